Context: an optimization exercise on an open-source flow, tuned for small area. The choices shown serve that exercise and are no tape-out recipe.
RTL that was checked went through simulation tests only; none was proved equivalent to the original.
Order is by start time. A run may have started before the one above it ended, and the first run may already hold edits.
Not every run is shown, and edits may drop behaviour that the tests do not exercise.
Only the layout flow was run in run 3; the RTL was not checked for function there.
No activity file was given, so power comes from the tool's default toggle rates.

===== run.sh =====
#!/bin/bash
# synth_recipe.tcl (not shown) runs the flow's synth.tcl, then flattens the netlist and writes it again
# the make line also repeats each setting of config.mk as NAME=value (left out here)
make -C /OpenROAD-flow-scripts/flow DESIGN_CONFIG=/design/flow/config.mk WORK_HOME=/design/flow/orfs CLKGATE_MAP_FILE= SYNTH_SCRIPT=/design/flow/synth_recipe.tcl finish

===== config.mk =====
export PLATFORM = sky130hd
export DESIGN_NAME = fp_convert_unit
export DESIGN_NICKNAME = fp_convert_unit
export VERILOG_FILES = /design/flow/design.v
export SDC_FILE = /design/flow/constraint.sdc
export NUM_CORES = 4
export LEC_CHECK = 0
export CAP_MARGIN = 20
export CORE_MARGIN = 2
export CORE_UTILIZATION = 40
export PLACE_DENSITY = 0.6
export SLEW_MARGIN = 20

===== constraint.sdc =====
create_clock -name core_clock -period 10.0 [get_ports {clk}]
set_input_delay 2.0000 -clock core_clock [delete_from_list [all_inputs] [get_ports {clk}]]
set_output_delay 2.0000 -clock core_clock [all_outputs]
set_load 0.01 [all_outputs]

===== design.v =====
`timescale 1ns / 1ps
module LZC
(
	input [31:0] i,
    output [5:0] o
);
wire [3:0] cnt1, cnt2, cnt3, cnt4;
cntlz8 u1 (i[ 7: 0],cnt1);
cntlz8 u2 (i[15: 8],cnt2);
cntlz8 u3 (i[23:16],cnt3);
cntlz8 u4 (i[31:24],cnt4);
assign o =
    !cnt4[3] ? cnt4 :
    !cnt3[3] ? cnt3 + 6'd8 :
    !cnt2[3] ? cnt2 + 6'd16 :
     cnt1 + 6'd24;
endmodule
module cntlz8(
input [7:0] i,
output reg [3:0] o
);
always @(i)
    case (i)
    8'b00000000:    o = 8;
    8'b00000001:    o = 7;
    8'b00000010:    o = 6;
    8'b00000011:    o = 6;
    8'b00000100:    o = 5;
    8'b00000101:    o = 5;
    8'b00000110:    o = 5;
    8'b00000111:    o = 5;
    8'b00001000:    o = 4;
    8'b00001001:    o = 4;
    8'b00001010:    o = 4;
    8'b00001011:    o = 4;
    8'b00001100:    o = 4;
    8'b00001101:    o = 4;
    8'b00001110:    o = 4;
    8'b00001111:    o = 4;
    8'b00010000:    o = 3;
    8'b00010001:    o = 3;
    8'b00010010:    o = 3;
    8'b00010011:    o = 3;
    8'b00010100:    o = 3;
    8'b00010101:    o = 3;
    8'b00010110:    o = 3;
    8'b00010111:    o = 3;
    8'b00011000:    o = 3;
    8'b00011001:    o = 3;
    8'b00011010:    o = 3;
    8'b00011011:    o = 3;
    8'b00011100:    o = 3;
    8'b00011101:    o = 3;
    8'b00011110:    o = 3;
    8'b00011111:    o = 3;
    8'b00100000:    o = 2;
    8'b00100001:    o = 2;
    8'b00100010:    o = 2;
    8'b00100011:    o = 2;
    8'b00100100:    o = 2;
    8'b00100101:    o = 2;
    8'b00100110:    o = 2;
    8'b00100111:    o = 2;
    8'b00101000:    o = 2;
    8'b00101001:    o = 2;
    8'b00101010:    o = 2;
    8'b00101011:    o = 2;
    8'b00101100:    o = 2;
    8'b00101101:    o = 2;
    8'b00101110:    o = 2;
    8'b00101111:    o = 2;
    8'b00110000:    o = 2;
    8'b00110001:    o = 2;
    8'b00110010:    o = 2;
    8'b00110011:    o = 2;
    8'b00110100:    o = 2;
    8'b00110101:    o = 2;
    8'b00110110:    o = 2;
    8'b00110111:    o = 2;
    8'b00111000:    o = 2;
    8'b00111001:    o = 2;
    8'b00111010:    o = 2;
    8'b00111011:    o = 2;
    8'b00111100:    o = 2;
    8'b00111101:    o = 2;
    8'b00111110:    o = 2;
    8'b00111111:    o = 2;
    8'b01000000:    o = 1;
    8'b01000001:    o = 1;
    8'b01000010:    o = 1;
    8'b01000011:    o = 1;
    8'b01000100:    o = 1;
    8'b01000101:    o = 1;
    8'b01000110:    o = 1;
    8'b01000111:    o = 1;
    8'b01001000:    o = 1;
    8'b01001001:    o = 1;
    8'b01001010:    o = 1;
    8'b01001011:    o = 1;
    8'b01001100:    o = 1;
    8'b01001101:    o = 1;
    8'b01001110:    o = 1;
    8'b01001111:    o = 1;
    8'b01010000:    o = 1;
    8'b01010001:    o = 1;
    8'b01010010:    o = 1;
    8'b01010011:    o = 1;
    8'b01010100:    o = 1;
    8'b01010101:    o = 1;
    8'b01010110:    o = 1;
    8'b01010111:    o = 1;
    8'b01011000:    o = 1;
    8'b01011001:    o = 1;
    8'b01011010:    o = 1;
    8'b01011011:    o = 1;
    8'b01011100:    o = 1;
    8'b01011101:    o = 1;
    8'b01011110:    o = 1;
    8'b01011111:    o = 1;
    8'b01100000:    o = 1;
    8'b01100001:    o = 1;
    8'b01100010:    o = 1;
    8'b01100011:    o = 1;
    8'b01100100:    o = 1;
    8'b01100101:    o = 1;
    8'b01100110:    o = 1;
    8'b01100111:    o = 1;
    8'b01101000:    o = 1;
    8'b01101001:    o = 1;
    8'b01101010:    o = 1;
    8'b01101011:    o = 1;
    8'b01101100:    o = 1;
    8'b01101101:    o = 1;
    8'b01101110:    o = 1;
    8'b01101111:    o = 1;
    8'b01110000:    o = 1;
    8'b01110001:    o = 1;
    8'b01110010:    o = 1;
    8'b01110011:    o = 1;
    8'b01110100:    o = 1;
    8'b01110101:    o = 1;
    8'b01110110:    o = 1;
    8'b01110111:    o = 1;
    8'b01111000:    o = 1;
    8'b01111001:    o = 1;
    8'b01111010:    o = 1;
    8'b01111011:    o = 1;
    8'b01111100:    o = 1;
    8'b01111101:    o = 1;
    8'b01111110:    o = 1;
    8'b01111111:    o = 1;
    8'b10000000:    o = 0;
    8'b10000001:    o = 0;
    8'b10000010:    o = 0;
    8'b10000011:    o = 0;
    8'b10000100:    o = 0;
    8'b10000101:    o = 0;
    8'b10000110:    o = 0;
    8'b10000111:    o = 0;
    8'b10001000:    o = 0;
    8'b10001001:    o = 0;
    8'b10001010:    o = 0;
    8'b10001011:    o = 0;
    8'b10001100:    o = 0;
    8'b10001101:    o = 0;
    8'b10001110:    o = 0;
    8'b10001111:    o = 0;
    8'b10010000:    o = 0;
    8'b10010001:    o = 0;
    8'b10010010:    o = 0;
    8'b10010011:    o = 0;
    8'b10010100:    o = 0;
    8'b10010101:    o = 0;
    8'b10010110:    o = 0;
    8'b10010111:    o = 0;
    8'b10011000:    o = 0;
    8'b10011001:    o = 0;
    8'b10011010:    o = 0;
    8'b10011011:    o = 0;
    8'b10011100:    o = 0;
    8'b10011101:    o = 0;
    8'b10011110:    o = 0;
    8'b10011111:    o = 0;
    8'b10100000:    o = 0;
    8'b10100001:    o = 0;
    8'b10100010:    o = 0;
    8'b10100011:    o = 0;
    8'b10100100:    o = 0;
    8'b10100101:    o = 0;
    8'b10100110:    o = 0;
    8'b10100111:    o = 0;
    8'b10101000:    o = 0;
    8'b10101001:    o = 0;
    8'b10101010:    o = 0;
    8'b10101011:    o = 0;
    8'b10101100:    o = 0;
    8'b10101101:    o = 0;
    8'b10101110:    o = 0;
    8'b10101111:    o = 0;
    8'b10110000:    o = 0;
    8'b10110001:    o = 0;
    8'b10110010:    o = 0;
    8'b10110011:    o = 0;
    8'b10110100:    o = 0;
    8'b10110101:    o = 0;
    8'b10110110:    o = 0;
    8'b10110111:    o = 0;
    8'b10111000:    o = 0;
    8'b10111001:    o = 0;
    8'b10111010:    o = 0;
    8'b10111011:    o = 0;
    8'b10111100:    o = 0;
    8'b10111101:    o = 0;
    8'b10111110:    o = 0;
    8'b10111111:    o = 0;
    8'b11000000:    o = 0;
    8'b11000001:    o = 0;
    8'b11000010:    o = 0;
    8'b11000011:    o = 0;
    8'b11000100:    o = 0;
    8'b11000101:    o = 0;
    8'b11000110:    o = 0;
    8'b11000111:    o = 0;
    8'b11001000:    o = 0;
    8'b11001001:    o = 0;
    8'b11001010:    o = 0;
    8'b11001011:    o = 0;
    8'b11001100:    o = 0;
    8'b11001101:    o = 0;
    8'b11001110:    o = 0;
    8'b11001111:    o = 0;
    8'b11010000:    o = 0;
    8'b11010001:    o = 0;
    8'b11010010:    o = 0;
    8'b11010011:    o = 0;
    8'b11010100:    o = 0;
    8'b11010101:    o = 0;
    8'b11010110:    o = 0;
    8'b11010111:    o = 0;
    8'b11011000:    o = 0;
    8'b11011001:    o = 0;
    8'b11011010:    o = 0;
    8'b11011011:    o = 0;
    8'b11011100:    o = 0;
    8'b11011101:    o = 0;
    8'b11011110:    o = 0;
    8'b11011111:    o = 0;
    8'b11100000:    o = 0;
    8'b11100001:    o = 0;
    8'b11100010:    o = 0;
    8'b11100011:    o = 0;
    8'b11100100:    o = 0;
    8'b11100101:    o = 0;
    8'b11100110:    o = 0;
    8'b11100111:    o = 0;
    8'b11101000:    o = 0;
    8'b11101001:    o = 0;
    8'b11101010:    o = 0;
    8'b11101011:    o = 0;
    8'b11101100:    o = 0;
    8'b11101101:    o = 0;
    8'b11101110:    o = 0;
    8'b11101111:    o = 0;
    8'b11110000:    o = 0;
    8'b11110001:    o = 0;
    8'b11110010:    o = 0;
    8'b11110011:    o = 0;
    8'b11110100:    o = 0;
    8'b11110101:    o = 0;
    8'b11110110:    o = 0;
    8'b11110111:    o = 0;
    8'b11111000:    o = 0;
    8'b11111001:    o = 0;
    8'b11111010:    o = 0;
    8'b11111011:    o = 0;
    8'b11111100:    o = 0;
    8'b11111101:    o = 0;
    8'b11111110:    o = 0;
    8'b11111111:    o = 0;
    endcase
endmodule
module FP_to_int
(
    input [63:0] INPUT,
    input SP_DP,
    input Signed_Unsigned,
    input [2:0] Rounding_Mode,
    output reg [31:0] OUTPUT,
    output reg INVALID,
    output reg OVERFLOW,                        
    output reg UNDERFLOW
);
wire [7:0] Zero_Exp_SP = {7{1'b1}};
wire [10:0] Zero_Exp_DP = {10{1'b1}};
wire sign;	
assign sign = SP_DP ? INPUT[63] : INPUT[31];
wire [7:0] exp_SP = INPUT[30:23];	
wire [10:0] exp_DP = INPUT[62:52];	
wire [23:0] man_SP = {exp_SP!=0,INPUT[22:0]};
wire [52:0] man_DP = {exp_DP!=0,INPUT[51:0]};	
wire INPUT_NaN = SP_DP ? ((&exp_DP) & (|INPUT[51:0])) : ((&exp_SP) & (|INPUT[22:0]));
wire [31:0] Max_Int_Signed  = (sign & ~INPUT_NaN) ? 32'b10000000000000000000000000000000 : 32'b01111111111111111111111111111111;
wire [31:0] Max_Int_Unsigned  = (sign & ~INPUT_NaN) ? 32'b00000000000000000000000000000000 : 32'b11111111111111111111111111111111;
wire INPUT_zero_SP = INPUT[30:0]==0;
wire INPUT_zero_DP = INPUT[62:0]==0;	
always @(*) begin
    if (INPUT_NaN == 1'b0) begin
        if(SP_DP==1) begin
            if(Signed_Unsigned==1) begin
                OVERFLOW  <= sign ?  1'b1 : exp_DP > (Zero_Exp_DP + 31);	
            end	
            else begin
                OVERFLOW  <= exp_DP > (Zero_Exp_DP + 30);
            end
            UNDERFLOW <= exp_DP < Zero_Exp_DP - 1;	
        end
        else begin
            if(Signed_Unsigned==1) begin
                OVERFLOW  <= sign ? 1'b1 : exp_SP > (Zero_Exp_SP + 31);	    
            end    
            else begin
                OVERFLOW  <= exp_SP > (Zero_Exp_SP + 30);	
            end	
            UNDERFLOW <= exp_SP < Zero_Exp_SP - 1;   
        end
    end
    else begin
        OVERFLOW  <= 1'b0;
        UNDERFLOW <= 1'b0;
    end
end				
always @(*) begin
    if ((INPUT_NaN == 1'b1) || (OVERFLOW == 1'b1) || (UNDERFLOW == 1'b1)) begin
        INVALID <= 1'b1;
    end
    else begin
        INVALID <= 1'b0;
    end
end
reg Add_Rounding_Bit;
wire [5:0] shift_SP = (31 - (exp_SP - Zero_Exp_SP));
wire [6:0] shift_DP = (63 - (exp_DP - Zero_Exp_DP));
wire [34:0] o1_SP = {man_SP,{8{1'b0}},3'b0} >> shift_SP;	
wire [31:0] o2_SP = o1_SP[34:3] + Add_Rounding_Bit;	
wire [34:0] o1_DP = {man_DP,{11{1'b0}},3'b0} >> shift_DP;	
wire [31:0] o2_DP = o1_DP[34:3] + Add_Rounding_Bit;	
wire LSB = o1_DP[3];
wire Guard = o1_DP[2];          
wire Round = o1_DP[1];
wire Sticky = o1_DP[0];
always @(*) begin
    case(Rounding_Mode)
        3'b000 : begin
                Add_Rounding_Bit <= Guard & (LSB | Round | Sticky);
                end
        3'b001  : begin
                Add_Rounding_Bit <= 1'b0;
                end
        3'b010 : begin
                Add_Rounding_Bit <= Signed_Unsigned ? 1'b0 : (sign & (Guard | Round | Sticky));
                end
        3'b011 : begin
                Add_Rounding_Bit <= Signed_Unsigned ? 1'b0 : ((~sign) & (Guard | Round | Sticky));
                end
        3'b100 : begin
                Add_Rounding_Bit <= Guard;
                end
        default: begin
                Add_Rounding_Bit <= 1'b0;
                end        
    endcase;
end
always @(*) begin
    if (SP_DP == 1) begin
        if (UNDERFLOW | INPUT_zero_DP)
            OUTPUT <= 0;
        else if (OVERFLOW | INPUT_NaN)
            if(Signed_Unsigned == 1)
                OUTPUT <= Max_Int_Unsigned;
            else
                OUTPUT <= Max_Int_Signed;
        else if (exp_DP==Zero_Exp_DP-1)
            OUTPUT <= 0;
        else
            if(Signed_Unsigned==1) begin
                OUTPUT <= o2_DP; 
            end    
            else begin
                OUTPUT <= sign ? -o2_DP : o2_DP;
            end
    end
    else begin
        if (UNDERFLOW | INPUT_zero_SP)
            OUTPUT <= 0;
        else if (OVERFLOW | INPUT_NaN)
            if(Signed_Unsigned == 1)
                OUTPUT <= Max_Int_Unsigned;
            else
                OUTPUT <= Max_Int_Signed;
        else if (exp_SP==Zero_Exp_SP-1)
            OUTPUT <= 0;
        else
            if(Signed_Unsigned==1) begin
                OUTPUT <= o2_SP; 
            end    
            else begin
                OUTPUT <= sign ? -o2_SP : o2_SP;
            end
    end
end
endmodule
`timescale 1ns / 1ps
module int_to_FP
(
    input [31:0] INPUT,
    input [2:0] Rounding_Mode,
    input SP_DP,
    input Signed_Unsigned,
    output reg [63:0] OUTPUT,
    output reg INEXACT
);
wire [7:0] Zero_Exp_SP = {7{1'b1}};
wire [10:0] Zero_Exp_DP = {10{1'b1}};
wire INPUT_zero = INPUT==0;
wire [31:0] INPUT_mag = Signed_Unsigned ? INPUT : INPUT[31] ? -INPUT : INPUT;
wire sign = Signed_Unsigned ? 1'b0 : INPUT[31];
wire [5:0] Leading_Zero_Count;
LZC  LZC (.i(INPUT_mag), .o(Leading_Zero_Count) );
wire [7:0] EXP_SP = INPUT_zero ? 0 : (Zero_Exp_SP + 31 - Leading_Zero_Count);
wire [10:0] EXP_DP = INPUT_zero ? 0 : (Zero_Exp_DP + 31 - Leading_Zero_Count);
wire [31:0] Sig_mag = INPUT_mag << Leading_Zero_Count;
wire LSB = Sig_mag[8];
wire Guard = Sig_mag[7];          
wire Round = Sig_mag[6];
wire Sticky = |Sig_mag[5:0];
reg Add_Rounding_Bit;
always @(*) begin
    case(Rounding_Mode)
        3'b000 : begin
                Add_Rounding_Bit <= Guard & (LSB | Round | Sticky);
                end
        3'b001  : begin
                Add_Rounding_Bit <= 1'b0;
                end
        3'b010 : begin
                Add_Rounding_Bit <= Signed_Unsigned ? 1'b0 : (sign & (Guard | Round | Sticky));
                end
        3'b011 : begin
                Add_Rounding_Bit <= Signed_Unsigned ? 1'b0 : ((~sign) & (Guard | Round | Sticky));
                end
        3'b100 : begin
                Add_Rounding_Bit <= Guard;
                end
        default: begin
                Add_Rounding_Bit <= 1'b0;
                end        
    endcase;
end
wire [22:0] Mantissa_SP = Sig_mag[30:8];
wire [51:0] Mantissa_DP = {Sig_mag[30:0] ,{21{1'b0}}};
always @(*) begin
    if(SP_DP==1) begin
        OUTPUT <= {sign,EXP_DP,Mantissa_DP};
        INEXACT <= 1'b0;
    end
    else begin
        OUTPUT <= {{32{1'b0}},sign,EXP_SP,Mantissa_SP} + Add_Rounding_Bit;
        INEXACT <= Add_Rounding_Bit;
    end   
end
endmodule
`timescale 1ns / 1ps
module FP_to_FP
(
    input [63:0] INPUT,
    input [2:0] Rounding_Mode,
    input SP_DP,
    output reg [63:0] OUTPUT,
    output reg OVERFLOW,                        
    output reg UNDERFLOW,
    output reg INEXACT
);
wire [10:0] Zero_Exp_DP = {10{1'b1}};
wire sign = SP_DP ? INPUT[63] : INPUT[31];
wire [7:0] exp_INPUT_SP = INPUT[30:23];	
wire [10:0] exp_INPUT_DP = INPUT[62:52];
wire [22:0] man_INPUT_SP = INPUT[22:0];
wire [51:0] man_INPUT_DP = INPUT[51:0];
wire INPUT_NaN = SP_DP ? ((&exp_INPUT_DP) & (|man_INPUT_DP)) : ((&exp_INPUT_SP) & (|man_INPUT_SP));
always @(*) begin
    if(INPUT_NaN == 1'b1) begin
       OVERFLOW  <= 1'b0;
       UNDERFLOW <= 1'b0;
    end
    else if(SP_DP==1) begin
       OVERFLOW  <= exp_INPUT_DP > (Zero_Exp_DP + 127);
       UNDERFLOW <= exp_INPUT_DP < (Zero_Exp_DP - 128);	
    end
    else begin
       OVERFLOW  <= (exp_INPUT_SP == 8'hFF);
       UNDERFLOW <= (exp_INPUT_SP == 8'h00);
    end
end	
wire [7:0] exp_SP = OVERFLOW ? {8{1'b1}} : UNDERFLOW ? {8{1'b0}} : (exp_INPUT_DP - 896);
wire [22:0] man_SP = OVERFLOW ? {23{1'b0}} : UNDERFLOW ? {23{1'b0}} : man_INPUT_DP[51:29];
wire [10:0] exp_DP = OVERFLOW ? {11{1'b1}} : UNDERFLOW ? {11{1'b0}} : ({3'b000,exp_INPUT_SP} + 896);
wire [51:0] man_DP = OVERFLOW ? {23{1'b0}} : UNDERFLOW ? {23{1'b0}} : {man_INPUT_SP,{29{1'b0}}};
wire LSB = man_INPUT_DP[29];
wire Guard = man_INPUT_DP[28];          
wire Round = man_INPUT_DP[27];
wire Sticky = |man_INPUT_DP[26:0];
reg Add_Rounding_Bit;
always @(*) begin
    case(Rounding_Mode)
        3'b000 : begin
                Add_Rounding_Bit <= Guard & (LSB | Round | Sticky);
                end
        3'b001  : begin
                Add_Rounding_Bit <= 1'b0;
                end
        3'b010 : begin
                Add_Rounding_Bit <= (sign & (Guard | Round | Sticky));
                end
        3'b011 : begin
                Add_Rounding_Bit <= ((~sign) & (Guard | Round | Sticky));
                end
        3'b100 : begin
                Add_Rounding_Bit <= Guard;
                end
        default: begin
                Add_Rounding_Bit <= 1'b0;
                end        
    endcase;
end
always @(*) begin
    if(SP_DP == 1) begin
        if(INPUT_NaN == 1'b1) begin
            OUTPUT <= {{32{1'b0}},32'h7FC00000};
            INEXACT <= 1'b0;
        end
        else begin
            OUTPUT <= {{32{1'b0}},sign,exp_SP,man_SP} + Add_Rounding_Bit;
            INEXACT <= Add_Rounding_Bit;
        end
    end
    else begin
        if(INPUT_NaN == 1'b1) begin
            OUTPUT <= 64'h7FF8000000000000;
            INEXACT <= 1'b0;
        end
        else begin
            OUTPUT <= {sign,exp_DP,man_DP};   
            INEXACT <= 1'b0;
        end
    end
end
endmodule
`timescale 1ns / 1ps
module SIGN_INJECTION
(
    input [63:0] INPUT_1,
    input [63:0] INPUT_2,
    input SP_DP,
    input [2:0] OPERATION,
    output reg [63:0] OUTPUT
);
wire sign_INPUT_1 = SP_DP ? INPUT_1[63] : INPUT_1[31];
wire sign_INPUT_2 = SP_DP ? INPUT_2[63] : INPUT_2[31];
wire sign = OPERATION[0] ? sign_INPUT_2 : OPERATION[1] ? ~sign_INPUT_2 : OPERATION[2] ? sign_INPUT_1 ^ sign_INPUT_2 : 1'b0;
always @(*) begin
    if(SP_DP == 1) begin
        OUTPUT <= {sign,INPUT_1[62:0]};
    end
    else begin
        OUTPUT <= {{32{1'b0}},sign,INPUT_1[30:0]};
    end
end
endmodule
`timescale 1ns / 1ps
module CONVERT
(
    input [63:0] INPUT_1,
    input [63:0] INPUT_2,
    input [2:0] Rounding_Mode,
    input SP_DP,
    input [2:0] OPERATION,
    output reg [63:0] OUTPUT,
    output reg INVALID,
    output reg OVERFLOW,                        
    output reg UNDERFLOW,
    output reg INEXACT
);
wire Signed_Unsigned = (OPERATION == 3'b001) || (OPERATION == 3'b011);
wire [63:0] INPUT_FP_to_int = ((OPERATION == 3'b000) || (OPERATION == 3'b001)) ? INPUT_1 : {64{1'b0}};
wire [31:0] INPUT_int_to_FP = ((OPERATION == 3'b010) || (OPERATION == 3'b011)) ? INPUT_1[31:0] : {32{1'b0}};
wire [63:0] INPUT_1_SIGN_INJECTION = ((OPERATION == 3'b100) || (OPERATION == 3'b101) || (OPERATION == 3'b110)) ? INPUT_1 : {64{1'b0}};  
wire [63:0] INPUT_2_SIGN_INJECTION = ((OPERATION == 3'b100) || (OPERATION == 3'b101) || (OPERATION == 3'b110)) ? INPUT_2 : {64{1'b0}};                     
wire [63:0] INPUT_FP_to_FP = (OPERATION == 3'b111) ? INPUT_1 : {64{1'b0}};
wire [2:0] OPERATION_SIGN_INJECTION = (OPERATION == 3'b100) ? 3'b001 : (OPERATION == 3'b101) ? 3'b010 : (OPERATION == 3'b110) ? 3'b100 : 3'b000;
wire [31:0] OUTPUT_FP_to_int;
wire [63:0] OUTPUT_int_to_FP;
wire [63:0] OUTPUT_SIGN_INJECTION;
wire [63:0] OUTPUT_FP_to_FP;
wire INVALID_FP_to_int;
wire OVERFLOW_FP_to_int;
wire OVERFLOW_FP_to_FP;
wire UNDERFLOW_FP_to_int;
wire UNDERFLOW_FP_to_FP;
wire INEXACT_int_to_FP;
wire INEXACT_FP_to_FP;
FP_to_int FP_TO_INT( .INPUT(INPUT_FP_to_int), .SP_DP(SP_DP), .Signed_Unsigned(Signed_Unsigned), .Rounding_Mode(Rounding_Mode), .OUTPUT(OUTPUT_FP_to_int), .INVALID(INVALID_FP_to_int), .OVERFLOW(OVERFLOW_FP_to_int), .UNDERFLOW(UNDERFLOW_FP_to_int));
int_to_FP INT_TO_FP( .INPUT(INPUT_int_to_FP), .Rounding_Mode(Rounding_Mode), .SP_DP(SP_DP), .Signed_Unsigned(Signed_Unsigned), .OUTPUT(OUTPUT_int_to_FP), .INEXACT(INEXACT_int_to_FP));
SIGN_INJECTION SGNJ( .INPUT_1(INPUT_1_SIGN_INJECTION), .INPUT_2(INPUT_2_SIGN_INJECTION), .SP_DP(SP_DP), .OPERATION(OPERATION_SIGN_INJECTION), .OUTPUT(OUTPUT_SIGN_INJECTION));
FP_to_FP FP_TO_FP( .INPUT(INPUT_FP_to_FP), .Rounding_Mode(Rounding_Mode), .SP_DP(~SP_DP), .OUTPUT(OUTPUT_FP_to_FP), .OVERFLOW(OVERFLOW_FP_to_FP), .UNDERFLOW(UNDERFLOW_FP_to_FP), .INEXACT(INEXACT_FP_to_FP));
always @(*) begin
    if((OPERATION == 3'b000) || (OPERATION == 3'b001)) begin
        OUTPUT <= {{32{1'b0}}, OUTPUT_FP_to_int};
        INVALID <= INVALID_FP_to_int;
        OVERFLOW <= OVERFLOW_FP_to_int;
        UNDERFLOW <= UNDERFLOW_FP_to_int;
        INEXACT <= 1'b0;
    end
    else if((OPERATION == 3'b010) || (OPERATION == 3'b011)) begin
        OUTPUT <= OUTPUT_int_to_FP;
        INVALID <= 1'b0;
        OVERFLOW <= 1'b0;
        UNDERFLOW <= 1'b0;
        INEXACT <= INEXACT_int_to_FP;
    end
    else if((OPERATION == 3'b100) || (OPERATION == 3'b101) || (OPERATION == 3'b110)) begin
        OUTPUT <= OUTPUT_SIGN_INJECTION;
        INVALID <= 1'b0;
        OVERFLOW <= 1'b0;
        UNDERFLOW <= 1'b0;
        INEXACT <= 1'b0;
    end
    else if(OPERATION == 3'b111) begin
        OUTPUT <= OUTPUT_FP_to_FP;
        INVALID <= 1'b0;
        OVERFLOW <= OVERFLOW_FP_to_FP;
        UNDERFLOW <= UNDERFLOW_FP_to_FP;
        INEXACT <= INEXACT_FP_to_FP;
    end
    else begin
        OUTPUT <= {64{1'b0}};
        INVALID <= 1'b0;
        OVERFLOW <= 1'b0;
        UNDERFLOW <= 1'b0;
        INEXACT <= 1'b0;
    end 
end
endmodule
`timescale 1ns / 1ps
module fp_convert_unit
(
    input             clk,
    input      [63:0] in1,
    input      [63:0] in2,
    input      [2:0]  rounding_mode,
    input             sp_dp,
    input      [2:0]  operation,
    output reg [63:0] result,
    output reg        invalid,
    output reg        overflow,
    output reg        underflow,
    output reg        inexact
);
reg [63:0] r_in1, r_in2;
reg [2:0]  r_rm, r_op;
reg        r_sp_dp;
wire [63:0] c_out;
wire        c_invalid, c_overflow, c_underflow, c_inexact;
CONVERT u_convert
(
    .INPUT_1       (r_in1),
    .INPUT_2       (r_in2),
    .Rounding_Mode (r_rm),
    .SP_DP         (r_sp_dp),
    .OPERATION     (r_op),
    .OUTPUT        (c_out),
    .INVALID       (c_invalid),
    .OVERFLOW      (c_overflow),
    .UNDERFLOW     (c_underflow),
    .INEXACT       (c_inexact)
);
always @(posedge clk) begin
    r_in1     <= in1;
    r_in2     <= in2;
    r_rm      <= rounding_mode;
    r_op      <= operation;
    r_sp_dp   <= sp_dp;
    result    <= c_out;
    invalid   <= c_invalid;
    overflow  <= c_overflow;
    underflow <= c_underflow;
    inexact   <= c_inexact;
end
endmodule

==> impl_metrics.yaml, run 1 <==
finish:
  fill_cells: 5088
  utilization_pct: 45.75
  final_layout_size_suffix_gt1_share_pct: 12.22
  area_growth_pct: 12.43
  final_common_cell: "nand2_1"
  design_area_um2: 23050
  layout_common_cells: "nand2_1 (267), nor2_1 (251), o21ai_0 (170)"
  final_nets: 2928
  fin_cells: 3458
  seq_area_um2: 2828
  multi_input_area_um2: 16430
setup_path:
  slowest_stage: "a211oi_1"
  r2r_setup_slack_ns: 0.95
  reg2regPathDepth: 26
  worstPathMaxFanout: 24
  crit_path_end_kind: "register"
  slowest_delay_ns: 0.58
  path_class: "reg -> reg"
  r2r-start: "r_op[2]"
  startpoint_type: "register"
  rr_endpoint: "result[25]"
  worstPathArrival_ns: 9.35
  cp.required_ns: 10.30
routing:
  vias: 24540
  routedWlPerCell_um: 29.97
  drt-initial-drc-count: 4230
  drc: 0
  drt.antenna.violating_nets: 0
  dr.pass1.iters: 9
  wl_um: 103600
  routed_via_density: 7.096
job:
  max_cap_viol_count: 0
logic_synthesis:
  synth.distinct_cells: 120
  netlist_area_um2: 20500
  synth_edf_count: 0
  synthFlopType: "dfxtp_1"
  yosys_register_bits: 141
  yosysWarnings: 7
  async_flop_share_pct: 0
  seq_area_frac_synth_pct: 13.77
  avgSynthCellArea_um2: 7.449
  syn_inst: 2752
global_routing:
  grt_pass1_wl_um: 150700
  antenna_found_initial: 10
  grt_start_max_net_pins: 63
  grt.overflow.total: 0
  grt_pass1_vias: 22550
  grt.total_usage_pct: 37.80
outcome:
  outcome: "timing/DRC/antenna clean"
timing:
  tns_ns: 0
  setup_slack_ns: 0.9489
  slew_headroom_pct: 19.03
  min_period_ns: 9.051
  finalMaxSlewViolations: 0
  fmax_mhz: 110.5
  rsz0062_at_grt: "false"
  finalSetupViolCount: 0
  fin_crit_sh_pct: 90.51
  skew_ns: 0.04357
  worst_pin_slew_ns: 1.211
  timing.hold.ws_ns: 0.5965
  hold_violations: 0
power:
  swShare_pct: 47.36
  ir_drop_mv: 0.1460
  power_mw: 2.685
  p_switching_mw: 1.272
  power_density_nw_per_um2: 116.5
  leakage_nw: 8.074
  p_int_mw: 1.414
  pwr-share-clk_pct: 24.5
  p_seq_share_pct: 24.7
  p_comb_share_pct: 50.8
place:
  dp_cells: 3421
  io_buffers: 141
  place_area_um2: 22440
  dpl.hpwl_um: 78180
  globalplace.congestion: 1.087
  post-place-ws_ns: 1.179
hold_path:
  holdCritStartpoint: "r_in1[61]"
  min_path_type: "reg -> reg"
  holdPathStages: 2
  holdPathEnd: "result[61]"
clock_tree:
  post_cts_buffers: 0
  cts_hold_buf: 0
  clockRootBuffer: "clkbuf_16"
  cts_buffer_depth: 2
  h-tree-depth: 4
  tritoncts: "built"
  cts.sinks: 141
  clk_pin_slew_ns: 0.09
  insertion_delay_ns: 0.52
  cts_buffers: 17
  cts_resized: 0
floorplan:
  dieHeight_um: 230.4
  fp-row-count: 82
  die_area_um2: 53070
  floorplan.initialDensity_pct: 40.69
  pin_count: 204
  fp.coreArea_um2: 50380
  die_x_um: 230.4
==> synth_stat cells, drive strengths merged, types with 13 or more instances <==
cell type | count | area share (%)
ha | 22 | 1.3
a211o | 14 | 0.60
a211oi | 60 | 2.2
nand3 | 102 | 2.6
mux2i | 129 | 6.3
o211ai | 42 | 1.6
nor2b | 13 | 0.40
nor3 | 102 | 2.7
or2 | 22 | 0.67
dfxtp | 141 | 14
nor2 | 256 | 4.7
o31ai | 28 | 1.0
a2111oi | 21 | 1.1
inv | 36 | 0.66
xnor2 | 103 | 4.4
a31oi | 39 | 1.2
mux2 | 48 | 2.7
and3 | 37 | 1.1
a21o | 19 | 0.70
and2 | 48 | 1.5
a221oi | 25 | 1.1
or4 | 16 | 0.59
o221ai | 34 | 1.5
or3 | 23 | 0.70
o22ai | 29 | 0.95
o2111ai | 14 | 0.63
buf | 107 | 3.1
nor4 | 47 | 1.9
xor2 | 80 | 3.5
nand4 | 38 | 1.3
o21a | 28 | 1.0
clkbuf | 140 | 2.6
o21ai | 180 | 4.4
nand2 | 267 | 4.9
mux4 | 55 | 6.0
nand2b | 22 | 0.67
a22oi | 27 | 0.99
a21oi | 139 | 3.4
a222oi | 23 | 1.1
==> worst max-delay path, delay by kind of cell, from the launching register on <==
kind | cells | cell delay, ns
xor+xnor | 2 | 0.67
fa+ha+maj | 3 | 1.18
simple gates | 11 | 3.34
flops | 1 | 0.34
mux | 1 | 0.35
buf+inv | 1 | 0.46
compound gates | 8 | 2.51
==> kinds of logic after synthesis <==
group	after synthesis	share of synthesized area, %
AND/OR/NAND/NOR	1035	25.84
XOR/XNOR	183	7.929
AO/OA/AOI/OAI	856	29.79
multiplexers	232	15.03
buffers and inverters	283	6.299
flip-flops	141	13.77
adder cells (fa/ha/maj)	22	1.343
==> cell type report <==
| type | instances | share of cell area, % |
|---|---|---|
| Multi-Input combinational cell | 2328 | 71.30 |
| Sequential cell | 141 | 12.27 |
| Timing Repair Buffer | 246 | 9.652 |
| Tap cell | 672 | 3.648 |
| Clock buffer | 18 | 1.905 |
| Clock inverter | 14 | 0.6080 |
| Inverter | 36 | 0.5863 |
| Antenna cell | 3 | 0.03257 |
==> power groups by stage <==
| stage | clock, mW | sequential [mW] | combinational [mW] |
|---|---|---|---|
| after floorplan | 0 | 0.654 | 0.812 |
| after global placement | 0 | 0.671 | 1.29 |
| after detailed placement | 0 | 0.673 | 1.29 |
| after CTS | 0.672 | 0.660 | 1.30 |
| after global routing | 0.685 | 0.665 | 1.42 |
| final | 0.657 | 0.664 | 1.36 |
==> registers in the layout, summed over array words and instances (netlist names) <==
signal / count
r_op: 3
r_in2: 2
overflow: 1
r_rm: 3
underflow: 1
result: 64
r_in1: 64
r_sp_dp: 1
inexact: 1
invalid: 1
==> worst max path at each step <==
stage / from / to / slack, ns
6_report: r_op[2] / result[25] / 0.95
5_1_grt: r_op[2] / result[25] / 0.59
4_1_cts: r_op[2] / result[25] / 1.19
3_5_place_dp: r_op[2] / result[25] / 1.18
3_3_place_gp: r_op[2] / result[25] / 1.22
2_1_floorplan: r_op[2] / result[27] / 1.43
==> metal layers <==
layer	up-vias	share of wire, %	global-route usage (%)
li1	10590	-	-
met1	11760	39	49.14
met2	1817	42	56.80
met3	372	12	8.671
met4	0	6.9	22.86
met5	-	0	0
==> inputs of run 2 (changes only) <==
==> design.v (replaced) <==
`timescale 1ns / 1ps
module fp_convert_unit
(
    input             clk,
    input      [63:0] in1,
    input      [63:0] in2,
    input      [2:0]  rounding_mode,
    input             sp_dp,
    input      [2:0]  operation,
    output reg [63:0] result,
    output reg        invalid,
    output reg        overflow,
    output reg        underflow,
    output reg        inexact
);
wire [63:0] s0_d;
wire [1:0]  s0_rc;
reg  [63:0] r_d;
reg  [2:0]  r_op;
reg         r_dp;
reg  [1:0]  r_rc;
wire [63:0] s1_res;
wire        s1_inv, s1_ovf, s1_unf, s1_inx;
cvt_pre u_pre
(
    .in1 (in1),
    .in2 (in2),
    .rm  (rounding_mode),
    .dp  (sp_dp),
    .op  (operation),
    .d   (s0_d),
    .rc  (s0_rc)
);
cvt_core u_core
(
    .d   (r_d),
    .op  (r_op),
    .dp  (r_dp),
    .rc  (r_rc),
    .res (s1_res),
    .inv (s1_inv),
    .ovf (s1_ovf),
    .unf (s1_unf),
    .inx (s1_inx)
);
always @(posedge clk) begin
    r_d       <= s0_d;
    r_op      <= operation;
    r_dp      <= sp_dp;
    r_rc      <= s0_rc;
    result    <= s1_res;
    invalid   <= s1_inv;
    overflow  <= s1_ovf;
    underflow <= s1_unf;
    inexact   <= s1_inx;
end
endmodule
module cvt_arb
(
    input  [1:0] rc,
    input        l, g, r, s,
    output       inc
);
assign inc = rc[1] ? (g | (~rc[0] & (r | s))) : (rc[0] & g & (l | r | s));
endmodule
module cvt_pre
(
    input  [63:0] in1,
    input  [63:0] in2,
    input  [2:0]  rm,
    input         dp,
    input  [2:0]  op,
    output [63:0] d,
    output [1:0]  rc
);
wire is_f2i  = ~op[2] & ~op[1];
wire is_i2f  = ~op[2] &  op[1];
wire is_f2f  = &op;
wire is_sgnj = op[2] & ~(op[1] & op[0]);
wire su      = ~op[2] & op[0];
wire sgn = is_i2f ? (~su & in1[31]) : ((dp ^ is_f2f) ? in1[63] : in1[31]);
assign rc = (rm == 3'd0) ? 2'b01 :
            (rm == 3'd2) ? {~su &  sgn, 1'b0} :
            (rm == 3'd3) ? {~su & ~sgn, 1'b0} :
            (rm == 3'd4) ? 2'b11 : 2'b00;
wire [6:0]  ws  = 7'd62 - in1[58:52];
wire [66:0] wx  = {(|in1[62:52]), in1[51:0], 14'b0};
wire [66:0] w6  = ws[6] ? {64'b0, wx[66:64]} : wx;
wire [34:0] w5  = ws[5] ? w6[66:32] : w6[34:0];
wire [18:0] w4  = ws[4] ? w5[34:16] : w5[18:0];
wire [10:0] w3  = ws[3] ? w4[18:8]  : w4[10:0];
wire [6:0]  w2  = ws[2] ? w3[10:4]  : w3[6:0];
wire [4:0]  w1  = ws[1] ? w2[6:2]   : w2[4:0];
wire [3:0]  w0  = ws[0] ? w1[4:1]   : w1[3:0];
wire arb_sp;
cvt_arb u_arb (.rc(rc), .l(w0[3]), .g(w0[2]), .r(w0[1]), .s(w0[0]), .inc(arb_sp));
wire ineg = is_i2f & ~su & in1[31];
wire [31:0] mag = (in1[31:0] ^ {32{ineg}}) + {31'b0, ineg};
wire s1 = dp ? in1[63] : in1[31];
wire s2 = dp ? in2[63] : in2[31];
wire nsign = s2 ^ op[0] ^ (op[1] & s1);
assign d[63] = (is_sgnj & dp)  ? nsign :
               (is_f2i & ~dp)  ? arb_sp :
               is_i2f          ? ineg : in1[63];
assign d[62:32] = in1[62:32];
assign d[31] = (is_sgnj & ~dp) ? nsign : mag[31];
assign d[30:0] = mag[30:0];
endmodule
module cvt_core
(
    input  [63:0] d,
    input  [2:0]  op,
    input         dp,
    input  [1:0]  rc,
    output [63:0] res,
    output        inv,
    output        ovf,
    output        unf,
    output        inx
);
wire is_f2i  = ~op[2] & ~op[1];
wire is_i2f  = ~op[2] &  op[1];
wire is_f2f  = &op;
wire is_sgnj = op[2] & ~(op[1] & op[0]);
wire su      = ~op[2] & op[0];
wire f2f_up  = is_f2f &  dp;    
wire f2f_dn  = is_f2f & ~dp;    
wire [10:0] ed = d[62:52];
wire [7:0]  es = d[30:23];
wire fsign = dp ? d[63] : d[31];
wire fnan  = dp ? ((&ed) & (|d[51:0])) : ((&es) & (|d[22:0]));
wire fbig  = su ? (fsign | (dp ? (ed > 11'd1054) : (es > 8'd158)))
                : (dp ? (ed > 11'd1053) : (es > 8'd157));
wire f_ovf = ~fnan & fbig;
wire f_unf = ~fnan & (dp ? (ed < 11'd1022) : (es < 8'd126));
wire f_half = dp ? (ed == 11'd1022) : (es == 8'd126);
wire f_max   = ~f_unf & (f_ovf | fnan);
wire f_shift = ~f_unf & ~f_ovf & ~fnan & ~f_half;
wire msel = fsign & ~fnan;
wire [31:0] fmaxv = su ? {32{~msel}} : {msel, {31{~msel}}};
wire fneg = ~su & fsign;
wire [34:0] fy = dp ? {1'b1, d[51:18]} : {1'b1, d[22:0], 11'b0};
wire [4:0] famt = 5'd30 - (dp ? d[56:52] : d[27:23]);
wire up_e1   = &es;
wire up_e0   = ~|es;
wire up_nan  = up_e1 & (|d[22:0]);
wire up_spec = up_e1 | up_e0;
wire [31:0] drev;
genvar gi;
generate
    for (gi = 0; gi < 32; gi = gi + 1) begin : g_rev
        assign drev[gi] = d[31-gi];
    end
endgenerate
wire [34:0] v0 = is_f2i ? fy : {3'b0, drev};
wire a4 = is_f2i ? famt[4] : is_i2f ? ~|v0[15:0] : up_spec;
wire [34:0] v1 = a4 ? {16'b0, v0[34:16]} : v0;
wire a3 = is_f2i ? famt[3] : is_i2f ? ~|v1[7:0] : 1'b1;
wire [34:0] v2 = a3 ? {8'b0, v1[34:8]} : v1;
wire a2 = is_f2i ? famt[2] : is_i2f ? ~|v2[3:0] : up_spec;
wire [34:0] v3 = a2 ? {4'b0, v2[34:4]} : v2;
wire a1 = is_f2i ? famt[1] : is_i2f ? ~|v3[1:0] : up_spec;
wire [34:0] v4 = a1 ? {2'b0, v3[34:2]} : v3;
wire a0 = is_f2i ? famt[0] : is_i2f ? ~v4[0] : up_spec;
wire [34:0] v5 = a0 ? {1'b0, v4[34:1]} : v4;
wire [4:0] lzc = {a4, a3, a2, a1, a0};
wire [31:0] sig;
generate
    for (gi = 0; gi < 32; gi = gi + 1) begin : g_sig
        assign sig[gi] = v5[31-gi];
    end
endgenerate
wire izero = ~|d[31:0];
wire [7:0]  iexp_sp = izero ? 8'd0  : (8'd158 - {3'b0, lzc});
wire [10:0] iexp_dp = izero ? 11'd0 : (11'd1054 - {6'b0, lzc});
wire dn_nan = (&ed) & (|d[51:0]);
wire dn_ovf = ~dn_nan & (ed > 11'd1150);
wire dn_unf = ~dn_nan & (ed < 11'd895);
wire [7:0]  dn_exp = dn_ovf ? 8'hFF : dn_unf ? 8'h00 : {~ed[7], ed[6:0]};
wire [22:0] dn_man = (dn_ovf | dn_unf) ? 23'd0 : d[51:29];
wire rl = is_f2i ? v5[3] : is_i2f ? sig[8] : d[29];
wire rg = is_f2i ? v5[2] : is_i2f ? sig[7] : d[28];
wire rr = is_f2i ? v5[1] : is_i2f ? sig[6] : d[27];
wire rs = is_f2i ? v5[0] : is_i2f ? (|sig[5:0]) : (|d[26:0]);
wire arb_c;
cvt_arb u_arb (.rc(rc), .l(rl), .g(rg), .r(rr), .s(rs), .inc(arb_c));
wire arb = (is_f2i & ~dp) ? d[63] : arb_c;
wire [31:0] inc_a = is_f2i ? (f_shift ? (v5[34:3] ^ {32{fneg}}) : f_max ? fmaxv : 32'd0) :
                    is_i2f ? {d[63], iexp_sp, sig[30:8]} :
                    dn_nan ? 32'h7FC00000 : {d[63], dn_exp, dn_man};
wire inc_b = is_f2i ? (f_shift & (arb ^ fneg)) : is_i2f ? arb : (~dn_nan & arb);
wire [32:0] inc = {1'b0, inc_a} + {32'b0, inc_b};
wire [10:0] up_exp = up_e1 ? 11'h7FF : up_e0 ? 11'h000 : {es[7], {3{~es[7]}}, es[6:0]};
wire        w_sign = is_i2f ? d[63] : (d[31] & ~up_nan);
wire [10:0] w_exp  = is_i2f ? iexp_dp : up_exp;
wire [63:0] wide   = {w_sign, w_exp, sig[30] | (f2f_up & up_nan), sig[29:0], 21'b0};
wire wide_sel = (is_i2f & dp) | f2f_up;
assign res[63:33] = (is_sgnj & dp) ? d[63:33] : wide_sel ? wide[63:33] : 31'd0;
assign res[32]    = (is_sgnj & dp) ? d[32] : wide_sel ? wide[32] : (f2f_dn & inc[32]);
assign res[31:0]  = is_sgnj ? d[31:0] : wide_sel ? wide[31:0] : inc[31:0];
assign inv = is_f2i & (fnan | f_ovf | f_unf);
assign ovf = is_f2i ? f_ovf : f2f_dn ? dn_ovf : f2f_up ? (up_e1 & ~up_nan) : 1'b0;
assign unf = is_f2i ? f_unf : f2f_dn ? dn_unf : f2f_up ? up_e0 : 1'b0;
assign inx = (is_i2f & ~dp & arb) | (f2f_dn & ~dn_nan & arb);
endmodule
--- a/config.mk
+++ b/config.mk
@@ -5,6 +5,7 @@
 export SDC_FILE = /design/flow/constraint.sdc
 export NUM_CORES = 4
 export LEC_CHECK = 0
+export ABC_AREA = 1
 export CAP_MARGIN = 20
 export CORE_MARGIN = 2
 export CORE_UTILIZATION = 40
==> run 2 against run 1 <==
- still clean on timing, DRC and antenna
- clock-buffer cell count increased by 1
- clock skew fell by 0.026 ns
- critical path depth rose by 24
- highest routed layer is now met5
==> impl_metrics.yaml, run 2 <==
outcome:
  outcome: "timing/DRC/antenna clean"
timing:
  timing.hold.ws_ns: 0.5513
  worst_pin_slew_ns: 1.100
  hold_violations: 0
  skew_ns: 0.01761
  finalSetupViolCount: 0
  rsz0062_at_grt: "false"
  min_period_ns: 8.458
  tns_ns: 0
  fin_crit_sh_pct: 84.58
  slew_headroom_pct: 26.56
  finalMaxSlewViolations: 0
  fmax_mhz: 118.2
finish:
  final_nets: 2312
  final_layout_size_suffix_gt1_share_pct: 6.055
  fill_cells: 3276
  area_growth_pct: 18.31
  final_common_cell: "nand2_1"
  fin_cells: 2570
  num_antenna_cells: 0
  layout_common_cells: "nand2_1 (563), inv_1 (279), nand3_1 (205)"
  reg_top3: "r_d: 64 flops, result: 64 flops, r_op: 3 flops"
clock_tree:
  clockRootBuffer: "clkbuf_16"
  insertion_delay_ns: 0.45
  cts_buffer_depth: 2
  post_cts_buffers: 0
  cts_resized: 0
  h-tree-depth: 4
  clk_pin_slew_ns: 0.07
  cts_buffers: 17
  cts_hold_buf: 0
  tritoncts: "built"
  cts.sinks: 138
power:
  p_seq_share_pct: 30.0
  power_density_nw_per_um2: 151.8
  leakage_nw: 6.446
  pwr-share-clk_pct: 31.8
  ir_drop_mv: 0.1206
  p_int_mw: 1.281
  p_switching_mw: 0.8729
  p_comb_share_pct: 38.2
  swShare_pct: 40.52
logic_synthesis:
  synth.distinct_cells: 53
  synth_edf_count: 0
  yosys_register_bits: 138
  syn_inst: 2078
  synthTopCellsByArea: "dfxtp_1 (23%), nand2_1 (18%), inv_1 (8.7%)"
  synthMostInstantiatedCell: "nand2_1"
  synthFlopType: "dfxtp_1"
  yosys.area.top_type: "dfxtp_1"
  async_flop_share_pct: 0
  netlist.area_leader.share_pct: 23.03
  avgSynthCellArea_um2: 5.773
  synthTopCellsByCount: "nand2_1 (563), inv_1 (279), nand3_1 (205)"
  yosysWarnings: 1
  seq_area_frac_synth_pct: 23.03
  netlist_area_um2: 12000
routing:
  drt.antenna.violating_nets: 0
  routed_via_density: 5.623
  drc: 0
  vias: 14450
  drt-initial-drc-count: 1854
  wl_um: 56210
  routedWlPerCell_um: 21.87
  dr.pass1.iters: 9
global_routing:
  grt_pass1_wl_um: 82610
  grt_pass1_vias: 13480
  grt.total_usage_pct: 35.73
  met1_usage_pct: 45.72
  met2_usage_pct: 56.92
  use_met3_pct: 4.725
  busiest_layer: "met2"
  grt_start_max_net_pins: 66
  grt.overflow.total: 0
  antenna_found_initial: 1
setup_path:
  path_class: "reg -> reg"
  reg2regPathDepth: 50
  cp.required_ns: 10.33
  worstPathMaxFanout: 65
  rr_endpoint: "result[26]"
  worstPathArrival_ns: 8.79
  r2r-start: "r_op[2]"
  startpoint_type: "register"
  cp_common_cell: "nand2_1"
  r2r_setup_slack_ns: 1.54
  slowest_delay_ns: 0.71
  slowest_stage: "a2111oi_0"
  crit_path_end_kind: "register"
floorplan:
  die_x_um: 177.2
  fp.coreArea_um2: 29560
  die_area_um2: 31390
  fp-row-count: 63
  floorplan.initialDensity_pct: 40.58
  dieHeight_um: 177.2
  pin_count: 204
place:
  dp_cells: 2538
  dpl.hpwl_um: 45270
  globalplace.congestion: 1.041
  io_buffers: 141
hold_path:
  holdPathEnd: "result[11]"
  min_path_type: "reg -> reg"
  holdCritStartpoint: "r_d[11]"
  holdPathStages: 2
job:
  max_cap_viol_count: 0
==> run 2: cell count changes after synthesis, sizes merged, moves of 55 or more <==
cell    before  now
nor3       102   22
a211oi      60    1
nand3      102  207
buf        107   37
clkbuf     140   53
xnor2      103   23
inv         36  295
a21oi      139   67
nand2      267  579
mux4        55    0
mux2i      129    0
==> run 2: through the flow <==
step                util [%]  area [µm²]  setup WS, ns  total power [mW]
floorplan                  -       12000         3.470             1.142
global placement       45.89       13570         1.741             1.457
detailed placement     45.89       13570         1.710             1.458
CTS                    47.99       14190         1.705             2.140
global route           48.02       14190        0.7126             2.258
finish                 48.02       14190         1.542             2.154
==> run 2: logic make-up (layout without fill, tap and decap cells) <==
group | count (synthesis) | after routing | share of synthesized area (%)
fa+ha+maj | 9 | 9 | 0.9387
flops | 138 | 138 | 23.03
simple gates | 1096 | 1096 | 39.85
buf+inv | 389 | 491 | 13.44
compound gates | 382 | 382 | 18.06
xor+xnor | 64 | 64 | 4.672
==> run 2: area by class of cell <==
| cell class | count | area, µm² | area share [%] |
|---|---|---|---|
| flip-flops and latches | 138 | 2763 | 19.46 |
| clock inverters | 13 | 177.7 | 1.252 |
| repair buffers | 160 | 1554 | 10.95 |
| multi-input cells | 1551 | 7641 | 53.83 |
| well taps | 390 | 488.0 | 3.438 |
| clock buffers | 19 | 442.9 | 3.121 |
| inverters | 299 | 1127 | 7.943 |
==> run 2: how the worst max path moves through the flow <==
stage                  to          from  slack, ns
2_1_floorplan     r_d[31]  operation[1]       3.47
3_3_place_gp   result[26]       r_op[2]       1.74
3_5_place_dp   result[26]       r_op[2]       1.71
4_1_cts        result[26]       r_op[2]       1.71
5_1_grt        result[12]       r_op[2]       0.71
6_report       result[26]       r_op[2]       1.54
==> run 2: metal layers <==
metal	routed length, µm	share of wire [%]
met5	9	0.016
met4	3705	6.6
met3	4333	7.7
met2	24950	44
met1	23210	41
==> run 2: power groups by stage <==
stage / Sequential (mW) / Clock [mW] / Combinational, mW
after floorplan: 0.656 / 0 / 0.486
after global placement: 0.658 / 0 / 0.799
after detailed placement: 0.658 / 0 / 0.800
after CTS: 0.646 / 0.691 / 0.804
after global routing: 0.650 / 0.713 / 0.895
final: 0.647 / 0.684 / 0.823
==> run 2: worst max-delay path: cells and delay by family, from the launching register on <==
kind / cells / cell delay (ns)
AND/OR/NAND/NOR: 42 / 5.29
buffers and inverters: 4 / 1.33
AO/OA/AOI/OAI: 2 / 0.92
adder cells (fa/ha/maj): 2 / 0.42
flip-flops: 1 / 0.29
==> inputs of run 3 (changes only) <==
==> design.v (replaced) <==
`timescale 1ns / 1ps
module fp_convert_unit
(
    input             clk,
    input      [63:0] in1,
    input      [63:0] in2,
    input      [2:0]  rounding_mode,
    input             sp_dp,
    input      [2:0]  operation,
    output     [63:0] result,
    output reg        invalid,
    output reg        overflow,
    output reg        underflow,
    output reg        inexact
);
wire [63:0] s0_d;
wire [1:0]  s0_rc;
reg  [63:0] r_d;
reg  [2:0]  r_op;
reg         r_dp;
reg  [1:0]  r_rc;
wire [63:0] s1_res;
wire        s1_inc, s1_cen;
wire        s1_inv, s1_ovf, s1_unf, s1_inx;
reg  [63:0] r_res;
reg         r_inc, r_cen;
cvt_pre u_pre
(
    .in1 (in1),
    .in2 (in2),
    .rm  (rounding_mode),
    .dp  (sp_dp),
    .op  (operation),
    .d   (s0_d),
    .rc  (s0_rc)
);
cvt_core u_core
(
    .d   (r_d),
    .op  (r_op),
    .dp  (r_dp),
    .rc  (r_rc),
    .res (s1_res),
    .inc (s1_inc),
    .cen (s1_cen),
    .inv (s1_inv),
    .ovf (s1_ovf),
    .unf (s1_unf),
    .inx (s1_inx)
);
always @(posedge clk) begin
    r_d       <= s0_d;
    r_op      <= operation;
    r_dp      <= sp_dp;
    r_rc      <= s0_rc;
    r_res     <= s1_res;
    r_inc     <= s1_inc;
    r_cen     <= s1_cen;
    invalid   <= s1_inv;
    overflow  <= s1_ovf;
    underflow <= s1_unf;
    inexact   <= s1_inx;
end
cvt_post u_post (.r(r_res), .inc(r_inc), .cen(r_cen), .res(result));
endmodule
module cvt_post
(
    input  [63:0] r,
    input         inc,
    input         cen,
    output [63:0] res
);
wire [32:0] sum;
cvt_inc #(32) u_inc (.a(r[31:0]), .b(inc), .y(sum));
assign res = {r[63:33], r[32] | (cen & sum[32]), sum[31:0]};
endmodule
module cvt_arb
(
    input  [1:0] rc,
    input        l, g, r, s,
    output       inc
);
assign inc = rc[1] ? (g | (~rc[0] & (r | s))) : (rc[0] & g & (l | r | s));
endmodule
module cvt_inc #(parameter N = 32)
(
    input  [N-1:0] a,
    input          b,
    output [N:0]   y
);
wire [N:0] c;
assign c[0] = b;
genvar i;
generate
    for (i = 0; i < N; i = i + 1) begin : g_bit
        assign y[i]   = a[i] ^ c[i];
        assign c[i+1] = a[i] & c[i];
    end
endgenerate
assign y[N] = c[N];
endmodule
module cvt_pre
(
    input  [63:0] in1,
    input  [63:0] in2,
    input  [2:0]  rm,
    input         dp,
    input  [2:0]  op,
    output [63:0] d,
    output [1:0]  rc
);
wire is_f2i  = ~op[2] & ~op[1];
wire is_i2f  = ~op[2] &  op[1];
wire is_f2f  = &op;
wire is_sgnj = op[2] & ~(op[1] & op[0]);
wire su      = ~op[2] & op[0];
wire sgn = is_i2f ? (~su & in1[31]) : ((dp ^ is_f2f) ? in1[63] : in1[31]);
assign rc = (rm == 3'd0) ? 2'b01 :
            (rm == 3'd2) ? {~su &  sgn, 1'b0} :
            (rm == 3'd3) ? {~su & ~sgn, 1'b0} :
            (rm == 3'd4) ? 2'b11 : 2'b00;
wire [6:0]  ws  = 7'd62 - in1[58:52];
wire [66:0] wx  = {(|in1[62:52]), in1[51:0], 14'b0};
wire [66:0] w6  = ws[6] ? {64'b0, wx[66:64]} : wx;
wire [34:0] w5  = ws[5] ? w6[66:32] : w6[34:0];
wire [18:0] w4  = ws[4] ? w5[34:16] : w5[18:0];
wire [10:0] w3  = ws[3] ? w4[18:8]  : w4[10:0];
wire [6:0]  w2  = ws[2] ? w3[10:4]  : w3[6:0];
wire [4:0]  w1  = ws[1] ? w2[6:2]   : w2[4:0];
wire [3:0]  w0  = ws[0] ? w1[4:1]   : w1[3:0];
wire arb_sp;
cvt_arb u_arb (.rc(rc), .l(w0[3]), .g(w0[2]), .r(w0[1]), .s(w0[0]), .inc(arb_sp));
wire ineg = is_i2f & ~su & in1[31];
wire [32:0] mag;
cvt_inc #(32) u_neg (.a(in1[31:0] ^ {32{ineg}}), .b(ineg), .y(mag));
wire s1 = dp ? in1[63] : in1[31];
wire s2 = dp ? in2[63] : in2[31];
wire nsign = s2 ^ op[0] ^ (op[1] & s1);
assign d[63] = (is_sgnj & dp)  ? nsign :
               (is_f2i & ~dp)  ? arb_sp :
               is_i2f          ? ineg : in1[63];
assign d[62:32] = in1[62:32];
assign d[31] = (is_sgnj & ~dp) ? nsign : mag[31];
assign d[30:0] = mag[30:0];
endmodule
module cvt_core
(
    input  [63:0] d,
    input  [2:0]  op,
    input         dp,
    input  [1:0]  rc,
    output [63:0] res,
    output        inc,
    output        cen,
    output        inv,
    output        ovf,
    output        unf,
    output        inx
);
wire is_f2i  = ~op[2] & ~op[1];
wire is_i2f  = ~op[2] &  op[1];
wire is_f2f  = &op;
wire is_sgnj = op[2] & ~(op[1] & op[0]);
wire su      = ~op[2] & op[0];
wire f2f_up  = is_f2f &  dp;    
wire f2f_dn  = is_f2f & ~dp;    
wire [10:0] ed = d[62:52];
wire [7:0]  es = d[30:23];
wire x_top  = dp ? ed[10] : es[7];
wire x_mid  = dp ? (|ed[9:5]) : (|es[6:5]);     
wire x_ones = dp ? (&ed[9:1]) : (&es[6:1]);
wire x_lo0  = dp ? ed[0] : es[0];
wire [4:0] x_lo = dp ? ed[4:0] : es[4:0];
wire x_gt31 = x_top & (x_mid | (&x_lo));         
wire x_gt30 = x_top & (x_mid | (&x_lo[4:1]));    
wire x_lt   = ~x_top & ~x_ones;                  
wire x_half = ~x_top & x_ones & ~x_lo0;          
wire man_nz_sp = |d[22:0];
wire man_nz_dp = man_nz_sp | (|d[51:23]);
wire fsign = dp ? d[63] : d[31];
wire fnan  = dp ? ((&ed) & man_nz_dp) : ((&es) & man_nz_sp);
wire f_ovf = ~fnan & (su ? (fsign | x_gt31) : x_gt30);
wire f_unf = ~fnan & x_lt;
wire f_max   = ~f_unf & (f_ovf | fnan);
wire f_shift = ~f_unf & ~f_ovf & ~fnan & ~x_half;
wire msel = fsign & ~fnan;
wire fneg = ~su & fsign;
wire [4:0] famt = {~x_lo[4] ^ (&x_lo[3:0]), ~x_lo[3] ^ (&x_lo[2:0]),
                   ~x_lo[2] ^ (&x_lo[1:0]), ~x_lo[1] ^ x_lo[0], x_lo[0]};
wire up_e1   = &es;
wire up_e0   = ~|es;
wire up_nan  = up_e1 & man_nz_sp;
wire up_spec = up_e1 | up_e0;
wire dn_nan = (&ed) & man_nz_dp;
wire dn_ovf = ~dn_nan & ed[10] & ((|ed[9:7]) | (&ed[6:0]));              
wire dn_unf = ~ed[10] & (~ed[9] | ~ed[8] | (~ed[7] & ~(&ed[6:0])));       
wire dn_spec = dn_nan | dn_ovf | dn_unf;
wire [31:0] drev;
genvar gi;
generate
    for (gi = 0; gi < 32; gi = gi + 1) begin : g_rev
        assign drev[gi] = d[31-gi];
    end
endgenerate
wire use_dpm = (is_f2i & dp) | f2f_dn;
wire hid = is_f2i & f_shift;
wire [34:0] fy = use_dpm ? {hid, d[51:18]} : {hid, d[22:0], 11'b0};
wire [34:0] v0 = (is_f2i | f2f_dn) ? fy : {3'b0, drev};
wire spec = dp ? up_spec : dn_spec;
wire fclr = ~f_shift;
wire a4 = is_f2i ? (famt[4] | fclr) : is_i2f ? ~|v0[15:0] : spec;
wire [34:0] v1 = a4 ? {16'b0, v0[34:16]} : v0;
wire a3 = is_f2i ? (famt[3] | fclr) : is_i2f ? ~|v1[7:0] : 1'b1;
wire [34:0] v2 = a3 ? {8'b0, v1[34:8]} : v1;
wire a2 = is_f2i ? (famt[2] | fclr) : is_i2f ? ~|v2[3:0] : spec;
wire [34:0] v3 = a2 ? {4'b0, v2[34:4]} : v2;
wire a1 = is_f2i ? (famt[1] | fclr) : is_i2f ? ~|v3[1:0] : spec;
wire [34:0] v4 = a1 ? {2'b0, v3[34:2]} : v3;
wire a0 = is_f2i ? (famt[0] | fclr) : is_i2f ? ~v4[0] : spec;
wire [34:0] v5 = a0 ? {1'b0, v4[34:1]} : v4;
wire [4:0] lzc = {a4, a3, a2, a1, a0};
wire [31:0] sig;
generate
    for (gi = 0; gi < 32; gi = gi + 1) begin : g_sig
        assign sig[gi] = v5[31-gi];
    end
endgenerate
wire izero = ~|d[31:0];
wire l31 = &lzc;
wire [4:0] t30 = {~lzc[4] ^ (&lzc[3:0]), ~lzc[3] ^ (&lzc[2:0]),
                  ~lzc[2] ^ (&lzc[1:0]), ~lzc[1] ^ lzc[0], lzc[0]};
wire [7:0]  iexp_sp = izero ? 8'd0  : {~l31, {2{l31}}, t30};    
wire [10:0] iexp_dp = izero ? 11'd0 : {~l31, {5{l31}}, t30};    
wire rl = is_i2f ? sig[8]       : is_f2f ? d[29]       : v5[3];
wire rg = is_i2f ? sig[7]       : is_f2f ? d[28]       : v5[2];
wire rr = is_i2f ? sig[6]       : is_f2f ? d[27]       : v5[1];
wire rs = is_i2f ? (|sig[5:0])  : is_f2f ? (|d[26:0])  : v5[0];
wire arb_c;
cvt_arb u_arb (.rc(rc), .l(rl), .g(rg), .r(rr), .s(rs), .inc(arb_c));
wire arb = (is_f2i & ~dp) ? d[63] : arb_c;
wire xt = is_f2i & (f_max ? (su ? ~msel : msel) : fneg);
wire xr = is_f2i & (f_max ? ~msel : fneg);
wire [7:0] dn_exp = (dn_nan | dn_ovf) ? 8'hFF : dn_unf ? 8'h00 : {~ed[7], ed[6:0]};
wire [31:0] inc_o = {(v5[34] ^ xt) | (f2f_dn & d[63] & ~dn_nan),
                     (v5[33:26] ^ {8{xr}}) | ({8{f2f_dn}} & dn_exp),
                     (v5[25] ^ xr) | (f2f_dn & dn_nan),
                     v5[24:3] ^ {22{xr}}};
wire [31:0] inc_a = is_i2f ? {d[63], iexp_sp, sig[30:8]} : inc_o;
assign inc = is_f2i ? (~f_max & ((f_shift & arb) ^ fneg)) : is_i2f ? (~dp & arb) : (f2f_dn & ~dn_nan & arb);
assign cen = f2f_dn;
wire [10:0] up_exp = up_e1 ? 11'h7FF : up_e0 ? 11'h000 : {es[7], {3{~es[7]}}, es[6:0]};
wire        w_sign = is_i2f ? d[63] : (d[31] & ~up_nan);
wire [10:0] w_exp  = is_i2f ? iexp_dp : up_exp;
wire [63:0] wide   = {w_sign, w_exp, sig[30] | (f2f_up & up_nan), sig[29:0], 21'b0};
wire wide_sel = (is_i2f & dp) | f2f_up;
assign res[63:32] = (is_sgnj & dp) ? d[63:32] : wide_sel ? wide[63:32] : 32'd0;
assign res[31:0]  = is_sgnj ? d[31:0] : wide_sel ? wide[31:0] : inc_a;
assign inv = is_f2i & (fnan | f_ovf | f_unf);
assign ovf = is_f2i ? f_ovf : f2f_dn ? dn_ovf : f2f_up ? (up_e1 & ~up_nan) : 1'b0;
assign unf = is_f2i ? f_unf : f2f_dn ? dn_unf : f2f_up ? up_e0 : 1'b0;
assign inx = (is_i2f & ~dp & arb) | (f2f_dn & ~dn_nan & arb);
endmodule
==> flow/run.sh (new file) <==
#!/bin/bash
# Standard ORFS flow with two changes:
#  - synthesis maps with an area-oriented ABC script (flow/abc_area.script)
#    in place of ORFS's abc_area.script; the rest of synthesis is the standard flow's;
#  - port buffers use the smallest buffer cell.
set -u
W=$(pwd)
rm -rf "$W/scripts_local"
cp -r "$FLOW_HOME/scripts" "$W/scripts_local"
cp "$W/flow/abc_area.script" "$W/scripts_local/abc_area.script"
bash standard.sh SCRIPTS_DIR="$W/scripts_local" synth > "$W/synth.log" 2>&1 || { echo "synth failed"; exit 1; }
bash standard.sh BUFFER_PORTS_ARGS="-buffer_cell sky130_fd_sc_hd__buf_1" finish > "$W/layout.log" 2>&1 || { echo "layout failed"; exit 1; }
==> flow/abc_area.script (new file) <==
strash
&get -n
&deepsyn -T 90
&put
dch -f
amap
topo
==> standard.sh (new file) <==
#!/bin/bash
# synth_recipe.tcl (not shown) runs the flow's synth.tcl, then flattens the netlist and writes it again
# the make line also repeats each setting of config.mk as NAME=value (left out here)
make -C /OpenROAD-flow-scripts/flow DESIGN_CONFIG=/design/flow/config.mk WORK_HOME=/design/flow/orfs CLKGATE_MAP_FILE= SYNTH_SCRIPT=/design/flow/synth_recipe.tcl "${@:-finish}"
removed: run.sh
==> run 3 against run 2 <==
- critical endpoint is now r_inc
- register-to-register slack got worse by 0.87 ns
- cell area decreased by 27%
- maximum frequency decreased by 9.3%
- highest routed layer is now met4
- clock-buffer cell count decreased by 1
- largest power group is now sequential cells
- sequential cell count increased by 2
- cell count decreased by 38%
- critical path type unchanged
- via count decreased by 32%
- routed wire length decreased by 37%
==> impl_metrics.yaml, run 3 <==
global_routing:
  grt_start_max_net_pins: 38
  grt_pass1_wl_um: 53650
  use_met3_pct: 6.364
  met1_usage_pct: 43.17
  grt.total_usage_pct: 31.55
  busiest_layer: "met2"
  antenna_found_initial: 0
  met2_usage_pct: 49.23
  grt.overflow.total: 0
  grt_pass1_vias: 9074
setup_path:
  cp.required_ns: 10.21
  r2r_setup_slack_ns: 0.67
  path_class: "reg -> reg"
  crit_path_end_kind: "register"
  cp_common_cell: "a21oi_1"
  rr_endpoint: "r_inc"
  worstPathArrival_ns: 9.54
  r2r-start: "r_dp"
  startpoint_type: "register"
  slowest_delay_ns: 0.61
  slowest_stage: "dfxtp_2"
  reg2regPathDepth: 44
  worstPathMaxFanout: 19
finish:
  reg_top3: "r_d: 64 flops, r_res: 64 flops, r_op: 3 flops"
  seq_area_um2: 2804
  area_growth_pct: 21.01
  num_antenna_cells: 0
  multi_input_area_um2: 5147
  final_nets: 1515
  layout_common_cells: "o22ai_1 (142), buf_1 (141), dfxtp_1 (139)"
  final_common_cell: "o22ai_1"
  fill_cells: 2167
  final_layout_size_suffix_gt1_share_pct: 8.251
timing:
  finalSetupViolCount: 0
  worst_pin_slew_ns: 1.226
  min_period_ns: 9.328
  skew_ns: 0.01403
  finalMaxSlewViolations: 0
  fin_crit_sh_pct: 93.28
  fmax_mhz: 107.2
  setup_slack_ns: 0.6719
  hold_violations: 0
  slew_headroom_pct: 18.26
floorplan:
  fp.coreArea_um2: 21020
  fp-row-count: 53
  die_area_um2: 22640
  die_x_um: 150.5
  dieHeight_um: 150.5
  pin_count: 204
  floorplan.initialDensity_pct: 40.82
logic_synthesis:
  async_flop_share_pct: 0
  synthMostInstantiatedCell: "o22ai_1"
  synthTopCellsByCount: "o22ai_1 (142), nor2_1 (141), dfxtp_1 (140)"
  synth.distinct_cells: 44
  synthSimpleGateAreaFrac_pct: 16.43
  yosys.area.top_type: "dfxtp_1"
  synth_mux_area_share_pct: 0
  avgSynthCellArea_um2: 7.669
  synthXorXnorAreaFrac_pct: 0.1021
  seq_area_frac_synth_pct: 32.66
  synthTopCellsByArea: "dfxtp_1 (33%), ha_1 (10%), o22ai_1 (10%)"
  yosys_register_bits: 140
  netlist_area_um2: 8582
  syn_inst: 1119
  synth_top_family_by_area: "compound AO/OA/AOI/OAI gates"
  yosysWarnings: 1
  netlist.area_leader.share_pct: 32.66
  synth_compound_area_share_pct: 32.06
  synth_edf_count: 0
  synthFlopType: "dfxtp_1"
  yosys.area_share.adder_pct: 10.35
routing:
  dr.pass1.iters: 8
  vias: 9774
  drt-initial-drc-count: 933
  drt.antenna.violating_nets: 0
  routedWlPerCell_um: 22.31
  wl_um: 35600
  routed_via_density: 6.124
  drc: 0
clock_tree:
  post_cts_buffers: 0
  cts_buffer_depth: 2
  cts_hold_buf: 0
  clockRootBuffer: "clkbuf_16"
  cts.sinks: 140
  cts_buffers: 17
  h-tree-depth: 4
  tritoncts: "built"
  clk_pin_slew_ns: 0.07
  cts_resized: 0
  insertion_delay_ns: 0.44
power:
  power_mw: 1.838
  power_density_nw_per_um2: 176.9
  ir_drop_mv: 0.06524
  leakage_nw: 3.983
hold_path:
  min_path_type: "reg -> reg"
  holdPathEnd: "r_res[61]"
  holdPathStages: 2
  holdCritStartpoint: "r_d[61]"
place:
  globalplace.congestion: 1.013
  io_buffers: 141
  dpl.hpwl_um: 28830
  post-place-ws_ns: 0.6265
job:
  max_cap_viol_count: 0
outcome:
  outcome: "timing/DRC/antenna clean"
## run 3: cell count changes after synthesis, sizes merged, moves of 16 or more
cell / change
clkbuf: -53
a222oi: +16
ha: +62
xor2: -40
nand3: -171
o221ai: +30
clkinv: +126
nand4: -31
o22ai: +95
inv: -295
xnor2: -23
nor2: -76
nand2: -500
o21ai: -125
## run 3: kinds of logic (layout without fill, tap and decap cells)
kind of cell / after synthesis / in the layout
compound gates: 426 / 426
xor+xnor: 1 / 1
fa+ha+maj: 71 / 71
buf+inv: 161 / 363
flops: 140 / 140
simple gates: 320 / 320
## run 3: area by class of cell
class,instances,area share (%)
clock buffers,18,4.133
clock inverters,14,1.482
inverters,130,4.952
multi-input cells,818,49.57
flip-flops and latches,140,27.00
well taps,275,3.313
repair buffers,201,9.554
## run 3: worst max-delay path by stage
stage | from | endpoint | slack (ns) | depth (start not counted)
finish | r_dp | r_inc | 0.67 | 44
global route | r_dp | r_inc | -0.000008 | 44
CTS | r_dp | r_inc | 0.69 | 45
detailed placement | operation[1] | r_d[31] | 0.63 | 38
global placement | operation[1] | r_d[31] | 0.71 | 38
floorplan | r_op[2] | r_inc | -0.04 | 38
## run 3: routing by layer
metal  wire (µm)  part of all wire [%]  up-vias
met5           0                     0        -
met4        1145                   3.2        0
met3        3471                   9.7       80
met2       15750                    44      585
met1       15240                    43     4473
li1            -                     -     4636
## run 3: worst max-delay path, delay by kind of cell, from the launching register on
| kind | cells | cell delay (ns) |
|---|---|---|
| adders and majority gates | 2 | 0.43 |
| and+or+nand+nor | 15 | 2.61 |
| AOI/OAI and AO/OA | 18 | 3.84 |
| buffers and inverters | 9 | 1.56 |
| DFF | 1 | 0.61 |
## run 3: through the flow
step | area (µm²) | TNS (ns) | hold slack, ns | util (%) | instances
floorplan | 8686 | -0.04386 | 0.4371 | - | 1119
global placement | 9799 | 0 | 0.4936 | 46.62 | 1564
detailed placement | 9799 | 0 | 0.4978 | 46.62 | 1564
CTS | 10380 | 0 | 0.5065 | 49.39 | 1596
global route | 10390 | -0.000007994 | 0.5360 | 49.40 | 1596
finish | 10390 | 0 | 0.4965 | 49.40 | 1596
## run 3: where the power goes
group	switching [mW]	internal [mW]	total (mW)
registers	0.0361	0.620	0.656
logic	0.361	0.193	0.554
clock network	0.276	0.352	0.628
==> inputs of run 4 (changes only) <==
--- a/design.v
+++ b/design.v
@@ -128,8 +128,9 @@
 wire [6:0]  w2  = ws[2] ? w3[10:4]  : w3[6:0];
 wire [4:0]  w1  = ws[1] ? w2[6:2]   : w2[4:0];
 wire [3:0]  w0  = ws[0] ? w1[4:1]   : w1[3:0];
-wire arb_sp;
-cvt_arb u_arb (.rc(rc), .l(w0[3]), .g(w0[2]), .r(w0[1]), .s(w0[0]), .inc(arb_sp));
+wire arb_fi;
+cvt_arb u_arb (.rc(rc), .l(w0[3]), .g(w0[2]), .r(w0[1]), .s(w0[0]), .inc(arb_fi));
+wire f2i_dp = is_f2i & dp;
 wire ineg = is_i2f & ~su & in1[31];
 wire [32:0] mag;
 cvt_inc #(32) u_neg (.a(in1[31:0] ^ {32{ineg}}), .b(ineg), .y(mag));
@@ -137,11 +138,14 @@
 wire s2 = dp ? in2[63] : in2[31];
 wire nsign = s2 ^ op[0] ^ (op[1] & s1);
 assign d[63] = (is_sgnj & dp)  ? nsign :
-               (is_f2i & ~dp)  ? arb_sp :
+               (is_f2i & ~dp)  ? arb_fi :
                is_i2f          ? ineg : in1[63];
 assign d[62:32] = in1[62:32];
 assign d[31] = (is_sgnj & ~dp) ? nsign : mag[31];
-assign d[30:0] = mag[30:0];
+assign d[30:21] = mag[30:21];
+assign d[20] = f2i_dp ? arb_fi : mag[20];
+assign d[19] = mag[19] | (f2i_dp & in1[20]);
+assign d[18:0] = mag[18:0];
 endmodule
 module cvt_core
 (
@@ -176,9 +180,10 @@
 wire x_lt   = ~x_top & ~x_ones;                  
 wire x_half = ~x_top & x_ones & ~x_lo0;          
 wire man_nz_sp = |d[22:0];
-wire man_nz_dp = man_nz_sp | (|d[51:23]);
+wire man_nz_fd = (|d[19:0]) | (|d[51:21]);        
+wire man_nz_dp = man_nz_fd | d[20];
 wire fsign = dp ? d[63] : d[31];
-wire fnan  = dp ? ((&ed) & man_nz_dp) : ((&es) & man_nz_sp);
+wire fnan  = dp ? ((&ed) & man_nz_fd) : ((&es) & man_nz_sp);
 wire f_ovf = ~fnan & (su ? (fsign | x_gt31) : x_gt30);
 wire f_unf = ~fnan & x_lt;
 wire f_max   = ~f_unf & (f_ovf | fnan);
@@ -204,20 +209,20 @@
 endgenerate
 wire use_dpm = (is_f2i & dp) | f2f_dn;
 wire hid = is_f2i & f_shift;
-wire [34:0] fy = use_dpm ? {hid, d[51:18]} : {hid, d[22:0], 11'b0};
-wire [34:0] v0 = (is_f2i | f2f_dn) ? fy : {3'b0, drev};
+wire [31:0] fy = use_dpm ? {hid, d[51:21]} : {hid, d[22:0], 8'b0};
+wire [31:0] v0 = (is_f2i | f2f_dn) ? fy : drev;
 wire spec = dp ? up_spec : dn_spec;
 wire fclr = ~f_shift;
 wire a4 = is_f2i ? (famt[4] | fclr) : is_i2f ? ~|v0[15:0] : spec;
-wire [34:0] v1 = a4 ? {16'b0, v0[34:16]} : v0;
+wire [31:0] v1 = a4 ? {16'b0, v0[31:16]} : v0;
 wire a3 = is_f2i ? (famt[3] | fclr) : is_i2f ? ~|v1[7:0] : 1'b1;
-wire [34:0] v2 = a3 ? {8'b0, v1[34:8]} : v1;
+wire [31:0] v2 = a3 ? {8'b0, v1[31:8]} : v1;
 wire a2 = is_f2i ? (famt[2] | fclr) : is_i2f ? ~|v2[3:0] : spec;
-wire [34:0] v3 = a2 ? {4'b0, v2[34:4]} : v2;
+wire [31:0] v3 = a2 ? {4'b0, v2[31:4]} : v2;
 wire a1 = is_f2i ? (famt[1] | fclr) : is_i2f ? ~|v3[1:0] : spec;
-wire [34:0] v4 = a1 ? {2'b0, v3[34:2]} : v3;
+wire [31:0] v4 = a1 ? {2'b0, v3[31:2]} : v3;
 wire a0 = is_f2i ? (famt[0] | fclr) : is_i2f ? ~v4[0] : spec;
-wire [34:0] v5 = a0 ? {1'b0, v4[34:1]} : v4;
+wire [31:0] v5 = a0 ? {1'b0, v4[31:1]} : v4;
 wire [4:0] lzc = {a4, a3, a2, a1, a0};
 wire [31:0] sig;
 generate
@@ -231,20 +236,20 @@
                   ~lzc[2] ^ (&lzc[1:0]), ~lzc[1] ^ lzc[0], lzc[0]};
 wire [7:0]  iexp_sp = izero ? 8'd0  : {~l31, {2{l31}}, t30};    
 wire [10:0] iexp_dp = izero ? 11'd0 : {~l31, {5{l31}}, t30};    
-wire rl = is_i2f ? sig[8]       : is_f2f ? d[29]       : v5[3];
-wire rg = is_i2f ? sig[7]       : is_f2f ? d[28]       : v5[2];
-wire rr = is_i2f ? sig[6]       : is_f2f ? d[27]       : v5[1];
-wire rs = is_i2f ? (|sig[5:0])  : is_f2f ? (|d[26:0])  : v5[0];
+wire rl = is_i2f ? sig[8]       : d[29];
+wire rg = is_i2f ? sig[7]       : d[28];
+wire rr = is_i2f ? sig[6]       : d[27];
+wire rs = is_i2f ? (|sig[5:0])  : (|d[26:0]);
 wire arb_c;
 cvt_arb u_arb (.rc(rc), .l(rl), .g(rg), .r(rr), .s(rs), .inc(arb_c));
-wire arb = (is_f2i & ~dp) ? d[63] : arb_c;
+wire arb = is_f2i ? (dp ? d[20] : d[63]) : arb_c;
 wire xt = is_f2i & (f_max ? (su ? ~msel : msel) : fneg);
 wire xr = is_f2i & (f_max ? ~msel : fneg);
 wire [7:0] dn_exp = (dn_nan | dn_ovf) ? 8'hFF : dn_unf ? 8'h00 : {~ed[7], ed[6:0]};
-wire [31:0] inc_o = {(v5[34] ^ xt) | (f2f_dn & d[63] & ~dn_nan),
-                     (v5[33:26] ^ {8{xr}}) | ({8{f2f_dn}} & dn_exp),
-                     (v5[25] ^ xr) | (f2f_dn & dn_nan),
-                     v5[24:3] ^ {22{xr}}};
+wire [31:0] inc_o = {(v5[31] ^ xt) | (f2f_dn & d[63] & ~dn_nan),
+                     (v5[30:23] ^ {8{xr}}) | ({8{f2f_dn}} & dn_exp),
+                     (v5[22] ^ xr) | (f2f_dn & dn_nan),
+                     v5[21:0] ^ {22{xr}}};
 wire [31:0] inc_a = is_i2f ? {d[63], iexp_sp, sig[30:8]} : inc_o;
 assign inc = is_f2i ? (~f_max & ((f_shift & arb) ^ fneg)) : is_i2f ? (~dp & arb) : (f2f_dn & ~dn_nan & arb);
 assign cen = f2f_dn;
==> run 4 against run 3 <==
- sequential power hardly changed
- register-to-register slack better by 0.50 ns
- clock-buffer cell count is 1 higher
- cell count is 1.1% lower
- sequential share of layout area is 0.45 points lower
- sequential cell count stayed put
- clock skew is 0.0041 ns lower
- cell area is 1.7% higher
- die area is 0.37% lower
- power hardly changed
- first-iteration DRC count is 22% higher
- critical path type is now reg -> out
- largest cell class unchanged
- largest power group unchanged
- highest routed layer unchanged
==> impl_metrics.yaml, run 4 <==
outcome:
  outcome: "timing/DRC/antenna clean"
clock_tree:
  cts.sinks: 140
  cts_hold_buf: 0
  cts_buffer_depth: 2
  insertion_delay_ns: 0.43
  post_cts_buffers: 0
  clk_pin_slew_ns: 0.07
  cts_resized: 0
  tritoncts: "built"
  clockRootBuffer: "clkbuf_16"
  h-tree-depth: 4
  cts_buffers: 17
setup_path:
  slowest_stage: "dfxtp_1"
  cp.required_ns: 8.00
  path_class: "reg -> out"
  crit_path_end_kind: "output port"
  cp_common_cell: "ha_1"
  slowest_delay_ns: 0.32
  worstPathArrival_ns: 7.04
  worstPathMaxFanout: 1
  startpoint_type: "register"
finish:
  multi_input_area_um2: 5075
  utilization_pct: 50.24
  final_layout_size_suffix_gt1_share_pct: 10.67
  fill_cells: 2156
  seq_area_um2: 2804
  layout_common_cells: "buf_1 (141), dfxtp_1 (139), clkinv_1 (135)"
  design_area_um2: 10560
  fin_cells: 1578
  reg_top3: "r_d: 64 flops, r_res: 64 flops, r_op: 3 flops"
  area_growth_pct: 23.52
  num_antenna_cells: 0
  final_nets: 1497
  final_common_cell: "buf_1"
routing:
  drt.antenna.violating_nets: 0
  drt-initial-drc-count: 1139
  wl_um: 35170
  routedWlPerCell_um: 22.29
  drc: 0
  dr.pass1.iters: 10
  routed_via_density: 6.119
  vias: 9656
global_routing:
  grt.total_usage_pct: 30.90
  grt_pass1_vias: 9042
  grt_pass1_wl_um: 52600
  grt_start_max_net_pins: 33
  antenna_found_initial: 0
  grt.overflow.total: 0
timing:
  finalSetupViolCount: 0
  min_period_ns: 9.044
  fin_crit_sh_pct: 90.44
  finalMaxSlewViolations: 0
  slew_headroom_pct: 35.97
  worst_pin_slew_ns: 0.9605
  timing.hold.ws_ns: 0.4973
  fmax_mhz: 110.6
  hold_violations: 0
  setup_slack_ns: 0.9555
  rsz0062_at_grt: "false"
  skew_ns: 0.009950
  tns_ns: 0
logic_synthesis:
  synth_edf_count: 0
  synthMostInstantiatedCell: "clkinv_1"
  async_flop_share_pct: 0
  synth_top_family_by_area: "compound AO/OA/AOI/OAI gates"
  yosysWarnings: 1
  synthSimpleGateAreaFrac_pct: 13.52
  synthTopCellsByArea: "dfxtp_1 (33%), ha_1 (10%), o22ai_1 (7.0%)"
  yosys.area.top_type: "dfxtp_1"
  yosys.area_share.adder_pct: 10.39
  avgSynthCellArea_um2: 7.990
  seq_area_frac_synth_pct: 32.78
  syn_inst: 1070
  yosys_register_bits: 140
  netlist_area_um2: 8549
  synthFlopType: "dfxtp_1"
  synthTopCellsByCount: "clkinv_1 (141), dfxtp_1 (140), nor2_1 (118)"
  synth_compound_area_share_pct: 34.29
  netlist.area_leader.share_pct: 32.78
  synth_mux_area_share_pct: 0
  synthXorXnorAreaFrac_pct: 0.1024
  synth.distinct_cells: 48
floorplan:
  die_x_um: 150.2
  fp.coreArea_um2: 21020
  pin_count: 204
  floorplan.initialDensity_pct: 40.67
  die_area_um2: 22560
  fp-row-count: 53
  dieHeight_um: 150.2
place:
  dp_cells: 1546
  place_area_um2: 9987
  post-place-ws_ns: 0.6137
  dpl.hpwl_um: 28070
  globalplace.congestion: 0.9817
  io_buffers: 141
power:
  leakage_nw: 4.092
  power_mw: 1.837
  ir_drop_mv: 0.09895
  power_density_nw_per_um2: 174.0
hold_path:
  min_path_type: "reg -> reg"
job:
  max_cap_viol_count: 0
## run 4: routing by layer
layer / global-route usage [%] / vias to the layer above / share of wire [%]
met5: 0 / - / 0
met4: 10.85 / 0 / 2.5
met3: 6.182 / 62 / 8.5
met2: 47.03 / 493 / 44
met1: 43.43 / 4551 / 45
li1: - / 4550 / -
## run 4: kinds of logic (layout without fill, tap and decap cells)
group                      after synthesis  after routing
AOI/OAI and AO/OA                      422            422
and+or+nand+nor                        264            264
buffers and inverters                  172            405
DFF                                    140            140
adders and majority gates               71             71
xor gates and xnor gates                 1              1
## run 4: final cells by class
class,count,area share [%]
multi-input cells,758,48.06
flip-flops and latches,140,26.55
repair buffers,232,11.48
inverters,141,5.225
clock buffers,19,4.289
well taps,275,3.258
clock inverters,13,1.137
## run 4: report_power, final
part           total [mW]  internal (mW)  leakage (nW)  switching [mW]
clock               0.616          0.341         0.275           0.275
combinational       0.565          0.214          2.64           0.351
sequential          0.656          0.619          1.17          0.0364
total                1.84           1.17          4.09           0.662
## run 4: final timing paths
path         cells after the start  slack (ns)     from          to
max reg2reg                     45        1.17  r_op[2]       r_inc
max                             34        0.96    r_inc  result[32]
min reg2reg                      2        0.50  r_d[59]   r_res[59]
min                              2        0.50  r_d[59]   r_res[59]
## run 4: worst max-delay path: cells and delay by family (launching register included)
family | cells | cell delay, ns
adders and majority gates | 32 | 5.99
DFF | 1 | 0.32
AOI/OAI and AO/OA | 1 | 0.17
buffers and inverters | 1 | 0.12
==> inputs of run 5 (changes only) <==
--- a/config.mk
+++ b/config.mk
@@ -8,6 +8,9 @@
 export ABC_AREA = 1
 export CAP_MARGIN = 20
 export CORE_MARGIN = 2
-export CORE_UTILIZATION = 40
-export PLACE_DENSITY = 0.6
+export CORE_UTILIZATION = 55
+export CTS_BUF_LIST = sky130_fd_sc_hd__clkbuf_8
+export CTS_CLUSTER_DIAMETER = 50
+export CTS_CLUSTER_SIZE = 24
+export PLACE_DENSITY = 0.7
 export SLEW_MARGIN = 20
==> run 5 against run 4 <==
- die area decreased by 28%
- clock power decreased by 15%
- routed wire length fell by 8.3%
- via count increased by 0.69%
- first-iteration DRC count up 47%
- combinational power down 8.8%
- critical endpoint is now r_d[31]
- cell area down 7.3%
- sequential share of layout area up 2.1 points
- hold slack worse by 0.0084 ns
- critical path type is now in -> reg
- critical path depth grew 6
- area after synthesis down 1.7%
- clock-buffer cell count shrank 2
- still clean on timing, DRC and antenna
==> impl_metrics.yaml, run 5 <==
timing:
  timing.hold.ws_ns: 0.4889
  fin_crit_sh_pct: 93.38
  skew_ns: 0.01806
  slew_headroom_pct: 24.82
  hold_violations: 0
  min_period_ns: 9.338
  worst_pin_slew_ns: 1.128
  finalSetupViolCount: 0
  fmax_mhz: 107.1
  rsz0062_at_grt: "false"
  tns_ns: 0
  finalMaxSlewViolations: 0
finish:
  final_layout_size_suffix_gt1_share_pct: 7.437
  reg_top3: "r_d: 64 flops, r_res: 64 flops, r_op: 3 flops"
  fill_cells: 1373
  area_growth_pct: 16.57
  final_common_cell: "buf_1"
  num_antenna_cells: 0
  layout_common_cells: "buf_1 (141), dfxtp_1 (140), nor2_1 (135)"
  final_nets: 1431
routing:
  vias: 9723
  routed_via_density: 6.823
  dr.pass1.iters: 10
  wl_um: 32250
  routedWlPerCell_um: 22.63
  drc: 0
  drt-initial-drc-count: 1673
  drt.antenna.violating_nets: 0
floorplan:
  fp.coreArea_um2: 15090
  dieHeight_um: 127.6
  die_x_um: 127.6
  floorplan.initialDensity_pct: 55.68
  fp-row-count: 45
  die_area_um2: 16280
  pin_count: 204
clock_tree:
  h-tree-depth: 4
  tritoncts: "built"
  clockRootBuffer: "clkbuf_8"
  cts.sinks: 140
  cts_hold_buf: 0
  post_cts_buffers: 0
  insertion_delay_ns: 0.48
  clk_pin_slew_ns: 0.09
  cts_buffer_depth: 2
  cts_resized: 0
  cts_buffers: 17
logic_synthesis:
  synth.distinct_cells: 51
  avgSynthCellArea_um2: 8.032
  syn_inst: 1046
  seq_area_frac_synth_pct: 33.36
  async_flop_share_pct: 0
  synthMostInstantiatedCell: "dfxtp_1"
  synthTopCellsByArea: "dfxtp_1 (33%), ha_1 (11%), o22ai_1 (8.2%)"
  yosysWarnings: 1
  synth_edf_count: 0
  synthTopCellsByCount: "dfxtp_1 (140), nor2_1 (137), o22ai_1 (110)"
  netlist.area_leader.share_pct: 33.36
  yosys.area.top_type: "dfxtp_1"
  netlist_area_um2: 8402
  synthFlopType: "dfxtp_1"
  yosys_register_bits: 140
setup_path:
  crit_path_end_kind: "register"
  worstPathArrival_ns: 9.71
  reg2regPathDepth: 40
  cp.required_ns: 10.37
  slowest_stage: "nor2_1"
  startpoint_type: "primary input"
  rr_endpoint: "r_inc"
  path_class: "in -> reg"
  slowest_delay_ns: 0.30
  r2r_setup_slack_ns: 1.20
  r2r-start: "r_op[2]"
  cp_common_cell: "ha_1"
  worstPathMaxFanout: 11
hold_path:
  holdPathEnd: "r_res[60]"
  holdCritStartpoint: "r_d[60]"
  min_path_type: "reg -> reg"
  holdPathStages: 2
global_routing:
  grt_start_max_net_pins: 44
  grt.overflow.total: 0
  grt.total_usage_pct: 38.66
  grt_pass1_wl_um: 48500
  antenna_found_initial: 0
  grt_pass1_vias: 8764
place:
  dpl.hpwl_um: 25280
  io_buffers: 141
  globalplace.congestion: 1.038
power:
  leakage_nw: 3.760
  ir_drop_mv: 0.08386
  power_density_nw_per_um2: 172.9
outcome:
  outcome: "timing/DRC/antenna clean"
job:
  max_cap_viol_count: 0
## run 5: cell count changes after synthesis, moves of 4 or more
| cell | before | now |
|---|---|---|
| a21oi_1 | 70 | 74 |
| nor3_1 | 21 | 26 |
| o21bai_1 | 5 | 1 |
| o22a_1 | 41 | 33 |
| nor2_1 | 118 | 137 |
| a221o_1 | 1 | 8 |
| o22ai_1 | 95 | 110 |
| a22oi_1 | 27 | 3 |
| o21ai_0 | 65 | 61 |
| nand3_1 | 16 | 11 |
| clkinv_1 | 141 | 107 |
## run 5: power by group
| part | internal [mW] | switching [mW] | leakage, nW |
|---|---|---|---|
| Combinational | 0.184 | 0.332 | 2.36 |
| Clock | 0.262 | 0.260 | 0.231 |
| Sequential | 0.617 | 0.0388 | 1.17 |
| Total | 1.06 | 0.631 | 3.76 |
## run 5: worst max path at each step
stage            startpoint      end  slack [ns]  cells past startpoint
2_1_floorplan          r_dp    r_inc         0.1                     33
3_3_place_gp   operation[1]  r_d[31]        0.41                     40
3_5_place_dp   operation[1]  r_d[31]        0.22                     40
4_1_cts        operation[1]  r_d[31]        0.69                     40
5_1_grt        operation[1]  r_d[31]        0.17                     41
6_report       operation[1]  r_d[31]        0.66                     40
## run 5: cell families after synthesis
| group | count (synthesis) | synth area share [%] |
|---|---|---|
| AND/OR/NAND/NOR | 289 | 15.15 |
| XOR/XNOR | 1 | 0.1043 |
| buffers and inverters | 138 | 7.550 |
| flip-flops | 140 | 33.36 |
| AO/OA/AOI/OAI | 407 | 33.27 |
| adder cells (fa/ha/maj) | 71 | 10.57 |
## run 5: layout make-up
| class | instances | area [µm²] | share of cell area [%] |
|---|---|---|---|
| Clock buffer | 17 | 234.0 | 2.389 |
| Clock inverter | 15 | 222.7 | 2.274 |
| Inverter | 107 | 406.6 | 4.152 |
| Multi-Input combinational cell | 768 | 5001 | 51.06 |
| Sequential cell | 140 | 2803 | 28.62 |
| Tap cell | 188 | 235.2 | 2.402 |
| Timing Repair Buffer | 190 | 892.1 | 9.108 |
## run 5: critical path: cells and delay by family
kind / cells / cell delay (ns)
buffers and inverters: 3 / 0.57
AOI/OAI and AO/OA: 2 / 0.25
adders and majority gates: 31 / 6.25
and+or+nand+nor: 4 / 0.64
## run 5: metal layers
metal  vias to the layer above  GRT usage [%]  wire [µm]
li1                       4401              -          -
met1                      4365          53.79      13120
met2                       819          58.76      13740
met3                       138          8.626       4051
met4                         0          14.41       1334
met5                         -              0          0
## run 5: metrics by stage
step	worst slack [ns]	std cells	util, %	area, µm²	power, mW
detailed placement	0.2154	1391	61.82	9328	1.157
CTS	0.6909	1423	64.84	9784	1.674
floorplan	0.09526	1046	-	8443	0.9895
finish	0.6619	1425	64.91	9794	1.694
global placement	0.4119	1391	61.82	9328	1.149
global route	0.1662	1425	64.91	9794	1.756
==> inputs of run 6 (changes only) <==
==> flow/run.sh (replaced) <==
#!/bin/bash
# Standard ORFS flow with these changes:
#  - synthesis maps with an area-oriented ABC script (flow/abc_area.script)
#    in place of ORFS's abc_area.script; the rest of synthesis is the standard flow's;
#  - port buffers use the smallest buffer cell;
#  - clock tree: clkbuf_8 clusters, no dummy loads.
set -u
W=$(pwd)
rm -rf "$W/scripts_local"
cp -r "$FLOW_HOME/scripts" "$W/scripts_local"
cp "$W/flow/abc_area.script" "$W/scripts_local/abc_area.script"
CTS="-sink_clustering_enable -repair_clock_nets -dont_use_dummy_load -buf_list sky130_fd_sc_hd__clkbuf_8 -sink_clustering_size 20 -sink_clustering_max_diameter 50"
bash standard.sh SCRIPTS_DIR="$W/scripts_local" synth > "$W/synth.log" 2>&1 || { echo "synth failed"; exit 1; }
bash standard.sh BUFFER_PORTS_ARGS="-buffer_cell sky130_fd_sc_hd__buf_1" CTS_ARGS="$CTS" finish > "$W/layout.log" 2>&1 || { echo "layout failed"; exit 1; }
==> config.mk (replaced) <==
export PLATFORM = sky130hd
export DESIGN_NAME = fp_convert_unit
export DESIGN_NICKNAME = fp_convert_unit
export VERILOG_FILES = /design/flow/design.v
export SDC_FILE = /design/flow/constraint.sdc
export NUM_CORES = 4
export LEC_CHECK = 0
export ABC_AREA = 1
export CAP_MARGIN = 10
export CORE_MARGIN = 2
export CORE_UTILIZATION = 55
export GPL_TIMING_DRIVEN = 0
export PLACE_DENSITY = 0.7
export SLEW_MARGIN = 10
==> run 6 against run 5 <==
- maximum frequency shrank 2.7%
- critical path depth decreased by 5
- clock power is 37% lower
- die area stayed put
- setup slack got worse by 0.26 ns
- non-clock buffer count shrank 3
- area after synthesis unchanged
- cell area shrank 0.10%
- hold slack got worse by 0.026 ns
- core utilization is 0.066 points lower
- critical path type is now reg -> reg
- power is 10% lower
==> impl_metrics.yaml, run 6 <==
logic_synthesis:
  yosysWarnings: 1
  seq_area_frac_synth_pct: 33.36
  synthMostInstantiatedCell: "dfxtp_1"
  async_flop_share_pct: 0
  synthFlopType: "dfxtp_1"
  synthTopCellsByCount: "dfxtp_1 (140), nor2_1 (137), o22ai_1 (110)"
  synth.distinct_cells: 51
  yosys.area.top_type: "dfxtp_1"
  yosys_register_bits: 140
  netlist.area_leader.share_pct: 33.36
  netlist_area_um2: 8402
  avgSynthCellArea_um2: 8.032
  syn_inst: 1046
  synthTopCellsByArea: "dfxtp_1 (33%), ha_1 (11%), o22ai_1 (8.2%)"
  synth_edf_count: 0
floorplan:
  dieHeight_um: 127.6
  floorplan.initialDensity_pct: 55.68
  die_x_um: 127.6
  fp-row-count: 45
  pin_count: 204
  fp.coreArea_um2: 15090
  die_area_um2: 16280
routing:
  drt.antenna.violating_nets: 0
  wl_um: 33000
  drt-initial-drc-count: 1855
  routed_via_density: 6.997
  vias: 9880
  dr.pass1.iters: 13
  routedWlPerCell_um: 23.37
  drc: 0
global_routing:
  grt.total_usage_pct: 39.08
  grt_pass1_wl_um: 48550
  grt_pass1_vias: 8772
  grt_start_max_net_pins: 54
  antenna_found_initial: 1
  grt.overflow.total: 0
setup_path:
  cp.required_ns: 10.34
  r2r-start: "r_op[2]"
  r2r_setup_slack_ns: 0.40
  rr_endpoint: "r_inc"
  crit_start: "r_op[2]"
  slowest_stage: "a222oi_1"
  slowest_delay_ns: 0.50
  path_class: "reg -> reg"
  crit_buf_inv: 5
  cp_top_family: "compound AO/OA/AOI/OAI gates"
  worstPathArrival_ns: 9.94
  reg2regPathDepth: 35
  crit_path_end_kind: "register"
  worstPathMaxFanout: 34
  startpoint_type: "register"
  cp_common_cell: "a21oi_1"
clock_tree:
  clockRootBuffer: "clkbuf_8"
  cts_buffer_depth: 2
  tritoncts: "built"
  cts_hold_buf: 0
  cts_buffers: 17
  h-tree-depth: 4
  clk_pin_slew_ns: 0.09
  insertion_delay_ns: 0.47
  cts.sinks: 140
power:
  power_mw: 1.522
  p_switching_mw: 0.5669
  p_seq_share_pct: 43.4
  p_int_mw: 0.9549
  power_density_nw_per_um2: 155.5
  p_comb_share_pct: 35.0
  leakage_nw: 3.707
  ir_drop_mv: 0.1032
  pwr-share-clk_pct: 21.7
  swShare_pct: 37.25
finish:
  reg_top3: "r_d: 64 flops, r_res: 64 flops, r_op: 3 flops"
  num_antenna_cells: 0
  area_growth_pct: 16.46
  final_layout_size_suffix_gt1_share_pct: 7.925
  final_common_cell: "buf_1"
  layout_common_cells: "buf_1 (140), dfxtp_1 (139), nor2_1 (130)"
  final_nets: 1433
  design_area_um2: 9784
  fin_cells: 1412
hold_path:
  min_path_type: "reg -> reg"
  holdCritStartpoint: "r_d[60]"
  holdPathEnd: "r_res[60]"
  holdPathStages: 2
timing:
  hold_violations: 0
  timing.hold.ws_ns: 0.4631
  finalMaxSlewViolations: 0
  rsz0062_at_grt: "false"
  fmax_mhz: 104.2
  min_period_ns: 9.596
  skew_ns: 0.03774
  worst_pin_slew_ns: 1.163
  slew_headroom_pct: 22.48
  finalSetupViolCount: 0
  fin_crit_sh_pct: 95.96
place:
  dp_cells: 1377
  place_area_um2: 9256
  globalplace.congestion: 1.045
  io_buffers: 141
  dpl.hpwl_um: 24770
job:
  max_cap_viol_count: 0
outcome:
  outcome: "timing/DRC/antenna clean"
[run 6: cell count changes in the layout (fill, tap and decap cells not counted), moves of 3 or more]
cell,delta
nor2_4,+3
bufinv_16,-3
inv_8,-4
inv_6,-4
buf_4,-3
nor2_1,-5
nor2_2,+3
clkinv_1,-3
[run 6: stage by stage]
stage | setup TNS (ns) | utilization, % | worst slack (ns)
after floorplan | 0 | - | 0.09526
after global placement | -149.24 | 61.02 | -3.568
after detailed placement | -142.25 | 61.34 | -3.428
after CTS | -0.2382 | 64.01 | -0.2382
after global routing | 0 | 64.84 | 0.01505
final | 0 | 64.84 | 0.4045
[run 6: cell type report]
| type | instances | area (µm²) |
|---|---|---|
| multi-input cells | 773 | 5176 |
| well taps | 188 | 235.2 |
| repair buffers | 156 | 670.6 |
| fillers | 1334 | 5305 |
| clock buffers | 17 | 234.0 |
| inverters | 107 | 429.2 |
| flip-flops and latches | 140 | 2806 |
| plain buffers | 31 | 232.7 |
[run 6: what timing repair did]
action,CTS,global route
endpoints found under the setup margin,68,18
gates cloned,3,2
endpoints found under the hold margin,0,0
pin swaps,4,5
gates resized for setup,21,13
buffers inserted,5,7
[run 6: power by group through the flow]
stage / Combinational, mW / Clock [mW] / Sequential (mW)
final: 0.532 / 0.330 / 0.660
after global routing: 0.568 / 0.352 / 0.663
after CTS: 0.498 / 0.332 / 0.657
after detailed placement: 0.476 / 0 / 0.669
after global placement: 0.470 / 0 / 0.666
after floorplan: 0.337 / 0 / 0.653
[run 6: cell families after synthesis]
| kind of cell | count (synthesis) | share of synthesized area, % |
|---|---|---|
| buffers and inverters | 138 | 7.550 |
| DFF | 140 | 33.36 |
| and+or+nand+nor | 289 | 15.15 |
| adders and majority gates | 71 | 10.57 |
| AOI/OAI and AO/OA | 407 | 33.27 |
| xor gates and xnor gates | 1 | 0.1043 |
[run 6: worst max path at each step]
| stage | cells past startpoint | slack [ns] | endpoint |
|---|---|---|---|
| after floorplan | 33 | 0.1 | r_inc |
| after global placement | 31 | -3.57 | r_inc |
| after detailed placement | 31 | -3.43 | r_inc |
| after CTS | 36 | -0.24 | r_inc |
| after global routing | 36 | 0.02 | r_inc |
| final | 35 | 0.40 | r_inc |
[run 6: worst reg2reg max path, delay by kind of cell, from the launching register on]
kind            cells  cell delay (ns)
compound gates     17             4.45
buf+inv             5             1.39
flops               1             0.42
simple gates       13             3.24
[run 6: metal layers]
metal,part of all wire (%),GRT usage [%]
met2,42,59.30
met4,5.5,19.20
met3,13,11.35
met1,39,50.84
met5,0,1.238
==> inputs of run 7 (changes only) <==
--- a/flow/run.sh
+++ b/flow/run.sh
@@ -9,6 +9,6 @@
 rm -rf "$W/scripts_local"
 cp -r "$FLOW_HOME/scripts" "$W/scripts_local"
 cp "$W/flow/abc_area.script" "$W/scripts_local/abc_area.script"
-CTS="-sink_clustering_enable -repair_clock_nets -dont_use_dummy_load -buf_list sky130_fd_sc_hd__clkbuf_8 -sink_clustering_size 20 -sink_clustering_max_diameter 50"
+CTS="-sink_clustering_enable -repair_clock_nets -dont_use_dummy_load -buf_list sky130_fd_sc_hd__clkbuf_8 -sink_clustering_size 30 -sink_clustering_max_diameter 60"
 bash standard.sh SCRIPTS_DIR="$W/scripts_local" synth > "$W/synth.log" 2>&1 || { echo "synth failed"; exit 1; }
 bash standard.sh BUFFER_PORTS_ARGS="-buffer_cell sky130_fd_sc_hd__buf_1" CTS_ARGS="$CTS" finish > "$W/layout.log" 2>&1 || { echo "layout failed"; exit 1; }
--- a/config.mk
+++ b/config.mk
@@ -9,6 +9,5 @@
 export CAP_MARGIN = 10
 export CORE_MARGIN = 2
 export CORE_UTILIZATION = 55
-export GPL_TIMING_DRIVEN = 0
 export PLACE_DENSITY = 0.7
 export SLEW_MARGIN = 10
==> run 7 against run 6 <==
- core utilization fell by 1.5 points
- non-clock buffer count rose by 1
- combinational power fell by 4%
- clock skew rose by 0.0049 ns
- global-route usage fell by 0.81 points
- sequential cell count did not move
- cell count fell by 0.28%
- hold slack improved by 0.025 ns
==> impl_metrics.yaml, run 7 <==
clock_tree:
  clk_pin_slew_ns: 0.09
  tritoncts: "built"
  insertion_delay_ns: 0.46
  cts_buffer_depth: 2
  cts_hold_buf: 0
  clockRootBuffer: "clkbuf_8"
  post_cts_buffers: 0
  h-tree-depth: 4
  cts_buffers: 17
  cts_resized: 0
  cts.sinks: 140
floorplan:
  die_x_um: 127.6
  fp-row-count: 45
  fp.coreArea_um2: 15090
  floorplan.initialDensity_pct: 55.68
  dieHeight_um: 127.6
  die_area_um2: 16280
  pin_count: 204
setup_path:
  cp.required_ns: 10.32
  startpoint_type: "primary input"
  slowest_stage: "nor2_1"
  worstPathArrival_ns: 9.73
  cp_common_cell: "ha_1"
  slowest_delay_ns: 0.29
  path_class: "in -> reg"
  worstPathMaxFanout: 11
  crit_path_end_kind: "register"
timing:
  finalSetupViolCount: 0
  tns_ns: 0
  finalMaxSlewViolations: 0
  hold_violations: 0
  slew_headroom_pct: 21.40
  setup_slack_ns: 0.5886
  fmax_mhz: 106.3
  fin_crit_sh_pct: 94.11
  min_period_ns: 9.411
  worst_pin_slew_ns: 1.179
  skew_ns: 0.04262
  rsz0062_at_grt: "false"
finish:
  reg_top3: "r_d: 64 flops, r_res: 64 flops, r_op: 3 flops"
  fill_cells: 1411
  final_common_cell: "buf_1"
  area_growth_pct: 13.80
  final_layout_size_suffix_gt1_share_pct: 6.148
  layout_common_cells: "buf_1 (141), dfxtp_1 (140), nor2_1 (135)"
  final_nets: 1429
  num_antenna_cells: 0
logic_synthesis:
  synthTopCellsByCount: "dfxtp_1 (140), nor2_1 (137), o22ai_1 (110)"
  seq_area_frac_synth_pct: 33.36
  yosysWarnings: 1
  async_flop_share_pct: 0
  synth_edf_count: 0
  synthMostInstantiatedCell: "dfxtp_1"
  netlist_area_um2: 8402
  yosys.area.top_type: "dfxtp_1"
  yosys_register_bits: 140
  synth.distinct_cells: 51
  netlist.area_leader.share_pct: 33.36
  synthFlopType: "dfxtp_1"
  syn_inst: 1046
  avgSynthCellArea_um2: 8.032
  synthTopCellsByArea: "dfxtp_1 (33%), ha_1 (11%), o22ai_1 (8.2%)"
routing:
  dr.pass1.iters: 10
  routedWlPerCell_um: 22.66
  vias: 9653
  routed_via_density: 6.856
  drc: 0
  drt.antenna.violating_nets: 0
  wl_um: 31910
  drt-initial-drc-count: 1559
global_routing:
  grt.overflow.total: 0
  antenna_found_initial: 0
  grt_pass1_vias: 8697
  grt_pass1_wl_um: 48020
  grt_start_max_net_pins: 44
  grt.total_usage_pct: 38.28
place:
  dpl.hpwl_um: 25280
  globalplace.congestion: 1.038
  post-place-ws_ns: 0.2154
  io_buffers: 141
power:
  leakage_nw: 3.643
  ir_drop_mv: 0.08850
  power_density_nw_per_um2: 157.0
hold_path:
  min_path_type: "reg -> reg"
outcome:
  outcome: "timing/DRC/antenna clean"
job:
  max_cap_viol_count: 0
## run 7: kinds of logic after synthesis
group,Yosys count,share of synthesized area (%)
XOR/XNOR,1,0.1043
flip-flops,140,33.36
buffers and inverters,138,7.550
adder cells (fa/ha/maj),71,10.57
AND/OR/NAND/NOR,289,15.15
AO/OA/AOI/OAI,407,33.27
## run 7: power breakdown
| group | switching, mW | internal, mW | total [mW] |
|---|---|---|---|
| combinational | 0.330 | 0.183 | 0.513 |
| clock | 0.183 | 0.149 | 0.332 |
| sequential | 0.0385 | 0.618 | 0.657 |
## run 7: worst paths after layout
| check | from | to | slack, ns | cells past startpoint |
|---|---|---|---|---|
| max | operation[1] | r_d[31] | 0.59 | 40 |
| min | r_d[60] | r_res[60] | 0.49 | 2 |
| max reg2reg | r_op[2] | r_inc | 1.09 | 40 |
| min reg2reg | r_d[60] | r_res[60] | 0.49 | 2 |
## run 7: cell type report
cell class              count  area [µm²]  area share [%]
multi-input cells         768        5001           52.30
flip-flops and latches    140        2803           29.31
repair buffers            188       882.1           9.225
inverters                 107       406.6           4.253
well taps                 188       235.2           2.460
clock buffers              17       234.0           2.447
## run 7: critical path: cells and delay by family
kind            cells  cell delay [ns]
compound gates      2             0.26
buf+inv             3             0.57
simple gates        4             0.63
fa+ha+maj          31             6.26
## run 7: stage by stage
stage               utilization, %  total power, mW  instance area [µm²]  cells  hold slack, ns
floorplan                        -           0.9895                 8443   1046          0.4371
global placement             61.82            1.149                 9328   1391          0.4738
detailed placement           61.82            1.157                 9328   1391          0.4813
CTS                          63.37            1.482                 9562   1408          0.4939
global route                 63.37            1.561                 9562   1408          0.5220
finish                       63.37            1.501                 9562   1408          0.4883
## run 7: routing by layer
metal  wire, µm  GRT usage [%]
met1      12860          52.84
met2      13850          59.23
met4        988          11.83
met3       4207          9.380
met5          0              0
==> inputs of run 8 (changes only) <==
--- a/design.v
+++ b/design.v
@@ -20,10 +20,10 @@
 reg         r_dp;
 reg  [1:0]  r_rc;
 wire [63:0] s1_res;
-wire        s1_inc, s1_cen;
+wire        s1_inc;
 wire        s1_inv, s1_ovf, s1_unf, s1_inx;
 reg  [63:0] r_res;
-reg         r_inc, r_cen;
+reg         r_inc;
 cvt_pre u_pre
 (
     .in1 (in1),
@@ -42,7 +42,6 @@
     .rc  (r_rc),
     .res (s1_res),
     .inc (s1_inc),
-    .cen (s1_cen),
     .inv (s1_inv),
     .ovf (s1_ovf),
     .unf (s1_unf),
@@ -55,13 +54,12 @@
     r_rc      <= s0_rc;
     r_res     <= s1_res;
     r_inc     <= s1_inc;
-    r_cen     <= s1_cen;
     invalid   <= s1_inv;
     overflow  <= s1_ovf;
     underflow <= s1_unf;
     inexact   <= s1_inx;
 end
-cvt_post u_post (.r(r_res), .inc(r_inc), .cen(r_cen), .res(result));
+cvt_post u_post (.r(r_res), .inc(r_inc), .cen(inexact), .res(result));
 endmodule
 module cvt_post
 (
@@ -155,7 +153,6 @@
     input  [1:0]  rc,
     output [63:0] res,
     output        inc,
-    output        cen,
     output        inv,
     output        ovf,
     output        unf,
@@ -252,7 +249,6 @@
                      v5[21:0] ^ {22{xr}}};
 wire [31:0] inc_a = is_i2f ? {d[63], iexp_sp, sig[30:8]} : inc_o;
 assign inc = is_f2i ? (~f_max & ((f_shift & arb) ^ fneg)) : is_i2f ? (~dp & arb) : (f2f_dn & ~dn_nan & arb);
-assign cen = f2f_dn;
 wire [10:0] up_exp = up_e1 ? 11'h7FF : up_e0 ? 11'h000 : {es[7], {3{~es[7]}}, es[6:0]};
 wire        w_sign = is_i2f ? d[63] : (d[31] & ~up_nan);
 wire [10:0] w_exp  = is_i2f ? iexp_dp : up_exp;
==> run 8 against run 7 <==
- critical path depth decreased by 6
- first-iteration DRC count decreased by 19%
- register-to-register slack improved by 0.23 ns
- cell count decreased by 2.8%
- synthesized cell count decreased by 1.9%
- combinational power decreased by 6.8%
- hold slack improved by 0.0085 ns
- largest cell class unchanged
- clock skew decreased by 0.0097 ns
==> impl_metrics.yaml, run 8 <==
clock_tree:
  clk_pin_slew_ns: 0.08
  cts_resized: 0
  insertion_delay_ns: 0.46
  clockRootBuffer: "clkbuf_8"
  h-tree-depth: 4
  cts_buffers: 17
  cts.sinks: 139
  tritoncts: "built"
  cts_hold_buf: 0
  post_cts_buffers: 0
  cts_buffer_depth: 2
setup_path:
  worstPathMaxFanout: 1
  cp_top_family: "adder cells"
  cp_common_cell: "ha_1"
  worstPathArrival_ns: 6.99
  r2r_setup_slack_ns: 1.32
  path_class: "reg -> out"
  slowest_stage: "dfxtp_1"
  crit_buf_inv: 1
  startpoint_type: "register"
  cp.required_ns: 8.00
  crit_path_end_kind: "output port"
  slowest_delay_ns: 0.31
finish:
  final_layout_size_suffix_gt1_share_pct: 4.826
  final_common_cell: "buf_1"
  final_nets: 1390
  design_area_um2: 9433
  layout_common_cells: "buf_1 (141), dfxtp_1 (138), nor2_1 (110)"
  fill_cells: 1439
  fin_cells: 1369
  area_growth_pct: 12.22
  reg_top3: "r_d: 64 flops, r_res: 64 flops, r_op: 3 flops"
  num_antenna_cells: 0
  utilization_pct: 62.51
floorplan:
  die_area_um2: 16290
  fp.coreArea_um2: 15090
  die_x_um: 127.6
  pin_count: 204
  floorplan.initialDensity_pct: 55.70
  fp-row-count: 45
  dieHeight_um: 127.6
global_routing:
  grt_start_max_net_pins: 36
  antenna_found_initial: 0
  grt.total_usage_pct: 36.87
  grt_pass1_vias: 8420
  grt_pass1_wl_um: 45870
  grt.overflow.total: 0
routing:
  drt-initial-drc-count: 1265
  routed_via_density: 6.773
  wl_um: 30410
  vias: 9272
  dr.pass1.iters: 8
  drt.antenna.violating_nets: 0
  routedWlPerCell_um: 22.22
  drc: 0
power:
  p_seq_share_pct: 44.6
  leakage_nw: 3.547
  pwr-share-clk_pct: 22.6
  p_comb_share_pct: 32.8
  ir_drop_mv: 0.08968
  p_int_mw: 0.9304
  power_mw: 1.455
  power_density_nw_per_um2: 154.3
  p_switching_mw: 0.5250
  swShare_pct: 36.07
place:
  globalplace.congestion: 1.026
  dpl.hpwl_um: 23780
  place_area_um2: 9199
  io_buffers: 141
  dp_cells: 1352
logic_synthesis:
  synth.distinct_cells: 47
  synthFlopType: "dfxtp_1"
  yosys.area.top_type: "dfxtp_1"
  synthTopCellsByCount: "dfxtp_1 (139), nor2_1 (113), clkinv_1 (103)"
  yosys_register_bits: 139
  synthTopCellsByArea: "dfxtp_1 (33%), ha_1 (11%), o22ai_1 (7.4%)"
  seq_area_frac_synth_pct: 33.11
  synthMostInstantiatedCell: "dfxtp_1"
  syn_inst: 1026
  yosysWarnings: 1
  synth_edf_count: 0
  async_flop_share_pct: 0
  netlist.area_leader.share_pct: 33.11
  netlist_area_um2: 8406
  avgSynthCellArea_um2: 8.193
timing:
  min_period_ns: 8.992
  worst_pin_slew_ns: 1.179
  rsz0062_at_grt: "false"
  slew_headroom_pct: 21.40
  skew_ns: 0.03294
  hold_violations: 0
  fmax_mhz: 111.2
  finalSetupViolCount: 0
  finalMaxSlewViolations: 0
  fin_crit_sh_pct: 89.92
  tns_ns: 0
job:
  max_cap_viol_count: 0
hold_path:
  min_path_type: "reg -> reg"
outcome:
  outcome: "timing/DRC/antenna clean"
## run 8: cell type report
class                           instances  area, µm²  area share, %
Multi-Input combinational cell        753       5049          53.52
Timing Repair Buffer                  169      739.5          7.839
Inverter                              103      391.6          4.152
Tap cell                              188      235.2          2.494
Sequential cell                       139       2784          29.51
Clock buffer                           17      234.0          2.480
## run 8: tightest hold or removal path: stages (launching register included)
cell and delay, ns:
dfxtp_1 0.31, clkinv_1 0.06, o21ai_0 0.08
## run 8: routing by layer
layer  share of wire, %  GRT usage (%)
met5                  0              0
met2                 43          56.06
met4                3.7          15.64
met1                 41          49.71
met3                 13          9.506
## run 8: cells by family after synthesis
kind of cell,synth area share (%)
compound gates,35.35
buf+inv,7.368
simple gates,13.50
flops,33.11
fa+ha+maj,10.57
xor+xnor,0.1042
## run 8: path summary, 6_finish.rpt
kind	startpoint	end	depth (start not counted)
worst min-delay path	r_d[60]	r_res[60]	2
worst min register to register	r_d[60]	r_res[60]	2
worst max-delay path	r_res[0]	result[32]	34
worst max register to register	r_d[56]	r_res[28]	41
## run 8: power by group through the flow
| stage | logic, mW | clock network, mW | registers (mW) |
|---|---|---|---|
| global placement | 0.459 | 0 | 0.657 |
| finish | 0.478 | 0.328 | 0.649 |
| CTS | 0.463 | 0.335 | 0.647 |
| global route | 0.517 | 0.353 | 0.652 |
| detailed placement | 0.460 | 0 | 0.659 |
| floorplan | 0.328 | 0 | 0.646 |
## run 8: per-stage QoR
step                      hold slack, ns  setup slack [ns]
after floorplan                   0.4488           0.01720
after global placement            0.4929            0.6606
after detailed placement          0.4948            0.5512
after CTS                         0.4882            0.8857
after global routing              0.5310            0.6541
final                             0.4969             1.008
==> inputs of run 9 (changes only) <==
==> flow/abc_area.script (replaced) <==
strash
&get -n
&deepsyn -T 60
&put
dch -f
amap
strash
dch -f
amap
strash
dch -f
amap
strash
dch -f
amap
strash
dch -f
amap
strash
dch -f
amap
strash
dch -f
amap
strash
dch -f
amap
strash
dch -f
amap
topo
==> run 9 against run 8 <==
- hold slack better by 0.035 ns
- still clean
- non-clock buffer count grew 44
- critical path depth increased by 9
==> impl_metrics.yaml, run 9 <==
global_routing:
  grt_start_max_net_pins: 40
  grt.total_usage_pct: 39.20
  grt.overflow.total: 0
  grt_pass1_vias: 8912
  grt_pass1_wl_um: 48940
  antenna_found_initial: 0
clock_tree:
  clk_pin_slew_ns: 0.08
  insertion_delay_ns: 0.46
  h-tree-depth: 4
  cts_buffer_depth: 2
  post_cts_buffers: 0
  cts_hold_buf: 0
  cts.sinks: 139
  tritoncts: "built"
  clockRootBuffer: "clkbuf_8"
  cts_buffers: 17
  cts_resized: 0
setup_path:
  slowest_stage: "dfxtp_4"
  slowest_delay_ns: 0.64
  crit_path_end_kind: "register"
  startpoint_type: "register"
  cp.required_ns: 10.36
  worstPathMaxFanout: 32
  worstPathArrival_ns: 9.46
  path_class: "reg -> reg"
finish:
  layout_common_cells: "buf_1 (141), dfxtp_1 (138), nor2_1 (130)"
  num_antenna_cells: 0
  area_growth_pct: 16.51
  final_common_cell: "buf_1"
  final_layout_size_suffix_gt1_share_pct: 8.274
  reg_top3: "r_d: 64 flops, r_res: 64 flops, r_op: 3 flops"
  final_nets: 1466
logic_synthesis:
  yosysWarnings: 1
  yosys_register_bits: 139
  seq_area_frac_synth_pct: 32.87
  synth.distinct_cells: 46
  avgSynthCellArea_um2: 8.003
  synthTopCellsByArea: "dfxtp_1 (33%), ha_1 (10%), o22ai_1 (8.6%)"
  synthMostInstantiatedCell: "dfxtp_1"
  synthFlopType: "dfxtp_1"
  netlist_area_um2: 8467
  synthTopCellsByCount: "dfxtp_1 (139), nor2_1 (133), o22ai_1 (116)"
  syn_inst: 1058
  netlist.area_leader.share_pct: 32.87
  synth_edf_count: 0
  yosys.area.top_type: "dfxtp_1"
  async_flop_share_pct: 0
power:
  leakage_nw: 3.808
  ir_drop_mv: 0.09691
  power_mw: 1.532
  power_density_nw_per_um2: 155.3
routing:
  vias: 9857
  drt-initial-drc-count: 1386
  routedWlPerCell_um: 22.59
  wl_um: 32640
  drc: 0
  dr.pass1.iters: 7
  routed_via_density: 6.821
  drt.antenna.violating_nets: 0
place:
  globalplace.congestion: 1.098
  dpl.hpwl_um: 25520
  io_buffers: 141
floorplan:
  die_x_um: 128.1
  floorplan.initialDensity_pct: 55.90
  fp.coreArea_um2: 15150
  fp-row-count: 45
  dieHeight_um: 128.1
  pin_count: 204
  die_area_um2: 16400
timing:
  hold_violations: 0
  worst_pin_slew_ns: 1.163
  skew_ns: 0.03180
  tns_ns: 0
  rsz0062_at_grt: "false"
  finalSetupViolCount: 0
  min_period_ns: 9.100
  fin_crit_sh_pct: 91.00
  slew_headroom_pct: 21.64
  finalMaxSlewViolations: 0
  fmax_mhz: 109.9
outcome:
  outcome: "timing/DRC/antenna clean"
hold_path:
  min_path_type: "reg -> reg"
job:
  max_cap_viol_count: 0
-- run 9: changes by cell type in the layout (fill, tap and decap cells not counted), moves of 4 or more --
cell / previous run / this run
nor2_1: 110 / 130
o221ai_1: 20 / 7
nand2_1: 40 / 51
o22ai_1: 98 / 116
or4_1: 10 / 6
buf_4: 28 / 72
a2111oi_0: 3 / 8
a221oi_1: 23 / 13
o21a_1: 7 / 1
a21oi_1: 63 / 50
o32ai_1: 9 / 13
clkinv_1: 99 / 108
nor3_1: 15 / 24
-- run 9: cells by family after synthesis --
family          Yosys count  synth area share [%]
buf+inv                 144                 7.758
compound gates          422                 34.21
simple gates            281                 14.57
xor+xnor                  1                0.1035
flops                   139                 32.87
fa+ha+maj                71                 10.49
-- run 9: cell type report --
cell class / instances / area (µm²)
Multi-Input combinational cell: 775 / 5097
Clock buffer: 17 / 234.0
Tap cell: 188 / 235.2
Fill cell: 1328 / 5281
Timing Repair Buffer: 213 / 1070
Inverter: 113 / 441.7
Sequential cell: 139 / 2786
-- run 9: routing by layer --
metal	vias to the layer above	track usage (%)	part of all wire [%]
met2	782	60.14	43
met5	-	0	0
li1	4481	-	-
met4	0	18.88	4.6
met3	129	10.35	13
met1	4465	51.38	40
-- run 9: path summary, 6_finish.rpt --
path	from	endpoint	slack (ns)	cells past startpoint
max	r_dp	r_inc	0.90	43
min	r_d[60]	r_res[60]	0.53	2
max reg2reg	r_dp	r_inc	0.90	43
min reg2reg	r_d[60]	r_res[60]	0.53	2
-- run 9: per-stage QoR --
| stage | area (µm²) | setup WS (ns) | utilization (%) | std cells | hold WS, ns |
|---|---|---|---|---|---|
| 6_report | 9864 | 0.8996 | 65.13 | 1445 | 0.5318 |
| 4_1_cts | 9864 | 0.8816 | 65.13 | 1445 | 0.5229 |
| 3_3_place_gp | 9630 | 0.5664 | 63.59 | 1428 | 0.4926 |
| 2_1_floorplan | 8556 | 0.01209 | - | 1058 | 0.4461 |
| 3_5_place_dp | 9630 | 0.3816 | 63.59 | 1428 | 0.5085 |
| 5_1_grt | 9864 | 0.2889 | 65.13 | 1445 | 0.5706 |
-- run 9: worst max-delay path: cells and delay by family, from the launching register on --
kind / cells / cell delay, ns
simple gates: 13 / 2.03
buf+inv: 11 / 2.07
compound gates: 17 / 3.83
flops: 1 / 0.64
fa+ha+maj: 2 / 0.37
-- run 9: where the power goes --
part           switching [mW]  leakage [nW]  internal (mW)
clock network           0.177         0.122          0.149
logic                   0.338          2.52          0.211
registers              0.0426          1.17          0.615
total                   0.557          3.81          0.975
==> inputs of run 10 (changes only) <==
==> flow/abc_area.script (replaced) <==
strash
&get -n
&deepsyn -T 90
&put
dch -f
amap
topo
--- a/config.mk
+++ b/config.mk
@@ -8,6 +8,6 @@
 export ABC_AREA = 1
 export CAP_MARGIN = 10
 export CORE_MARGIN = 2
-export CORE_UTILIZATION = 55
-export PLACE_DENSITY = 0.7
+export CORE_UTILIZATION = 70
+export PLACE_DENSITY = 0.85
 export SLEW_MARGIN = 10
==> run 10 against run 9 <==
- still clean
- combinational power fell by 6.9%
- area after synthesis up 0.21%
- hold slack got worse by 0.010 ns
- synthesized cell count up 2.7%
- sequential share of layout area increased by 1.0 points
- critical path depth is 4 lower
- clock power about the same
- critical path type is now in -> reg
==> impl_metrics.yaml, run 10 <==
logic_synthesis:
  netlist.area_leader.share_pct: 32.80
  synth.distinct_cells: 46
  synthSimpleGateAreaFrac_pct: 15.15
  synth_edf_count: 0
  async_flop_share_pct: 0
  seq_area_frac_synth_pct: 32.80
  netlist_area_um2: 8484
  synthTopCellsByCount: "dfxtp_1 (139), nor2_1 (134), clkinv_1 (132)"
  synthMostInstantiatedCell: "dfxtp_1"
  synthXorXnorAreaFrac_pct: 0.1032
  synthTopCellsByArea: "dfxtp_1 (33%), ha_1 (10%), o22ai_1 (8.8%)"
  synth_compound_area_share_pct: 32.90
  synth_top_family_by_area: "compound AO/OA/AOI/OAI gates"
  yosys.area_share.adder_pct: 10.47
  yosysWarnings: 1
  avgSynthCellArea_um2: 7.805
  synthFlopType: "dfxtp_1"
  syn_inst: 1087
  yosys_register_bits: 139
  synth_mux_area_share_pct: 0
  yosys.area.top_type: "dfxtp_1"
clock_tree:
  cts_resized: 0
  insertion_delay_ns: 0.46
  cts_hold_buf: 0
  h-tree-depth: 4
  tritoncts: "built"
  clk_pin_slew_ns: 0.08
  cts_buffers: 17
  cts_buffer_depth: 2
  clockRootBuffer: "clkbuf_8"
  cts.sinks: 139
  post_cts_buffers: 0
power:
  power_density_nw_per_um2: 156.4
  leakage_nw: 3.616
  power_mw: 1.488
  ir_drop_mv: 0.1440
routing:
  routed_via_density: 7.245
  vias: 10060
  dr.pass1.iters: 28
  drt.antenna.violating_nets: 0
  wl_um: 30180
  drc: 0
  drt-initial-drc-count: 2047
  routedWlPerCell_um: 21.73
timing:
  fin_crit_sh_pct: 92.61
  finalSetupViolCount: 0
  finalMaxSlewViolations: 0
  skew_ns: 0.03390
  tns_ns: 0
  min_period_ns: 9.261
  slew_headroom_pct: 24.80
  rsz0062_at_grt: "false"
  setup_slack_ns: 0.7392
  worst_pin_slew_ns: 1.128
  hold_violations: 0
  fmax_mhz: 108.0
  timing.hold.ws_ns: 0.5215
setup_path:
  rr_endpoint: "r_inc"
  cp.required_ns: 10.36
  r2r-start: "r_op[1]"
  slowest_delay_ns: 0.37
  worstPathArrival_ns: 9.62
  slowest_stage: "buf_4"
  worstPathMaxFanout: 36
  reg2regPathDepth: 40
  crit_path_end_kind: "register"
  r2r_setup_slack_ns: 0.78
  startpoint_type: "primary input"
  path_class: "in -> reg"
  crit_start: "operation[1]"
  cp_common_cell: "ha_1"
hold_path:
  holdCritStartpoint: "r_d[60]"
  min_path_type: "reg -> reg"
  holdPathEnd: "r_res[60]"
  holdPathStages: 2
place:
  globalplace.congestion: 1.173
  io_buffers: 141
  post-place-ws_ns: 0.3909
  dpl.hpwl_um: 23240
global_routing:
  grt.total_usage_pct: 45.54
  grt_pass1_wl_um: 46070
  grt.overflow.total: 0
  grt_start_max_net_pins: 37
  antenna_found_initial: 0
  grt_pass1_vias: 8990
floorplan:
  floorplan.initialDensity_pct: 71.23
  dieHeight_um: 114.1
  die_x_um: 114.1
  fp-row-count: 40
  fp.coreArea_um2: 11910
  die_area_um2: 13020
  pin_count: 204
outcome:
  outcome: "timing/DRC/antenna clean"
finish:
  num_antenna_cells: 0
  layout_common_cells: "buf_1 (141), dfxtp_1 (138), nor2_1 (132)"
  final_common_cell: "buf_1"
  area_growth_pct: 12.11
  final_layout_size_suffix_gt1_share_pct: 4.750
  reg_top3: "r_d: 64 flops, r_res: 64 flops, r_op: 3 flops"
  final_nets: 1451
  fill_cells: 874
job:
  max_cap_viol_count: 0
==> run 10: cell types whose count changed after synthesis, sizes merged, moves of 6 or more <==
cell and delta:
o22a -36, o221ai +25, a21oi +19, clkinv +19, nand2 +9, a221o -8, o21ai +8, nand3 -6
==> run 10: critical path: cells and delay by family <==
| kind | cells | cell delay, ns |
|---|---|---|
| AND/OR/NAND/NOR | 3 | 0.54 |
| adder cells (fa/ha/maj) | 29 | 5.83 |
| buffers and inverters | 4 | 0.83 |
| AO/OA/AOI/OAI | 3 | 0.41 |
==> run 10: where the power goes <==
part	leakage, nW	internal, mW	total, mW	switching (mW)
Combinational	2.33	0.170	0.511	0.341
Clock	0.122	0.149	0.325	0.176
Sequential	1.17	0.616	0.652	0.0357
Total	3.62	0.935	1.49	0.553
==> run 10: layout make-up <==
class | count | area (µm²) | share of cell area, %
clock buffers | 17 | 234.0 | 2.460
inverters | 132 | 505.5 | 5.314
multi-input cells | 785 | 5065 | 53.25
flip-flops and latches | 139 | 2784 | 29.27
well taps | 147 | 183.9 | 1.934
repair buffers | 169 | 739.5 | 7.774
==> run 10: worst max path at each step <==
stage | end | slack (ns) | cells past startpoint
6_report | r_d[31] | 0.74 | 39
5_1_grt | r_res[28] | 0.28 | 40
4_1_cts | r_d[31] | 0.82 | 39
3_5_place_dp | r_d[31] | 0.39 | 39
3_3_place_gp | r_d[31] | 0.62 | 39
2_1_floorplan | r_inc | 0.11 | 37
==> run 10: cells by family after synthesis <==
group | after synthesis
AND/OR/NAND/NOR | 290
AO/OA/AOI/OAI | 423
XOR/XNOR | 1
buffers and inverters | 163
flip-flops | 139
adder cells (fa/ha/maj) | 71
==> run 10: layer usage <==
metal / up-vias / track usage, % / wire, µm
met1: 4412 / 59.82 / 10940
met4: 0 / 19.51 / 1552
met2: 991 / 69.84 / 12790
met3: 217 / 13.66 / 4893
met5: - / 0 / 0
li1: 4443 / - / -
==> run 10: through the flow <==
stage	instances	area (µm²)	util, %
after floorplan	1087	8583	-
after global placement	1372	9278	77.89
after detailed placement	1372	9278	77.89
after CTS	1389	9512	79.85
after global routing	1389	9512	79.85
final	1389	9512	79.85
==> inputs of run 11 (changes only) <==
==> design.v (replaced) <==
`timescale 1ns / 1ps
module fp_convert_unit
(
    input             clk,
    input      [63:0] in1,
    input      [63:0] in2,
    input      [2:0]  rounding_mode,
    input             sp_dp,
    input      [2:0]  operation,
    output     [63:0] result,
    output reg        invalid,
    output reg        overflow,
    output reg        underflow,
    output reg        inexact
);
wire [63:0] s0_d;
wire [1:0]  s0_rc;
reg  [63:0] r_d;
reg  [2:0]  r_op;
reg         r_dp;
reg  [1:0]  r_rc;
wire [63:0] s1_res;
wire        s1_inc;
wire        s1_inv, s1_ovf, s1_unf, s1_inx;
reg  [63:0] r_res;
reg         r_inc;
cvt_pre u_pre
(
    .in1 (in1),
    .in2 (in2),
    .rm  (rounding_mode),
    .dp  (sp_dp),
    .op  (operation),
    .d   (s0_d),
    .rc  (s0_rc)
);
cvt_core u_core
(
    .d   (r_d),
    .op  (r_op),
    .dp  (r_dp),
    .rc  (r_rc),
    .res (s1_res),
    .inc (s1_inc),
    .inv (s1_inv),
    .ovf (s1_ovf),
    .unf (s1_unf),
    .inx (s1_inx)
);
always @(posedge clk) begin
    r_d       <= s0_d;
    r_op      <= operation;
    r_dp      <= sp_dp;
    r_rc      <= s0_rc;
    r_res     <= s1_res;
    r_inc     <= s1_inc;
    invalid   <= s1_inv;
    overflow  <= s1_ovf;
    underflow <= s1_unf;
    inexact   <= s1_inx;
end
cvt_post u_post (.r(r_res), .inc(r_inc), .cen(inexact), .res(result));
endmodule
module cvt_pre
(
    input  [63:0] in1,
    input  [63:0] in2,
    input  [2:0]  rm,
    input         dp,
    input  [2:0]  op,
    output [63:0] d,
    output [1:0]  rc
);
wire new_n202, new_n203, new_n204, new_n205, new_n206, new_n207, new_n209, new_n210, new_n211, new_n212, new_n214, new_n215, new_n216, new_n217, new_n219, new_n220, new_n221, new_n222, new_n224, new_n225, new_n226, new_n227, new_n229, new_n230, new_n231, new_n232, new_n234, new_n235, new_n236, new_n237, new_n239, new_n240, new_n241, new_n242, new_n244, new_n245, new_n246, new_n247, new_n249, new_n250, new_n251, new_n253, new_n254, new_n255, new_n256, new_n257, new_n259, new_n260, new_n261, new_n262, new_n264, new_n265, new_n266, new_n267, new_n269, new_n270, new_n271, new_n272, new_n274, new_n275, new_n276, new_n277, new_n279, new_n280, new_n281, new_n282, new_n284, new_n285, new_n286, new_n287, new_n289, new_n290, new_n291, new_n292, new_n294, new_n295, new_n296, new_n297, new_n298, new_n299, new_n300, new_n301, new_n303, new_n304, new_n305, new_n306, new_n307, new_n308, new_n309, new_n310, new_n311, new_n312, new_n313, new_n314, new_n315, new_n316, new_n317, new_n318, new_n319, new_n320, new_n321, new_n322, new_n323, new_n324, new_n325, new_n326, new_n327, new_n328, new_n329, new_n330, new_n331, new_n332, new_n333, new_n334, new_n335, new_n336, new_n337, new_n338, new_n339, new_n340, new_n341, new_n342, new_n343, new_n344, new_n345, new_n346, new_n347, new_n348, new_n349, new_n350, new_n351, new_n352, new_n353, new_n354, new_n355, new_n356, new_n357, new_n358, new_n359, new_n360, new_n361, new_n362, new_n363, new_n364, new_n365, new_n366, new_n367, new_n368, new_n369, new_n370, new_n371, new_n372, new_n373, new_n374, new_n375, new_n376, new_n377, new_n378, new_n379, new_n380, new_n381, new_n382, new_n383, new_n384, new_n385, new_n386, new_n387, new_n388, new_n389, new_n390, new_n391, new_n392, new_n393, new_n394, new_n395, new_n396, new_n397, new_n398, new_n399, new_n400, new_n401, new_n402, new_n403, new_n404, new_n405, new_n406, new_n407, new_n408, new_n409, new_n410, new_n411, new_n412, new_n413, new_n414, new_n415, new_n416, new_n417, new_n418, new_n419, new_n420, new_n421, new_n422, new_n423, new_n424, new_n425, new_n426, new_n427, new_n428, new_n429, new_n430, new_n431, new_n432, new_n433, new_n434, new_n435, new_n436, new_n437, new_n438, new_n439, new_n440, new_n441, new_n442, new_n443, new_n444, new_n445, new_n446, new_n447, new_n448, new_n449, new_n450, new_n451, new_n452, new_n453, new_n454, new_n455, new_n456, new_n457, new_n458, new_n459, new_n460, new_n461, new_n462, new_n463, new_n464, new_n465, new_n466, new_n467, new_n468, new_n469, new_n470, new_n471, new_n472, new_n473, new_n474, new_n475, new_n476, new_n477, new_n478, new_n479, new_n480, new_n481, new_n482, new_n483, new_n484, new_n485, new_n486, new_n487, new_n488, new_n489, new_n490, new_n491, new_n492, new_n493, new_n494, new_n495, new_n496, new_n497, new_n498, new_n499, new_n500, new_n501, new_n502, new_n503, new_n504, new_n505, new_n506, new_n507, new_n508, new_n509, new_n510, new_n511, new_n512, new_n513, new_n514, new_n515, new_n516, new_n517, new_n518, new_n519, new_n520, new_n521, new_n522, new_n523, new_n524, new_n526, new_n527, new_n528, new_n529, new_n531, new_n532, new_n533, new_n534, new_n536, new_n537, new_n538, new_n539, new_n541, new_n542, new_n543, new_n544, new_n546, new_n547, new_n548, new_n549, new_n551, new_n552, new_n553, new_n554, new_n556, new_n557, new_n558, new_n559, new_n561, new_n562, new_n563, new_n564, new_n566, new_n567, new_n568, new_n569, new_n571, new_n572, new_n573, new_n574, new_n576, new_n577, new_n578, new_n579, new_n580, new_n581, new_n582, new_n583, new_n584, new_n585, new_n586, new_n587, new_n588, new_n589, new_n590, new_n591, new_n592, new_n593, new_n595, new_n596, new_n597, new_n598, new_n599, new_n600, new_n601, new_n602;
assign new_n202 = op[1] & ~op[2];
assign new_n203 = ~op[0] & new_n202;
assign new_n204 = in1[31] & new_n203;
assign new_n205 = in1[0] & new_n204;
assign new_n206 = in1[1] & ~new_n205;
assign new_n207 = ~in1[1] & new_n205;
assign d[1] = new_n206 | new_n207;
assign new_n209 = ~in1[0] & ~in1[1];
assign new_n210 = new_n204 & ~new_n209;
assign new_n211 = ~in1[2] & new_n210;
assign new_n212 = in1[2] & ~new_n210;
assign d[2] = new_n211 | new_n212;
assign new_n214 = ~in1[2] & new_n209;
assign new_n215 = new_n204 & ~new_n214;
assign new_n216 = ~in1[3] & new_n215;
assign new_n217 = in1[3] & ~new_n215;
assign d[3] = new_n216 | new_n217;
assign new_n219 = ~in1[3] & new_n214;
assign new_n220 = new_n204 & ~new_n219;
assign new_n221 = in1[4] & new_n220;
assign new_n222 = ~in1[4] & ~new_n220;
assign d[4] = ~new_n221 & ~new_n222;
assign new_n224 = ~in1[4] & new_n219;
assign new_n225 = new_n204 & ~new_n224;
assign new_n226 = ~in1[5] & new_n225;
assign new_n227 = in1[5] & ~new_n225;
assign d[5] = new_n226 | new_n227;
assign new_n229 = ~in1[5] & new_n224;
assign new_n230 = new_n204 & ~new_n229;
assign new_n231 = in1[6] & new_n230;
assign new_n232 = ~in1[6] & ~new_n230;
assign d[6] = ~new_n231 & ~new_n232;
assign new_n234 = ~in1[6] & new_n229;
assign new_n235 = new_n204 & ~new_n234;
assign new_n236 = ~in1[7] & new_n235;
assign new_n237 = in1[7] & ~new_n235;
assign d[7] = new_n236 | new_n237;
assign new_n239 = ~in1[7] & new_n234;
assign new_n240 = new_n204 & ~new_n239;
assign new_n241 = in1[8] & new_n240;
assign new_n242 = ~in1[8] & ~new_n240;
assign d[8] = ~new_n241 & ~new_n242;
assign new_n244 = ~in1[8] & new_n239;
assign new_n245 = new_n204 & ~new_n244;
assign new_n246 = in1[9] & new_n245;
assign new_n247 = ~in1[9] & ~new_n245;
assign d[9] = ~new_n246 & ~new_n247;
assign new_n249 = new_n204 & ~new_n247;
assign new_n250 = ~in1[10] & new_n249;
assign new_n251 = in1[10] & ~new_n249;
assign d[10] = new_n250 | new_n251;
assign new_n253 = ~in1[9] & ~in1[10];
assign new_n254 = new_n244 & new_n253;
assign new_n255 = new_n204 & ~new_n254;
assign new_n256 = ~in1[11] & new_n255;
assign new_n257 = in1[11] & ~new_n255;
assign d[11] = new_n256 | new_n257;
assign new_n259 = ~in1[11] & new_n254;
assign new_n260 = new_n204 & ~new_n259;
assign new_n261 = in1[12] & new_n260;
assign new_n262 = ~in1[12] & ~new_n260;
assign d[12] = ~new_n261 & ~new_n262;
assign new_n264 = ~in1[12] & new_n259;
assign new_n265 = new_n204 & ~new_n264;
assign new_n266 = in1[13] & new_n265;
assign new_n267 = ~in1[13] & ~new_n265;
assign d[13] = ~new_n266 & ~new_n267;
assign new_n269 = ~in1[13] & new_n264;
assign new_n270 = new_n204 & ~new_n269;
assign new_n271 = ~in1[14] & new_n270;
assign new_n272 = in1[14] & ~new_n270;
assign d[14] = new_n271 | new_n272;
assign new_n274 = ~in1[14] & new_n269;
assign new_n275 = new_n204 & ~new_n274;
assign new_n276 = in1[15] & new_n275;
assign new_n277 = ~in1[15] & ~new_n275;
assign d[15] = ~new_n276 & ~new_n277;
assign new_n279 = ~in1[15] & new_n274;
assign new_n280 = new_n204 & ~new_n279;
assign new_n281 = ~in1[16] & new_n280;
assign new_n282 = in1[16] & ~new_n280;
assign d[16] = new_n281 | new_n282;
assign new_n284 = ~in1[16] & new_n279;
assign new_n285 = new_n204 & ~new_n284;
assign new_n286 = in1[17] & new_n285;
assign new_n287 = ~in1[17] & ~new_n285;
assign d[17] = ~new_n286 & ~new_n287;
assign new_n289 = ~in1[17] & new_n284;
assign new_n290 = new_n204 & ~new_n289;
assign new_n291 = ~in1[18] & new_n290;
assign new_n292 = in1[18] & ~new_n290;
assign d[18] = new_n291 | new_n292;
assign new_n294 = ~in1[18] & new_n289;
assign new_n295 = new_n204 & ~new_n294;
assign new_n296 = in1[19] & ~new_n295;
assign new_n297 = ~op[1] & ~op[2];
assign new_n298 = dp & new_n297;
assign new_n299 = in1[20] & new_n298;
assign new_n300 = ~in1[19] & new_n295;
assign new_n301 = ~new_n299 & ~new_n300;
assign d[19] = new_n296 | ~new_n301;
assign new_n303 = ~in1[19] & new_n294;
assign new_n304 = new_n204 & ~new_n303;
assign new_n305 = ~in1[20] & ~new_n304;
assign new_n306 = in1[20] & new_n304;
assign new_n307 = ~new_n305 & ~new_n306;
assign new_n308 = ~new_n298 & ~new_n307;
assign new_n309 = in1[54] & ~in1[55];
assign new_n310 = ~in1[56] & in1[57];
assign new_n311 = in1[11] & new_n310;
assign new_n312 = in1[56] & ~in1[57];
assign new_n313 = in1[27] & new_n312;
assign new_n314 = ~in1[56] & ~in1[57];
assign new_n315 = in1[43] & new_n314;
assign new_n316 = ~new_n313 & ~new_n315;
assign new_n317 = ~new_n311 & new_n316;
assign new_n318 = new_n309 & ~new_n317;
assign new_n319 = in1[15] & new_n310;
assign new_n320 = ~in1[55] & ~new_n319;
assign new_n321 = in1[47] & new_n314;
assign new_n322 = in1[31] & new_n312;
assign new_n323 = ~new_n321 & ~new_n322;
assign new_n324 = new_n320 & new_n323;
assign new_n325 = in1[39] & new_n314;
assign new_n326 = in1[55] & ~new_n325;
assign new_n327 = in1[7] & new_n310;
assign new_n328 = in1[23] & new_n312;
assign new_n329 = ~new_n327 & ~new_n328;
assign new_n330 = new_n326 & new_n329;
assign new_n331 = ~new_n324 & ~new_n330;
assign new_n332 = ~in1[54] & new_n331;
assign new_n333 = ~new_n318 & ~new_n332;
assign new_n334 = ~in1[58] & ~new_n333;
assign new_n335 = in1[55] & in1[56];
assign new_n336 = in1[57] & new_n335;
assign new_n337 = ~in1[58] & ~new_n336;
assign new_n338 = in1[58] & new_n336;
assign new_n339 = ~new_n337 & ~new_n338;
assign new_n340 = in1[3] & in1[57];
assign new_n341 = in1[35] & ~in1[57];
assign new_n342 = ~new_n335 & ~new_n341;
assign new_n343 = ~new_n340 & new_n342;
assign new_n344 = ~new_n339 & ~new_n343;
assign new_n345 = in1[56] & in1[57];
assign new_n346 = ~in1[51] & new_n345;
assign new_n347 = in1[54] & in1[55];
assign new_n348 = ~in1[19] & new_n312;
assign new_n349 = new_n347 & ~new_n348;
assign new_n350 = ~new_n346 & new_n349;
assign new_n351 = new_n344 & new_n350;
assign new_n352 = ~new_n334 & ~new_n351;
assign new_n353 = in1[16] & new_n310;
assign new_n354 = ~in1[54] & ~in1[55];
assign new_n355 = ~new_n353 & new_n354;
assign new_n356 = in1[32] & new_n312;
assign new_n357 = in1[0] & new_n345;
assign new_n358 = in1[48] & new_n314;
assign new_n359 = ~new_n357 & ~new_n358;
assign new_n360 = ~new_n356 & new_n359;
assign new_n361 = new_n355 & new_n360;
assign new_n362 = ~in1[36] & new_n314;
assign new_n363 = ~in1[20] & new_n312;
assign new_n364 = ~in1[4] & new_n310;
assign new_n365 = ~new_n363 & ~new_n364;
assign new_n366 = ~new_n362 & new_n365;
assign new_n367 = new_n347 & ~new_n366;
assign new_n368 = in1[28] & new_n312;
assign new_n369 = new_n309 & ~new_n368;
assign new_n370 = in1[44] & new_n314;
assign new_n371 = in1[12] & new_n310;
assign new_n372 = ~new_n370 & ~new_n371;
assign new_n373 = new_n369 & new_n372;
assign new_n374 = in1[24] & new_n312;
assign new_n375 = ~in1[54] & in1[55];
assign new_n376 = ~new_n374 & new_n375;
assign new_n377 = in1[40] & new_n314;
assign new_n378 = in1[8] & new_n310;
assign new_n379 = ~new_n377 & ~new_n378;
assign new_n380 = new_n376 & new_n379;
assign new_n381 = ~new_n373 & ~new_n380;
assign new_n382 = ~new_n367 & new_n381;
assign new_n383 = ~new_n361 & new_n382;
assign new_n384 = in1[52] & ~new_n383;
assign new_n385 = ~new_n352 & ~new_n384;
assign new_n386 = ~in1[55] & ~in1[56];
assign new_n387 = ~in1[57] & new_n386;
assign new_n388 = ~new_n336 & ~new_n387;
assign new_n389 = ~new_n335 & ~new_n386;
assign new_n390 = ~in1[17] & ~new_n389;
assign new_n391 = new_n388 & new_n390;
assign new_n392 = ~in1[49] & ~new_n388;
assign new_n393 = ~new_n347 & ~new_n354;
assign new_n394 = in1[33] & ~in1[57];
assign new_n395 = in1[1] & in1[57];
assign new_n396 = ~new_n394 & ~new_n395;
assign new_n397 = new_n389 & new_n396;
assign new_n398 = ~new_n393 & ~new_n397;
assign new_n399 = ~new_n392 & new_n398;
assign new_n400 = ~new_n391 & new_n399;
assign new_n401 = ~in1[52] & in1[54];
assign new_n402 = in1[53] & ~in1[54];
assign new_n403 = ~in1[53] & in1[54];
assign new_n404 = ~new_n402 & ~new_n403;
assign new_n405 = in1[52] & ~new_n404;
assign new_n406 = ~new_n401 & ~new_n405;
assign new_n407 = in1[41] & new_n314;
assign new_n408 = in1[25] & new_n312;
assign new_n409 = in1[9] & new_n310;
assign new_n410 = ~new_n408 & ~new_n409;
assign new_n411 = ~new_n407 & new_n410;
assign new_n412 = new_n393 & ~new_n411;
assign new_n413 = new_n406 & ~new_n412;
assign new_n414 = ~new_n400 & new_n413;
assign new_n415 = in1[45] & new_n314;
assign new_n416 = ~in1[55] & ~new_n415;
assign new_n417 = in1[13] & new_n310;
assign new_n418 = in1[29] & new_n312;
assign new_n419 = ~new_n417 & ~new_n418;
assign new_n420 = new_n416 & new_n419;
assign new_n421 = in1[37] & new_n314;
assign new_n422 = in1[55] & ~new_n421;
assign new_n423 = in1[21] & new_n312;
assign new_n424 = in1[5] & new_n310;
assign new_n425 = ~new_n423 & ~new_n424;
assign new_n426 = new_n422 & new_n425;
assign new_n427 = ~new_n420 & ~new_n426;
assign new_n428 = ~new_n406 & ~new_n427;
assign new_n429 = ~new_n339 & ~new_n428;
assign new_n430 = ~new_n414 & new_n429;
assign new_n431 = ~in1[52] & ~new_n383;
assign new_n432 = new_n430 & ~new_n431;
assign new_n433 = in1[14] & new_n310;
assign new_n434 = ~in1[55] & ~new_n433;
assign new_n435 = in1[46] & new_n314;
assign new_n436 = in1[30] & new_n312;
assign new_n437 = ~new_n435 & ~new_n436;
assign new_n438 = new_n434 & new_n437;
assign new_n439 = in1[38] & new_n314;
assign new_n440 = in1[55] & ~new_n439;
assign new_n441 = in1[6] & new_n310;
assign new_n442 = in1[22] & new_n312;
assign new_n443 = ~new_n441 & ~new_n442;
assign new_n444 = new_n440 & new_n443;
assign new_n445 = ~new_n438 & ~new_n444;
assign new_n446 = ~new_n404 & ~new_n445;
assign new_n447 = new_n393 & new_n404;
assign new_n448 = in1[42] & new_n314;
assign new_n449 = in1[10] & new_n310;
assign new_n450 = in1[26] & new_n312;
assign new_n451 = ~new_n449 & ~new_n450;
assign new_n452 = ~new_n448 & new_n451;
assign new_n453 = new_n447 & new_n452;
assign new_n454 = ~new_n339 & ~new_n453;
assign new_n455 = ~new_n446 & new_n454;
assign new_n456 = in1[50] & ~new_n388;
assign new_n457 = ~in1[34] & ~in1[57];
assign new_n458 = ~in1[2] & in1[57];
assign new_n459 = ~new_n457 & ~new_n458;
assign new_n460 = new_n389 & new_n459;
assign new_n461 = ~new_n456 & ~new_n460;
assign new_n462 = in1[18] & new_n312;
assign new_n463 = new_n347 & ~new_n462;
assign new_n464 = new_n461 & new_n463;
assign new_n465 = new_n455 & ~new_n464;
assign new_n466 = in1[53] & ~new_n465;
assign new_n467 = ~new_n432 & new_n466;
assign new_n468 = ~new_n385 & new_n467;
assign new_n469 = in1[52] & ~new_n352;
assign new_n470 = ~new_n339 & new_n383;
assign new_n471 = ~in1[53] & ~new_n470;
assign new_n472 = ~new_n469 & new_n471;
assign new_n473 = in1[18] & new_n310;
assign new_n474 = new_n354 & ~new_n473;
assign new_n475 = new_n461 & new_n474;
assign new_n476 = new_n455 & ~new_n475;
assign new_n477 = ~in1[52] & new_n476;
assign new_n478 = in1[56] & new_n344;
assign new_n479 = in1[51] & new_n314;
assign new_n480 = in1[19] & new_n310;
assign new_n481 = ~new_n479 & ~new_n480;
assign new_n482 = ~new_n478 & new_n481;
assign new_n483 = new_n354 & ~new_n482;
assign new_n484 = ~new_n317 & new_n375;
assign new_n485 = in1[54] & new_n331;
assign new_n486 = ~new_n484 & ~new_n485;
assign new_n487 = ~new_n483 & new_n486;
assign new_n488 = new_n477 & ~new_n487;
assign new_n489 = in1[52] & ~new_n476;
assign new_n490 = new_n430 & ~new_n489;
assign new_n491 = ~new_n488 & ~new_n490;
assign new_n492 = new_n472 & new_n491;
assign new_n493 = ~new_n468 & ~new_n492;
assign new_n494 = ~in1[52] & new_n470;
assign new_n495 = in1[53] & ~new_n494;
assign new_n496 = ~new_n469 & new_n495;
assign new_n497 = in1[52] & new_n430;
assign new_n498 = ~in1[53] & ~new_n497;
assign new_n499 = ~new_n477 & new_n498;
assign new_n500 = ~new_n496 & ~new_n499;
assign new_n501 = ~rm[1] & ~rm[2];
assign new_n502 = new_n500 & ~new_n501;
assign new_n503 = ~new_n493 & ~new_n502;
assign new_n504 = ~rm[1] & ~new_n500;
assign new_n505 = op[0] & ~op[2];
assign new_n506 = ~rm[2] & ~new_n505;
assign new_n507 = rm[1] & ~new_n506;
assign new_n508 = op[0] & op[1];
assign new_n509 = ~dp & ~new_n508;
assign new_n510 = dp & new_n508;
assign new_n511 = ~new_n509 & ~new_n510;
assign new_n512 = in1[63] & ~new_n202;
assign new_n513 = ~new_n204 & ~new_n512;
assign new_n514 = new_n511 & ~new_n513;
assign new_n515 = in1[31] & ~new_n511;
assign new_n516 = rm[1] & ~new_n515;
assign new_n517 = ~new_n514 & new_n516;
assign new_n518 = ~rm[0] & ~new_n517;
assign new_n519 = rm[0] & new_n517;
assign new_n520 = ~new_n518 & ~new_n519;
assign new_n521 = ~new_n507 & ~new_n520;
assign new_n522 = ~new_n504 & new_n521;
assign new_n523 = ~new_n503 & new_n522;
assign new_n524 = new_n298 & ~new_n523;
assign d[20] = ~new_n308 & ~new_n524;
assign new_n526 = ~in1[20] & new_n303;
assign new_n527 = new_n204 & ~new_n526;
assign new_n528 = in1[21] & new_n527;
assign new_n529 = ~in1[21] & ~new_n527;
assign d[21] = ~new_n528 & ~new_n529;
assign new_n531 = ~in1[21] & new_n526;
assign new_n532 = new_n204 & ~new_n531;
assign new_n533 = in1[22] & new_n532;
assign new_n534 = ~in1[22] & ~new_n532;
assign d[22] = ~new_n533 & ~new_n534;
assign new_n536 = ~in1[22] & new_n531;
assign new_n537 = new_n204 & ~new_n536;
assign new_n538 = ~in1[23] & new_n537;
assign new_n539 = in1[23] & ~new_n537;
assign d[23] = new_n538 | new_n539;
assign new_n541 = ~in1[23] & new_n536;
assign new_n542 = new_n204 & ~new_n541;
assign new_n543 = in1[24] & new_n542;
assign new_n544 = ~in1[24] & ~new_n542;
assign d[24] = ~new_n543 & ~new_n544;
assign new_n546 = ~in1[24] & new_n541;
assign new_n547 = new_n204 & ~new_n546;
assign new_n548 = in1[25] & new_n547;
assign new_n549 = ~in1[25] & ~new_n547;
assign d[25] = ~new_n548 & ~new_n549;
assign new_n551 = ~in1[25] & new_n546;
assign new_n552 = new_n204 & ~new_n551;
assign new_n553 = ~in1[26] & new_n552;
assign new_n554 = in1[26] & ~new_n552;
assign d[26] = new_n553 | new_n554;
assign new_n556 = ~in1[26] & new_n551;
assign new_n557 = new_n204 & ~new_n556;
assign new_n558 = in1[27] & new_n557;
assign new_n559 = ~in1[27] & ~new_n557;
assign d[27] = ~new_n558 & ~new_n559;
assign new_n561 = ~in1[27] & new_n556;
assign new_n562 = new_n204 & ~new_n561;
assign new_n563 = in1[28] & new_n562;
assign new_n564 = ~in1[28] & ~new_n562;
assign d[28] = ~new_n563 & ~new_n564;
assign new_n566 = ~in1[28] & new_n561;
assign new_n567 = new_n204 & ~new_n566;
assign new_n568 = in1[29] & new_n567;
assign new_n569 = ~in1[29] & ~new_n567;
assign d[29] = ~new_n568 & ~new_n569;
assign new_n571 = ~in1[29] & new_n566;
assign new_n572 = new_n204 & ~new_n571;
assign new_n573 = in1[30] & new_n572;
assign new_n574 = ~in1[30] & ~new_n572;
assign d[30] = ~new_n573 & ~new_n574;
assign new_n576 = op[2] & new_n509;
assign new_n577 = ~in1[63] & dp;
assign new_n578 = op[1] & ~new_n577;
assign new_n579 = ~op[0] & ~new_n578;
assign new_n580 = ~in1[31] & ~dp;
assign new_n581 = op[1] & new_n580;
assign new_n582 = ~new_n579 & ~new_n581;
assign new_n583 = ~in2[63] & dp;
assign new_n584 = ~in2[31] & ~dp;
assign new_n585 = ~new_n583 & ~new_n584;
assign new_n586 = new_n582 & ~new_n585;
assign new_n587 = ~new_n582 & new_n585;
assign new_n588 = ~new_n586 & ~new_n587;
assign new_n589 = new_n576 & ~new_n588;
assign new_n590 = ~in1[30] & new_n571;
assign new_n591 = new_n203 & ~new_n590;
assign new_n592 = in1[31] & ~new_n576;
assign new_n593 = ~new_n591 & new_n592;
assign d[31] = new_n589 | new_n593;
assign new_n595 = ~dp & new_n297;
assign new_n596 = dp & op[2];
assign new_n597 = ~new_n508 & new_n596;
assign new_n598 = ~new_n513 & ~new_n597;
assign new_n599 = ~new_n588 & new_n597;
assign new_n600 = ~new_n598 & ~new_n599;
assign new_n601 = ~new_n595 & ~new_n600;
assign new_n602 = new_n523 & new_n595;
assign d[63] = new_n601 | new_n602;
assign rc[0] = ~rm[0] & ~rm[1];
assign rc[1] = ~new_n501 & new_n521;
assign d[0] = in1[0];
assign d[32] = in1[32];
assign d[33] = in1[33];
assign d[34] = in1[34];
assign d[35] = in1[35];
assign d[36] = in1[36];
assign d[37] = in1[37];
assign d[38] = in1[38];
assign d[39] = in1[39];
assign d[40] = in1[40];
assign d[41] = in1[41];
assign d[42] = in1[42];
assign d[43] = in1[43];
assign d[44] = in1[44];
assign d[45] = in1[45];
assign d[46] = in1[46];
assign d[47] = in1[47];
assign d[48] = in1[48];
assign d[49] = in1[49];
assign d[50] = in1[50];
assign d[51] = in1[51];
assign d[52] = in1[52];
assign d[53] = in1[53];
assign d[54] = in1[54];
assign d[55] = in1[55];
assign d[56] = in1[56];
assign d[57] = in1[57];
assign d[58] = in1[58];
assign d[59] = in1[59];
assign d[60] = in1[60];
assign d[61] = in1[61];
assign d[62] = in1[62];
endmodule
module cvt_core
(
    input  [63:0] d,
    input  [2:0]  op,
    input         dp,
    input  [1:0]  rc,
    output [63:0] res,
    output        inc,
    output        inv,
    output        ovf,
    output        unf,
    output        inx
);
wire new_n140, new_n141, new_n142, new_n143, new_n144, new_n145, new_n146, new_n147, new_n148, new_n149, new_n150, new_n151, new_n152, new_n153, new_n154, new_n155, new_n156, new_n157, new_n158, new_n159, new_n160, new_n161, new_n162, new_n163, new_n164, new_n165, new_n166, new_n167, new_n168, new_n169, new_n170, new_n171, new_n172, new_n173, new_n174, new_n175, new_n176, new_n177, new_n178, new_n179, new_n180, new_n181, new_n182, new_n183, new_n184, new_n185, new_n186, new_n187, new_n188, new_n189, new_n190, new_n191, new_n192, new_n193, new_n194, new_n195, new_n196, new_n197, new_n198, new_n199, new_n200, new_n201, new_n202, new_n203, new_n204, new_n205, new_n206, new_n208, new_n209, new_n210, new_n211, new_n212, new_n213, new_n214, new_n215, new_n216, new_n217, new_n218, new_n219, new_n220, new_n221, new_n222, new_n223, new_n224, new_n225, new_n226, new_n227, new_n228, new_n229, new_n230, new_n231, new_n232, new_n233, new_n234, new_n235, new_n236, new_n237, new_n238, new_n239, new_n240, new_n241, new_n242, new_n243, new_n244, new_n245, new_n246, new_n247, new_n248, new_n249, new_n250, new_n251, new_n252, new_n253, new_n254, new_n255, new_n256, new_n257, new_n258, new_n259, new_n260, new_n261, new_n262, new_n263, new_n264, new_n265, new_n266, new_n267, new_n268, new_n269, new_n270, new_n271, new_n272, new_n273, new_n274, new_n275, new_n276, new_n277, new_n278, new_n279, new_n280, new_n281, new_n282, new_n283, new_n284, new_n285, new_n286, new_n287, new_n288, new_n289, new_n290, new_n291, new_n292, new_n293, new_n294, new_n295, new_n296, new_n297, new_n298, new_n299, new_n300, new_n301, new_n302, new_n303, new_n304, new_n305, new_n306, new_n307, new_n308, new_n309, new_n310, new_n311, new_n312, new_n313, new_n314, new_n315, new_n316, new_n317, new_n318, new_n319, new_n320, new_n321, new_n322, new_n323, new_n324, new_n325, new_n326, new_n327, new_n328, new_n329, new_n330, new_n331, new_n332, new_n333, new_n334, new_n335, new_n336, new_n337, new_n338, new_n339, new_n340, new_n341, new_n342, new_n343, new_n344, new_n345, new_n346, new_n347, new_n348, new_n349, new_n350, new_n351, new_n352, new_n353, new_n354, new_n355, new_n356, new_n357, new_n358, new_n359, new_n360, new_n361, new_n362, new_n363, new_n364, new_n365, new_n366, new_n367, new_n368, new_n369, new_n370, new_n371, new_n372, new_n373, new_n374, new_n375, new_n376, new_n377, new_n378, new_n379, new_n380, new_n381, new_n382, new_n383, new_n384, new_n385, new_n386, new_n387, new_n388, new_n389, new_n390, new_n391, new_n392, new_n393, new_n394, new_n395, new_n396, new_n397, new_n398, new_n399, new_n400, new_n401, new_n402, new_n403, new_n404, new_n405, new_n406, new_n407, new_n408, new_n409, new_n410, new_n411, new_n412, new_n413, new_n414, new_n415, new_n416, new_n417, new_n418, new_n419, new_n420, new_n421, new_n422, new_n423, new_n424, new_n425, new_n426, new_n427, new_n428, new_n429, new_n430, new_n431, new_n432, new_n433, new_n434, new_n435, new_n436, new_n437, new_n438, new_n439, new_n440, new_n441, new_n442, new_n443, new_n444, new_n445, new_n446, new_n447, new_n448, new_n449, new_n450, new_n451, new_n452, new_n453, new_n454, new_n455, new_n456, new_n457, new_n458, new_n459, new_n460, new_n461, new_n462, new_n463, new_n464, new_n465, new_n466, new_n467, new_n468, new_n469, new_n470, new_n471, new_n472, new_n473, new_n474, new_n475, new_n476, new_n477, new_n478, new_n479, new_n480, new_n481, new_n482, new_n483, new_n484, new_n485, new_n486, new_n487, new_n488, new_n489, new_n490, new_n491, new_n492, new_n493, new_n494, new_n495, new_n496, new_n497, new_n498, new_n499, new_n500, new_n501, new_n502, new_n503, new_n504, new_n505, new_n506, new_n507, new_n508, new_n509, new_n510, new_n511, new_n512, new_n513, new_n514, new_n515, new_n516, new_n517, new_n518, new_n519, new_n520, new_n521, new_n522, new_n523, new_n524, new_n525, new_n526, new_n527, new_n528, new_n529, new_n530, new_n531, new_n532, new_n533, new_n534, new_n535, new_n536, new_n537, new_n538, new_n539, new_n540, new_n541, new_n542, new_n543, new_n544, new_n545, new_n546, new_n547, new_n548, new_n549, new_n550, new_n551, new_n552, new_n553, new_n554, new_n555, new_n556, new_n557, new_n558, new_n559, new_n560, new_n561, new_n562, new_n563, new_n564, new_n565, new_n566, new_n567, new_n568, new_n569, new_n570, new_n571, new_n572, new_n573, new_n574, new_n575, new_n576, new_n577, new_n578, new_n579, new_n580, new_n581, new_n582, new_n583, new_n584, new_n585, new_n586, new_n587, new_n588, new_n589, new_n590, new_n591, new_n592, new_n593, new_n594, new_n595, new_n596, new_n597, new_n598, new_n599, new_n600, new_n601, new_n602, new_n603, new_n605, new_n606, new_n607, new_n608, new_n609, new_n610, new_n611, new_n612, new_n613, new_n614, new_n615, new_n616, new_n617, new_n618, new_n619, new_n620, new_n621, new_n622, new_n623, new_n624, new_n625, new_n626, new_n627, new_n628, new_n629, new_n630, new_n631, new_n632, new_n633, new_n634, new_n635, new_n637, new_n638, new_n639, new_n640, new_n641, new_n642, new_n643, new_n644, new_n645, new_n646, new_n647, new_n648, new_n649, new_n650, new_n651, new_n652, new_n653, new_n654, new_n655, new_n656, new_n657, new_n658, new_n659, new_n660, new_n661, new_n662, new_n663, new_n664, new_n665, new_n666, new_n668, new_n669, new_n670, new_n671, new_n672, new_n673, new_n674, new_n675, new_n676, new_n677, new_n678, new_n679, new_n680, new_n681, new_n682, new_n683, new_n684, new_n685, new_n686, new_n687, new_n688, new_n689, new_n690, new_n691, new_n692, new_n693, new_n694, new_n695, new_n696, new_n697, new_n699, new_n700, new_n701, new_n702, new_n703, new_n704, new_n705, new_n706, new_n707, new_n708, new_n709, new_n710, new_n711, new_n712, new_n713, new_n714, new_n715, new_n716, new_n717, new_n718, new_n719, new_n720, new_n721, new_n722, new_n723, new_n724, new_n725, new_n726, new_n727, new_n728, new_n730, new_n731, new_n732, new_n733, new_n734, new_n735, new_n736, new_n737, new_n738, new_n739, new_n740, new_n741, new_n742, new_n743, new_n744, new_n745, new_n746, new_n747, new_n748, new_n749, new_n750, new_n751, new_n752, new_n753, new_n754, new_n755, new_n756, new_n757, new_n758, new_n759, new_n761, new_n762, new_n763, new_n764, new_n765, new_n766, new_n767, new_n768, new_n769, new_n770, new_n771, new_n772, new_n773, new_n774, new_n775, new_n776, new_n777, new_n778, new_n779, new_n780, new_n781, new_n782, new_n783, new_n784, new_n785, new_n786, new_n787, new_n788, new_n789, new_n790, new_n792, new_n793, new_n794, new_n795, new_n796, new_n797, new_n798, new_n799, new_n800, new_n801, new_n802, new_n803, new_n804, new_n805, new_n806, new_n807, new_n808, new_n809, new_n810, new_n811, new_n812, new_n813, new_n814, new_n815, new_n816, new_n817, new_n818, new_n819, new_n820, new_n821, new_n823, new_n824, new_n825, new_n826, new_n827, new_n828, new_n829, new_n830, new_n831, new_n832, new_n833, new_n834, new_n835, new_n836, new_n837, new_n838, new_n839, new_n840, new_n841, new_n842, new_n843, new_n844, new_n845, new_n846, new_n847, new_n848, new_n849, new_n851, new_n852, new_n853, new_n854, new_n855, new_n856, new_n857, new_n858, new_n859, new_n860, new_n861, new_n862, new_n863, new_n864, new_n865, new_n866, new_n867, new_n868, new_n869, new_n870, new_n871, new_n872, new_n873, new_n874, new_n876, new_n877, new_n878, new_n879, new_n880, new_n881, new_n882, new_n883, new_n884, new_n885, new_n886, new_n887, new_n888, new_n889, new_n890, new_n891, new_n892, new_n893, new_n894, new_n895, new_n896, new_n898, new_n899, new_n900, new_n901, new_n902, new_n903, new_n904, new_n905, new_n906, new_n907, new_n908, new_n909, new_n910, new_n911, new_n912, new_n914, new_n915, new_n916, new_n917, new_n918, new_n919, new_n921, new_n922, new_n923, new_n924, new_n925, new_n926, new_n928, new_n929, new_n930, new_n931, new_n932, new_n933, new_n935, new_n936, new_n937, new_n938, new_n939, new_n940, new_n942, new_n943, new_n944, new_n945, new_n946, new_n947, new_n949, new_n950, new_n951, new_n952, new_n953, new_n954, new_n956, new_n957, new_n958, new_n959, new_n960, new_n961, new_n963, new_n964, new_n965, new_n966, new_n967, new_n968, new_n970, new_n971, new_n972, new_n973, new_n974, new_n975, new_n977, new_n978, new_n979, new_n980, new_n981, new_n982, new_n983, new_n984, new_n985, new_n986, new_n987, new_n988, new_n989, new_n991, new_n992, new_n993, new_n994, new_n995, new_n996, new_n997, new_n998, new_n999, new_n1000, new_n1001, new_n1002, new_n1003, new_n1004, new_n1005, new_n1006, new_n1007, new_n1009, new_n1010, new_n1011, new_n1012, new_n1013, new_n1014, new_n1015, new_n1016, new_n1017, new_n1018, new_n1019, new_n1020, new_n1021, new_n1022, new_n1023, new_n1024, new_n1025, new_n1026, new_n1027, new_n1028, new_n1029, new_n1030, new_n1032, new_n1033, new_n1034, new_n1035, new_n1036, new_n1037, new_n1038, new_n1039, new_n1040, new_n1041, new_n1042, new_n1043, new_n1044, new_n1045, new_n1046, new_n1047, new_n1048, new_n1049, new_n1050, new_n1051, new_n1052, new_n1053, new_n1054, new_n1055, new_n1056, new_n1057, new_n1058, new_n1059, new_n1060, new_n1061, new_n1062, new_n1063, new_n1065, new_n1066, new_n1067, new_n1068, new_n1069, new_n1070, new_n1071, new_n1072, new_n1073, new_n1074, new_n1075, new_n1076, new_n1077, new_n1078, new_n1079, new_n1080, new_n1081, new_n1082, new_n1083, new_n1084, new_n1085, new_n1086, new_n1087, new_n1088, new_n1089, new_n1090, new_n1091, new_n1092, new_n1093, new_n1095, new_n1096, new_n1097, new_n1098, new_n1099, new_n1100, new_n1101, new_n1102, new_n1103, new_n1104, new_n1105, new_n1106, new_n1107, new_n1108, new_n1109, new_n1110, new_n1112, new_n1113, new_n1114, new_n1115, new_n1116, new_n1117, new_n1118, new_n1119, new_n1120, new_n1121, new_n1122, new_n1123, new_n1124, new_n1126, new_n1127, new_n1128, new_n1129, new_n1130, new_n1131, new_n1132, new_n1133, new_n1134, new_n1135, new_n1136, new_n1138, new_n1139, new_n1140, new_n1141, new_n1142, new_n1143, new_n1144, new_n1145, new_n1146, new_n1148, new_n1149, new_n1150, new_n1151, new_n1152, new_n1153, new_n1154, new_n1155, new_n1156, new_n1157, new_n1158, new_n1160, new_n1161, new_n1162, new_n1163, new_n1164, new_n1165, new_n1166, new_n1167, new_n1168, new_n1169, new_n1170, new_n1171, new_n1172, new_n1173, new_n1175, new_n1176, new_n1177, new_n1179, new_n1180, new_n1182, new_n1183, new_n1185, new_n1186, new_n1188, new_n1189, new_n1191, new_n1192, new_n1194, new_n1195, new_n1197, new_n1198, new_n1200, new_n1201, new_n1203, new_n1204, new_n1206, new_n1207, new_n1209, new_n1210, new_n1212, new_n1213, new_n1215, new_n1216, new_n1218, new_n1219, new_n1221, new_n1222, new_n1224, new_n1225, new_n1227, new_n1228, new_n1230, new_n1231, new_n1233, new_n1234, new_n1235, new_n1237, new_n1238, new_n1239, new_n1240, new_n1242, new_n1243, new_n1244, new_n1245, new_n1247, new_n1248, new_n1249, new_n1250, new_n1251, new_n1253, new_n1254, new_n1255, new_n1257, new_n1258, new_n1259, new_n1261, new_n1262, new_n1263, new_n1264, new_n1266, new_n1267, new_n1268, new_n1270, new_n1271, new_n1272, new_n1273, new_n1274, new_n1276, new_n1278, new_n1280, new_n1281, new_n1282, new_n1284, new_n1285, new_n1286, new_n1287, new_n1289, new_n1290, new_n1291, new_n1292, new_n1293, new_n1294, new_n1295, new_n1296, new_n1297, new_n1298, new_n1299, new_n1300, new_n1301, new_n1302, new_n1303, new_n1304, new_n1305, new_n1306, new_n1307, new_n1308, new_n1309, new_n1310, new_n1311, new_n1312, new_n1313, new_n1314, new_n1315, new_n1317, new_n1318, new_n1320, new_n1321, new_n1322, new_n1323, new_n1325, new_n1326;
assign new_n140 = d[60] & d[61];
assign new_n141 = d[59] & new_n140;
assign new_n142 = d[53] & d[54];
assign new_n143 = d[55] & d[56];
assign new_n144 = new_n142 & new_n143;
assign new_n145 = d[57] & d[58];
assign new_n146 = new_n144 & new_n145;
assign new_n147 = d[52] & new_n146;
assign new_n148 = ~d[59] & new_n140;
assign new_n149 = new_n147 & new_n148;
assign new_n150 = ~d[62] & ~new_n149;
assign new_n151 = ~new_n141 & new_n150;
assign new_n152 = ~dp & ~new_n151;
assign new_n153 = d[62] & new_n147;
assign new_n154 = ~d[59] & ~d[60];
assign new_n155 = ~d[61] & new_n154;
assign new_n156 = d[62] & ~new_n155;
assign new_n157 = ~new_n153 & ~new_n156;
assign new_n158 = new_n152 & new_n157;
assign new_n159 = d[24] & d[25];
assign new_n160 = d[26] & d[27];
assign new_n161 = new_n159 & new_n160;
assign new_n162 = d[28] & d[29];
assign new_n163 = new_n161 & new_n162;
assign new_n164 = d[23] & new_n163;
assign new_n165 = d[30] & new_n164;
assign new_n166 = ~d[28] & ~d[29];
assign new_n167 = ~d[24] & ~d[26];
assign new_n168 = ~d[23] & ~d[25];
assign new_n169 = ~d[27] & new_n168;
assign new_n170 = new_n167 & new_n169;
assign new_n171 = new_n166 & new_n170;
assign new_n172 = ~d[30] & new_n171;
assign new_n173 = dp & ~new_n172;
assign new_n174 = ~new_n165 & new_n173;
assign new_n175 = ~new_n158 & ~new_n174;
assign new_n176 = op[2] & ~new_n175;
assign new_n177 = d[52] & dp;
assign new_n178 = d[23] & ~dp;
assign new_n179 = ~new_n177 & ~new_n178;
assign new_n180 = ~op[1] & ~op[2];
assign new_n181 = d[62] & dp;
assign new_n182 = ~d[52] & op[0];
assign new_n183 = new_n144 & ~new_n182;
assign new_n184 = ~d[57] & ~d[58];
assign new_n185 = new_n155 & new_n184;
assign new_n186 = ~new_n183 & new_n185;
assign new_n187 = new_n181 & ~new_n186;
assign new_n188 = d[31] & ~dp;
assign new_n189 = d[63] & dp;
assign new_n190 = ~new_n188 & ~new_n189;
assign new_n191 = op[0] & ~new_n190;
assign new_n192 = d[30] & ~dp;
assign new_n193 = ~d[23] & op[0];
assign new_n194 = new_n161 & ~new_n193;
assign new_n195 = new_n166 & ~new_n194;
assign new_n196 = new_n192 & ~new_n195;
assign new_n197 = ~new_n191 & ~new_n196;
assign new_n198 = ~new_n187 & new_n197;
assign new_n199 = new_n180 & ~new_n198;
assign new_n200 = dp & new_n141;
assign new_n201 = new_n146 & new_n200;
assign new_n202 = new_n180 & ~new_n192;
assign new_n203 = ~new_n181 & new_n202;
assign new_n204 = ~dp & new_n163;
assign new_n205 = new_n203 & ~new_n204;
assign new_n206 = ~new_n201 & new_n205;
assign inv = new_n199 | new_n206;
assign new_n208 = new_n179 & new_n203;
assign new_n209 = new_n180 & ~new_n208;
assign new_n210 = ~inv & new_n209;
assign new_n211 = new_n179 & new_n210;
assign new_n212 = ~new_n176 & ~new_n211;
assign new_n213 = op[1] & ~op[2];
assign new_n214 = ~d[52] & ~d[53];
assign new_n215 = d[52] & d[53];
assign new_n216 = ~new_n214 & ~new_n215;
assign new_n217 = dp & ~new_n216;
assign new_n218 = ~d[23] & d[24];
assign new_n219 = d[23] & ~d[24];
assign new_n220 = ~dp & ~new_n219;
assign new_n221 = ~new_n218 & new_n220;
assign new_n222 = ~new_n217 & ~new_n221;
assign new_n223 = ~new_n179 & ~new_n222;
assign new_n224 = ~d[54] & dp;
assign new_n225 = ~d[25] & ~dp;
assign new_n226 = ~new_n224 & ~new_n225;
assign new_n227 = new_n223 & new_n226;
assign new_n228 = ~d[55] & dp;
assign new_n229 = ~d[26] & ~dp;
assign new_n230 = ~new_n228 & ~new_n229;
assign new_n231 = new_n227 & new_n230;
assign new_n232 = ~d[56] & dp;
assign new_n233 = ~d[27] & ~dp;
assign new_n234 = ~new_n232 & ~new_n233;
assign new_n235 = ~new_n231 & ~new_n234;
assign new_n236 = new_n231 & new_n234;
assign new_n237 = ~new_n235 & ~new_n236;
assign new_n238 = new_n210 & new_n237;
assign new_n239 = ~d[6] & ~d[7];
assign new_n240 = ~d[9] & ~d[11];
assign new_n241 = new_n239 & new_n240;
assign new_n242 = ~d[8] & ~d[10];
assign new_n243 = ~d[4] & ~d[5];
assign new_n244 = new_n242 & new_n243;
assign new_n245 = new_n241 & new_n244;
assign new_n246 = ~d[0] & ~d[1];
assign new_n247 = ~d[2] & ~d[3];
assign new_n248 = new_n246 & new_n247;
assign new_n249 = ~d[16] & ~d[17];
assign new_n250 = ~d[18] & ~d[19];
assign new_n251 = new_n249 & new_n250;
assign new_n252 = ~d[12] & ~d[13];
assign new_n253 = ~d[14] & ~d[15];
assign new_n254 = new_n252 & new_n253;
assign new_n255 = new_n251 & new_n254;
assign new_n256 = new_n248 & new_n255;
assign new_n257 = new_n245 & new_n256;
assign new_n258 = ~d[20] & ~d[21];
assign new_n259 = ~d[22] & new_n258;
assign new_n260 = new_n257 & new_n259;
assign new_n261 = ~d[31] & new_n172;
assign new_n262 = new_n260 & new_n261;
assign new_n263 = new_n213 & ~new_n262;
assign new_n264 = op[0] & op[1];
assign new_n265 = op[2] & new_n264;
assign new_n266 = ~dp & new_n265;
assign new_n267 = ~new_n180 & ~new_n266;
assign new_n268 = ~op[1] & ~dp;
assign new_n269 = ~new_n267 & ~new_n268;
assign new_n270 = d[32] & new_n269;
assign new_n271 = new_n267 & ~new_n268;
assign new_n272 = d[20] & new_n271;
assign new_n273 = d[3] & new_n268;
assign new_n274 = ~new_n272 & ~new_n273;
assign new_n275 = ~new_n270 & new_n274;
assign new_n276 = d[30] & new_n269;
assign new_n277 = d[22] & new_n271;
assign new_n278 = d[1] & new_n268;
assign new_n279 = ~new_n277 & ~new_n278;
assign new_n280 = ~new_n276 & new_n279;
assign new_n281 = ~d[21] & new_n261;
assign new_n282 = new_n251 & new_n281;
assign new_n283 = new_n280 & new_n282;
assign new_n284 = new_n275 & new_n283;
assign new_n285 = new_n263 & ~new_n284;
assign new_n286 = ~new_n176 & ~new_n285;
assign new_n287 = ~new_n238 & new_n286;
assign new_n288 = new_n269 & ~new_n287;
assign new_n289 = d[23] & new_n288;
assign new_n290 = ~d[39] & new_n269;
assign new_n291 = ~d[13] & new_n271;
assign new_n292 = ~d[10] & new_n268;
assign new_n293 = ~new_n291 & ~new_n292;
assign new_n294 = ~new_n290 & new_n293;
assign new_n295 = new_n287 & new_n294;
assign new_n296 = d[29] & ~new_n269;
assign new_n297 = ~new_n295 & ~new_n296;
assign new_n298 = ~new_n289 & new_n297;
assign new_n299 = ~d[28] & ~d[31];
assign new_n300 = new_n167 & new_n299;
assign new_n301 = ~new_n287 & new_n300;
assign new_n302 = d[12] & new_n271;
assign new_n303 = d[40] & new_n269;
assign new_n304 = d[11] & new_n268;
assign new_n305 = ~new_n303 & ~new_n304;
assign new_n306 = ~new_n302 & new_n305;
assign new_n307 = ~d[15] & new_n242;
assign new_n308 = new_n306 & new_n307;
assign new_n309 = new_n287 & new_n308;
assign new_n310 = ~new_n301 & ~new_n309;
assign new_n311 = new_n298 & ~new_n310;
assign new_n312 = d[27] & new_n288;
assign new_n313 = d[9] & new_n271;
assign new_n314 = d[43] & new_n269;
assign new_n315 = d[14] & new_n268;
assign new_n316 = ~new_n314 & ~new_n315;
assign new_n317 = ~new_n313 & new_n316;
assign new_n318 = new_n287 & ~new_n317;
assign new_n319 = d[25] & new_n267;
assign new_n320 = ~new_n318 & ~new_n319;
assign new_n321 = ~new_n312 & new_n320;
assign new_n322 = d[25] & new_n288;
assign new_n323 = d[41] & new_n269;
assign new_n324 = d[11] & new_n271;
assign new_n325 = d[12] & new_n268;
assign new_n326 = ~new_n324 & ~new_n325;
assign new_n327 = ~new_n323 & new_n326;
assign new_n328 = new_n287 & ~new_n327;
assign new_n329 = d[27] & new_n267;
assign new_n330 = ~new_n328 & ~new_n329;
assign new_n331 = ~new_n322 & new_n330;
assign new_n332 = d[22] & new_n288;
assign new_n333 = ~d[38] & new_n269;
assign new_n334 = ~d[14] & new_n271;
assign new_n335 = ~d[9] & new_n268;
assign new_n336 = ~new_n334 & ~new_n335;
assign new_n337 = ~new_n333 & new_n336;
assign new_n338 = new_n287 & new_n337;
assign new_n339 = d[30] & new_n267;
assign new_n340 = ~new_n338 & ~new_n339;
assign new_n341 = ~new_n332 & new_n340;
assign new_n342 = new_n331 & new_n341;
assign new_n343 = new_n321 & new_n342;
assign new_n344 = new_n311 & new_n343;
assign new_n345 = new_n213 & ~new_n344;
assign new_n346 = ~new_n227 & ~new_n230;
assign new_n347 = ~new_n231 & ~new_n346;
assign new_n348 = new_n210 & new_n347;
assign new_n349 = ~new_n345 & ~new_n348;
assign new_n350 = ~new_n287 & ~new_n349;
assign new_n351 = d[21] & new_n269;
assign new_n352 = d[31] & ~new_n269;
assign new_n353 = ~new_n351 & ~new_n352;
assign new_n354 = new_n350 & new_n353;
assign new_n355 = new_n287 & ~new_n349;
assign new_n356 = d[37] & new_n269;
assign new_n357 = d[15] & new_n271;
assign new_n358 = d[8] & new_n268;
assign new_n359 = ~new_n357 & ~new_n358;
assign new_n360 = ~new_n356 & new_n359;
assign new_n361 = new_n355 & new_n360;
assign new_n362 = ~new_n268 & ~new_n287;
assign new_n363 = new_n267 & new_n362;
assign new_n364 = ~d[23] & new_n363;
assign new_n365 = new_n268 & ~new_n287;
assign new_n366 = ~d[0] & new_n365;
assign new_n367 = ~d[29] & new_n288;
assign new_n368 = ~d[7] & new_n271;
assign new_n369 = ~d[45] & new_n269;
assign new_n370 = ~d[16] & new_n268;
assign new_n371 = ~new_n369 & ~new_n370;
assign new_n372 = ~new_n368 & new_n371;
assign new_n373 = new_n287 & ~new_n372;
assign new_n374 = ~new_n367 & ~new_n373;
assign new_n375 = ~new_n366 & new_n374;
assign new_n376 = ~new_n364 & new_n375;
assign new_n377 = new_n349 & ~new_n376;
assign new_n378 = ~new_n361 & ~new_n377;
assign new_n379 = ~new_n354 & new_n378;
assign new_n380 = d[24] & new_n269;
assign new_n381 = d[28] & ~new_n269;
assign new_n382 = ~new_n380 & ~new_n381;
assign new_n383 = new_n350 & new_n382;
assign new_n384 = new_n306 & new_n355;
assign new_n385 = ~new_n275 & ~new_n287;
assign new_n386 = ~d[48] & new_n269;
assign new_n387 = ~d[4] & new_n271;
assign new_n388 = ~d[19] & new_n268;
assign new_n389 = ~new_n387 & ~new_n388;
assign new_n390 = ~new_n386 & new_n389;
assign new_n391 = new_n287 & new_n390;
assign new_n392 = ~new_n385 & ~new_n391;
assign new_n393 = new_n349 & new_n392;
assign new_n394 = ~new_n384 & ~new_n393;
assign new_n395 = ~new_n383 & new_n394;
assign new_n396 = new_n298 & ~new_n349;
assign new_n397 = d[21] & new_n363;
assign new_n398 = d[2] & new_n365;
assign new_n399 = d[31] & new_n288;
assign new_n400 = d[47] & new_n269;
assign new_n401 = d[5] & new_n271;
assign new_n402 = d[18] & new_n268;
assign new_n403 = ~new_n401 & ~new_n402;
assign new_n404 = ~new_n400 & new_n403;
assign new_n405 = new_n287 & ~new_n404;
assign new_n406 = ~new_n399 & ~new_n405;
assign new_n407 = ~new_n398 & new_n406;
assign new_n408 = ~new_n397 & new_n407;
assign new_n409 = new_n349 & new_n408;
assign new_n410 = ~new_n396 & ~new_n409;
assign new_n411 = new_n341 & ~new_n349;
assign new_n412 = ~new_n280 & ~new_n287;
assign new_n413 = ~d[6] & new_n271;
assign new_n414 = ~d[46] & new_n269;
assign new_n415 = ~d[17] & new_n268;
assign new_n416 = ~new_n414 & ~new_n415;
assign new_n417 = ~new_n413 & new_n416;
assign new_n418 = new_n287 & new_n417;
assign new_n419 = ~new_n412 & ~new_n418;
assign new_n420 = new_n349 & new_n419;
assign new_n421 = ~new_n411 & ~new_n420;
assign new_n422 = ~new_n410 & ~new_n421;
assign new_n423 = ~new_n379 & new_n422;
assign new_n424 = ~new_n395 & new_n423;
assign new_n425 = new_n213 & ~new_n424;
assign new_n426 = ~new_n223 & ~new_n226;
assign new_n427 = ~new_n227 & ~new_n426;
assign new_n428 = new_n210 & new_n427;
assign new_n429 = ~new_n176 & ~new_n428;
assign new_n430 = ~new_n425 & new_n429;
assign new_n431 = ~new_n379 & ~new_n430;
assign new_n432 = ~new_n331 & ~new_n349;
assign new_n433 = ~d[19] & new_n363;
assign new_n434 = ~d[4] & new_n365;
assign new_n435 = ~d[33] & new_n288;
assign new_n436 = ~d[3] & new_n271;
assign new_n437 = ~d[49] & new_n269;
assign new_n438 = ~d[20] & new_n268;
assign new_n439 = ~new_n437 & ~new_n438;
assign new_n440 = ~new_n436 & new_n439;
assign new_n441 = new_n287 & ~new_n440;
assign new_n442 = ~new_n435 & ~new_n441;
assign new_n443 = ~new_n434 & new_n442;
assign new_n444 = ~new_n433 & new_n443;
assign new_n445 = new_n349 & new_n444;
assign new_n446 = ~new_n432 & ~new_n445;
assign new_n447 = new_n430 & new_n446;
assign new_n448 = ~new_n431 & ~new_n447;
assign new_n449 = ~new_n421 & ~new_n430;
assign new_n450 = ~d[42] & new_n269;
assign new_n451 = ~d[10] & new_n271;
assign new_n452 = ~d[13] & new_n268;
assign new_n453 = ~new_n451 & ~new_n452;
assign new_n454 = ~new_n450 & new_n453;
assign new_n455 = new_n355 & new_n454;
assign new_n456 = ~d[18] & new_n363;
assign new_n457 = ~d[5] & new_n365;
assign new_n458 = ~d[34] & new_n288;
assign new_n459 = d[50] & new_n269;
assign new_n460 = d[2] & new_n271;
assign new_n461 = d[21] & new_n268;
assign new_n462 = ~new_n460 & ~new_n461;
assign new_n463 = ~new_n459 & new_n462;
assign new_n464 = new_n287 & new_n463;
assign new_n465 = ~new_n458 & ~new_n464;
assign new_n466 = ~new_n457 & new_n465;
assign new_n467 = ~new_n456 & new_n466;
assign new_n468 = new_n349 & new_n467;
assign new_n469 = d[26] & new_n362;
assign new_n470 = ~new_n349 & new_n469;
assign new_n471 = ~new_n468 & ~new_n470;
assign new_n472 = ~new_n455 & new_n471;
assign new_n473 = new_n430 & new_n472;
assign new_n474 = ~new_n449 & ~new_n473;
assign new_n475 = ~new_n448 & ~new_n474;
assign new_n476 = new_n213 & ~new_n475;
assign new_n477 = new_n210 & new_n222;
assign new_n478 = ~new_n176 & ~new_n477;
assign new_n479 = ~new_n476 & new_n478;
assign new_n480 = new_n448 & ~new_n479;
assign new_n481 = ~new_n410 & ~new_n430;
assign new_n482 = ~new_n321 & ~new_n349;
assign new_n483 = ~d[17] & new_n363;
assign new_n484 = ~d[6] & new_n365;
assign new_n485 = ~d[35] & new_n288;
assign new_n486 = ~d[1] & new_n271;
assign new_n487 = ~d[51] & new_n269;
assign new_n488 = ~d[22] & new_n268;
assign new_n489 = ~new_n487 & ~new_n488;
assign new_n490 = ~new_n486 & new_n489;
assign new_n491 = new_n287 & ~new_n490;
assign new_n492 = ~new_n485 & ~new_n491;
assign new_n493 = ~new_n484 & new_n492;
assign new_n494 = ~new_n483 & new_n493;
assign new_n495 = new_n349 & new_n494;
assign new_n496 = ~new_n482 & ~new_n495;
assign new_n497 = new_n430 & new_n496;
assign new_n498 = ~new_n481 & ~new_n497;
assign new_n499 = new_n479 & new_n498;
assign new_n500 = ~new_n480 & ~new_n499;
assign new_n501 = new_n213 & ~new_n500;
assign new_n502 = new_n212 & ~new_n501;
assign new_n503 = d[0] & new_n267;
assign new_n504 = ~new_n210 & ~new_n503;
assign new_n505 = ~new_n287 & new_n349;
assign new_n506 = ~new_n504 & new_n505;
assign new_n507 = d[44] & new_n269;
assign new_n508 = d[8] & new_n271;
assign new_n509 = d[15] & new_n268;
assign new_n510 = ~new_n508 & ~new_n509;
assign new_n511 = ~new_n507 & new_n510;
assign new_n512 = new_n350 & ~new_n511;
assign new_n513 = ~new_n506 & ~new_n512;
assign new_n514 = ~new_n430 & ~new_n513;
assign new_n515 = new_n350 & new_n430;
assign new_n516 = new_n390 & new_n515;
assign new_n517 = ~new_n514 & ~new_n516;
assign new_n518 = ~new_n479 & new_n517;
assign new_n519 = ~new_n463 & new_n515;
assign new_n520 = new_n350 & ~new_n430;
assign new_n521 = new_n417 & new_n520;
assign new_n522 = ~new_n519 & ~new_n521;
assign new_n523 = new_n479 & new_n522;
assign new_n524 = ~new_n518 & ~new_n523;
assign new_n525 = ~new_n502 & new_n524;
assign new_n526 = new_n440 & new_n515;
assign new_n527 = new_n372 & new_n520;
assign new_n528 = ~new_n526 & ~new_n527;
assign new_n529 = ~new_n479 & new_n528;
assign new_n530 = new_n490 & new_n515;
assign new_n531 = ~new_n404 & new_n520;
assign new_n532 = ~new_n530 & ~new_n531;
assign new_n533 = new_n479 & new_n532;
assign new_n534 = ~new_n529 & ~new_n533;
assign new_n535 = new_n502 & new_n534;
assign new_n536 = ~new_n525 & ~new_n535;
assign new_n537 = op[1] & ~dp;
assign new_n538 = ~new_n536 & new_n537;
assign new_n539 = ~new_n212 & ~new_n500;
assign new_n540 = new_n474 & ~new_n479;
assign new_n541 = ~new_n395 & ~new_n430;
assign new_n542 = ~d[28] & ~new_n267;
assign new_n543 = ~d[24] & new_n267;
assign new_n544 = ~new_n542 & ~new_n543;
assign new_n545 = new_n350 & new_n544;
assign new_n546 = new_n355 & ~new_n511;
assign new_n547 = d[16] & new_n363;
assign new_n548 = d[7] & new_n365;
assign new_n549 = d[36] & new_n288;
assign new_n550 = new_n287 & ~new_n504;
assign new_n551 = ~new_n549 & ~new_n550;
assign new_n552 = ~new_n548 & new_n551;
assign new_n553 = ~new_n547 & new_n552;
assign new_n554 = new_n349 & ~new_n553;
assign new_n555 = ~new_n546 & ~new_n554;
assign new_n556 = ~new_n545 & new_n555;
assign new_n557 = new_n430 & new_n556;
assign new_n558 = ~new_n541 & ~new_n557;
assign new_n559 = new_n479 & new_n558;
assign new_n560 = ~new_n540 & ~new_n559;
assign new_n561 = new_n212 & ~new_n560;
assign new_n562 = ~new_n539 & ~new_n561;
assign new_n563 = ~new_n190 & ~new_n267;
assign new_n564 = new_n198 & new_n563;
assign new_n565 = new_n165 & ~new_n260;
assign new_n566 = ~dp & ~new_n565;
assign new_n567 = new_n141 & new_n153;
assign new_n568 = ~d[22] & ~d[32];
assign new_n569 = ~d[33] & ~d[34];
assign new_n570 = ~d[35] & ~d[36];
assign new_n571 = new_n569 & new_n570;
assign new_n572 = new_n568 & new_n571;
assign new_n573 = ~d[41] & ~d[42];
assign new_n574 = ~d[43] & ~d[44];
assign new_n575 = new_n573 & new_n574;
assign new_n576 = ~d[37] & ~d[38];
assign new_n577 = ~d[39] & ~d[40];
assign new_n578 = new_n576 & new_n577;
assign new_n579 = new_n575 & new_n578;
assign new_n580 = ~d[49] & ~d[50];
assign new_n581 = ~d[51] & new_n580;
assign new_n582 = ~d[45] & ~d[46];
assign new_n583 = ~d[47] & ~d[48];
assign new_n584 = new_n582 & new_n583;
assign new_n585 = new_n581 & new_n584;
assign new_n586 = new_n579 & new_n585;
assign new_n587 = new_n572 & new_n586;
assign new_n588 = new_n257 & new_n587;
assign new_n589 = new_n281 & new_n588;
assign new_n590 = new_n567 & ~new_n589;
assign new_n591 = dp & ~new_n590;
assign new_n592 = ~new_n566 & ~new_n591;
assign new_n593 = ~new_n190 & ~new_n592;
assign new_n594 = ~new_n198 & ~new_n593;
assign new_n595 = new_n180 & new_n594;
assign new_n596 = ~new_n564 & ~new_n595;
assign new_n597 = ~new_n267 & new_n596;
assign new_n598 = ~new_n562 & new_n597;
assign new_n599 = new_n562 & ~new_n596;
assign new_n600 = op[2] & ~new_n264;
assign new_n601 = d[0] & new_n600;
assign new_n602 = ~new_n599 & ~new_n601;
assign new_n603 = ~new_n598 & new_n602;
assign res[0] = new_n538 | ~new_n603;
assign new_n605 = ~dp & new_n213;
assign new_n606 = new_n490 & new_n505;
assign new_n607 = ~new_n317 & new_n350;
assign new_n608 = ~new_n606 & ~new_n607;
assign new_n609 = ~new_n430 & ~new_n608;
assign new_n610 = ~new_n404 & new_n515;
assign new_n611 = ~new_n609 & ~new_n610;
assign new_n612 = ~new_n479 & new_n611;
assign new_n613 = new_n479 & new_n528;
assign new_n614 = ~new_n612 & ~new_n613;
assign new_n615 = ~new_n502 & new_n614;
assign new_n616 = new_n502 & new_n524;
assign new_n617 = ~new_n615 & ~new_n616;
assign new_n618 = new_n605 & ~new_n617;
assign new_n619 = d[1] & new_n600;
assign new_n620 = ~new_n618 & ~new_n619;
assign new_n621 = ~new_n479 & ~new_n498;
assign new_n622 = ~new_n430 & new_n446;
assign new_n623 = ~new_n360 & new_n505;
assign new_n624 = ~new_n349 & new_n376;
assign new_n625 = ~new_n623 & ~new_n624;
assign new_n626 = new_n430 & new_n625;
assign new_n627 = ~new_n622 & ~new_n626;
assign new_n628 = new_n479 & ~new_n627;
assign new_n629 = ~new_n621 & ~new_n628;
assign new_n630 = new_n502 & ~new_n629;
assign new_n631 = ~new_n502 & new_n560;
assign new_n632 = ~new_n630 & ~new_n631;
assign new_n633 = ~new_n596 & ~new_n632;
assign new_n634 = new_n597 & new_n632;
assign new_n635 = ~new_n633 & ~new_n634;
assign res[1] = ~new_n620 | ~new_n635;
assign new_n637 = ~new_n463 & new_n505;
assign new_n638 = new_n350 & new_n454;
assign new_n639 = ~new_n637 & ~new_n638;
assign new_n640 = ~new_n430 & ~new_n639;
assign new_n641 = new_n417 & new_n515;
assign new_n642 = ~new_n640 & ~new_n641;
assign new_n643 = ~new_n479 & new_n642;
assign new_n644 = new_n479 & new_n517;
assign new_n645 = ~new_n643 & ~new_n644;
assign new_n646 = ~new_n502 & new_n645;
assign new_n647 = new_n502 & new_n614;
assign new_n648 = ~new_n646 & ~new_n647;
assign new_n649 = new_n605 & ~new_n648;
assign new_n650 = d[2] & new_n600;
assign new_n651 = ~new_n649 & ~new_n650;
assign new_n652 = ~new_n502 & new_n629;
assign new_n653 = ~new_n479 & new_n558;
assign new_n654 = ~new_n430 & new_n472;
assign new_n655 = ~new_n349 & ~new_n419;
assign new_n656 = new_n337 & new_n505;
assign new_n657 = ~new_n655 & ~new_n656;
assign new_n658 = new_n430 & new_n657;
assign new_n659 = ~new_n654 & ~new_n658;
assign new_n660 = new_n479 & new_n659;
assign new_n661 = ~new_n653 & ~new_n660;
assign new_n662 = new_n502 & ~new_n661;
assign new_n663 = ~new_n652 & ~new_n662;
assign new_n664 = ~new_n596 & new_n663;
assign new_n665 = new_n597 & ~new_n663;
assign new_n666 = ~new_n664 & ~new_n665;
assign res[2] = ~new_n651 | ~new_n666;
assign new_n668 = new_n440 & new_n505;
assign new_n669 = ~new_n327 & new_n350;
assign new_n670 = ~new_n668 & ~new_n669;
assign new_n671 = ~new_n430 & ~new_n670;
assign new_n672 = new_n372 & new_n515;
assign new_n673 = ~new_n671 & ~new_n672;
assign new_n674 = ~new_n479 & new_n673;
assign new_n675 = new_n479 & new_n611;
assign new_n676 = ~new_n674 & ~new_n675;
assign new_n677 = ~new_n502 & new_n676;
assign new_n678 = new_n502 & new_n645;
assign new_n679 = ~new_n677 & ~new_n678;
assign new_n680 = new_n605 & ~new_n679;
assign new_n681 = d[3] & new_n600;
assign new_n682 = ~new_n680 & ~new_n681;
assign new_n683 = ~new_n502 & ~new_n661;
assign new_n684 = ~new_n479 & new_n627;
assign new_n685 = ~new_n430 & new_n496;
assign new_n686 = ~new_n349 & ~new_n408;
assign new_n687 = new_n294 & new_n505;
assign new_n688 = ~new_n686 & ~new_n687;
assign new_n689 = new_n430 & new_n688;
assign new_n690 = ~new_n685 & ~new_n689;
assign new_n691 = new_n479 & new_n690;
assign new_n692 = ~new_n684 & ~new_n691;
assign new_n693 = new_n502 & ~new_n692;
assign new_n694 = ~new_n683 & ~new_n693;
assign new_n695 = ~new_n596 & new_n694;
assign new_n696 = new_n597 & ~new_n694;
assign new_n697 = ~new_n695 & ~new_n696;
assign res[3] = ~new_n682 | ~new_n697;
assign new_n699 = new_n502 & ~new_n676;
assign new_n700 = new_n479 & ~new_n642;
assign new_n701 = new_n390 & new_n505;
assign new_n702 = ~new_n306 & new_n350;
assign new_n703 = ~new_n701 & ~new_n702;
assign new_n704 = ~new_n430 & new_n703;
assign new_n705 = new_n430 & new_n513;
assign new_n706 = ~new_n704 & ~new_n705;
assign new_n707 = ~new_n479 & new_n706;
assign new_n708 = ~new_n700 & ~new_n707;
assign new_n709 = ~new_n502 & new_n708;
assign new_n710 = ~new_n699 & ~new_n709;
assign new_n711 = new_n605 & new_n710;
assign new_n712 = d[4] & new_n600;
assign new_n713 = ~new_n711 & ~new_n712;
assign new_n714 = ~new_n502 & ~new_n692;
assign new_n715 = ~new_n479 & new_n659;
assign new_n716 = ~new_n430 & new_n556;
assign new_n717 = ~new_n349 & ~new_n392;
assign new_n718 = ~new_n306 & new_n505;
assign new_n719 = ~new_n717 & ~new_n718;
assign new_n720 = new_n430 & new_n719;
assign new_n721 = ~new_n716 & ~new_n720;
assign new_n722 = new_n479 & new_n721;
assign new_n723 = ~new_n715 & ~new_n722;
assign new_n724 = new_n502 & ~new_n723;
assign new_n725 = ~new_n714 & ~new_n724;
assign new_n726 = ~new_n596 & new_n725;
assign new_n727 = new_n597 & ~new_n725;
assign new_n728 = ~new_n726 & ~new_n727;
assign res[4] = ~new_n713 | ~new_n728;
assign new_n730 = new_n479 & ~new_n673;
assign new_n731 = ~new_n404 & new_n505;
assign new_n732 = new_n294 & new_n350;
assign new_n733 = ~new_n731 & ~new_n732;
assign new_n734 = ~new_n430 & new_n733;
assign new_n735 = new_n430 & new_n608;
assign new_n736 = ~new_n734 & ~new_n735;
assign new_n737 = ~new_n479 & new_n736;
assign new_n738 = ~new_n730 & ~new_n737;
assign new_n739 = ~new_n502 & ~new_n738;
assign new_n740 = new_n502 & ~new_n708;
assign new_n741 = ~new_n739 & ~new_n740;
assign new_n742 = new_n605 & ~new_n741;
assign new_n743 = d[5] & new_n600;
assign new_n744 = ~new_n742 & ~new_n743;
assign new_n745 = ~new_n502 & ~new_n723;
assign new_n746 = ~new_n479 & new_n690;
assign new_n747 = ~new_n430 & new_n625;
assign new_n748 = ~new_n349 & new_n444;
assign new_n749 = ~new_n327 & new_n505;
assign new_n750 = ~new_n748 & ~new_n749;
assign new_n751 = new_n430 & new_n750;
assign new_n752 = ~new_n747 & ~new_n751;
assign new_n753 = new_n479 & new_n752;
assign new_n754 = ~new_n746 & ~new_n753;
assign new_n755 = new_n502 & ~new_n754;
assign new_n756 = ~new_n745 & ~new_n755;
assign new_n757 = ~new_n596 & new_n756;
assign new_n758 = new_n597 & ~new_n756;
assign new_n759 = ~new_n757 & ~new_n758;
assign res[5] = ~new_n744 | ~new_n759;
assign new_n761 = new_n417 & new_n505;
assign new_n762 = new_n337 & new_n350;
assign new_n763 = ~new_n761 & ~new_n762;
assign new_n764 = ~new_n430 & new_n763;
assign new_n765 = new_n430 & new_n639;
assign new_n766 = ~new_n764 & ~new_n765;
assign new_n767 = ~new_n479 & new_n766;
assign new_n768 = new_n479 & new_n706;
assign new_n769 = ~new_n767 & ~new_n768;
assign new_n770 = ~new_n502 & ~new_n769;
assign new_n771 = new_n502 & ~new_n738;
assign new_n772 = ~new_n770 & ~new_n771;
assign new_n773 = new_n605 & ~new_n772;
assign new_n774 = d[6] & new_n600;
assign new_n775 = ~new_n773 & ~new_n774;
assign new_n776 = ~new_n502 & ~new_n754;
assign new_n777 = ~new_n479 & new_n721;
assign new_n778 = ~new_n430 & new_n657;
assign new_n779 = new_n454 & new_n505;
assign new_n780 = ~new_n349 & new_n467;
assign new_n781 = ~new_n779 & ~new_n780;
assign new_n782 = new_n430 & new_n781;
assign new_n783 = ~new_n778 & ~new_n782;
assign new_n784 = new_n479 & new_n783;
assign new_n785 = ~new_n777 & ~new_n784;
assign new_n786 = new_n502 & ~new_n785;
assign new_n787 = ~new_n776 & ~new_n786;
assign new_n788 = ~new_n596 & new_n787;
assign new_n789 = new_n597 & ~new_n787;
assign new_n790 = ~new_n788 & ~new_n789;
assign res[6] = ~new_n775 | ~new_n790;
assign new_n792 = new_n372 & new_n505;
assign new_n793 = new_n350 & ~new_n360;
assign new_n794 = ~new_n792 & ~new_n793;
assign new_n795 = ~new_n430 & new_n794;
assign new_n796 = new_n430 & new_n670;
assign new_n797 = ~new_n795 & ~new_n796;
assign new_n798 = ~new_n479 & new_n797;
assign new_n799 = new_n479 & new_n736;
assign new_n800 = ~new_n798 & ~new_n799;
assign new_n801 = ~new_n502 & ~new_n800;
assign new_n802 = new_n502 & ~new_n769;
assign new_n803 = ~new_n801 & ~new_n802;
assign new_n804 = new_n605 & ~new_n803;
assign new_n805 = d[7] & new_n600;
assign new_n806 = ~new_n804 & ~new_n805;
assign new_n807 = ~new_n502 & ~new_n785;
assign new_n808 = ~new_n479 & new_n752;
assign new_n809 = ~new_n430 & new_n688;
assign new_n810 = ~new_n349 & new_n494;
assign new_n811 = ~new_n317 & new_n505;
assign new_n812 = ~new_n810 & ~new_n811;
assign new_n813 = new_n430 & new_n812;
assign new_n814 = ~new_n809 & ~new_n813;
assign new_n815 = new_n479 & new_n814;
assign new_n816 = ~new_n808 & ~new_n815;
assign new_n817 = new_n502 & ~new_n816;
assign new_n818 = ~new_n807 & ~new_n817;
assign new_n819 = ~new_n596 & new_n818;
assign new_n820 = new_n597 & ~new_n818;
assign new_n821 = ~new_n819 & ~new_n820;
assign res[7] = ~new_n806 | ~new_n821;
assign new_n823 = new_n505 & ~new_n511;
assign new_n824 = ~new_n349 & ~new_n553;
assign new_n825 = ~new_n823 & ~new_n824;
assign new_n826 = ~new_n430 & new_n825;
assign new_n827 = new_n430 & new_n703;
assign new_n828 = ~new_n826 & ~new_n827;
assign new_n829 = ~new_n479 & new_n828;
assign new_n830 = new_n479 & new_n766;
assign new_n831 = ~new_n829 & ~new_n830;
assign new_n832 = ~new_n502 & ~new_n831;
assign new_n833 = new_n502 & ~new_n800;
assign new_n834 = ~new_n832 & ~new_n833;
assign new_n835 = new_n605 & ~new_n834;
assign new_n836 = d[8] & new_n600;
assign new_n837 = ~new_n835 & ~new_n836;
assign new_n838 = ~new_n502 & ~new_n816;
assign new_n839 = ~new_n479 & new_n783;
assign new_n840 = ~new_n430 & new_n719;
assign new_n841 = new_n430 & new_n825;
assign new_n842 = ~new_n840 & ~new_n841;
assign new_n843 = new_n479 & new_n842;
assign new_n844 = ~new_n839 & ~new_n843;
assign new_n845 = new_n502 & ~new_n844;
assign new_n846 = ~new_n838 & ~new_n845;
assign new_n847 = ~new_n596 & new_n846;
assign new_n848 = new_n597 & ~new_n846;
assign new_n849 = ~new_n847 & ~new_n848;
assign res[8] = ~new_n837 | ~new_n849;
assign new_n851 = ~new_n430 & new_n812;
assign new_n852 = new_n430 & new_n733;
assign new_n853 = ~new_n851 & ~new_n852;
assign new_n854 = ~new_n479 & new_n853;
assign new_n855 = new_n479 & new_n797;
assign new_n856 = ~new_n854 & ~new_n855;
assign new_n857 = ~new_n502 & ~new_n856;
assign new_n858 = new_n502 & ~new_n831;
assign new_n859 = ~new_n857 & ~new_n858;
assign new_n860 = new_n605 & ~new_n859;
assign new_n861 = d[9] & new_n600;
assign new_n862 = ~new_n860 & ~new_n861;
assign new_n863 = ~new_n502 & ~new_n844;
assign new_n864 = ~new_n479 & new_n814;
assign new_n865 = ~new_n430 & new_n750;
assign new_n866 = new_n430 & new_n794;
assign new_n867 = ~new_n865 & ~new_n866;
assign new_n868 = new_n479 & new_n867;
assign new_n869 = ~new_n864 & ~new_n868;
assign new_n870 = new_n502 & ~new_n869;
assign new_n871 = ~new_n863 & ~new_n870;
assign new_n872 = ~new_n596 & new_n871;
assign new_n873 = new_n597 & ~new_n871;
assign new_n874 = ~new_n872 & ~new_n873;
assign res[9] = ~new_n862 | ~new_n874;
assign new_n876 = ~new_n430 & new_n781;
assign new_n877 = new_n430 & new_n763;
assign new_n878 = ~new_n876 & ~new_n877;
assign new_n879 = ~new_n479 & new_n878;
assign new_n880 = new_n479 & new_n828;
assign new_n881 = ~new_n879 & ~new_n880;
assign new_n882 = ~new_n502 & ~new_n881;
assign new_n883 = new_n502 & ~new_n856;
assign new_n884 = ~new_n882 & ~new_n883;
assign new_n885 = new_n605 & ~new_n884;
assign new_n886 = d[10] & new_n600;
assign new_n887 = ~new_n885 & ~new_n886;
assign new_n888 = ~new_n502 & ~new_n869;
assign new_n889 = ~new_n479 & new_n842;
assign new_n890 = new_n479 & new_n878;
assign new_n891 = ~new_n889 & ~new_n890;
assign new_n892 = new_n502 & ~new_n891;
assign new_n893 = ~new_n888 & ~new_n892;
assign new_n894 = ~new_n596 & new_n893;
assign new_n895 = new_n597 & ~new_n893;
assign new_n896 = ~new_n894 & ~new_n895;
assign res[10] = ~new_n887 | ~new_n896;
assign new_n898 = ~new_n479 & new_n867;
assign new_n899 = new_n479 & new_n853;
assign new_n900 = ~new_n898 & ~new_n899;
assign new_n901 = ~new_n502 & ~new_n900;
assign new_n902 = new_n502 & ~new_n881;
assign new_n903 = ~new_n901 & ~new_n902;
assign new_n904 = new_n605 & ~new_n903;
assign new_n905 = d[11] & new_n600;
assign new_n906 = ~new_n904 & ~new_n905;
assign new_n907 = ~new_n502 & ~new_n891;
assign new_n908 = new_n502 & ~new_n900;
assign new_n909 = ~new_n907 & ~new_n908;
assign new_n910 = ~new_n596 & new_n909;
assign new_n911 = new_n597 & ~new_n909;
assign new_n912 = ~new_n910 & ~new_n911;
assign res[11] = ~new_n906 | ~new_n912;
assign new_n914 = new_n605 & ~new_n909;
assign new_n915 = d[12] & new_n600;
assign new_n916 = ~new_n914 & ~new_n915;
assign new_n917 = ~new_n596 & new_n903;
assign new_n918 = new_n597 & ~new_n903;
assign new_n919 = ~new_n917 & ~new_n918;
assign res[12] = ~new_n916 | ~new_n919;
assign new_n921 = new_n605 & ~new_n893;
assign new_n922 = d[13] & new_n600;
assign new_n923 = ~new_n921 & ~new_n922;
assign new_n924 = ~new_n596 & new_n884;
assign new_n925 = new_n597 & ~new_n884;
assign new_n926 = ~new_n924 & ~new_n925;
assign res[13] = ~new_n923 | ~new_n926;
assign new_n928 = new_n605 & ~new_n871;
assign new_n929 = d[14] & new_n600;
assign new_n930 = ~new_n928 & ~new_n929;
assign new_n931 = ~new_n596 & new_n859;
assign new_n932 = new_n597 & ~new_n859;
assign new_n933 = ~new_n931 & ~new_n932;
assign res[14] = ~new_n930 | ~new_n933;
assign new_n935 = new_n605 & ~new_n846;
assign new_n936 = d[15] & new_n600;
assign new_n937 = ~new_n935 & ~new_n936;
assign new_n938 = ~new_n596 & new_n834;
assign new_n939 = new_n597 & ~new_n834;
assign new_n940 = ~new_n938 & ~new_n939;
assign res[15] = ~new_n937 | ~new_n940;
assign new_n942 = new_n605 & ~new_n818;
assign new_n943 = d[16] & new_n600;
assign new_n944 = ~new_n942 & ~new_n943;
assign new_n945 = ~new_n596 & new_n803;
assign new_n946 = new_n597 & ~new_n803;
assign new_n947 = ~new_n945 & ~new_n946;
assign res[16] = ~new_n944 | ~new_n947;
assign new_n949 = new_n605 & ~new_n787;
assign new_n950 = d[17] & new_n600;
assign new_n951 = ~new_n949 & ~new_n950;
assign new_n952 = ~new_n596 & new_n772;
assign new_n953 = new_n597 & ~new_n772;
assign new_n954 = ~new_n952 & ~new_n953;
assign res[17] = ~new_n951 | ~new_n954;
assign new_n956 = new_n605 & ~new_n756;
assign new_n957 = d[18] & new_n600;
assign new_n958 = ~new_n956 & ~new_n957;
assign new_n959 = ~new_n596 & new_n741;
assign new_n960 = new_n597 & ~new_n741;
assign new_n961 = ~new_n959 & ~new_n960;
assign res[18] = ~new_n958 | ~new_n961;
assign new_n963 = new_n605 & ~new_n725;
assign new_n964 = d[19] & new_n600;
assign new_n965 = ~new_n963 & ~new_n964;
assign new_n966 = ~new_n596 & ~new_n710;
assign new_n967 = new_n597 & new_n710;
assign new_n968 = ~new_n966 & ~new_n967;
assign res[19] = ~new_n965 | ~new_n968;
assign new_n970 = new_n605 & ~new_n694;
assign new_n971 = d[20] & new_n600;
assign new_n972 = ~new_n970 & ~new_n971;
assign new_n973 = ~new_n596 & new_n679;
assign new_n974 = new_n597 & ~new_n679;
assign new_n975 = ~new_n973 & ~new_n974;
assign res[20] = ~new_n972 | ~new_n975;
assign new_n977 = new_n597 & new_n648;
assign new_n978 = ~d[21] & new_n600;
assign new_n979 = ~new_n977 & ~new_n978;
assign new_n980 = ~new_n596 & ~new_n648;
assign new_n981 = op[1] & dp;
assign new_n982 = ~new_n600 & new_n981;
assign new_n983 = ~new_n479 & new_n520;
assign new_n984 = ~new_n502 & new_n983;
assign new_n985 = ~new_n504 & new_n984;
assign new_n986 = new_n982 & ~new_n985;
assign new_n987 = new_n605 & new_n663;
assign new_n988 = ~new_n986 & ~new_n987;
assign new_n989 = ~new_n980 & new_n988;
assign res[21] = new_n979 & new_n989;
assign new_n991 = new_n596 & ~new_n617;
assign new_n992 = d[20] & new_n567;
assign new_n993 = new_n266 & ~new_n992;
assign new_n994 = ~new_n590 & new_n993;
assign new_n995 = ~new_n180 & ~new_n994;
assign new_n996 = ~new_n596 & new_n617;
assign new_n997 = ~new_n995 & ~new_n996;
assign new_n998 = ~new_n991 & new_n997;
assign new_n999 = ~new_n490 & ~new_n502;
assign new_n1000 = new_n502 & new_n504;
assign new_n1001 = new_n983 & ~new_n1000;
assign new_n1002 = ~new_n999 & new_n1001;
assign new_n1003 = new_n982 & ~new_n1002;
assign new_n1004 = new_n605 & ~new_n632;
assign new_n1005 = ~d[22] & new_n600;
assign new_n1006 = ~new_n1004 & ~new_n1005;
assign new_n1007 = ~new_n1003 & new_n1006;
assign res[22] = ~new_n998 & new_n1007;
assign new_n1009 = ~new_n536 & ~new_n596;
assign new_n1010 = new_n536 & new_n596;
assign new_n1011 = ~new_n1009 & ~new_n1010;
assign new_n1012 = ~new_n151 & new_n265;
assign new_n1013 = ~d[52] & ~new_n156;
assign new_n1014 = new_n1012 & ~new_n1013;
assign new_n1015 = ~new_n263 & ~new_n1014;
assign new_n1016 = ~new_n1011 & new_n1015;
assign new_n1017 = new_n479 & new_n520;
assign new_n1018 = ~new_n504 & new_n1017;
assign new_n1019 = ~new_n463 & new_n983;
assign new_n1020 = ~new_n1018 & ~new_n1019;
assign new_n1021 = ~new_n502 & ~new_n1020;
assign new_n1022 = new_n490 & new_n983;
assign new_n1023 = new_n502 & new_n1022;
assign new_n1024 = ~new_n1021 & ~new_n1023;
assign new_n1025 = new_n981 & new_n1024;
assign new_n1026 = ~dp & new_n501;
assign new_n1027 = ~new_n600 & ~new_n1026;
assign new_n1028 = ~new_n1025 & new_n1027;
assign new_n1029 = ~new_n1016 & new_n1028;
assign new_n1030 = d[23] & new_n600;
assign res[23] = new_n1029 | new_n1030;
assign new_n1032 = new_n156 & new_n265;
assign new_n1033 = new_n596 & ~new_n1032;
assign new_n1034 = d[53] & new_n1012;
assign new_n1035 = new_n1033 & ~new_n1034;
assign new_n1036 = ~new_n479 & ~new_n502;
assign new_n1037 = new_n479 & new_n502;
assign new_n1038 = ~new_n1036 & ~new_n1037;
assign new_n1039 = new_n263 & new_n1038;
assign new_n1040 = ~new_n502 & new_n534;
assign new_n1041 = ~new_n479 & new_n522;
assign new_n1042 = ~new_n504 & new_n515;
assign new_n1043 = new_n390 & new_n520;
assign new_n1044 = ~new_n1042 & ~new_n1043;
assign new_n1045 = new_n479 & new_n1044;
assign new_n1046 = ~new_n1041 & ~new_n1045;
assign new_n1047 = new_n502 & new_n1046;
assign new_n1048 = ~new_n1040 & ~new_n1047;
assign new_n1049 = ~new_n263 & new_n1048;
assign new_n1050 = ~new_n1039 & ~new_n1049;
assign new_n1051 = new_n1035 & ~new_n1050;
assign new_n1052 = ~new_n1035 & new_n1050;
assign new_n1053 = ~new_n982 & ~new_n1052;
assign new_n1054 = ~new_n1051 & new_n1053;
assign new_n1055 = d[24] & new_n600;
assign new_n1056 = new_n490 & new_n1017;
assign new_n1057 = new_n440 & new_n983;
assign new_n1058 = ~new_n1056 & ~new_n1057;
assign new_n1059 = ~new_n502 & new_n1058;
assign new_n1060 = new_n502 & new_n1020;
assign new_n1061 = ~new_n1059 & ~new_n1060;
assign new_n1062 = new_n982 & new_n1061;
assign new_n1063 = ~new_n1055 & ~new_n1062;
assign res[24] = new_n1054 | ~new_n1063;
assign new_n1065 = d[25] & new_n600;
assign new_n1066 = ~new_n479 & ~new_n1044;
assign new_n1067 = ~new_n463 & new_n1017;
assign new_n1068 = ~new_n1066 & ~new_n1067;
assign new_n1069 = ~new_n502 & new_n1068;
assign new_n1070 = new_n502 & new_n1058;
assign new_n1071 = ~new_n1069 & ~new_n1070;
assign new_n1072 = new_n982 & ~new_n1071;
assign new_n1073 = new_n430 & new_n1037;
assign new_n1074 = ~new_n430 & ~new_n1037;
assign new_n1075 = ~new_n1073 & ~new_n1074;
assign new_n1076 = new_n263 & ~new_n1075;
assign new_n1077 = ~new_n502 & new_n1046;
assign new_n1078 = ~new_n479 & ~new_n532;
assign new_n1079 = new_n440 & new_n1017;
assign new_n1080 = ~new_n1078 & ~new_n1079;
assign new_n1081 = new_n502 & ~new_n1080;
assign new_n1082 = ~new_n1077 & ~new_n1081;
assign new_n1083 = ~new_n596 & new_n1082;
assign new_n1084 = ~op[1] & new_n596;
assign new_n1085 = ~new_n1082 & new_n1084;
assign new_n1086 = new_n982 & ~new_n1012;
assign new_n1087 = ~d[54] & ~new_n156;
assign new_n1088 = new_n1012 & ~new_n1087;
assign new_n1089 = ~new_n1086 & ~new_n1088;
assign new_n1090 = ~new_n1085 & new_n1089;
assign new_n1091 = ~new_n1083 & new_n1090;
assign new_n1092 = ~new_n1076 & new_n1091;
assign new_n1093 = ~new_n1072 & ~new_n1092;
assign res[25] = new_n1065 | new_n1093;
assign new_n1095 = d[26] & new_n600;
assign new_n1096 = ~new_n502 & ~new_n1080;
assign new_n1097 = new_n502 & ~new_n1068;
assign new_n1098 = ~new_n1096 & ~new_n1097;
assign new_n1099 = ~new_n1095 & new_n1098;
assign new_n1100 = ~new_n563 & ~new_n1099;
assign new_n1101 = new_n349 & new_n1073;
assign new_n1102 = ~new_n349 & ~new_n1073;
assign new_n1103 = ~new_n1101 & ~new_n1102;
assign new_n1104 = new_n263 & ~new_n1103;
assign new_n1105 = ~new_n596 & new_n1098;
assign new_n1106 = d[55] & new_n1012;
assign new_n1107 = ~new_n1032 & ~new_n1106;
assign new_n1108 = ~new_n1105 & new_n1107;
assign new_n1109 = ~new_n1104 & new_n1108;
assign new_n1110 = ~new_n982 & ~new_n1109;
assign res[26] = new_n1100 | new_n1110;
assign new_n1112 = d[27] & new_n600;
assign new_n1113 = new_n982 & new_n1082;
assign new_n1114 = new_n284 & new_n1101;
assign new_n1115 = new_n263 & new_n1114;
assign new_n1116 = new_n285 & ~new_n1101;
assign new_n1117 = ~new_n1115 & ~new_n1116;
assign new_n1118 = d[56] & new_n1012;
assign new_n1119 = new_n1033 & ~new_n1118;
assign new_n1120 = ~new_n1071 & ~new_n1119;
assign new_n1121 = new_n1071 & new_n1119;
assign new_n1122 = ~new_n1120 & ~new_n1121;
assign new_n1123 = new_n1117 & new_n1122;
assign new_n1124 = ~new_n1113 & ~new_n1123;
assign res[27] = new_n1112 | new_n1124;
assign new_n1126 = new_n982 & new_n1048;
assign new_n1127 = ~new_n982 & ~new_n1032;
assign new_n1128 = ~new_n1115 & new_n1127;
assign new_n1129 = ~new_n596 & ~new_n1061;
assign new_n1130 = new_n1061 & new_n1084;
assign new_n1131 = d[57] & new_n1012;
assign new_n1132 = ~new_n1130 & ~new_n1131;
assign new_n1133 = ~new_n1129 & new_n1132;
assign new_n1134 = new_n1128 & new_n1133;
assign new_n1135 = ~new_n1126 & ~new_n1134;
assign new_n1136 = d[28] & new_n600;
assign res[28] = new_n1135 | new_n1136;
assign new_n1138 = new_n536 & new_n982;
assign new_n1139 = ~new_n596 & new_n1024;
assign new_n1140 = ~new_n1024 & new_n1084;
assign new_n1141 = d[58] & new_n1012;
assign new_n1142 = ~new_n1140 & ~new_n1141;
assign new_n1143 = ~new_n1139 & new_n1142;
assign new_n1144 = new_n1128 & new_n1143;
assign new_n1145 = ~new_n1138 & ~new_n1144;
assign new_n1146 = d[29] & new_n600;
assign res[29] = new_n1145 | new_n1146;
assign new_n1148 = d[30] & new_n600;
assign new_n1149 = new_n617 & new_n982;
assign new_n1150 = new_n263 & ~new_n1114;
assign new_n1151 = new_n596 & new_n1002;
assign new_n1152 = ~dp & new_n150;
assign new_n1153 = new_n265 & ~new_n1152;
assign new_n1154 = ~new_n596 & ~new_n1002;
assign new_n1155 = ~new_n1153 & ~new_n1154;
assign new_n1156 = ~new_n1151 & new_n1155;
assign new_n1157 = ~new_n1150 & new_n1156;
assign new_n1158 = ~new_n1149 & ~new_n1157;
assign res[30] = new_n1148 | new_n1158;
assign new_n1160 = ~new_n605 & ~new_n994;
assign new_n1161 = ~op[0] & new_n594;
assign new_n1162 = ~op[0] & ~new_n190;
assign new_n1163 = ~new_n594 & ~new_n1162;
assign new_n1164 = ~op[2] & ~new_n1163;
assign new_n1165 = ~new_n1161 & new_n1164;
assign new_n1166 = new_n1160 & ~new_n1165;
assign new_n1167 = ~new_n984 & new_n1166;
assign new_n1168 = ~d[63] & ~new_n1160;
assign new_n1169 = ~new_n982 & ~new_n1168;
assign new_n1170 = ~new_n1167 & new_n1169;
assign new_n1171 = ~new_n648 & new_n982;
assign new_n1172 = d[31] & new_n600;
assign new_n1173 = ~new_n1171 & ~new_n1172;
assign res[31] = new_n1170 | ~new_n1173;
assign new_n1175 = ~new_n679 & new_n982;
assign new_n1176 = dp & new_n600;
assign new_n1177 = d[32] & new_n1176;
assign res[32] = new_n1175 | new_n1177;
assign new_n1179 = new_n710 & new_n982;
assign new_n1180 = d[33] & new_n1176;
assign res[33] = new_n1179 | new_n1180;
assign new_n1182 = ~new_n741 & new_n982;
assign new_n1183 = d[34] & new_n1176;
assign res[34] = new_n1182 | new_n1183;
assign new_n1185 = ~new_n772 & new_n982;
assign new_n1186 = d[35] & new_n1176;
assign res[35] = new_n1185 | new_n1186;
assign new_n1188 = ~new_n803 & new_n982;
assign new_n1189 = d[36] & new_n1176;
assign res[36] = new_n1188 | new_n1189;
assign new_n1191 = ~new_n834 & new_n982;
assign new_n1192 = d[37] & new_n1176;
assign res[37] = new_n1191 | new_n1192;
assign new_n1194 = ~new_n859 & new_n982;
assign new_n1195 = d[38] & new_n1176;
assign res[38] = new_n1194 | new_n1195;
assign new_n1197 = ~new_n884 & new_n982;
assign new_n1198 = d[39] & new_n1176;
assign res[39] = new_n1197 | new_n1198;
assign new_n1200 = ~new_n903 & new_n982;
assign new_n1201 = d[40] & new_n1176;
assign res[40] = new_n1200 | new_n1201;
assign new_n1203 = ~new_n909 & new_n982;
assign new_n1204 = d[41] & new_n1176;
assign res[41] = new_n1203 | new_n1204;
assign new_n1206 = ~new_n893 & new_n982;
assign new_n1207 = d[42] & new_n1176;
assign res[42] = new_n1206 | new_n1207;
assign new_n1209 = ~new_n871 & new_n982;
assign new_n1210 = d[43] & new_n1176;
assign res[43] = new_n1209 | new_n1210;
assign new_n1212 = ~new_n846 & new_n982;
assign new_n1213 = d[44] & new_n1176;
assign res[44] = new_n1212 | new_n1213;
assign new_n1215 = ~new_n818 & new_n982;
assign new_n1216 = d[45] & new_n1176;
assign res[45] = new_n1215 | new_n1216;
assign new_n1218 = ~new_n787 & new_n982;
assign new_n1219 = d[46] & new_n1176;
assign res[46] = new_n1218 | new_n1219;
assign new_n1221 = ~new_n756 & new_n982;
assign new_n1222 = d[47] & new_n1176;
assign res[47] = new_n1221 | new_n1222;
assign new_n1224 = ~new_n725 & new_n982;
assign new_n1225 = d[48] & new_n1176;
assign res[48] = new_n1224 | new_n1225;
assign new_n1227 = ~new_n694 & new_n982;
assign new_n1228 = d[49] & new_n1176;
assign res[49] = new_n1227 | new_n1228;
assign new_n1230 = ~new_n663 & new_n982;
assign new_n1231 = d[50] & new_n1176;
assign res[50] = new_n1230 | new_n1231;
assign new_n1233 = ~new_n565 & ~new_n632;
assign new_n1234 = new_n982 & ~new_n1233;
assign new_n1235 = d[51] & new_n1176;
assign res[51] = new_n1234 | new_n1235;
assign new_n1237 = ~d[23] & ~new_n263;
assign new_n1238 = new_n982 & ~new_n1237;
assign new_n1239 = ~new_n501 & new_n1238;
assign new_n1240 = d[52] & new_n1176;
assign res[52] = new_n1239 | new_n1240;
assign new_n1242 = d[53] & new_n1176;
assign new_n1243 = ~d[24] & ~new_n263;
assign new_n1244 = new_n982 & ~new_n1243;
assign new_n1245 = ~new_n1038 & new_n1244;
assign res[53] = new_n1242 | new_n1245;
assign new_n1247 = new_n982 & new_n1076;
assign new_n1248 = dp & new_n265;
assign new_n1249 = d[25] & new_n1248;
assign new_n1250 = d[54] & new_n1176;
assign new_n1251 = ~new_n1249 & ~new_n1250;
assign res[54] = new_n1247 | ~new_n1251;
assign new_n1253 = ~d[26] & ~new_n1104;
assign new_n1254 = new_n982 & ~new_n1253;
assign new_n1255 = d[55] & new_n1176;
assign res[55] = new_n1254 | new_n1255;
assign new_n1257 = ~d[27] & new_n1117;
assign new_n1258 = new_n982 & ~new_n1257;
assign new_n1259 = d[56] & new_n1176;
assign res[56] = new_n1258 | new_n1259;
assign new_n1261 = new_n982 & new_n1115;
assign new_n1262 = d[28] & new_n1248;
assign new_n1263 = d[57] & new_n1176;
assign new_n1264 = ~new_n1262 & ~new_n1263;
assign res[57] = new_n1261 | ~new_n1264;
assign new_n1266 = d[29] & new_n1248;
assign new_n1267 = d[58] & new_n1176;
assign new_n1268 = ~new_n1266 & ~new_n1267;
assign res[58] = new_n1261 | ~new_n1268;
assign new_n1270 = d[59] & new_n1176;
assign new_n1271 = d[30] & ~new_n164;
assign new_n1272 = ~new_n171 & new_n1248;
assign new_n1273 = ~new_n1271 & new_n1272;
assign new_n1274 = ~new_n1261 & ~new_n1273;
assign res[59] = new_n1270 | ~new_n1274;
assign new_n1276 = d[60] & new_n1176;
assign res[60] = ~new_n1274 | new_n1276;
assign new_n1278 = d[61] & new_n1176;
assign res[61] = ~new_n1274 | new_n1278;
assign new_n1280 = ~d[30] & ~new_n1150;
assign new_n1281 = new_n982 & ~new_n1280;
assign new_n1282 = d[62] & new_n1176;
assign res[62] = new_n1281 | new_n1282;
assign new_n1284 = ~new_n565 & new_n1248;
assign new_n1285 = d[31] & new_n1284;
assign new_n1286 = ~new_n180 & new_n189;
assign new_n1287 = ~new_n265 & new_n1286;
assign res[63] = new_n1285 | new_n1287;
assign new_n1289 = new_n213 & ~new_n1048;
assign new_n1290 = d[28] & op[2];
assign new_n1291 = ~new_n1289 & ~new_n1290;
assign new_n1292 = new_n170 & new_n260;
assign new_n1293 = ~new_n248 & new_n520;
assign new_n1294 = ~op[2] & ~new_n1293;
assign new_n1295 = new_n1068 & new_n1294;
assign new_n1296 = new_n1080 & new_n1295;
assign new_n1297 = ~new_n1077 & new_n1296;
assign new_n1298 = ~new_n1292 & ~new_n1297;
assign new_n1299 = d[29] & op[2];
assign new_n1300 = new_n536 & ~new_n1299;
assign new_n1301 = ~new_n1298 & new_n1300;
assign new_n1302 = rc[0] & ~new_n1301;
assign new_n1303 = ~rc[1] & ~new_n1302;
assign new_n1304 = ~new_n1291 & ~new_n1303;
assign new_n1305 = ~d[20] & dp;
assign new_n1306 = ~d[63] & ~dp;
assign new_n1307 = ~op[1] & ~new_n1306;
assign new_n1308 = ~new_n1305 & new_n1307;
assign new_n1309 = op[1] & ~rc[0];
assign new_n1310 = rc[1] & new_n1309;
assign new_n1311 = new_n1298 & new_n1310;
assign new_n1312 = ~new_n1308 & ~new_n1311;
assign new_n1313 = ~new_n1304 & new_n1312;
assign new_n1314 = new_n210 & ~new_n1313;
assign new_n1315 = ~new_n564 & new_n1314;
assign inx = ~new_n1160 & ~new_n1313;
assign new_n1317 = new_n564 & ~new_n1314;
assign new_n1318 = ~inx & ~new_n1317;
assign inc = new_n1315 | ~new_n1318;
assign new_n1320 = new_n199 & ~new_n592;
assign new_n1321 = ~new_n157 & new_n994;
assign new_n1322 = new_n165 & new_n1284;
assign new_n1323 = ~new_n1321 & ~new_n1322;
assign ovf = new_n1320 | ~new_n1323;
assign new_n1325 = ~new_n173 & new_n265;
assign new_n1326 = ~new_n152 & new_n1325;
assign unf = new_n206 | new_n1326;
endmodule
module cvt_post
(
    input  [63:0] r,
    input         inc,
    input         cen,
    output [63:0] res
);
wire new_n131, new_n132, new_n134, new_n135, new_n137, new_n138, new_n140, new_n141, new_n143, new_n144, new_n146, new_n147, new_n149, new_n150, new_n152, new_n153, new_n155, new_n156, new_n158, new_n159, new_n161, new_n162, new_n164, new_n165, new_n167, new_n168, new_n170, new_n171, new_n173, new_n174, new_n176, new_n177, new_n179, new_n180, new_n182, new_n183, new_n185, new_n186, new_n188, new_n189, new_n191, new_n192, new_n194, new_n195, new_n197, new_n198, new_n200, new_n201, new_n203, new_n204, new_n206, new_n207, new_n209, new_n210, new_n212, new_n213, new_n215, new_n216, new_n218, new_n219, new_n221, new_n222, new_n224, new_n225, new_n227;
assign new_n131 = r[0] & inc;
assign new_n132 = ~r[0] & ~inc;
assign res[0] = ~new_n131 & ~new_n132;
assign new_n134 = r[1] & new_n131;
assign new_n135 = ~r[1] & ~new_n131;
assign res[1] = ~new_n134 & ~new_n135;
assign new_n137 = r[2] & new_n134;
assign new_n138 = ~r[2] & ~new_n134;
assign res[2] = ~new_n137 & ~new_n138;
assign new_n140 = r[3] & new_n137;
assign new_n141 = ~r[3] & ~new_n137;
assign res[3] = ~new_n140 & ~new_n141;
assign new_n143 = r[4] & new_n140;
assign new_n144 = ~r[4] & ~new_n140;
assign res[4] = ~new_n143 & ~new_n144;
assign new_n146 = r[5] & new_n143;
assign new_n147 = ~r[5] & ~new_n143;
assign res[5] = ~new_n146 & ~new_n147;
assign new_n149 = r[6] & new_n146;
assign new_n150 = ~r[6] & ~new_n146;
assign res[6] = ~new_n149 & ~new_n150;
assign new_n152 = r[7] & new_n149;
assign new_n153 = ~r[7] & ~new_n149;
assign res[7] = ~new_n152 & ~new_n153;
assign new_n155 = r[8] & new_n152;
assign new_n156 = ~r[8] & ~new_n152;
assign res[8] = ~new_n155 & ~new_n156;
assign new_n158 = r[9] & new_n155;
assign new_n159 = ~r[9] & ~new_n155;
assign res[9] = ~new_n158 & ~new_n159;
assign new_n161 = r[10] & new_n158;
assign new_n162 = ~r[10] & ~new_n158;
assign res[10] = ~new_n161 & ~new_n162;
assign new_n164 = r[11] & new_n161;
assign new_n165 = ~r[11] & ~new_n161;
assign res[11] = ~new_n164 & ~new_n165;
assign new_n167 = r[12] & new_n164;
assign new_n168 = ~r[12] & ~new_n164;
assign res[12] = ~new_n167 & ~new_n168;
assign new_n170 = r[13] & new_n167;
assign new_n171 = ~r[13] & ~new_n167;
assign res[13] = ~new_n170 & ~new_n171;
assign new_n173 = r[14] & new_n170;
assign new_n174 = ~r[14] & ~new_n170;
assign res[14] = ~new_n173 & ~new_n174;
assign new_n176 = r[15] & new_n173;
assign new_n177 = ~r[15] & ~new_n173;
assign res[15] = ~new_n176 & ~new_n177;
assign new_n179 = r[16] & new_n176;
assign new_n180 = ~r[16] & ~new_n176;
assign res[16] = ~new_n179 & ~new_n180;
assign new_n182 = r[17] & new_n179;
assign new_n183 = ~r[17] & ~new_n179;
assign res[17] = ~new_n182 & ~new_n183;
assign new_n185 = r[18] & new_n182;
assign new_n186 = ~r[18] & ~new_n182;
assign res[18] = ~new_n185 & ~new_n186;
assign new_n188 = r[19] & new_n185;
assign new_n189 = ~r[19] & ~new_n185;
assign res[19] = ~new_n188 & ~new_n189;
assign new_n191 = r[20] & new_n188;
assign new_n192 = ~r[20] & ~new_n188;
assign res[20] = ~new_n191 & ~new_n192;
assign new_n194 = r[21] & new_n191;
assign new_n195 = ~r[21] & ~new_n191;
assign res[21] = ~new_n194 & ~new_n195;
assign new_n197 = r[22] & new_n194;
assign new_n198 = ~r[22] & ~new_n194;
assign res[22] = ~new_n197 & ~new_n198;
assign new_n200 = r[23] & new_n197;
assign new_n201 = ~r[23] & ~new_n197;
assign res[23] = ~new_n200 & ~new_n201;
assign new_n203 = r[24] & new_n200;
assign new_n204 = ~r[24] & ~new_n200;
assign res[24] = ~new_n203 & ~new_n204;
assign new_n206 = r[25] & new_n203;
assign new_n207 = ~r[25] & ~new_n203;
assign res[25] = ~new_n206 & ~new_n207;
assign new_n209 = r[26] & new_n206;
assign new_n210 = ~r[26] & ~new_n206;
assign res[26] = ~new_n209 & ~new_n210;
assign new_n212 = r[27] & new_n209;
assign new_n213 = ~r[27] & ~new_n209;
assign res[27] = ~new_n212 & ~new_n213;
assign new_n215 = r[28] & new_n212;
assign new_n216 = ~r[28] & ~new_n212;
assign res[28] = ~new_n215 & ~new_n216;
assign new_n218 = r[29] & new_n215;
assign new_n219 = ~r[29] & ~new_n215;
assign res[29] = ~new_n218 & ~new_n219;
assign new_n221 = r[30] & new_n218;
assign new_n222 = ~r[30] & ~new_n218;
assign res[30] = ~new_n221 & ~new_n222;
assign new_n224 = r[31] & new_n221;
assign new_n225 = ~r[31] & ~new_n221;
assign res[31] = ~new_n224 & ~new_n225;
assign new_n227 = cen & new_n224;
assign res[32] = r[32] | new_n227;
assign res[33] = r[33];
assign res[34] = r[34];
assign res[35] = r[35];
assign res[36] = r[36];
assign res[37] = r[37];
assign res[38] = r[38];
assign res[39] = r[39];
assign res[40] = r[40];
assign res[41] = r[41];
assign res[42] = r[42];
assign res[43] = r[43];
assign res[44] = r[44];
assign res[45] = r[45];
assign res[46] = r[46];
assign res[47] = r[47];
assign res[48] = r[48];
assign res[49] = r[49];
assign res[50] = r[50];
assign res[51] = r[51];
assign res[52] = r[52];
assign res[53] = r[53];
assign res[54] = r[54];
assign res[55] = r[55];
assign res[56] = r[56];
assign res[57] = r[57];
assign res[58] = r[58];
assign res[59] = r[59];
assign res[60] = r[60];
assign res[61] = r[61];
assign res[62] = r[62];
assign res[63] = r[63];
endmodule
==> flow/abc_area.script (replaced) <==
strash
dch -f
amap
topo
--- a/config.mk
+++ b/config.mk
@@ -8,6 +8,6 @@
 export ABC_AREA = 1
 export CAP_MARGIN = 10
 export CORE_MARGIN = 2
-export CORE_UTILIZATION = 70
-export PLACE_DENSITY = 0.85
+export CORE_UTILIZATION = 55
+export PLACE_DENSITY = 0.7
 export SLEW_MARGIN = 10
==> run 11 against run 10 <==
- hold slack got worse by 0.037 ns
- still clean
- synthesized cell count decreased by 3.1%
- critical path type is now reg -> reg
- register-to-register slack got worse by 0.21 ns
- core utilization fell by 12 points
- non-clock buffer count increased by 78
- power up 6.2%
- clock-buffer cell count is the same
- sequential share of layout area is 1.1 points lower
==> impl_metrics.yaml, run 11 <==
routing:
  vias: 10170
  drt.antenna.violating_nets: 0
  routed_via_density: 6.920
  routedWlPerCell_um: 22.71
  dr.pass1.iters: 15
  wl_um: 33390
  drc: 0
  drt-initial-drc-count: 1699
clock_tree:
  cts.sinks: 139
  cts_hold_buf: 0
  cts_buffers: 17
  cts_buffer_depth: 2
  cts_resized: 0
  post_cts_buffers: 0
  clockRootBuffer: "clkbuf_8"
  h-tree-depth: 4
  tritoncts: "built"
  clk_pin_slew_ns: 0.09
  insertion_delay_ns: 0.47
floorplan:
  die_x_um: 126.7
  dieHeight_um: 126.7
  pin_count: 204
  fp-row-count: 44
  fp.coreArea_um2: 14640
  die_area_um2: 16050
  floorplan.initialDensity_pct: 56.52
finish:
  final_layout_size_suffix_gt1_share_pct: 10.19
  layout_common_cells: "buf_1 (141), dfxtp_1 (139), nor2_1 (138)"
  design_area_um2: 9877
  final_common_cell: "buf_1"
  area_growth_pct: 19.33
  fill_cells: 1296
  utilization_pct: 67.45
  seq_area_um2: 2783
  num_antenna_cells: 0
  multi_input_area_um2: 4813
  final_nets: 1469
  reg_top3: "r_d: 64 flops, r_res: 64 flops, r_op: 3 flops"
  fin_cells: 1470
global_routing:
  grt.overflow.total: 0
  grt_pass1_vias: 9245
  antenna_found_initial: 0
  grt_start_max_net_pins: 33
  grt_pass1_wl_um: 50200
  grt.total_usage_pct: 40.42
logic_synthesis:
  avgSynthCellArea_um2: 7.860
  async_flop_share_pct: 0
  yosys.area_share.adder_pct: 6.803
  yosysWarnings: 1
  netlist.area_leader.share_pct: 33.62
  synth.distinct_cells: 49
  yosys.area.top_type: "dfxtp_1"
  synth_mux_area_share_pct: 0
  yosys_register_bits: 139
  synthSimpleGateAreaFrac_pct: 14.80
  synth_top_family_by_area: "compound AO/OA/AOI/OAI gates"
  syn_inst: 1053
  synthTopCellsByCount: "nor2_1 (140), dfxtp_1 (139), clkinv_1 (130)"
  synth_compound_area_share_pct: 36.07
  synthTopCellsByArea: "dfxtp_1 (34%), ha_1 (6.8%), nor2_1 (6.3%)"
  synthMostInstantiatedCell: "nor2_1"
  seq_area_frac_synth_pct: 33.62
  synthFlopType: "dfxtp_1"
  synthXorXnorAreaFrac_pct: 0
  synth_edf_count: 0
  netlist_area_um2: 8277
timing:
  finalMaxSlewViolations: 0
  min_period_ns: 9.429
  rsz0062_at_grt: "false"
  skew_ns: 0.04201
  slew_headroom_pct: 14.77
  fmax_mhz: 106.1
  setup_slack_ns: 0.5710
  worst_pin_slew_ns: 1.267
  fin_crit_sh_pct: 94.29
  finalSetupViolCount: 0
  tns_ns: 0
  hold_violations: 0
setup_path:
  r2r_setup_slack_ns: 0.57
  crit_path_end_kind: "register"
  cp.required_ns: 10.38
  startpoint_type: "register"
  cp_top_family: "compound AO/OA/AOI/OAI gates"
  path_class: "reg -> reg"
  cp_common_cell: "buf_4"
  r2r-start: "r_op[1]"
  slowest_stage: "a2111oi_0"
  reg2regPathDepth: 41
  crit_buf_inv: 17
  rr_endpoint: "r_res[22]"
  worstPathMaxFanout: 25
  worstPathArrival_ns: 9.81
  slowest_delay_ns: 0.72
job:
  max_cap_viol_count: 0
hold_path:
  min_path_type: "reg -> reg"
  holdPathEnd: "r_res[61]"
  holdPathStages: 2
  holdCritStartpoint: "r_d[61]"
place:
  place_area_um2: 9642
  globalplace.congestion: 1.080
  dpl.hpwl_um: 26100
  post-place-ws_ns: 1.079
  io_buffers: 141
  dp_cells: 1453
power:
  power_density_nw_per_um2: 159.9
  ir_drop_mv: 0.08251
  leakage_nw: 3.746
outcome:
  outcome: "timing/DRC/antenna clean"
run 11: cell count changes after synthesis, sizes merged, moves of 10 or more:
| cell | previous run | this run |
|---|---|---|
| a21oi | 69 | 59 |
| ha | 71 | 45 |
| o22a | 16 | 58 |
| a22oi | 2 | 12 |
| o22ai | 119 | 67 |
| a32o | 0 | 10 |
| nand3 | 24 | 14 |
| o221ai | 32 | 19 |
run 11: per-stage QoR:
stage	hold slack, ns	power, mW
CTS	0.4823	1.552
floorplan	0.4509	0.9929
global placement	0.4698	1.222
detailed placement	0.4688	1.233
global route	0.5153	1.641
finish	0.4848	1.579
run 11: worst max-delay path by stage:
| stage | slack (ns) | to | cells past startpoint | from |
|---|---|---|---|---|
| after CTS | 0.91 | result[32] | 34 | r_res[0] |
| final | 0.57 | r_res[22] | 41 | r_op[1] |
| after global routing | 0.18 | r_res[22] | 41 | r_op[1] |
| after global placement | 1.16 | r_res[22] | 41 | r_op[1] |
| after floorplan | 0.16 | r_inc | 35 | r_op[1] |
| after detailed placement | 1.08 | r_res[22] | 41 | r_op[1] |
run 11: cells by family (layout without fill, tap and decap cells):
kind of cell,Yosys count,after routing
AND/OR/NAND/NOR,282,282
adder cells (fa/ha/maj),45,45
flip-flops,139,139
AO/OA/AOI/OAI,426,426
buffers and inverters,161,394
run 11: final cells by class:
| class | count | area share (%) |
|---|---|---|
| inverters | 130 | 4.978 |
| flip-flops and latches | 139 | 28.17 |
| clock buffers | 17 | 2.369 |
| multi-input cells | 753 | 48.73 |
| well taps | 184 | 2.331 |
| repair buffers | 247 | 13.42 |
run 11: per-layer routing:
metal / up-vias / wire, µm / global-route usage (%)
met5: - / 0 / 0
met4: 0 / 2094 / 22.37
met3: 212 / 5048 / 11.39
met2: 950 / 13930 / 61.59
met1: 4528 / 12310 / 51.85
li1: 4483 / - / -
run 11: worst register-to-register path: cells and delay by family (launching register included):
family                 cells  cell delay, ns
flip-flops                 1            0.54
buffers and inverters     17            3.17
AO/OA/AOI/OAI             11            3.17
AND/OR/NAND/NOR           13            2.45
run 11: power by group:
group	internal [mW]	leakage, nW	switching, mW
Combinational	0.241	2.46	0.359
Sequential	0.613	1.16	0.0401
Clock	0.149	0.122	0.178
==> inputs of run 12 (changes only) <==
==> flow/abc_area.script (replaced) <==
strash
dch -f
amap
strash
dch -f
amap
strash
dch -f
amap
strash
dch -f
amap
strash
dch -f
amap
topo
==> run 12 against run 11 <==
- via count shrank 1.6%
- cell area grew 0.66%
- register-to-register slack gained 0.29 ns
- clock-buffer cell count is the same
- sequential power is essentially flat
- sequential cell count is the same
- routed wire length grew 1.4%
- maximum frequency grew 3.2%
- core utilization grew 0.70 points
- sequential share of layout area shrank 0.18 points
- first-iteration DRC count shrank 2.1%
- combinational power grew 2%
- critical endpoint is now r_inc
- largest cell class unchanged
==> impl_metrics.yaml, run 12 <==
clock_tree:
  h-tree-depth: 4
  post_cts_buffers: 0
  cts_buffer_depth: 2
  tritoncts: "built"
  clockRootBuffer: "clkbuf_8"
  cts_hold_buf: 0
  cts.sinks: 139
  insertion_delay_ns: 0.47
  cts_resized: 0
  clk_pin_slew_ns: 0.09
  cts_buffers: 17
finish:
  final_layout_size_suffix_gt1_share_pct: 10.80
  layout_common_cells: "buf_1 (141), nor2_1 (139), dfxtp_1 (139)"
  num_antenna_cells: 0
  design_area_um2: 9942
  fill_cells: 1280
  utilization_pct: 68.15
  final_common_cell: "buf_1"
  final_nets: 1489
  fin_cells: 1490
  area_growth_pct: 20.21
  reg_top3: "r_d: 64 flops, r_res: 64 flops, r_op: 3 flops"
setup_path:
  slowest_stage: "dfxtp_1"
  worstPathMaxFanout: 19
  slowest_delay_ns: 0.52
  worstPathArrival_ns: 9.41
  cp_common_cell: "buf_4"
  startpoint_type: "register"
  path_class: "reg -> reg"
  crit_path_end_kind: "register"
  cp.required_ns: 10.27
place:
  place_area_um2: 9708
  dpl.hpwl_um: 26690
  globalplace.congestion: 1.055
  dp_cells: 1473
  io_buffers: 141
floorplan:
  fp-row-count: 44
  fp.coreArea_um2: 14590
  pin_count: 204
  dieHeight_um: 126.6
  die_x_um: 126.6
  floorplan.initialDensity_pct: 56.69
  die_area_um2: 16030
logic_synthesis:
  async_flop_share_pct: 0
  netlist.area_leader.share_pct: 33.65
  netlist_area_um2: 8270
  synth.distinct_cells: 45
  syn_inst: 1067
  avgSynthCellArea_um2: 7.751
  synthTopCellsByArea: "dfxtp_1 (34%), ha_1 (6.8%), nor2_1 (6.4%)"
  seq_area_frac_synth_pct: 33.65
  synthMostInstantiatedCell: "nor2_1"
  synthTopCellsByCount: "nor2_1 (142), dfxtp_1 (139), clkinv_1 (137)"
  synth_edf_count: 0
  yosysWarnings: 1
  synthFlopType: "dfxtp_1"
  yosys_register_bits: 139
  yosys.area.top_type: "dfxtp_1"
power:
  power_density_nw_per_um2: 160.9
  p_comb_share_pct: 38.3
  ir_drop_mv: 0.09238
  p_switching_mw: 0.5888
  leakage_nw: 3.752
  p_int_mw: 1.011
  swShare_pct: 36.81
  pwr-share-clk_pct: 20.9
  power_mw: 1.599
  p_seq_share_pct: 40.8
global_routing:
  antenna_found_initial: 0
  grt_pass1_vias: 9267
  grt.total_usage_pct: 40.89
  grt_start_max_net_pins: 31
  grt_pass1_wl_um: 50480
  grt.overflow.total: 0
routing:
  drt.antenna.violating_nets: 0
  drc: 0
  dr.pass1.iters: 9
  wl_um: 33860
  vias: 10010
  routedWlPerCell_um: 22.73
  drt-initial-drc-count: 1663
  routed_via_density: 6.719
hold_path:
  min_path_type: "reg -> reg"
timing:
  worst_pin_slew_ns: 1.084
  fmax_mhz: 109.4
  rsz0062_at_grt: "false"
  finalSetupViolCount: 0
  hold_violations: 0
  fin_crit_sh_pct: 91.39
  tns_ns: 0
  finalMaxSlewViolations: 0
  skew_ns: 0.04414
  slew_headroom_pct: 27.56
  min_period_ns: 9.139
job:
  max_cap_viol_count: 0
outcome:
  outcome: "timing/DRC/antenna clean"
run 12: cell count changes in the layout (fill, tap and decap cells not counted), sizes merged, moves of 5 or more:
cell | previous run | this run
nor3 | 19 | 26
a32o | 10 | 4
clkinv | 130 | 137
a2111oi | 8 | 3
buf | 247 | 253
a21oi | 59 | 68
nand2 | 65 | 60
o22ai | 67 | 81
run 12: layout make-up:
class	count	area, µm²	share of cell area (%)
multi-input cells	760	4790	48.18
flip-flops and latches	139	2783	27.99
repair buffers	253	1383	13.91
inverters	137	523.0	5.261
clock buffers	17	234.0	2.353
well taps	184	230.2	2.316
run 12: cell families (layout without fill, tap and decap cells):
group           after synthesis  count (layout)  share of synthesized area (%)
simple gates                285             285                          14.99
buf+inv                     168             407                          9.032
compound gates              430             430                          35.52
fa+ha+maj                    45              45                          6.808
flops                       139             139                          33.65
run 12: per-stage QoR:
step / worst slack [ns] / hold slack [ns]
floorplan: 0.06682 / 0.4485
global placement: 1.163 / 0.4629
detailed placement: 1.201 / 0.4820
CTS: 0.8812 / 0.4665
global route: 0.4851 / 0.5055
finish: 0.8615 / 0.4685
run 12: layer usage:
| layer | share of wire, % | up-vias | global-route usage [%] |
|---|---|---|---|
| met5 | 0 | - | 0 |
| met4 | 4.5 | 0 | 18.55 |
| met3 | 14 | 129 | 11.05 |
| met2 | 44 | 815 | 64.14 |
| met1 | 38 | 4545 | 52.70 |
| li1 | - | 4523 | - |
run 12: worst paths after layout:
kind / endpoint / from / slack [ns] / depth (start not counted)
max reg2reg: r_inc / r_op[2] / 0.86 / 43
min: r_res[60] / r_d[60] / 0.47 / 2
min reg2reg: r_res[60] / r_d[60] / 0.47 / 2
max: r_inc / r_op[2] / 0.86 / 43
run 12: power groups by stage:
| stage | clock (mW) | combinational, mW | sequential (mW) |
|---|---|---|---|
| floorplan | 0 | 0.348 | 0.648 |
| global placement | 0 | 0.578 | 0.657 |
| detailed placement | 0 | 0.588 | 0.662 |
| CTS | 0.334 | 0.592 | 0.650 |
| global route | 0.355 | 0.650 | 0.655 |
| finish | 0.334 | 0.613 | 0.653 |
run 12: critical path, delay by kind of cell, from the launching register on:
kind,cells,cell delay (ns)
flops,1,0.52
simple gates,14,2.97
buf+inv,14,2.24
compound gates,15,3.20
==> inputs of run 13 (changes only) <==
==> flow/run.sh (replaced) <==
#!/bin/bash
# Standard ORFS flow with these changes:
#  - synthesis maps with an area-oriented ABC script (flow/abc_area.script)
#    in place of ORFS's abc_area.script; the rest of synthesis is the standard flow's;
#  - port buffers use the smallest buffer cell;
#  - clock tree: clkbuf_8 clusters, no dummy loads;
#  - placement keeps no resizer changes (repair comes after placement)
#    and floorplan only removes synthesis buffers.
set -u
W=$(pwd)
rm -rf "$W/scripts_local"
cp -r "$FLOW_HOME/scripts" "$W/scripts_local"
cp "$W/flow/abc_area.script" "$W/scripts_local/abc_area.script"
CTS="-sink_clustering_enable -repair_clock_nets -dont_use_dummy_load -buf_list sky130_fd_sc_hd__clkbuf_8 -sink_clustering_size 30 -sink_clustering_max_diameter 60"
bash standard.sh SCRIPTS_DIR="$W/scripts_local" synth > "$W/synth.log" 2>&1 || { echo "synth failed"; exit 1; }
bash standard.sh BUFFER_PORTS_ARGS="-buffer_cell sky130_fd_sc_hd__buf_1" CTS_ARGS="$CTS" GPL_KEEP_OVERFLOW=0 REMOVE_ABC_BUFFERS=1 finish > "$W/layout.log" 2>&1 || { echo "layout failed"; exit 1; }
==> flow/abc_area.script (replaced) <==
strash
dch -f
amap
topo
==> run 13 against run 12 <==
- critical path depth fell by 7
- still clean on timing, DRC and antenna
- cell count fell by 6.9%
- via count fell by 4.5%
- first-iteration DRC count fell by 1.4%
- non-clock buffer count fell by 90
- sequential cell count did not move
- clock-buffer cell count did not move
- routed wire length fell by 6.4%
- setup slack got worse by 0.54 ns
- critical endpoint unchanged
==> impl_metrics.yaml, run 13 <==
setup_path:
  slowest_delay_ns: 0.84
  cp.depth: 36
  cp_top_family: "simple AND/OR/NAND/NOR gates"
  reg2regPathDepth: 36
  r2r_setup_slack_ns: 0.32
  slowest_stage: "nor4_1"
  crit_buf_inv: 7
  worstPathArrival_ns: 9.97
  crit_start: "r_d[1]"
  path_class: "reg -> reg"
  cp_common_cell: "nor2_1"
  cp.required_ns: 10.28
  r2r-start: "r_d[1]"
  crit_path_end_kind: "register"
  rr_endpoint: "r_inc"
  worstPathMaxFanout: 29
  startpoint_type: "register"
timing:
  min_period_ns: 9.683
  hold_violations: 0
  fmax_mhz: 103.3
  slew_headroom_pct: 16.00
  skew_ns: 0.03011
  timing.hold.ws_ns: 0.5071
  setup_slack_ns: 0.3170
  finalSetupViolCount: 0
  fin_crit_sh_pct: 96.83
  finalMaxSlewViolations: 0
  rsz0062_at_grt: "false"
  worst_pin_slew_ns: 1.255
routing:
  routed_via_density: 6.897
  drt-initial-drc-count: 1640
  vias: 9566
  drc: 0
  m1WireLength_um: 12230
  routedWlPerCell_um: 22.86
  drt.antenna.violating_nets: 0
  top_layer_used: "met4"
  dr.pass1.iters: 10
  wl_um: 31700
  wl_met3_um: 4400
  wl_met2_um: 13250
logic_synthesis:
  netlist.area_leader.share_pct: 33.62
  yosysWarnings: 1
  synthTopCellsByArea: "dfxtp_1 (34%), ha_1 (6.8%), nor2_1 (6.3%)"
  synthMostInstantiatedCell: "nor2_1"
  seq_area_frac_synth_pct: 33.62
  yosys.area.top_type: "dfxtp_1"
  synth_edf_count: 0
  synth.distinct_cells: 49
  synthTopCellsByCount: "nor2_1 (140), dfxtp_1 (139), clkinv_1 (130)"
  yosys_register_bits: 139
  avgSynthCellArea_um2: 7.860
  syn_inst: 1053
  synthFlopType: "dfxtp_1"
  async_flop_share_pct: 0
  netlist_area_um2: 8277
clock_tree:
  tritoncts: "built"
  clk_pin_slew_ns: 0.07
  cts_buffer_depth: 2
  clockRootBuffer: "clkbuf_8"
  insertion_delay_ns: 0.45
  h-tree-depth: 4
  cts_buffers: 17
  cts_hold_buf: 0
  cts.sinks: 139
finish:
  final_common_cell: "buf_1"
  final_nets: 1386
  layout_common_cells: "buf_1 (141), dfxtp_1 (137), nor2_1 (134)"
  num_antenna_cells: 0
  reg_top3: "r_d: 64 flops, r_res: 64 flops, r_op: 3 flops"
  design_area_um2: 9366
  fin_cells: 1387
  final_layout_size_suffix_gt1_share_pct: 5.403
  area_growth_pct: 13.17
power:
  power_mw: 1.507
  p_int_mw: 0.9445
  p_switching_mw: 0.5621
  p_seq_share_pct: 43.4
  power_density_nw_per_um2: 160.9
  p_comb_share_pct: 35.0
  swShare_pct: 37.31
  leakage_nw: 3.363
  pwr-share-clk_pct: 21.6
  ir_drop_mv: 0.08214
job:
  max_cap_viol_count: 0
floorplan:
  die_x_um: 126.7
  die_area_um2: 16050
  fp-row-count: 44
  pin_count: 204
  dieHeight_um: 126.7
  fp.coreArea_um2: 14640
  floorplan.initialDensity_pct: 56.52
global_routing:
  grt_start_max_net_pins: 36
  grt_pass1_vias: 8716
  antenna_found_initial: 0
  grt_pass1_wl_um: 47470
  grt.total_usage_pct: 38.45
  grt.overflow.total: 0
hold_path:
  min_path_type: "reg -> reg"
  holdCritStartpoint: "r_d[43]"
  holdPathStages: 2
  holdPathEnd: "r_res[43]"
place:
  dpl.hpwl_um: 24550
  globalplace.congestion: 1.082
  io_buffers: 141
  post-place-ws_ns: -3.511
  place_area_um2: 8920
  dp_cells: 1355
outcome:
  outcome: "timing/DRC/antenna clean"
run 13: changes by cell type after synthesis, moves of 5 or more:
cell and delta:
o22ai_1 -14, a21oi_1 -9, clkinv_1 -7, nor3_1 -7, a32o_1 +6, a2111oi_0 +5
nand2_1 +5
run 13: how the worst max path moves through the flow:
stage	to	slack, ns
floorplan	r_inc	-2.60
global placement	r_inc	-8.01
detailed placement	r_inc	-3.51
CTS	r_inc	0.10
global route	r_inc	0.03
finish	r_inc	0.32
run 13: stage by stage:
step           TNS, ns  utilization [%]
5_1_grt              0            63.96
3_5_place_dp   -174.67            60.91
2_1_floorplan  -138.54                -
6_report             0            63.96
4_1_cts              0            63.18
3_3_place_gp   -469.78            60.12
run 13: cell families after synthesis:
family	after synthesis	share of synthesized area, %
flip-flops	139	33.62
buffers and inverters	161	8.707
AND/OR/NAND/NOR	282	14.80
adder cells (fa/ha/maj)	45	6.803
AO/OA/AOI/OAI	426	36.07
run 13: cell type report:
cell class | instances | area [µm²]
Inverter | 130 | 508.0
Fill cell | 1345 | 5278
Sequential cell | 139 | 2788
Clock buffer | 17 | 234.0
Multi-Input combinational cell | 753 | 4875
Tap cell | 184 | 230.2
Timing Repair inverter | 1 | 3.754
Timing Repair Buffer | 163 | 728.2
run 13: worst reg2reg max path: cells and delay by family (launching register included):
| family | cells | cell delay (ns) |
|---|---|---|
| AND/OR/NAND/NOR | 15 | 4.16 |
| AO/OA/AOI/OAI | 14 | 3.30 |
| buffers and inverters | 7 | 1.71 |
| flip-flops | 1 | 0.38 |
run 13: repair_timing:
action / in CTS / in global routing
setup buffers: 3 / 11
resized for setup: 20 / 12
hold endpoints to repair: 0 / 0
cloned: 1 / 0
pin swaps: 2 / 3
setup endpoints to repair: 65 / 55
run 13: power groups by stage:
stage | Sequential, mW | Combinational [mW] | Clock [mW]
after floorplan | 0.653 | 0.324 | 0
after global placement | 0.659 | 0.477 | 0
after detailed placement | 0.662 | 0.485 | 0
after CTS | 0.650 | 0.496 | 0.331
after global routing | 0.656 | 0.562 | 0.351
final | 0.653 | 0.527 | 0.326
run 13: layer usage:
metal  GRT usage (%)  up-vias
li1                -     4303
met1           49.88     4278
met2           56.53      837
met3           12.44      148
met4           21.65        0
met5               0        -
==> inputs of run 14 (changes only) <==
--- a/flow/run.sh
+++ b/flow/run.sh
@@ -11,6 +11,6 @@
 rm -rf "$W/scripts_local"
 cp -r "$FLOW_HOME/scripts" "$W/scripts_local"
 cp "$W/flow/abc_area.script" "$W/scripts_local/abc_area.script"
-CTS="-sink_clustering_enable -repair_clock_nets -dont_use_dummy_load -buf_list sky130_fd_sc_hd__clkbuf_8 -sink_clustering_size 30 -sink_clustering_max_diameter 60"
+CTS="-sink_clustering_enable -repair_clock_nets -dont_use_dummy_load -root_buf sky130_fd_sc_hd__clkbuf_8 -buf_list {sky130_fd_sc_hd__clkbuf_4 sky130_fd_sc_hd__clkbuf_8} -sink_clustering_size 20 -sink_clustering_max_diameter 40"
 bash standard.sh SCRIPTS_DIR="$W/scripts_local" synth > "$W/synth.log" 2>&1 || { echo "synth failed"; exit 1; }
 bash standard.sh BUFFER_PORTS_ARGS="-buffer_cell sky130_fd_sc_hd__buf_1" CTS_ARGS="$CTS" GPL_KEEP_OVERFLOW=0 REMOVE_ABC_BUFFERS=1 finish > "$W/layout.log" 2>&1 || { echo "layout failed"; exit 1; }
==> run 14 against run 13 <==
- hold slack unchanged
- power did not move
- combinational power about the same
- maximum frequency unchanged
- non-clock buffer count unchanged
- sequential power about the same
- global-route usage stayed put
- via count unchanged
- routed wire length unchanged
- area after synthesis unchanged
- clock power about the same
- sequential cell count did not move
==> impl_metrics.yaml, run 14 <==
logic_synthesis:
  avgSynthCellArea_um2: 7.860
  synthFlopType: "dfxtp_1"
  synthTopCellsByArea: "dfxtp_1 (34%), ha_1 (6.8%), nor2_1 (6.3%)"
  seq_area_frac_synth_pct: 33.62
  yosysWarnings: 1
  syn_inst: 1053
  synth_edf_count: 0
  netlist_area_um2: 8277
  yosys_register_bits: 139
  synth.distinct_cells: 49
  synthTopCellsByCount: "nor2_1 (140), dfxtp_1 (139), clkinv_1 (130)"
  synthMostInstantiatedCell: "nor2_1"
  yosys.area.top_type: "dfxtp_1"
  async_flop_share_pct: 0
  netlist.area_leader.share_pct: 33.62
timing:
  skew_ns: 0.03011
  min_period_ns: 9.683
  slew_headroom_pct: 16.00
  hold_violations: 0
  rsz0062_at_grt: "false"
  finalMaxSlewViolations: 0
  fin_crit_sh_pct: 96.83
  fmax_mhz: 103.3
  timing.hold.ws_ns: 0.5071
  finalSetupViolCount: 0
  worst_pin_slew_ns: 1.255
floorplan:
  die_x_um: 126.7
  fp-row-count: 44
  floorplan.initialDensity_pct: 56.52
  die_area_um2: 16050
  fp.coreArea_um2: 14640
  pin_count: 204
  dieHeight_um: 126.7
global_routing:
  grt.total_usage_pct: 38.45
  grt_start_max_net_pins: 36
  antenna_found_initial: 0
  grt_pass1_vias: 8716
  grt.overflow.total: 0
  grt_pass1_wl_um: 47470
setup_path:
  cp.required_ns: 10.28
  slowest_stage: "nor4_1"
  slowest_delay_ns: 0.84
  crit_start: "r_d[1]"
  worstPathArrival_ns: 9.97
  path_class: "reg -> reg"
  r2r-start: "r_d[1]"
  cp_common_cell: "nor2_1"
  startpoint_type: "register"
  crit_path_end_kind: "register"
  worstPathMaxFanout: 29
routing:
  drt.antenna.violating_nets: 0
  drc: 0
  routed_via_density: 6.897
  wl_um: 31700
  routedWlPerCell_um: 22.86
  dr.pass1.iters: 10
  vias: 9566
  drt-initial-drc-count: 1640
finish:
  utilization_pct: 63.96
  design_area_um2: 9366
  reg_top3: "r_d: 64 flops, r_res: 64 flops, r_op: 3 flops"
  area_growth_pct: 13.17
  fin_cells: 1387
  final_common_cell: "buf_1"
  final_nets: 1386
  num_antenna_cells: 0
  layout_common_cells: "buf_1 (141), dfxtp_1 (137), nor2_1 (134)"
  final_layout_size_suffix_gt1_share_pct: 5.403
place:
  dp_cells: 1355
  globalplace.congestion: 1.082
  dpl.hpwl_um: 24550
  io_buffers: 141
  place_area_um2: 8920
clock_tree:
  tritoncts: "built"
  cts_buffer_depth: 2
  clockRootBuffer: "clkbuf_8"
  h-tree-depth: 4
  cts_buffers: 17
  clk_pin_slew_ns: 0.07
  insertion_delay_ns: 0.45
  cts.sinks: 139
hold_path:
  holdCritStartpoint: "r_d[43]"
  min_path_type: "reg -> reg"
power:
  leakage_nw: 3.363
  ir_drop_mv: 0.08214
  power_density_nw_per_um2: 160.9
job:
  max_cap_viol_count: 0
outcome:
  outcome: "timing/DRC/antenna clean"
run 14: cell counts in the layout (fill, tap and decap cells not counted):
Identical to the previous run, type by type.
run 14: layer usage:
metal	global-route usage (%)	vias up	routed length, µm	part of all wire [%]
met1	49.88	4278	12230	39
li1	-	4303	-	-
met5	0	-	0	0
met3	12.44	148	4400	14
met4	21.65	0	1820	5.7
met2	56.53	837	13250	42
run 14: path summary, 6_finish.rpt:
kind                             endpoint  slack (ns)  cells after the start
worst max-delay path                r_inc        0.32                     36
worst min-delay path            r_res[43]        0.51                      2
worst max register to register      r_inc        0.32                     36
worst min register to register  r_res[43]        0.51                      2
run 14: area by class of cell:
class                           instances  area [µm²]
Tap cell                              184       230.2
Multi-Input combinational cell        753        4875
Timing Repair inverter                  1       3.754
Inverter                              130       508.0
Timing Repair Buffer                  163       728.2
Fill cell                            1345        5278
Sequential cell                       139        2788
Clock buffer                           17       234.0
run 14: where the power goes:
group          switching [mW]  internal [mW]
Clock                   0.177          0.149
Combinational           0.345          0.182
Sequential             0.0404          0.613
run 14: kinds of logic after synthesis:
family                     share of synthesized area [%]
DFF                                                33.62
AOI/OAI and AO/OA                                  36.07
and+or+nand+nor                                    14.80
buffers and inverters                              8.707
adders and majority gates                          6.803
run 14: repair_timing:
item,4_1_cts,5_1_grt
cloned,1,0
hold buffers,0,0
resized for setup,20,12
pin swaps,2,3
endpoints found under the setup margin,65,55
setup buffers,3,11
endpoints found under the hold margin,0,0
run 14: per-stage QoR:
| stage | setup WS, ns | power (mW) | TNS (ns) |
|---|---|---|---|
| 2_1_floorplan | -2.596 | 0.9770 | -138.54 |
| 3_3_place_gp | -8.013 | 1.136 | -469.78 |
| 5_1_grt | 0.03154 | 1.569 | 0 |
| 4_1_cts | 0.1010 | 1.477 | 0 |
| 3_5_place_dp | -3.511 | 1.147 | -174.67 |
| 6_report | 0.3170 | 1.507 | 0 |
run 14: critical path: cells and delay by family (launching register included):
family	cells	cell delay, ns
buffers and inverters	7	1.70
AO/OA/AOI/OAI	14	3.28
AND/OR/NAND/NOR	15	4.15
flip-flops	1	0.38

-- static timing again, ports no longer ideal --
The flow's constraints put no driver on any port. The routed layouts listed below were extracted and timed again, unchanged, in two steps. Step 1: set_driving_cell puts a clkbuf_16 on clk and a buf_2 on each other input, an assumption about the parent block. Step 2 moves the port delays by t, midway between the first and last clock arrival at a register: inputs arrive t later, outputs are due t later. That takes back most of the time a late clock gives input paths. Slacks: no drivers / after step 1 / after step 2; pairs: no drivers / after step 1.
| run | t (ns) | slack for setup (ns) | worst setup path at the end |
|---|---|---|---|
| run 1 | 0.556 | 0.949 / 0.949 / 0.949 | register to register |
| run 2 | 0.485 | 1.542 / 1.542 / 1.542 | register to register |
| run 3 | 0.484 | 0.672 / 0.672 / 0.657 | input to register |
| run 4 | 0.460 | 0.956 / 0.917 / 0.666 | input to register |
| run 5 | 0.508 | 0.662 / 0.677 / 0.169 | input to register |
| run 6 | 0.486 | 0.404 / 0.404 / 0.020 | input to register |
| run 7 | 0.476 | 0.589 / 0.606 / 0.131 | input to register |
| run 8 | 0.482 | 1.008 / 0.967 / 0.581 | input to register |
| run 9 | 0.480 | 0.900 / 0.900 / 0.437 | input to register |
| run 10 | 0.479 | 0.739 / 0.757 / 0.278 | input to register |
| run 11 | 0.488 | 0.571 / 0.571 / 0.571 | register to register |
| run 12 | 0.493 | 0.861 / 0.861 / 0.861 | register to register |
| run 13 | 0.482 | 0.317 / 0.317 / 0.317 | register to register |
| run 14 | 0.482 | 0.317 / 0.317 / 0.317 | register to register |
After both steps every run listed still meets setup and hold. The setup slack of run 5, which loses most, moves by +0.015 ns with the drivers and by -0.493 ns with both steps.
